This is an optimization exercise on Yosys and OpenROAD, whose aim is small area, not a production implementation.
At most, simulation tests tie the RTL to the original design; equivalence was not proved.
Order is by start time. A run may have started before the one above it ended, and the first run may already hold edits.
Not every run is shown, and edits may drop behaviour that the tests do not exercise.
Function not checked in run 5: the RTL went through the layout flow alone.
Power figures rest on the tool's default switching activity, not on a simulated workload.

===== config.mk =====
export PLATFORM = sky130hd
export DESIGN_NAME = mc6809i
export DESIGN_NICKNAME = mc6809i
export VERILOG_FILES = /design/flow/design.v
export SDC_FILE = /design/flow/constraint.sdc
export NUM_CORES = 4
export LEC_CHECK = 0
export CAP_MARGIN = 20
export CORE_MARGIN = 2
export CORE_UTILIZATION = 30
export PLACE_DENSITY = 0.45
export SLEW_MARGIN = 20

===== constraint.sdc =====
create_clock -name core_clock -period 24.0 [get_ports {clk}]
set_input_delay 4.8000 -clock core_clock [delete_from_list [all_inputs] [get_ports {clk}]]
set_output_delay 4.8000 -clock core_clock [all_outputs]
set_load 0.01 [all_outputs]

===== design.v =====
`timescale 1ns / 1ns
module mc6809i
#(
    parameter ILLEGAL_INSTRUCTIONS="GHOST"
)
(
    input   [7:0]  D,
    output  [7:0]  DOut,
    output  [15:0] ADDR,
    output  RnW,
    input   clk,
    output  BS,
    output  BA,
    input   nIRQ,
    input   nFIRQ,
    input   nNMI,
    output  AVMA,
    output  BUSY,
    output  LIC,
    input   nHALT,
    input   nRESET,
    input   nDMABREQ
);
reg     [7:0]   a;
reg     [7:0]   b;
reg     [15:0]  x;
reg     [15:0]  y;
reg     [15:0]  u;
reg     [15:0]  s;
reg     [15:0]  pc;
reg     [7:0]   dp;
reg     [7:0]   cc;
reg     [15:0]  ea;
reg     [7:0]   Inst1;
reg     [7:0]   Inst2;       
reg             InstPage2;
reg             InstPage3;
reg     [5:0]   st;          
reg     [1:0]   ns;          
reg     [2:0]   ity;         
reg             fhi;         
reg             fu;          
reg             flic;        
reg             frti;        
reg     rnRESET;
reg     NMILatched;
reg     NMISample2;
reg     NMIMask;
reg     IRQSample2;
reg     IRQLatched;
reg     FIRQSample2;
reg     FIRQLatched;
reg     HALTSample2;
reg     HALTLatched;
reg     DMABREQSample2;
reg     DMABREQLatched;
localparam CC_E=  8'H80;
localparam CC_F=  8'H40;
localparam CC_H=  8'H20;
localparam CC_I=  8'H10;
localparam CC_N=  8'H08;
localparam CC_Z=  8'H04;
localparam CC_V=  8'H02;
localparam CC_C=  8'H01;
localparam CC_E_BIT=  3'd7;
localparam CC_F_BIT=  3'd6;
localparam CC_H_BIT=  3'd5;
localparam CC_I_BIT=  3'd4;
localparam CC_N_BIT=  3'd3;
localparam CC_Z_BIT=  3'd2;
localparam CC_V_BIT=  3'd1;
localparam CC_C_BIT=  3'd0;
localparam INTTYPE_NMI      = 3'H0 ;
localparam INTTYPE_IRQ      = 3'H1 ;
localparam INTTYPE_FIRQ     = 3'H2 ;
localparam INTTYPE_SWI      = 3'H3 ;
localparam INTTYPE_SWI2     = 3'H4 ;
localparam INTTYPE_SWI3     = 3'H5 ;
localparam IDX_REG_X   =  3'd0;
localparam IDX_REG_Y   =  3'd1;
localparam IDX_REG_U   =  3'd2;
localparam IDX_REG_S   =  3'd3;
localparam IDX_REG_PC  =  3'd4;
localparam IDX_MODE_POSTINC1   =  4'd0;
localparam IDX_MODE_POSTINC2   =  4'd1;
localparam IDX_MODE_PREDEC1    =  4'd2;
localparam IDX_MODE_PREDEC2    =  4'd3;
localparam IDX_MODE_NOOFFSET   =  4'd4;
localparam IDX_MODE_B_OFFSET   =  4'd5;
localparam IDX_MODE_A_OFFSET   =  4'd6;
localparam IDX_MODE_5BIT_OFFSET=  4'd7;     
localparam IDX_MODE_8BIT_OFFSET=  4'd8;
localparam IDX_MODE_16BIT_OFFSET   =  4'd9;
localparam IDX_MODE_D_OFFSET       =  4'd11;
localparam IDX_MODE_8BIT_OFFSET_PC =  4'd12;
localparam IDX_MODE_16BIT_OFFSET_PC=  4'd13;
localparam IDX_MODE_EXTENDED_INDIRECT  =  4'd15;
localparam ST8_REG_A   =  1'b0;
localparam ST8_REG_B   =  1'b1;
localparam ST16_REG_X  =  3'd0;
localparam ST16_REG_Y  =  3'd1;
localparam ST16_REG_U  =  3'd2;
localparam ST16_REG_S  =  3'd3;
localparam ST16_REG_D  =  3'd4;
localparam ALU16_REG_X =  3'd0;
localparam ALU16_REG_Y =  3'd1;
localparam ALU16_REG_U =  3'd2;
localparam ALU16_REG_S =  3'd3;
localparam ALU16_REG_D =  3'd4;
localparam  ALUOP16_SUB        =  3'H0;
localparam  ALUOP16_ADD        =  3'H1;
localparam  ALUOP16_LD         =  3'H2;
localparam  ALUOP16_CMP        =  3'H3;
localparam  ALUOP16_LEA        =  3'H4;
localparam  ALUOP16_INVALID    =  3'H7;
localparam        ALUOP_NEG  =  5'd0;
localparam        ALUOP_COM  =  5'd3;
localparam        ALUOP_LSR  =  5'd4;
localparam        ALUOP_ROR  =  5'd6;
localparam        ALUOP_ASR  =  5'd7;
localparam        ALUOP_ASL  =  5'd8;
localparam        ALUOP_LSL  =  5'd8;
localparam        ALUOP_ROL  =  5'd9;
localparam        ALUOP_DEC  =  5'd10;
localparam        ALUOP_INC  =  5'd12;
localparam        ALUOP_TST  =  5'd13;
localparam        ALUOP_CLR  =  5'd15;
localparam        ALUOP_SUB  =  5'd16;
localparam        ALUOP_CMP  =  5'd17;
localparam        ALUOP_SBC  =  5'd18;
localparam        ALUOP_AND  =  5'd20;
localparam        ALUOP_BIT  =  5'd21;
localparam        ALUOP_LD   =  5'd22;
localparam        ALUOP_EOR  =  5'd24;
localparam        ALUOP_ADC  =  5'd25;
localparam        ALUOP_OR   =  5'd26;
localparam        ALUOP_ADD  =  5'd27;
localparam TYPE_INHERENT   =  3'd0;
localparam TYPE_IMMEDIATE  =  3'd1;
localparam TYPE_DIRECT     =  3'd2;
localparam TYPE_RELATIVE   =  3'd3;
localparam TYPE_INDEXED    =  3'd4;
localparam TYPE_EXTENDED   =  3'd5;
localparam TYPE_INVALID    =  3'd7;
localparam OPCODE_INH_ABX           =  8'H3A;
localparam OPCODE_INH_RTS           =  8'H39;
localparam OPCODE_INH_RTI           =  8'H3B;
localparam OPCODE_INH_CWAI          =  8'H3C;
localparam OPCODE_INH_MUL           =  8'H3D;
localparam OPCODE_INH_SWI           =  8'H3F;
localparam OPCODE_INH_SEX           =  8'H1D;
localparam OPCODE_INH_NOP           =  8'H12;
localparam OPCODE_INH_SYNC          =  8'H13;
localparam OPCODE_INH_DAA           =  8'H19;
localparam OPCODE_IMM_ORCC          =  8'H1A;
localparam OPCODE_IMM_ANDCC         =  8'H1C;
localparam OPCODE_IMM_EXG           =  8'H1E;
localparam OPCODE_IMM_TFR           =  8'H1F;
localparam OPCODE_IMM_PSHS          =  8'H34;
localparam OPCODE_IMM_PULS          =  8'H35;
localparam OPCODE_IMM_PSHU          =  8'H36;
localparam OPCODE_IMM_PULU          =  8'H37;
localparam OPCODE_IMM_SUBD          =  8'H83;
localparam OPCODE_IMM_CMPX          =  8'H8C;
localparam OPCODE_IMM_LDX           =  8'H8E;
localparam OPCODE_IMM_ADDD          =  8'HC3;
localparam OPCODE_IMM_LDD           =  8'HCC;
localparam OPCODE_IMM_LDU           =  8'HCE;
localparam OPCODE_IMM_CMPD          =  8'H83;     
localparam OPCODE_IMM_CMPY          =  8'H8C;     
localparam OPCODE_IMM_LDY           =  8'H8E;     
localparam OPCODE_IMM_LDS           =  8'HCE;     
localparam OPCODE_IMM_CMPU          =  8'H83;     
localparam OPCODE_IMM_CMPS          =  8'H8C;     
localparam EXGTFR_REG_D             =  4'H0;
localparam EXGTFR_REG_X             =  4'H1;
localparam EXGTFR_REG_Y             =  4'H2;
localparam EXGTFR_REG_U             =  4'H3;
localparam EXGTFR_REG_S             =  4'H4;
localparam EXGTFR_REG_PC            =  4'H5;
localparam EXGTFR_REG_A             =  4'H8;
localparam EXGTFR_REG_B             =  4'H9;
localparam EXGTFR_REG_CC            =  4'HA;
localparam EXGTFR_REG_DP            =  4'HB;
localparam INST_LBRA   =  8'H16;                 
localparam INST_LBSR   =  8'H17;                
localparam INST_BRA    =  8'H20;            
localparam INST_BRN    =  8'H21;            
localparam INST_BHI    =  8'H22;            
localparam INST_BLS    =  8'H23;            
localparam INST_BCC    =  8'H24;            
localparam INST_BHS    =  8'H24;            
localparam INST_BCS    =  8'H25;            
localparam INST_BLO    =  8'H25;            
localparam INST_BNE    =  8'H26;            
localparam INST_BEQ    =  8'H27;            
localparam INST_BVC    =  8'H28;            
localparam INST_BVS    =  8'H29;            
localparam INST_BPL    =  8'H2A;            
localparam INST_BMI    =  8'H2B;            
localparam INST_BGE    =  8'H2C;            
localparam INST_BLT    =  8'H2D;            
localparam INST_BGT    =  8'H2E;            
localparam INST_BLE    =  8'H2F;            
localparam INST_BSR    =  8'H8D;            
localparam NYB_BRA     =  4'H0;             
localparam NYB_BRN     =  4'H1;             
localparam NYB_BHI     =  4'H2;             
localparam NYB_BLS     =  4'H3;             
localparam NYB_BCC     =  4'H4;             
localparam NYB_BHS     =  4'H4;             
localparam NYB_BCS     =  4'H5;             
localparam NYB_BLO     =  4'H5;             
localparam NYB_BNE     =  4'H6;             
localparam NYB_BEQ     =  4'H7;             
localparam NYB_BVC     =  4'H8;             
localparam NYB_BVS     =  4'H9;             
localparam NYB_BPL     =  4'HA;             
localparam NYB_BMI     =  4'HB;             
localparam NYB_BGE     =  4'HC;             
localparam NYB_BLT     =  4'HD;             
localparam NYB_BGT     =  4'HE;             
localparam NYB_BLE     =  4'HF;             
function [7:0] MapInstruction(input [7:0] i);
reg [3:0] topnyb;
reg [3:0] btmnyb;
reg [7:0] newinst;
begin
    newinst = i;
    topnyb = i[7:4];
    btmnyb = i[3:0];
    if ( (topnyb == 4'H0) || 
         (topnyb == 4'H4) || 
         (topnyb == 4'H5) || 
         (topnyb == 4'H6) ||
         (topnyb == 4'H7) 
        )
    begin
        if (btmnyb == 4'H1)
            newinst = {topnyb, 4'H0};
        if (btmnyb == 4'H2)
            newinst = {topnyb, 4'H3};
        if (btmnyb == 4'H5)
            newinst = {topnyb, 4'H4};
        if (btmnyb == 4'HB)
            newinst = {topnyb, 4'HA};
    end
    MapInstruction = newinst;
end
endfunction
function [7:0] IndexDecode(input   [7:0] postbyte);
reg     [2:0]  regnum;
reg     indirect;
reg     [3:0]  mode;
begin
    indirect   =  0;
    mode       =  0;
    if (postbyte[7] == 0)            
    begin
        mode   =  IDX_MODE_5BIT_OFFSET;
    end
    else
    begin
        mode   =  postbyte[3:0];
        indirect   =  postbyte[4];
    end            
    if ((mode != IDX_MODE_8BIT_OFFSET_PC) && (mode != IDX_MODE_16BIT_OFFSET_PC))
        regnum[2:0]    =  postbyte[6:5];
    else
        regnum[2:0]    =  IDX_REG_PC;
    IndexDecode    =  {indirect, mode, regnum};
end
endfunction
function IsJMP(input   [7:0] inst);
reg     [3:0] hi;
reg     [3:0] lo;
begin
    hi =  inst[7:4];
    lo =  inst[3:0];
    IsJMP  =  0;
    if ((hi == 4'H0) || (hi == 4'H6) || (hi == 4'H7))
        if (lo == 4'HE)
            IsJMP  =  1;
end
endfunction
function [1:0] IsST8(input   [7:0] inst);
reg     regnum;
reg     IsStore;
begin
    IsStore        =  1'b0;
    regnum =  1'b1;
    if ( (Inst1 == 8'H97) || (Inst1 == 8'HA7) || (Inst1 == 8'HB7) )
    begin
        IsStore    =  1'b1;
        regnum     =  1'b0;
    end
    else if ( (Inst1 == 8'HD7) || (Inst1 == 8'HE7) || (Inst1 == 8'HF7) )
    begin
        IsStore    =  1'b1;
        regnum     =  1'b1;
    end
    IsST8  =  {IsStore, regnum};
end
endfunction
function [3:0] IsST16(input   [7:0] inst);
reg     [3:0] hi;
reg     [3:0] lo;
reg     [2:0] regnum;
reg     IsStore;
begin
    hi =  inst[7:4];
    lo =  inst[3:0];
    IsStore    =  1'b0;
    regnum     =  3'b111;
    if ((inst == 8'H9F) || (inst == 8'HAF) || (inst == 8'HBF))
    begin
        IsStore    =  1;
        if (~InstPage2)
            regnum =  ST16_REG_X;
        else
            regnum =  ST16_REG_Y;
    end
    else if ((inst == 8'HDF) || (inst == 8'HEF) || (inst == 8'HFF))
    begin
        IsStore        =  1;
        if (~InstPage2)
            regnum =  ST16_REG_U;
        else
            regnum =  ST16_REG_S;
    end
    else if ((inst == 8'HDD) || (inst == 8'HED) || (inst == 8'HFD))
    begin
        IsStore        =  1;
        regnum =  ST16_REG_D;
    end
    IsST16 =  {IsStore, regnum};
end
endfunction
function IsSpecialImm(input   [7:0] inst);
reg     is;
reg     [3:0] hi;
reg     [3:0] lo;
begin
    hi =  inst[7:4];
    lo =  inst[3:0];
    is =  0;
    if (hi == 4'H1)
    begin
        if ( (lo == 4'HA) || (lo == 4'HC) || (lo == 4'HE) || (lo == 4'HF) )      
            is =  1;
    end
    else if (hi == 4'H3)
    begin
        if ( (lo >= 4'H3) && (lo <= 4'H7) )      
            is =  1;
    end
    else
        is =  0;
    IsSpecialImm   =  is;
end
endfunction
function IsOneByteInstruction(input   [7:0] inst);
reg     is;
reg     [3:0] hi;
reg     [3:0] lo;
begin
    hi =  inst[7:4];
    lo =  inst[3:0];
    is = 1'b0;
    if ( (hi == 4'H4) || (hi == 4'H5) )
        is =  1'b1;
    else if ( hi == 4'H1)
    begin
        if ( (lo == 4'H2) || (lo == 4'H3) || (lo == 4'H9) || (lo == 4'HD) )
            is =  1'b1;
    end
    else if (hi == 4'H3)
    begin
        if ( (lo >= 4'H9) && (lo != 4'HC) )
            is =  1'b1;
    end
    else
        is =  1'b0;
    IsOneByteInstruction   =  is;           
end
endfunction 
function [2:0] ALU16RegFromInst(input   Page2, input   Page3, input   [7:0] inst);
reg     [2:0] srcreg;
begin
    srcreg =  3'b111;        
    casex ({Page2, Page3, inst})  
        10'b1010xx0011:          
            srcreg =  ALU16_REG_D;
        10'b1010xx1100:          
            srcreg =  ALU16_REG_Y;
        10'b0110xx0011:          
            srcreg =  ALU16_REG_U;
        10'b0110xx1100:          
            srcreg =  ALU16_REG_S;
        10'b0010xx1100:          
            srcreg =  ALU16_REG_X;
        10'b0011xx0011:          
            srcreg =  ALU16_REG_D;
        10'b0011xx1100:          
            srcreg =  ALU16_REG_D;            
        10'b0010xx1110:          
            srcreg =  ALU16_REG_X;
        10'b0011xx1110:          
            srcreg =  ALU16_REG_U;        
        10'b1010xx1110:          
            srcreg =  ALU16_REG_Y;
        10'b1011xx1110:          
            srcreg =  ALU16_REG_S;               
        10'b0010xx0011:          
            srcreg =  ALU16_REG_D;
        10'H03A:                 
            srcreg =  ALU16_REG_X;
        10'H030:                 
            srcreg =  ALU16_REG_X;
        10'H031:                 
            srcreg =  ALU16_REG_Y;
        10'H032:                 
            srcreg =  ALU16_REG_S;
        10'H033:                 
            srcreg =  ALU16_REG_U;
        default:
            srcreg =  3'b111;
    endcase
    ALU16RegFromInst   =  srcreg;
end
endfunction
function [3:0] ALU16OpFromInst(input   Page2, input   Page3, input   [7:0] inst);
reg     [2:0] aluop;
reg     writeback;
begin
    aluop  =  3'b111;
    writeback  =  1'b1;
    casex ({Page2, Page3, inst})
        10'b1010xx0011:          
        begin 
            aluop  =  ALUOP16_CMP;
            writeback  =  1'b0;
        end                
        10'b1010xx1100:          
        begin 
            aluop      =  ALUOP16_CMP;
            writeback  =  1'b0;
        end                
        10'b0110xx0011:          
        begin 
            aluop      =  ALUOP16_CMP;
            writeback  =  1'b0;
        end                
        10'b0110xx1100:          
        begin 
            aluop      =  ALUOP16_CMP;
            writeback  =  1'b0;
        end                
        10'b0010xx1100:          
        begin 
            aluop      =  ALUOP16_CMP;
            writeback  =  1'b0;
        end                
        10'b0011xx0011:          
            aluop  =  ALUOP16_ADD;
        10'b0011xx1100:          
            aluop  =  ALUOP16_LD;                
        10'b001xxx1110:          
            aluop  =  ALUOP16_LD;
        10'b101xxx1110:          
            aluop  =  ALUOP16_LD;
        10'b0010xx0011:          
            aluop  =  ALUOP16_SUB;
        10'H03A:                 
            aluop  =  ALUOP16_ADD;
        10'b00001100xx:          
            aluop  =  ALUOP16_LEA;
        default:
            aluop  =  ALUOP16_INVALID;
    endcase
    ALU16OpFromInst    =  {writeback, aluop};
end
endfunction
function [2:0] addressing_mode_type(input   [7:0] inst);
begin
    casex (inst)
    8'b0000???? :                 addressing_mode_type   =  TYPE_DIRECT;
    8'b0001???? :
    begin
        casex (inst[3:0])
        4'b0010:
            addressing_mode_type   =  TYPE_INHERENT;
        4'b0011:
            addressing_mode_type   =  TYPE_INHERENT;
        4'b1001:
            addressing_mode_type   =  TYPE_INHERENT;
        4'b1101:
            addressing_mode_type   =  TYPE_INHERENT;
        4'b0110:
            addressing_mode_type   =  TYPE_RELATIVE;
        4'b0111:
            addressing_mode_type   =  TYPE_RELATIVE;
        4'b1010:
            addressing_mode_type   =  TYPE_IMMEDIATE;
        4'b1100:
            addressing_mode_type   =  TYPE_IMMEDIATE;
        4'b1110:
            addressing_mode_type   =  TYPE_IMMEDIATE;
        4'b1111:
            addressing_mode_type   =  TYPE_IMMEDIATE;
        default:
            addressing_mode_type   =  TYPE_INVALID;
        endcase
    end
    8'b0010????:                     addressing_mode_type   =  TYPE_RELATIVE;
    8'b0011????:
    begin
        casex(inst[3:0])
        4'b00??:
            addressing_mode_type   =  TYPE_INDEXED;
        4'b01??:
            addressing_mode_type   =  TYPE_IMMEDIATE;
        4'b1001:
            addressing_mode_type   =  TYPE_INHERENT;
        4'b101?:
            addressing_mode_type   =  TYPE_INHERENT;
        4'b1100:
            addressing_mode_type   =  TYPE_INHERENT;
        4'b1101:
            addressing_mode_type   =  TYPE_INHERENT;
        4'b1111:
            addressing_mode_type   =  TYPE_INHERENT;
        default:
            addressing_mode_type   =  TYPE_INVALID;
        endcase
    end
    8'b010?????:                addressing_mode_type   =  TYPE_INHERENT;
    8'b0110????:                addressing_mode_type   =  TYPE_INDEXED;
    8'b0111????:                addressing_mode_type   =  TYPE_EXTENDED;
    8'b1000????:
    begin
        casex (inst[3:0])
        4'b0111:                addressing_mode_type   =  TYPE_INVALID;
        4'b1111:                addressing_mode_type   =  TYPE_INVALID;
        4'b1101:                addressing_mode_type   =  TYPE_RELATIVE;
        default:                addressing_mode_type   =  TYPE_IMMEDIATE;
        endcase
    end
    8'b1001????:                addressing_mode_type   =  TYPE_DIRECT;
    8'b1010????:                addressing_mode_type   =  TYPE_INDEXED;
    8'b1011????:                addressing_mode_type   =  TYPE_EXTENDED;
    8'b1100????:                addressing_mode_type   =  TYPE_IMMEDIATE;
    8'b1101????:                addressing_mode_type   =  TYPE_DIRECT;
    8'b1110????:                addressing_mode_type   =  TYPE_INDEXED;
    8'b1111????:                addressing_mode_type   =  TYPE_EXTENDED;
    endcase
end
endfunction
function IsALU8Set0(input   [7:0] instr);
reg     result;
reg     [3:0] hi;
reg     [3:0] lo;
begin
    hi =  instr[7:4];
    lo =  instr[3:0];
    if ( (hi == 4'H0) || (hi == 4'H4) || (hi == 4'H5) || (hi == 4'H6) || (hi == 4'H7) )
    begin
        if ( (lo != 4'H1) && (lo != 4'H2) && (lo != 4'H5) && (lo != 4'HB) && (lo != 4'HE) )      
            result =  1;
        else
            result =  0;
    end
    else
        result =  0;
    IsALU8Set0     =  result;            
end
endfunction    
function IsALU8Set1(input   [7:0] instr);
reg     result;
reg     [3:0] hi;
reg     [3:0] lo;
begin
    hi =  instr[7:4];
    lo =  instr[3:0];
    if ( (hi >= 4'H8) )
    begin
        if ( (lo <= 4'HB) && (lo != 4'H3) && (lo != 4'H7) )      
            result =  1;
        else
            result =  0;
    end
    else
        result =  0;
    IsALU8Set1     =  result;                
end
endfunction
function IsRegA(input   [7:0] instr);
reg     result;
reg     [3:0]    hi;
begin
    hi =  instr[7:4];
    if ((hi == 4'H4) || (hi == 4'H8) || (hi == 4'H9) || (hi == 4'HA) || (hi == 4'HB) )
        result =  1;
    else
        result =  0;
    IsRegA =  result;
end
endfunction
function take_branch(input   [7:0] Inst1, input   [7:0] cc);
begin
    take_branch    =  0;     
    if ( (Inst1 == INST_BSR) || (Inst1 == INST_LBSR) || (Inst1 == INST_LBRA) )
        take_branch    =  1;
    else
        case (Inst1[3:0])
            NYB_BRA:
                take_branch    =  1;
            NYB_BRN:
                take_branch    =  0;
            NYB_BHI:
                if ( ( cc[CC_Z_BIT] | cc[CC_C_BIT] ) == 0)
                    take_branch    =  1;
            NYB_BLS:
                if ( cc[CC_Z_BIT] | cc[CC_C_BIT] )
                    take_branch    =  1;
            NYB_BCC:
                if ( cc[CC_C_BIT] == 0 )
                    take_branch    =  1;
            NYB_BCS:
                if ( cc[CC_C_BIT] == 1 )
                    take_branch    =  1;
            NYB_BNE:
                if ( cc[CC_Z_BIT] == 0 )
                    take_branch    =  1;
            NYB_BEQ:
                if ( cc[CC_Z_BIT] == 1 )
                    take_branch    =  1;
            NYB_BVC:
                if ( cc[CC_V_BIT] == 0)
                    take_branch    =  1;
            NYB_BVS:
                if ( cc[CC_V_BIT] == 1)
                    take_branch    =  1;
            NYB_BPL:
                if ( cc[CC_N_BIT] == 0 )
                    take_branch    =  1;
            NYB_BMI:
                if (cc[CC_N_BIT] == 1)
                    take_branch    =  1;
            NYB_BGE:
                if ((cc[CC_N_BIT] ^ cc[CC_V_BIT]) == 0)
                    take_branch    =  1;
            NYB_BLT:
                if ((cc[CC_N_BIT] ^ cc[CC_V_BIT]) == 1)
                    take_branch    =  1;
            NYB_BGT:
                if ( ((cc[CC_N_BIT] ^ cc[CC_V_BIT]) == 0) & (cc[CC_Z_BIT] == 0) )
                    take_branch    =  1;
            NYB_BLE:
                if ( ((cc[CC_N_BIT] ^ cc[CC_V_BIT]) == 1) | (cc[CC_Z_BIT] == 1) )
                    take_branch    =  1;
    endcase
end
endfunction
localparam RC_D   = 4'h0;
localparam RC_X   = 4'h1;
localparam RC_Y   = 4'h2;
localparam RC_U   = 4'h3;
localparam RC_S   = 4'h4;
localparam RC_PC  = 4'h5;
localparam RC_NO  = 4'h7;
localparam RC_A   = 4'h8;
localparam RC_B   = 4'h9;
localparam RC_CC  = 4'hA;
localparam RC_DP  = 4'hB;
localparam RB_EA   = 5'h10;
localparam RB_DPH  = 5'h11;
localparam RB_I2   = 5'h12;
localparam RB_ZERO = 5'h13;
localparam Y_ZERO = 4'd0;
localparam Y_ONE  = 4'd1;
localparam Y_SD   = 4'd2;
localparam Y_ID   = 4'd3;
localparam Y_ED   = 4'd4;
localparam Y_SA   = 4'd5;
localparam Y_SB   = 4'd6;
localparam Y_AB   = 4'd7;
localparam Y_ZB   = 4'd8;
localparam Y_S5   = 4'd9;
localparam Y_SI   = 4'd10;
localparam Y_EA   = 4'd11;
localparam Y_CORR = 4'd12;
localparam Y_MUL  = 4'd13;
localparam RS_ADD = 2'd0;
localparam RS_L   = 2'd1;
localparam RS_DD  = 2'd2;
localparam RS_MUL = 2'd3;
localparam AO_XI    = 2'd0;
localparam AO_XO    = 2'd1;
localparam AO_CONST = 2'd2;
localparam AO_PC    = 2'd3;
localparam XI_PC = 2'd0;
localparam XI_S  = 2'd1;
localparam XI_U  = 2'd2;
localparam XI_EA = 2'd3;
localparam XD_P1 = 2'd0;
localparam XD_P2 = 2'd1;
localparam XD_M1 = 2'd2;
localparam XD_0  = 2'd3;
localparam ES_R   = 2'd0;
localparam ES_XO  = 2'd1;
localparam ES_X16 = 2'd2;
localparam F_NONE = 3'd0;
localparam F_ALU8 = 3'd1;
localparam F_A16  = 3'd2;
localparam F_LD16 = 3'd3;
localparam F_LEAZ = 3'd4;
localparam F_DAA  = 3'd5;
localparam F_MUL  = 3'd6;
localparam I2_HOLD = 3'd0;
localparam I2_D    = 3'd1;
localparam I2_R    = 3'd2;
localparam I2_FF   = 3'd3;
localparam I2_81   = 3'd4;
localparam I2_01   = 3'd5;
localparam I2_0F   = 3'd6;
localparam I2_DEC  = 3'd7;
localparam IV_NMI  = 3'b110;
localparam IV_SWI  = 3'b101;
localparam IV_IRQ  = 3'b100;
localparam IV_FIRQ = 3'b011;
localparam IV_SWI2 = 3'b010;
localparam NS_FETCH = 2'd0;
localparam NS_IRQ   = 2'd1;
localparam NS_CWAI  = 2'd2;
localparam S_RESET        = 6'd0;
localparam S_RESET0       = 6'd1;
localparam S_RESET2       = 6'd2;
localparam S_FETCH_I1     = 6'd3;
localparam S_FETCH_I1V2   = 6'd4;
localparam S_FETCH_I2     = 6'd5;
localparam S_LBRA_OFFLO   = 6'd6;
localparam S_LBRA_DC      = 6'd7;
localparam S_LBRA_DC2     = 6'd8;
localparam S_BRA_DC       = 6'd9;
localparam S_BSR_DC1      = 6'd10;
localparam S_JSR_DC       = 6'd11;
localparam S_RET_LO       = 6'd12;
localparam S_RET_HI       = 6'd13;
localparam S_EXG1         = 6'd14;
localparam S_EXG2         = 6'd15;
localparam S_TFR1         = 6'd16;
localparam S_TFR2         = 6'd17;
localparam S_TFR3         = 6'd18;
localparam S_DONE         = 6'd19;
localparam S_RTS_HI       = 6'd20;
localparam S_RTS_LO       = 6'd21;
localparam S_IMM16_LO     = 6'd22;
localparam S_JMPCHK       = 6'd23;
localparam S_ALU_EA       = 6'd24;
localparam S_ALU_DC       = 6'd25;
localparam S_ALU_WB       = 6'd26;
localparam S_LD16_LO      = 6'd27;
localparam S_ST16_LO      = 6'd28;
localparam S_ALU16_LO     = 6'd29;
localparam S_EXT_ADDRLO   = 6'd30;
localparam S_INDEXED_BASE = 6'd31;
localparam S_IDXCHK       = 6'd32;
localparam S_IDX16_LO     = 6'd33;
localparam S_OFF16_DC1    = 6'd34;
localparam S_OFF16_DC0    = 6'd35;
localparam S_OFF16_DC2    = 6'd36;
localparam S_PC16OFF_DC   = 6'd37;
localparam S_DOFF_DC1     = 6'd38;
localparam S_DOFF_DC2     = 6'd39;
localparam S_EXTIND_LO    = 6'd40;
localparam S_EXTIND_DC    = 6'd41;
localparam S_INDIRECT_HI  = 6'd42;
localparam S_INDIRECT_LO  = 6'd43;
localparam S_MUL          = 6'd44;
localparam S_PP_DC1       = 6'd45;
localparam S_PP_DC2       = 6'd46;
localparam S_PSH_DC3      = 6'd47;
localparam S_PSH          = 6'd48;
localparam S_PUL          = 6'd49;
localparam S_INT_START    = 6'd50;
localparam S_IRQ_DC       = 6'd51;
localparam S_IRQ_DC2      = 6'd52;
localparam S_VEC_HI       = 6'd53;
localparam S_VEC_LO       = 6'd54;
localparam S_CC_DC        = 6'd55;
localparam S_CWAI         = 6'd56;
localparam S_CWAI_POST    = 6'd57;
localparam S_SYNC         = 6'd58;
localparam S_SYNC_EXIT    = 6'd59;
localparam S_DMABREQ      = 6'd60;
localparam S_BUSEXIT      = 6'd61;
localparam S_HALTED       = 6'd62;
wire [7:0] MappedInstruction = MapInstruction(D);
wire    [3:0]  IndexedMode;
wire    IndexedIndirect;
wire    [2:0]  IndexedRegister;
assign  {IndexedIndirect, IndexedMode, IndexedRegister}    =  IndexDecode(Inst2);
wire    IsStore8;
wire    Store8RegisterNum;
assign  {IsStore8, Store8RegisterNum}  =  IsST8(Inst1);
wire    IsStore16;
wire    [2:0] StoreRegisterNum;
assign  {IsStore16, StoreRegisterNum}  =  IsST16(Inst1);
wire    IsSpecialImmediate =  IsSpecialImm(Inst1);
wire    [2:0] ALU16Reg     =  ALU16RegFromInst(InstPage2, InstPage3, Inst1);
wire    ALU16OpWriteback;
wire    [2:0]  ALU16Opcode;
assign  {ALU16OpWriteback, ALU16Opcode}    =  ALU16OpFromInst(InstPage2, InstPage3, Inst1);
wire    IsALU16Opcode  =  (ALU16Opcode != 3'b111);
wire    [4:0] ALU8Op = {Inst1[7], Inst1[3:0]};
wire    ALU8Writeback = (ALU8Op != ALUOP_CMP) && (ALU8Op != ALUOP_TST) && (ALU8Op != ALUOP_BIT);
wire    [2:0] AddrModeType = addressing_mode_type(Inst1);
wire    Is8BitInst     =  IsALU8Set0(Inst1) | IsALU8Set1(Inst1);
wire    IsTargetRegA   =  IsRegA(Inst1);
wire    TakeBranch     =  take_branch(Inst1, cc);
wire    InstIsJMP      =  IsJMP(Inst1);
function [3:0] code16(input [2:0] r);    
begin
    case (r)
        3'd0: code16 = RC_X;
        3'd1: code16 = RC_Y;
        3'd2: code16 = RC_U;
        3'd3: code16 = RC_S;
        3'd4: code16 = RC_D;
        default: code16 = RC_NO;
    endcase
end
endfunction
wire [3:0] a16code = code16(ALU16Reg);
wire [3:0] st16code = code16(StoreRegisterNum);
wire [3:0] idxcode  = (IndexedRegister == IDX_REG_PC) ? RC_PC : code16(IndexedRegister);
wire       idxpc    = (IndexedRegister == IDX_REG_PC);
wire [3:0] acode    = IsTargetRegA ? RC_A : RC_B;
reg  [1:0]  ao;
reg  [2:0]  vidx;
reg         vlo;
reg  [1:0]  xisel;
reg  [1:0]  xd;
reg         rnw;
reg         dhi;
reg         bs, ba, avma, busy, lic;
reg  [4:0]  rb;
reg         xdsel;
reg         ix, iy, cin;
reg  [3:0]  ysel;
reg  [1:0]  rsel;
reg  [4:0]  aop;         
reg         alu8;        
reg  [3:0]  wp;          
reg         whi, wlo;
reg         pc_inc, s_xo, u_xo;
reg         ea_hi_we, ea_lo_we;
reg  [1:0]  ea_src;
reg  [2:0]  fop;
reg         f_sub;
reg         set_e, clr_e, set_f, set_i;
reg         rst_regs, a_clr;
reg  [2:0]  i2op;
reg         i2mask;
reg  [7:0]  i2mask_v;
reg         i1_we;
reg         fl_we;
reg  [3:0]  fl_v;
reg         fhi_tog;
reg  [5:0]  st_n;
reg  [1:0]  ns_n;
reg  [2:0]  ity_n;
reg  [2:0]  pshbit;
reg  [2:0]  pulbit;
always @(*)
begin
    casez (Inst2)
        8'b1???????: pshbit = 3'd7;
        8'b01??????: pshbit = 3'd6;
        8'b001?????: pshbit = 3'd5;
        8'b0001????: pshbit = 3'd4;
        8'b00001???: pshbit = 3'd3;
        8'b000001??: pshbit = 3'd2;
        8'b0000001?: pshbit = 3'd1;
        default:     pshbit = 3'd0;
    endcase
    casez (Inst2)
        8'b???????1: pulbit = 3'd0;
        8'b??????10: pulbit = 3'd1;
        8'b?????100: pulbit = 3'd2;
        8'b????1000: pulbit = 3'd3;
        8'b???10000: pulbit = 3'd4;
        8'b??100000: pulbit = 3'd5;
        8'b?1000000: pulbit = 3'd6;
        default:     pulbit = 3'd7;
    endcase
end
function [3:0] stkcode(input [2:0] bitn, input onu);
begin
    case (bitn)
        3'd7: stkcode = RC_PC;
        3'd6: stkcode = onu ? RC_S : RC_U;
        3'd5: stkcode = RC_Y;
        3'd4: stkcode = RC_X;
        3'd3: stkcode = RC_DP;
        3'd2: stkcode = RC_B;
        3'd1: stkcode = RC_A;
        default: stkcode = RC_CC;
    endcase
end
endfunction
wire [7:0] pshclr = Inst2 & ~(8'd1 << pshbit);
wire [7:0] pulclr = Inst2 & ~(8'd1 << pulbit);
wire       psh16  = pshbit[2];
wire       pul16  = pulbit[2];
wire [7:0] psh_next = (psh16 & ~fhi) ? Inst2 : pshclr;
wire [3:0] exD1 = D[7:4];
wire [3:0] exD2 = D[3:0];
wire       exDs = (exD1 == RC_S) ^ (exD2 == RC_S);
wire [3:0] exDq = (exD1 == RC_S) ? exD2 : exD1;
wire [3:0] exI1 = Inst2[7:4];
wire [3:0] exI2 = Inst2[3:0];
wire       exIs = (exI1 == RC_S) ^ (exI2 == RC_S);
wire [3:0] exIq = (exI1 == RC_S) ? exI2 : exI1;
wire ity_hw   = (ity == IV_NMI) | (ity == IV_IRQ) | (ity == IV_FIRQ);
always @(*)
begin
    ao = AO_CONST; vidx = 3'b111; vlo = 1'b1;
    xisel = XI_PC; xd = XD_P1;
    rnw = 1'b1; dhi = 1'b0;
    bs = 1'b0; ba = 1'b0; avma = 1'b1; busy = 1'b0; lic = 1'b0;
    rb = RB_ZERO; xdsel = 1'b0; ix = 1'b0; iy = 1'b0; cin = 1'b0;
    ysel = Y_ZERO; rsel = RS_ADD;
    aop = ALU8Op; alu8 = 1'b0;
    wp = RC_NO; whi = 1'b1; wlo = 1'b1;
    pc_inc = 1'b0; s_xo = 1'b0; u_xo = 1'b0;
    ea_hi_we = 1'b0; ea_lo_we = 1'b0; ea_src = ES_R;
    fop = F_NONE; f_sub = 1'b0;
    set_e = 1'b0; clr_e = 1'b0; set_f = 1'b0; set_i = 1'b0;
    rst_regs = 1'b0; a_clr = 1'b0;
    i2op = I2_HOLD; i2mask = 1'b0; i2mask_v = Inst2;
    i1_we = 1'b0;
    fl_we = 1'b0; fl_v = 4'b0000; fhi_tog = 1'b0;
    st_n = st; ns_n = ns; ity_n = ity;
    case (st)
    S_RESET:
    begin
        rst_regs = 1'b1;
        st_n = S_RESET0;
    end
    S_RESET0:
    begin
        vlo = 1'b0;              
        busy = 1'b1;
        bs = 1'b1;
        lic = 1'b1;
        rsel = RS_DD; ysel = Y_SD; wp = RC_PC; wlo = 1'b0;
        st_n = S_RESET2;
    end
    S_RESET2:
    begin
        bs = 1'b1;
        lic = 1'b1;
        rsel = RS_DD; ysel = Y_SD; wp = RC_PC; whi = 1'b0;
        st_n = S_FETCH_I1;
    end
    S_FETCH_I1:
    begin
        ao = AO_XI;
        i1_we = 1'b1;
        if (~DMABREQLatched)
        begin
            avma = 1'b0;
            i2op = I2_0F;
            bs = 1'b1; ba = 1'b1; lic = 1'b1;
            st_n = S_DMABREQ;
        end
        else if (~HALTLatched)
        begin
            avma = 1'b0;
            bs = 1'b1; ba = 1'b1; lic = 1'b1;
            st_n = S_HALTED;
        end
        else if (~NMILatched)
        begin
            ity_n = IV_NMI;
            st_n = S_INT_START;
        end
        else if (~FIRQLatched & ~cc[CC_F_BIT])
        begin
            ity_n = IV_FIRQ;
            st_n = S_INT_START;
        end
        else if (~IRQLatched & ~cc[CC_I_BIT])
        begin
            ity_n = IV_IRQ;
            st_n = S_INT_START;
        end
        else
        begin
            pc_inc = 1'b1;
            if ((MappedInstruction == 8'h10) | (MappedInstruction == 8'h11))
                st_n = S_FETCH_I1V2;
            else
                st_n = S_FETCH_I2;
        end
    end
    S_FETCH_I1V2:
    begin
        ao = AO_XI;
        pc_inc = 1'b1;
        i1_we = 1'b1;
        if ((MappedInstruction == 8'h10) | (MappedInstruction == 8'h11))
            st_n = S_FETCH_I1V2;
        else
            st_n = S_FETCH_I2;
    end
    S_FETCH_I2:
    begin
        ao = AO_XI;
        pc_inc = 1'b1;
        i2op = I2_D;
        st_n = S_FETCH_I1;
        case (AddrModeType)
        TYPE_INDEXED:
            st_n = S_INDEXED_BASE;
        TYPE_EXTENDED:
        begin
            rsel = RS_DD; ea_hi_we = 1'b1;
            st_n = S_EXT_ADDRLO;
        end
        TYPE_DIRECT:
        begin
            rb = RB_DPH; xdsel = 1'b1;           
            ea_hi_we = 1'b1; ea_lo_we = 1'b1;
            avma = 1'b0;
            st_n = S_JMPCHK;
        end
        TYPE_INHERENT:
        begin
            if (IsOneByteInstruction(Inst1))
                pc_inc = 1'b0;
            if (Inst1 == OPCODE_INH_NOP)
                lic = 1'b1;
            else if (Inst1 == OPCODE_INH_DAA)
            begin
                rb = {1'b0, RC_A}; ysel = Y_CORR;
                wp = RC_A; fop = F_DAA;
                lic = 1'b1;
            end
            else if (Inst1 == OPCODE_INH_SYNC)
            begin
                lic = 1'b1; avma = 1'b0;
                st_n = S_SYNC;
            end
            else if (Inst1 == OPCODE_INH_MUL)
            begin
                rb = {1'b0, RC_D};                   
                ea_hi_we = 1'b1; ea_lo_we = 1'b1;
                a_clr = 1'b1;
                i2op = I2_0F;
                avma = 1'b0;
                st_n = S_MUL;
            end
            else if (Inst1 == OPCODE_INH_RTS)
                st_n = S_RTS_HI;
            else if (Inst1 == OPCODE_INH_RTI)
            begin
                i2op = I2_01;
                fl_we = 1'b1; fl_v = 4'b0001;
                ns_n = NS_FETCH;
                st_n = S_PUL;
            end
            else if (Inst1 == OPCODE_INH_SWI)
            begin
                ity_n = InstPage2 ? IV_SWI2 : IV_SWI;
                st_n = S_INT_START;
            end
            else if (Inst1 == OPCODE_INH_CWAI)
            begin
                rb = {1'b0, RC_CC}; aop = ALUOP_AND; rsel = RS_L;
                wp = RC_CC; set_e = 1'b1;
                st_n = S_CWAI;
            end
            else if (Inst1 == OPCODE_INH_SEX)
            begin
                ysel = Y_SB; wp = RC_D; fop = F_LD16;
                lic = 1'b1;
            end
            else if (Inst1 == OPCODE_INH_ABX)
            begin
                rb = {1'b0, RC_X}; ysel = Y_ZB; wp = RC_X;
                avma = 1'b0;
                st_n = S_DONE;
            end
            else
            begin
                rb = {1'b0, acode}; alu8 = 1'b1; fop = F_ALU8;
                if (ALU8Writeback)
                    wp = acode;
                lic = 1'b1;
            end
        end
        TYPE_IMMEDIATE:
        begin
            if (IsSpecialImmediate)
            begin
                if ((Inst1 == OPCODE_IMM_ANDCC) | (Inst1 == OPCODE_IMM_ORCC))
                begin
                    rb = {1'b0, RC_CC}; rsel = RS_L;
                    aop = Inst1[1] ? ALUOP_OR : ALUOP_AND;
                    wp = RC_CC;
                    st_n = S_CC_DC;
                end
                else if (Inst1 == OPCODE_IMM_TFR)
                begin
                    rb = {1'b0, exD1}; cin = (exD1 == RC_PC);
                    wp = exD2;
                    avma = 1'b0;
                    st_n = S_TFR1;
                end
                else if (Inst1 == OPCODE_IMM_EXG)
                begin
                    if (exDs)
                    begin
                        rb = {1'b0, exDq}; cin = (exDq == RC_PC);
                        wp = RC_S;
                        ao = AO_PC;
                        xisel = XI_S; xd = XD_0;
                        ea_src = ES_XO; ea_hi_we = 1'b1; ea_lo_we = 1'b1;
                        pc_inc = 1'b0;
                    end
                    else
                    begin
                        rb = {1'b0, exD1}; cin = (exD1 == RC_PC);
                        ea_hi_we = 1'b1; ea_lo_we = 1'b1;
                    end
                    avma = 1'b0;
                    st_n = S_EXG1;
                end
                else     
                begin
                    fl_we = 1'b1; fl_v = {1'b0, Inst1[1], 2'b00};
                    ns_n = NS_FETCH;
                    avma = 1'b0;
                    st_n = S_PP_DC1;
                end
            end
            else if (Is8BitInst)
            begin
                rb = {1'b0, acode}; alu8 = 1'b1; fop = F_ALU8;
                if (ALU8Writeback)
                    wp = acode;
                lic = 1'b1;
            end
            else if (IsALU16Opcode)
                st_n = S_IMM16_LO;
        end
        TYPE_RELATIVE:
        begin
            rsel = RS_DD; ea_hi_we = 1'b1;
            if (InstPage2 | (Inst1 == INST_LBRA) | (Inst1 == INST_LBSR))
                st_n = S_LBRA_OFFLO;
            else
            begin
                avma = 1'b0;
                st_n = S_BRA_DC;
            end
        end
        default:
        begin
        end
        endcase
    end
    S_LBRA_OFFLO:
    begin
        ao = AO_XI;
        pc_inc = 1'b1;
        ysel = Y_SD; ea_lo_we = 1'b1;
        avma = 1'b0;
        st_n = S_LBRA_DC;
    end
    S_LBRA_DC:
    begin
        if (TakeBranch)
        begin
            avma = 1'b0;
            st_n = S_LBRA_DC2;
        end
        else
        begin
            lic = 1'b1;
            st_n = S_FETCH_I1;
        end
    end
    S_LBRA_DC2:
    begin
        rb = {1'b0, RC_PC}; ysel = Y_EA;
        if (Inst1 == INST_LBSR)
        begin
            ea_hi_we = 1'b1; ea_lo_we = 1'b1;
            st_n = S_BSR_DC1;
        end
        else
        begin
            wp = RC_PC;
            lic = 1'b1;
            st_n = S_FETCH_I1;
        end
    end
    S_BRA_DC:
    begin
        rb = {1'b0, RC_PC}; ysel = Y_SI;
        if (TakeBranch & (Inst1 == INST_BSR))
        begin
            ea_hi_we = 1'b1; ea_lo_we = 1'b1;
            st_n = S_BSR_DC1;
        end
        else
        begin
            if (TakeBranch)
                wp = RC_PC;
            lic = 1'b1;
            st_n = S_FETCH_I1;
        end
    end
    S_BSR_DC1:
    begin
        ao = AO_XI; xisel = XI_EA;
        avma = 1'b0;
        st_n = S_JSR_DC;
    end
    S_JSR_DC:
    begin
        ysel = Y_EA; wp = RC_PC;
        xisel = XI_PC; xd = XD_0;
        ea_src = ES_XO; ea_hi_we = 1'b1; ea_lo_we = 1'b1;
        st_n = S_RET_LO;
    end
    S_RET_LO:
    begin
        ao = AO_XO; xisel = XI_S; xd = XD_M1; s_xo = 1'b1;
        rnw = 1'b0; rb = RB_EA;
        st_n = S_RET_HI;
    end
    S_RET_HI:
    begin
        ao = AO_XO; xisel = XI_S; xd = XD_M1; s_xo = 1'b1;
        rnw = 1'b0; rb = RB_EA; dhi = 1'b1;
        lic = 1'b1;
        st_n = S_FETCH_I1;
    end
    S_EXG1:
    begin
        avma = 1'b0;
        if (exIs)
        begin
            ysel = Y_EA; wp = exIq;      
            pc_inc = 1'b1;
        end
        else
        begin
            rb = {1'b0, exI2}; wp = exI1;
        end
        st_n = S_EXG2;
    end
    S_EXG2:
    begin
        avma = 1'b0;
        if (~exIs)
        begin
            ysel = Y_EA; wp = exI2;
        end
        st_n = S_TFR1;
    end
    S_TFR1:
    begin
        avma = 1'b0;
        st_n = S_TFR2;
    end
    S_TFR2:
    begin
        avma = 1'b0;
        st_n = S_TFR3;
    end
    S_TFR3:
    begin
        avma = 1'b0;
        st_n = S_DONE;
    end
    S_DONE:
    begin
        lic = 1'b1;
        st_n = S_FETCH_I1;
    end
    S_RTS_HI:
    begin
        ao = AO_XI; xisel = XI_S; xd = XD_P1; s_xo = 1'b1;
        rsel = RS_DD; ysel = Y_SD; wp = RC_PC; wlo = 1'b0;
        st_n = S_RTS_LO;
    end
    S_RTS_LO:
    begin
        ao = AO_XI; xisel = XI_S; xd = XD_P1; s_xo = 1'b1;
        rsel = RS_DD; ysel = Y_SD; wp = RC_PC; whi = 1'b0;
        avma = 1'b0;
        st_n = S_DONE;
    end
    S_IMM16_LO:
    begin
        ao = AO_XI;
        pc_inc = 1'b1;
        ysel = Y_ID;
        if (ALU16Opcode == ALUOP16_LD)
        begin
            fop = F_LD16;
            lic = 1'b1;
            st_n = S_FETCH_I1;
        end
        else
        begin
            rb = {1'b0, a16code};
            fop = F_A16;
            if (ALU16Opcode != ALUOP16_ADD)
            begin
                iy = 1'b1; cin = 1'b1; f_sub = 1'b1;
            end
            avma = 1'b0;
            st_n = S_DONE;
        end
        if (ALU16OpWriteback)
            wp = a16code;
    end
    S_JMPCHK:
    begin
        if (InstIsJMP)
        begin
            ysel = Y_EA; wp = RC_PC;
            lic = 1'b1;
            st_n = S_FETCH_I1;
        end
        else
            st_n = S_ALU_EA;
    end
    S_ALU_EA:
    begin
        if (IsALU8Set1(Inst1))
        begin
            ao = AO_XI; xisel = XI_EA;
            rb = {1'b0, acode}; alu8 = 1'b1; fop = F_ALU8;
            if (ALU8Writeback)
                wp = acode;
            lic = 1'b1;
            st_n = S_FETCH_I1;
        end
        else if (IsStore8)
        begin
            ao = AO_XI; xisel = XI_EA;
            rnw = 1'b0;
            rb = {1'b0, acode}; aop = ALUOP_TST; alu8 = 1'b1; fop = F_ALU8;
            lic = 1'b1;
            st_n = S_FETCH_I1;
        end
        else if (IsALU16Opcode & (ALU16Opcode == ALUOP16_LD))
        begin
            ao = AO_XI; xisel = XI_EA;
            ea_src = ES_XO; ea_hi_we = 1'b1; ea_lo_we = 1'b1;
            rsel = RS_DD; wp = a16code; wlo = 1'b0;
            busy = 1'b1;
            st_n = S_LD16_LO;
        end
        else if (IsStore16)
        begin
            ao = AO_XI; xisel = XI_EA;
            ea_src = ES_XO; ea_hi_we = 1'b1; ea_lo_we = 1'b1;
            rb = {1'b0, st16code}; dhi = 1'b1;
            fop = F_LD16;
            rnw = 1'b0;
            busy = 1'b1;
            st_n = S_ST16_LO;
        end
        else if (IsALU8Set0(Inst1))
        begin
            ao = AO_XI; xisel = XI_EA;
            xdsel = 1'b1; alu8 = 1'b1; fop = F_ALU8;
            i2op = I2_R;
            avma = 1'b0;
            if (ALU8Op == ALUOP_TST)
                st_n = S_TFR3;
            else
            begin
                busy = 1'b1;
                st_n = S_ALU_DC;
            end
        end
        else if (IsALU16Opcode && (ALU16Opcode != ALUOP16_LD) && ((Inst1 < 8'H30) || (Inst1 > 8'H33)))
        begin
            ao = AO_XI; xisel = XI_EA;
            ea_src = ES_XO; ea_hi_we = 1'b1; ea_lo_we = 1'b1;
            i2op = I2_D;
            busy = 1'b1;
            st_n = S_ALU16_LO;
        end
        else if ((Inst1 == 8'H9D) || (Inst1 == 8'HAD) || (Inst1 == 8'HBD))
        begin
            ao = AO_XI; xisel = XI_EA;
            avma = 1'b0;
            st_n = S_JSR_DC;
        end
        else if ((Inst1 >= 8'H30) && (Inst1 <= 8'H33))
        begin
            if (ALU16Opcode == ALUOP16_LEA)
            begin
                ysel = Y_EA; wp = a16code;
                if ((ALU16Reg == ALU16_REG_X) | (ALU16Reg == ALU16_REG_Y))
                    fop = F_LEAZ;
            end
            lic = 1'b1;
            st_n = S_FETCH_I1;
        end
    end
    S_ALU_DC:
    begin
        busy = 1'b1;
        st_n = S_ALU_WB;
    end
    S_ALU_WB:
    begin
        ao = AO_XI; xisel = XI_EA;
        rnw = 1'b0; rb = RB_I2;
        lic = 1'b1;
        st_n = S_FETCH_I1;
    end
    S_LD16_LO:
    begin
        ao = AO_XI; xisel = XI_EA;
        rb = {1'b0, a16code}; xdsel = 1'b1;      
        wp = a16code; whi = 1'b0;
        fop = F_LD16;
        lic = 1'b1;
        st_n = S_FETCH_I1;
    end
    S_ST16_LO:
    begin
        ao = AO_XI; xisel = XI_EA;
        rb = {1'b0, st16code};
        rnw = 1'b0;
        lic = 1'b1;
        st_n = S_FETCH_I1;
    end
    S_ALU16_LO:
    begin
        ao = AO_XI; xisel = XI_EA;
        rb = {1'b0, a16code}; ysel = Y_ID;
        fop = F_A16;
        if (ALU16Opcode != ALUOP16_ADD)
        begin
            iy = 1'b1; cin = 1'b1; f_sub = 1'b1;
        end
        if (ALU16OpWriteback)
            wp = a16code;
        avma = 1'b0;
        st_n = S_DONE;
    end
    S_EXT_ADDRLO:
    begin
        ao = AO_XI;
        pc_inc = 1'b1;
        ysel = Y_SD; ea_lo_we = 1'b1;
        avma = 1'b0;
        st_n = S_JMPCHK;
    end
    S_INDEXED_BASE:
    begin
        ao = AO_XI;
        rb = {1'b0, idxcode};
        case (IndexedMode)
            IDX_MODE_NOOFFSET:
            begin
                ea_hi_we = 1'b1; ea_lo_we = 1'b1;
                if (IndexedIndirect)
                    st_n = S_INDIRECT_HI;
                else if (InstIsJMP)
                begin
                    wp = RC_PC;
                    lic = 1'b1;
                    st_n = S_FETCH_I1;
                end
                else
                    st_n = S_ALU_EA;
            end
            IDX_MODE_5BIT_OFFSET:
            begin
                ysel = Y_S5;
                ea_hi_we = 1'b1; ea_lo_we = 1'b1;
                avma = 1'b0;
                st_n = S_IDXCHK;
            end
            IDX_MODE_8BIT_OFFSET_PC,
            IDX_MODE_8BIT_OFFSET:
            begin
                ysel = Y_SD; cin = idxpc;
                pc_inc = 1'b1;
                ea_hi_we = 1'b1; ea_lo_we = 1'b1;
                avma = 1'b0;
                st_n = S_IDXCHK;
            end
            IDX_MODE_A_OFFSET:
            begin
                ysel = Y_SA;
                ea_hi_we = 1'b1; ea_lo_we = 1'b1;
                avma = 1'b0;
                st_n = S_IDXCHK;
            end
            IDX_MODE_B_OFFSET:
            begin
                ysel = Y_SB;
                ea_hi_we = 1'b1; ea_lo_we = 1'b1;
                avma = 1'b0;
                st_n = S_IDXCHK;
            end
            IDX_MODE_D_OFFSET:
            begin
                ysel = Y_AB;
                ea_hi_we = 1'b1; ea_lo_we = 1'b1;
                st_n = S_DOFF_DC1;
            end
            IDX_MODE_POSTINC1:
            begin
                cin = 1'b1; wp = idxcode;
                ea_src = ES_X16; ea_hi_we = 1'b1; ea_lo_we = 1'b1;
                avma = 1'b0;
                st_n = S_OFF16_DC2;
            end
            IDX_MODE_POSTINC2:
            begin
                ysel = Y_ONE; cin = 1'b1; wp = idxcode;
                ea_src = ES_X16; ea_hi_we = 1'b1; ea_lo_we = 1'b1;
                avma = 1'b0;
                st_n = S_OFF16_DC0;
            end
            IDX_MODE_PREDEC1:
            begin
                iy = 1'b1; wp = idxcode;
                ea_hi_we = 1'b1; ea_lo_we = 1'b1;
                avma = 1'b0;
                st_n = S_OFF16_DC2;
            end
            IDX_MODE_PREDEC2:
            begin
                ysel = Y_ONE; iy = 1'b1; wp = idxcode;
                ea_hi_we = 1'b1; ea_lo_we = 1'b1;
                st_n = S_OFF16_DC0;
            end
            IDX_MODE_16BIT_OFFSET_PC,
            IDX_MODE_16BIT_OFFSET:
            begin
                rsel = RS_DD; ea_hi_we = 1'b1;
                pc_inc = 1'b1;
                st_n = S_IDX16_LO;
            end
            IDX_MODE_EXTENDED_INDIRECT:
            begin
                rsel = RS_DD; ea_hi_we = 1'b1;
                pc_inc = 1'b1;
                st_n = S_EXTIND_LO;
            end
            default:
            begin
                lic = 1'b1;
                st_n = S_FETCH_I1;
            end
        endcase
    end
    S_IDXCHK:
    begin
        if (IndexedIndirect)
            st_n = S_INDIRECT_HI;
        else if (InstIsJMP)
        begin
            ysel = Y_EA; wp = RC_PC;
            lic = 1'b1;
            st_n = S_FETCH_I1;
        end
        else
            st_n = S_ALU_EA;
    end
    S_IDX16_LO:
    begin
        ao = AO_XI;
        pc_inc = 1'b1;
        rb = {1'b0, idxcode}; cin = idxpc; ysel = Y_ED;
        ea_hi_we = 1'b1; ea_lo_we = 1'b1;
        st_n = S_OFF16_DC1;
    end
    S_OFF16_DC1:
    begin
        ao = AO_XI;
        avma = 1'b0;
        st_n = S_OFF16_DC2;
    end
    S_OFF16_DC0:
    begin
        avma = 1'b0;
        st_n = S_OFF16_DC2;
    end
    S_OFF16_DC2:
    begin
        avma = 1'b0;
        st_n = idxpc ? S_PC16OFF_DC : S_IDXCHK;
    end
    S_PC16OFF_DC:
    begin
        avma = 1'b0;
        st_n = S_IDXCHK;
    end
    S_DOFF_DC1:
    begin
        ao = AO_XO; xd = XD_P1;
        st_n = S_DOFF_DC2;
    end
    S_DOFF_DC2:
    begin
        ao = AO_XO; xd = XD_P2;
        avma = 1'b0;
        st_n = S_OFF16_DC2;
    end
    S_EXTIND_LO:
    begin
        ao = AO_XI;
        pc_inc = 1'b1;
        ysel = Y_SD; ea_lo_we = 1'b1;
        st_n = S_EXTIND_DC;
    end
    S_EXTIND_DC:
    begin
        ao = AO_XI;
        if (IndexedIndirect)
            st_n = S_INDIRECT_HI;
        else if (InstIsJMP)
        begin
            ysel = Y_EA; wp = RC_PC;
            lic = 1'b1;
            st_n = S_FETCH_I1;
        end
        else
            st_n = S_ALU_EA;
    end
    S_INDIRECT_HI:
    begin
        ao = AO_XI; xisel = XI_EA;
        i2op = I2_D;
        busy = 1'b1;
        st_n = S_INDIRECT_LO;
    end
    S_INDIRECT_LO:
    begin
        ao = AO_XO; xisel = XI_EA; xd = XD_P1;
        ysel = Y_ID; ea_hi_we = 1'b1; ea_lo_we = 1'b1;
        avma = 1'b0;
        st_n = S_JMPCHK;
    end
    S_MUL:
    begin
        avma = 1'b0;
        rb = {1'b0, RC_D};
        if (Inst2[3])
        begin
            ysel = Y_MUL; rsel = RS_MUL; wp = RC_D;
            i2op = I2_DEC;
        end
        else
        begin
            fop = F_MUL;
            lic = 1'b1; avma = 1'b1;
            st_n = S_FETCH_I1;
        end
    end
    S_PP_DC1:
    begin
        avma = 1'b0;
        st_n = S_PP_DC2;
    end
    S_PP_DC2:
    begin
        st_n = Inst1[0] ? S_PUL : S_PSH_DC3;
    end
    S_PSH_DC3:
    begin
        ao = AO_XI; xisel = Inst1[1] ? XI_U : XI_S;
        st_n = S_PSH;
    end
    S_PSH:
    begin
        lic = flic;
        xisel = fu ? XI_U : XI_S; xd = XD_M1;
        i2mask = 1'b1; i2mask_v = psh_next;
        if (Inst2 != 8'h00)
        begin
            ao = AO_XO;
            s_xo = ~fu; u_xo = fu;
            rnw = 1'b0;
            rb = {1'b0, stkcode(pshbit, fu)};
            dhi = psh16 & fhi;
            fhi_tog = psh16;
        end
        if (psh_next == 8'h00)
        begin
            if (ns == NS_FETCH)
            begin
                lic = 1'b1;
                st_n = S_FETCH_I1;
            end
            else
            begin
                avma = 1'b0;
                st_n = (ns == NS_IRQ) ? S_IRQ_DC2 : S_CWAI_POST;
            end
        end
    end
    S_PUL:
    begin
        ao = AO_XI; xisel = fu ? XI_U : XI_S; xd = XD_P1;
        if (Inst2 != 8'h00)
        begin
            s_xo = ~fu; u_xo = fu;
            rsel = RS_DD; ysel = Y_SD;
            wp = stkcode(pulbit, fu);
            i2mask = 1'b1;
            if (pul16)
            begin
                whi = ~fhi; wlo = fhi;
                fhi_tog = 1'b1;
                i2mask_v = fhi ? pulclr : Inst2;
            end
            else if ((pulbit == 3'd0) & frti)
                i2mask_v = D[CC_E_BIT] ? 8'hFE : 8'h80;
            else
                i2mask_v = pulclr;
        end
        else
        begin
            lic = 1'b1;
            st_n = S_FETCH_I1;
        end
    end
    S_INT_START:
    begin
        ao = AO_XI;
        avma = (ity != IV_NMI);
        i2op = (ity == IV_FIRQ) ? I2_81 : I2_FF;
        fl_we = 1'b1; fl_v = {2'b00, ity_hw, 1'b0};
        ns_n = NS_IRQ;
        if (ity == IV_FIRQ)
            clr_e = 1'b1;
        else
            set_e = 1'b1;
        st_n = S_IRQ_DC;
    end
    S_IRQ_DC:
    begin
        st_n = S_PSH;
    end
    S_IRQ_DC2:
    begin
        lic = 1'b1;
        st_n = S_VEC_HI;
    end
    S_VEC_HI:
    begin
        vidx = ity; vlo = 1'b0;
        bs = ity_hw;
        rsel = RS_DD; ysel = Y_SD; wp = RC_PC; wlo = 1'b0;
        busy = 1'b1;
        lic = 1'b1;
        st_n = S_VEC_LO;
    end
    S_VEC_LO:
    begin
        vidx = ity;
        bs = ity_hw;
        rsel = RS_DD; ysel = Y_SD; wp = RC_PC; whi = 1'b0;
        set_i = (ity != IV_SWI2);
        set_f = (ity == IV_NMI) | (ity == IV_SWI) | (ity == IV_FIRQ);
        lic = 1'b1;
        st_n = S_DONE;
    end
    S_CC_DC:
    begin
        ao = AO_XI;
        lic = 1'b1;
        st_n = S_FETCH_I1;
    end
    S_CWAI:
    begin
        ao = AO_XI;
        i2op = I2_FF;
        fl_we = 1'b1; fl_v = 4'b0000;
        ns_n = NS_CWAI;
        avma = 1'b0;
        st_n = S_IRQ_DC;
    end
    S_CWAI_POST:
    begin
        avma = 1'b0;
        if (~NMILatched)
        begin
            avma = 1'b1;
            ity_n = IV_NMI;
            set_f = 1'b1; set_i = 1'b1;
            st_n = S_VEC_HI;
        end
        else if (~FIRQLatched & ~cc[CC_F_BIT])
        begin
            avma = 1'b1;
            ity_n = IV_FIRQ;
            set_f = 1'b1; set_i = 1'b1;
            st_n = S_VEC_HI;
        end
        else if (~IRQLatched & ~cc[CC_I_BIT])
        begin
            avma = 1'b1;
            ity_n = IV_IRQ;
            set_i = 1'b1;
            st_n = S_VEC_HI;
        end
    end
    S_SYNC:
    begin
        ba = 1'b1; lic = 1'b1; avma = 1'b0;
        if (~(NMILatched & FIRQLatched & IRQLatched))
            st_n = S_SYNC_EXIT;
    end
    S_SYNC_EXIT:
    begin
        ba = 1'b1; lic = 1'b1;
        st_n = S_FETCH_I1;
    end
    S_DMABREQ:
    begin
        avma = 1'b0;
        bs = 1'b1; ba = 1'b1; lic = 1'b1;
        i2op = I2_DEC;
        if ((Inst2[3:0] == 4'h0) | DMABREQSample2)
            st_n = S_BUSEXIT;
    end
    S_BUSEXIT:
    begin
        st_n = S_FETCH_I1;
    end
    S_HALTED:
    begin
        avma = 1'b0;
        bs = 1'b1; ba = 1'b1; lic = 1'b1;
        if (HALTSample2)
            st_n = S_BUSEXIT;
    end
    default:
    begin
        st_n = S_FETCH_I1;
    end
    endcase
    if (alu8)
    begin
        if (aop[4])
            ysel = Y_SD;
        case (aop)
            ALUOP_NEG: begin ix = 1'b1; cin = 1'b1; end
            ALUOP_DEC: begin iy = 1'b1; end
            ALUOP_INC: begin cin = 1'b1; end
            ALUOP_SUB, ALUOP_CMP: begin iy = 1'b1; cin = 1'b1; end
            ALUOP_SBC: begin iy = 1'b1; cin = ~cc[CC_C_BIT]; end
            ALUOP_ADC: begin cin = cc[CC_C_BIT]; end
            default: begin end
        endcase
        case (aop)
            ALUOP_NEG, ALUOP_DEC, ALUOP_INC, ALUOP_SUB, ALUOP_CMP, ALUOP_SBC, ALUOP_ADC, ALUOP_ADD:
                rsel = RS_ADD;
            default:
                rsel = RS_L;
        endcase
    end
end
reg [15:0] RB;
always @(*)
begin
    case (rb)
        {1'b0, RC_D}:  RB = {a, b};
        {1'b0, RC_X}:  RB = x;
        {1'b0, RC_Y}:  RB = y;
        {1'b0, RC_U}:  RB = u;
        {1'b0, RC_S}:  RB = s;
        {1'b0, RC_PC}: RB = pc;
        {1'b0, RC_A}:  RB = {8'hFF, a};
        {1'b0, RC_B}:  RB = {8'hFF, b};
        {1'b0, RC_CC}: RB = {8'hFF, cc};
        {1'b0, RC_DP}: RB = {8'hFF, dp};
        RB_EA:         RB = ea;
        RB_DPH:        RB = {dp, 8'h00};
        RB_I2:         RB = {8'h00, Inst2};
        default:       RB = 16'h0000;
    endcase
end
wire [7:0]  P   = xdsel ? D : RB[7:0];
wire [15:0] X16 = {RB[15:8], P};
wire daa_hi = cc[CC_C_BIT] | (a[7:4] > 4'H9) | ((a[7:4] > 4'H8) & (a[3:0] > 4'H9));
wire daa_lo = cc[CC_H_BIT] | (a[3:0] > 4'H9);
wire [7:0] corr = {1'b0, daa_hi, daa_hi, 1'b0, 1'b0, daa_lo, daa_lo, 1'b0};
reg [15:0] Y16;
always @(*)
begin
    case (ysel)
        Y_ONE:  Y16 = 16'h0001;
        Y_SD:   Y16 = {{8{D[7]}}, D};
        Y_ID:   Y16 = {Inst2, D};
        Y_ED:   Y16 = {ea[15:8], D};
        Y_SA:   Y16 = {{8{a[7]}}, a};
        Y_SB:   Y16 = {{8{b[7]}}, b};
        Y_AB:   Y16 = {a, b};
        Y_ZB:   Y16 = {8'h00, b};
        Y_S5:   Y16 = {{11{Inst2[4]}}, Inst2[4:0]};
        Y_SI:   Y16 = {{8{Inst2[7]}}, Inst2};
        Y_EA:   Y16 = ea;
        Y_CORR: Y16 = {8'h00, corr};
        Y_MUL:  Y16 = {ea[15:8] & {8{b[0]}}, 8'h00};
        default: Y16 = 16'h0000;
    endcase
end
wire [15:0] ax = X16 ^ {16{ix}};
wire [15:0] ay = Y16 ^ {16{iy}};
wire [16:0] ac;
wire [15:0] Radd;
assign ac[0] = cin;
genvar gi;
generate
    for (gi = 0; gi < 16; gi = gi + 1)
    begin : addbit
        wire p = ax[gi] ^ ay[gi];
        assign Radd[gi] = p ^ ac[gi];
        assign ac[gi+1] = (ax[gi] & ay[gi]) | (p & ac[gi]);
    end
endgenerate
reg [7:0] L8;
always @(*)
begin
    case (aop)
        ALUOP_COM: L8 = ~P;
        ALUOP_LSR: L8 = {1'b0, P[7:1]};
        ALUOP_ROR: L8 = {cc[CC_C_BIT], P[7:1]};
        ALUOP_ASR: L8 = {P[7], P[7:1]};
        ALUOP_ASL: L8 = {P[6:0], 1'b0};
        ALUOP_ROL: L8 = {P[6:0], cc[CC_C_BIT]};
        ALUOP_TST: L8 = P;
        ALUOP_AND, ALUOP_BIT: L8 = P & D;
        ALUOP_LD:  L8 = D;
        ALUOP_EOR: L8 = P ^ D;
        ALUOP_OR:  L8 = P | D;
        default:   L8 = 8'h00;
    endcase
end
reg [15:0] R;
always @(*)
begin
    case (rsel)
        RS_L:    R = {Radd[15:8], L8};
        RS_DD:   R = {D, Radd[7:0]};
        RS_MUL:  R = {ac[16], Radd[15:1]};
        default: R = Radd;
    endcase
end
reg [15:0] XI;
always @(*)
begin
    case (xisel)
        XI_S:    XI = s;
        XI_U:    XI = u;
        XI_EA:   XI = ea;
        default: XI = pc;
    endcase
end
wire        xdn = (xd == XD_M1);
wire [16:0] xc;
wire [15:0] XO;
assign xc[0] = (xd == XD_P1) | (xd == XD_M1);
assign XO[0] = XI[0] ^ xc[0];
assign xc[1] = (xd == XD_P2) | (xc[0] & (XI[0] ^ xdn));
generate
    for (gi = 1; gi < 16; gi = gi + 1)
    begin : incbit
        assign XO[gi] = XI[gi] ^ xc[gi];
        assign xc[gi+1] = xc[gi] & (XI[gi] ^ xdn);
    end
endgenerate
reg [15:0] addr_o;
always @(*)
begin
    case (ao)
        AO_XI:   addr_o = XI;
        AO_XO:   addr_o = XO;
        AO_PC:   addr_o = pc;
        default: addr_o = {12'hFFF, vidx, vlo};
    endcase
end
assign ADDR = addr_o;
assign RnW  = rnw;
assign DOut = dhi ? RB[15:8] : RB[7:0];
assign BS   = bs;
assign BA   = ba;
assign AVMA = avma;
assign BUSY = busy;
assign LIC  = lic;
wire z8  = (R[7:0] == 8'h00);
wire z16 = (Radd == 16'h0000);
wire ov8 = ac[7] ^ ac[8];
wire ov16 = ac[15] ^ ac[16];
reg [7:0] cc_f;
always @(*)
begin
    cc_f = cc;
    if (wp == RC_CC)
        cc_f = R[7:0];
    case (fop)
        F_ALU8:
        begin
            cc_f[CC_N_BIT] = R[7];
            cc_f[CC_Z_BIT] = z8;
            case (aop)
                ALUOP_NEG, ALUOP_SUB, ALUOP_CMP, ALUOP_SBC:
                begin
                    cc_f[CC_V_BIT] = ov8;
                    cc_f[CC_C_BIT] = ~ac[8];
                end
                ALUOP_ADD, ALUOP_ADC:
                begin
                    cc_f[CC_V_BIT] = ov8;
                    cc_f[CC_C_BIT] = ac[8];
                    cc_f[CC_H_BIT] = ac[4];
                end
                ALUOP_INC, ALUOP_DEC:
                    cc_f[CC_V_BIT] = ov8;
                ALUOP_COM:
                begin
                    cc_f[CC_V_BIT] = 1'b0;
                    cc_f[CC_C_BIT] = 1'b1;
                end
                ALUOP_CLR:
                begin
                    cc_f[CC_V_BIT] = 1'b0;
                    cc_f[CC_C_BIT] = 1'b0;
                end
                ALUOP_LSR, ALUOP_ROR, ALUOP_ASR:
                    cc_f[CC_C_BIT] = P[0];
                ALUOP_ASL, ALUOP_ROL:
                begin
                    cc_f[CC_V_BIT] = P[7] ^ P[6];
                    cc_f[CC_C_BIT] = P[7];
                end
                ALUOP_TST, ALUOP_AND, ALUOP_BIT, ALUOP_LD, ALUOP_EOR, ALUOP_OR:
                    cc_f[CC_V_BIT] = 1'b0;
                default:
                begin
                end
            endcase
        end
        F_A16:
        begin
            cc_f[CC_N_BIT] = Radd[15];
            cc_f[CC_Z_BIT] = z16;
            cc_f[CC_V_BIT] = ov16;
            cc_f[CC_C_BIT] = ac[16] ^ f_sub;
        end
        F_LD16:
        begin
            cc_f[CC_N_BIT] = Radd[15];
            cc_f[CC_Z_BIT] = z16;
            cc_f[CC_V_BIT] = 1'b0;
        end
        F_LEAZ:
            cc_f[CC_Z_BIT] = z16;
        F_DAA:
        begin
            cc_f[CC_N_BIT] = R[7];
            cc_f[CC_Z_BIT] = z8;
            cc_f[CC_C_BIT] = cc[CC_C_BIT] | ac[8];
        end
        F_MUL:
        begin
            cc_f[CC_Z_BIT] = z16;
            cc_f[CC_C_BIT] = Radd[7];
        end
        default:
        begin
        end
    endcase
    if (set_e) cc_f[CC_E_BIT] = 1'b1;
    if (clr_e) cc_f[CC_E_BIT] = 1'b0;
    if (set_f) cc_f[CC_F_BIT] = 1'b1;
    if (set_i) cc_f[CC_I_BIT] = 1'b1;
    if (rst_regs) cc_f = CC_F | CC_I;
end
wire wp_d  = (wp == RC_D);
wire wp_x  = (wp == RC_X);
wire wp_y  = (wp == RC_Y);
wire wp_u  = (wp == RC_U);
wire wp_s  = (wp == RC_S);
wire wp_pc = (wp == RC_PC);
wire wp_a  = (wp == RC_A);
wire wp_b  = (wp == RC_B);
wire wp_dp = (wp == RC_DP);
reg [15:0] s_d;
always @(*)
begin
    s_d = s;
    if (rst_regs)
        s_d = 16'hFFFD;
    else if (wp_s)
    begin
        if (whi) s_d[15:8] = R[15:8];
        if (wlo) s_d[7:0]  = R[7:0];
    end
    else if (s_xo)
        s_d = XO;
end
wire s_change = (s_d != s);
wire NMIClear_new = (st == S_INT_START) & (ity == IV_NMI);
wire NMIMask_new  = s_change ? 1'b0 : NMIMask;
always @(posedge clk)
begin
    if (rnRESET == 0)
        NMILatched <= 1;
    else if (NMIClear_new == 1)
        NMILatched <= 1;
    else if ((NMISample2 == 1) && (nNMI == 0))
        NMILatched <= NMIMask_new;
end
always @(posedge clk)
begin
    rnRESET <= nRESET;
    NMISample2 <= nNMI;
    IRQSample2 <= nIRQ;
    IRQLatched <= IRQSample2;
    FIRQSample2 <= nFIRQ;
    FIRQLatched <= FIRQSample2;
    HALTSample2 <= nHALT;
    HALTLatched <= HALTSample2;
    DMABREQSample2 <= nDMABREQ;
    DMABREQLatched <= DMABREQSample2;
    if (rnRESET == 1)
    begin
        st <= st_n;
        ns <= ns_n;
        ity <= ity_n;
        if (s_change)
            NMIMask <= 1'b0;
        s <= s_d;
        cc <= cc_f;
        if (rst_regs | a_clr)
            a <= 8'h00;
        else if (wp_d & whi)
            a <= R[15:8];
        else if (wp_a & wlo)
            a <= R[7:0];
        if (rst_regs)
            b <= 8'h00;
        else if ((wp_d | wp_b) & wlo)
            b <= R[7:0];
        if (rst_regs)
            dp <= 8'h00;
        else if (wp_dp & wlo)
            dp <= R[7:0];
        if (rst_regs)
            x <= 16'h0000;
        else if (wp_x)
        begin
            if (whi) x[15:8] <= R[15:8];
            if (wlo) x[7:0]  <= R[7:0];
        end
        if (rst_regs)
            y <= 16'h0000;
        else if (wp_y)
        begin
            if (whi) y[15:8] <= R[15:8];
            if (wlo) y[7:0]  <= R[7:0];
        end
        if (rst_regs)
            u <= 16'h0000;
        else if (wp_u)
        begin
            if (whi) u[15:8] <= R[15:8];
            if (wlo) u[7:0]  <= R[7:0];
        end
        else if (u_xo)
            u <= XO;
        if (wp_pc)
        begin
            if (whi) pc[15:8] <= R[15:8];
            if (wlo) pc[7:0]  <= R[7:0];
        end
        else if (pc_inc)
            pc <= XO;
        if (ea_hi_we)
            ea[15:8] <= (ea_src == ES_XO) ? XO[15:8] : (ea_src == ES_X16) ? X16[15:8] : R[15:8];
        if (ea_lo_we)
            ea[7:0]  <= (ea_src == ES_XO) ? XO[7:0]  : (ea_src == ES_X16) ? X16[7:0]  : R[7:0];
        if (i1_we)
        begin
            Inst1 <= MappedInstruction;
            if (st == S_FETCH_I1)
            begin
                InstPage2 <= (MappedInstruction == 8'h10);
                InstPage3 <= (MappedInstruction == 8'h11);
            end
            else
            begin
                if ((MappedInstruction == 8'h10) & ~InstPage3)
                    InstPage2 <= 1'b1;
                if ((MappedInstruction == 8'h11) & ~InstPage2)
                    InstPage3 <= 1'b1;
            end
        end
        if (i2mask)
            Inst2 <= i2mask_v;
        else
            case (i2op)
                I2_D:   Inst2 <= D;
                I2_R:   Inst2 <= R[7:0];
                I2_FF:  Inst2 <= 8'hFF;
                I2_81:  Inst2 <= 8'h81;
                I2_01:  Inst2 <= 8'h01;
                I2_0F:  Inst2 <= 8'h0F;
                I2_DEC: Inst2[3:0] <= Inst2[3:0] - 4'h1;
                default: begin end
            endcase
        if (fl_we)
            {fhi, fu, flic, frti} <= fl_v;
        else if (fhi_tog)
            fhi <= ~fhi;
    end
    else
    begin
        st <= S_RESET;
        NMIMask <= 1'b1;
    end
end
endmodule

===== run.sh =====
#!/bin/bash
# synth_recipe.tcl (not shown) runs the flow's synth.tcl, then flattens the netlist and writes it again
# the make line also repeats each setting of config.mk as NAME=value (left out here)
make -C /OpenROAD-flow-scripts/flow DESIGN_CONFIG=/design/flow/config.mk WORK_HOME=/design/flow/orfs CLKGATE_MAP_FILE= SYNTH_SCRIPT=/design/flow/synth_recipe.tcl finish

==> key figures, run 1 <==
Synth
  • Most common library cells after synthesis: 332 x nor2_1, 298 x nand2_1, 221 x a21oi_1
  • Dominant cells by area after synthesis: edfxtp_1 22%, nor2_1 5.9%, nand2_1 5.3%, a21oi_1 5.3%, o21ai_0 4.0%
  • Fraction of registers with async set/reset: 0%
  • Mapped Area: 0.0210 sq mm
  • Synthesized net count: 2850
  • Post-synthesis register bit count: 176
  • Yosys cell types: 125
  • Top-count cell post-synth: nor2_1
  • Synthesized instance count: 2795
  • Seq/Total Area, Yosys: 24.2%
  • Synth top area share: 22.2%
  • Main synth FF type: edfxtp_1
  • Post-synth EDFFs: 155
  • Yosys top cell by area: edfxtp_1
  • Avg Cell Area, Syn: 7.50 sq um
  • Warnings from Yosys: 1

Timing
  • Endpoints failing hold: 0
  • Final worst path period need: 17.15 ns
  • Slew @ Worst Pin: 1.24 ns
  • FMAX: 58.3 MHz
  • RSZ-0062 raised after global routing: false
  • Final period util: 71.5%
  • # setup viols final: 0
  • Skew final: 0.0247 ns
  • Slew margin rel.: 15.0%
  • Setup_tns: 0 ns
  • Final Max Tran Viols: 0
  • Hold Slack: 0.333 ns

Power and ir drop
  • Clock power share: 9.5%
  • Lkg Pwr: 7.82 nW
  • Flop pwr share: 23.2%
  • Peak VDD IR: 72.2 uV
  • Switching share of total power: 59.1%
  • P_sw: 1.89 mW
  • Cell Int Power: 1.31 mW
  • Pwr Total: 3.19 mW
  • Logic pwr share: 67.3%
  • P per Cell Area: 138 mW/mm^2

GRT
  • Number of global-route vias before repair: 23.9k
  • GR Util All Layers: 38.5%
  • Number of antenna violations at the first check in global routing: 3
  • GR Util met1: 48.4%
  • First-pass GRT wire length: 194000 um
  • Met3 layer usage reported by global route: 8.17%
  • GR Layer Usage met2: 58.7%
  • Busiest grt layer: met2
  • Grt total ovfl: 0
  • Largest net degree at the start of global routing: 59

Clocking
  • Post-CTS setup buffer count: 0
  • Num CTS Buffers: 17
  • Clock transition at path regs: 0.09 ns
  • CTS tree: yes
  • H-Tree Depth: 4
  • CTS resizes: 0
  • Hold buffer count at CTS: 0
  • Root Driver: clkbuf_16
  • TritonCTS sink count: 176
  • Maximum buffer depth of the clock tree: 2
  • Clock Latency Late Sink: 0.51 ns

Critical path
  • Most used cell, CP: fa_1
  • CP startpoint kind: input pin
  • R2R cell count: 37
  • Worst R2R Setup Slack: 9.74 ns
  • CP max FO: 19
  • Critical R2R Capture: NMILatched
  • Reg2reg start: Inst1[6]
  • Setup crit end kind: flip-flop
  • WS Path Type: input pin to flip-flop
  • Data required, critical path: 24.42 ns
  • CP max stage delay: 0.88 ns
  • Worst path arrival time: 17.57 ns
  • Slowest CP cell: clkdlybuf4s50_1

Die
  • Initial Util: 30.4%
  • Chip width: 268 um
  • # IOs: 45
  • Die Y-Extent: 268 um
  • CORE AREA: 0.0688 sq mm
  • Die area: 0.0720 sq mm
  • # rows: 96

Min path
  • Worst hold stages: 0
  • Worst hold-check path type: flip-flop to flip-flop
  • Worst hold start: FIRQSample2
  • Hold Crit Endpoint: FIRQLatched

Route
  • DR vias/cell: 6.98
  • Initial DRT Pass Iterations: 10
  • Routed Antenna Nets: 0
  • # DRC: 0
  • Wire per inst: 38.1 um
  • DRT Wirelength: 141000 um
  • DRT iter0 DRCs: 4470
  • Vias: 25.9k

Run
  • Max-cap violations: 0

Placement
  • I/O Buffers: 44
  • Final RePlAce weighted congestion: 1.05
  • HPWL after DPL: 109000 um

Finish
  • Core Util, Final: 33.6%
  • # nets final: 2810
  • Area delta synth->final: 10.3%
  • Share of cells above drive strength 1: 9.61%
  • Layout filler cell count: 7449

Run status
  • Status: no timing/DRC/antenna violations
worst max-delay path, delay by kind of cell:
kind            cells  cell delay (ns)
buf+inv             4             1.19
compound gates      9             1.97
simple gates        8             3.07
xor+xnor            1             0.15
fa+ha+maj          16             6.35
power groups by stage:
stage | logic [mW] | registers [mW] | clock network [mW]
2_1_floorplan | 1.24 | 0.597 | 0
3_3_place_gp | 2.07 | 0.738 | 0
3_5_place_dp | 2.06 | 0.735 | 0
4_1_cts | 2.07 | 0.728 | 0.307
5_1_grt | 2.22 | 0.733 | 0.315
6_report | 2.15 | 0.740 | 0.303
kinds of logic after synthesis:
| logic type | synth area share, % |
|---|---|
| buffers and inverters | 6.03 |
| AND/OR/NAND/NOR | 28.1 |
| XOR/XNOR | 3.17 |
| AO/OA/AOI/OAI | 32.5 |
| flip-flops | 24.2 |
| multiplexers | 2.91 |
| adder cells (fa/ha/maj) | 3.01 |
routing by layer:
| layer | part of all wire (%) | up-vias |
|---|---|---|
| li1 | - | 10700 |
| met1 | 38 | 12700 |
| met2 | 43 | 1978 |
| met3 | 10 | 481 |
| met4 | 8.4 | 2 |
| met5 | 0.0092 | - |
layout make-up:
cell class / instances / area (sq um) / area share (%)
clock inverter: 15 / 166 / 0.720
tap: 931 / 1160 / 5.04
timing repair buffer: 159 / 1300 / 5.64
multi-input combinational: 2332 / 14700 / 63.6
inverter: 69 / 259 / 1.12
sequential: 176 / 5080 / 22.0
antenna: 4 / 10.0 / 0.0433
clock buffer: 17 / 425 / 1.84
metrics by stage:
step	setup slack, ns	instances	cell area [sq um]
2_1_floorplan	9.11	2795	21000
6_report	6.85	3703	23100
3_5_place_dp	6.72	3667	22500
3_3_place_gp	6.81	3667	22500
4_1_cts	7.21	3699	23100
5_1_grt	6.40	3699	23100
flip-flops by register name, indices dropped and copies added (netlist names), 2 cells and up, named ones only:
name	flops
cc	8
ns	2
st	6
a	8
ity	3
ea	16
pc	16
Inst2	8
Inst1	8
y	16
s	16
b	8
u	16
x	16
dp	8
cell usage in the layout (no fill, tap or decap), types with 25 or more instances in the layout:
master,count
a221o_1,29
a221oi_1,30
nor3_1,90
a21oi_1,221
clkdlybuf4s50_1,44
xnor2_1,38
a22oi_1,50
o22ai_1,54
mux2i_1,38
a211oi_1,44
o211ai_1,25
o31ai_1,28
nor2_1,332
nand4_1,38
nand2_1,298
xor2_1,36
inv_1,67
nand2b_1,35
nor2b_1,42
o21ai_0,167
a31oi_1,52
and3_1,39
nand3_1,113
buf_4,115
edfxtp_1,155
worst max-delay path by stage:
stage,from,to
final,D[6],NMILatched
after detailed placement,D[6],NMILatched
after global placement,D[6],NMILatched
after global routing,D[6],NMILatched
after floorplan,D[5],NMILatched
after CTS,D[6],NMILatched
==> run 2: changes to the inputs <==
--- a/design.v
+++ b/design.v
@@ -41,5 +41,2 @@
 reg             fhi;         
-reg             fu;          
-reg             flic;        
-reg             frti;        
 reg     rnRESET;
@@ -697,10 +694,9 @@
 localparam RS_MUL = 2'd3;
-localparam AO_XI    = 2'd0;
-localparam AO_XO    = 2'd1;
-localparam AO_CONST = 2'd2;
-localparam AO_PC    = 2'd3;
-localparam XI_PC = 2'd0;
-localparam XI_S  = 2'd1;
-localparam XI_U  = 2'd2;
-localparam XI_EA = 2'd3;
+localparam AO_XI    = 1'b0;
+localparam AO_XO    = 1'b1;
+localparam XI_PC = 3'd0;
+localparam XI_S  = 3'd1;
+localparam XI_U  = 3'd2;
+localparam XI_EA = 3'd3;
+localparam XI_K  = 3'd4;
 localparam XD_P1 = 2'd0;
@@ -839,6 +835,6 @@
 wire [3:0] acode    = IsTargetRegA ? RC_A : RC_B;
-reg  [1:0]  ao;
+reg         ao;
 reg  [2:0]  vidx;
 reg         vlo;
-reg  [1:0]  xisel;
+reg  [2:0]  xisel;
 reg  [1:0]  xd;
@@ -849,3 +845,3 @@
 reg         xdsel;
-reg         ix, iy, cin;
+reg         iy, cin;
 reg  [3:0]  ysel;
@@ -926,9 +922,12 @@
 wire ity_hw   = (ity == IV_NMI) | (ity == IV_IRQ) | (ity == IV_FIRQ);
+wire fu   = (ns == NS_FETCH) & Inst1[1] & ~Inst1[3];      
+wire flic = (ns == NS_IRQ) & ity_hw;                      
+wire frti = Inst1[3];                                     
 always @(*)
 begin
-    ao = AO_CONST; vidx = 3'b111; vlo = 1'b1;
-    xisel = XI_PC; xd = XD_P1;
+    ao = AO_XI; vidx = 3'b111; vlo = 1'b1;
+    xisel = XI_K; xd = XD_P1;
     rnw = 1'b1; dhi = 1'b0;
     bs = 1'b0; ba = 1'b0; avma = 1'b1; busy = 1'b0; lic = 1'b0;
-    rb = RB_ZERO; xdsel = 1'b0; ix = 1'b0; iy = 1'b0; cin = 1'b0;
+    rb = RB_ZERO; xdsel = 1'b0; iy = 1'b0; cin = 1'b0;
     ysel = Y_ZERO; rsel = RS_ADD;
@@ -969,4 +968,6 @@
     begin
-        ao = AO_XI;
+        ao = AO_XI; xisel = XI_PC;
         i1_we = 1'b1;
+        rb = {1'b0, RC_S};                   
+        ea_hi_we = 1'b1; ea_lo_we = 1'b1;
         if (~DMABREQLatched)
@@ -1010,3 +1011,3 @@
     begin
-        ao = AO_XI;
+        ao = AO_XI; xisel = XI_PC;
         pc_inc = 1'b1;
@@ -1020,3 +1021,3 @@
     begin
-        ao = AO_XI;
+        ao = AO_XI; xisel = XI_PC;
         pc_inc = 1'b1;
@@ -1041,58 +1042,3 @@
         begin
-            if (IsOneByteInstruction(Inst1))
-                pc_inc = 1'b0;
-            if (Inst1 == OPCODE_INH_NOP)
-                lic = 1'b1;
-            else if (Inst1 == OPCODE_INH_DAA)
-            begin
-                rb = {1'b0, RC_A}; ysel = Y_CORR;
-                wp = RC_A; fop = F_DAA;
-                lic = 1'b1;
-            end
-            else if (Inst1 == OPCODE_INH_SYNC)
-            begin
-                lic = 1'b1; avma = 1'b0;
-                st_n = S_SYNC;
-            end
-            else if (Inst1 == OPCODE_INH_MUL)
-            begin
-                rb = {1'b0, RC_D};                   
-                ea_hi_we = 1'b1; ea_lo_we = 1'b1;
-                a_clr = 1'b1;
-                i2op = I2_0F;
-                avma = 1'b0;
-                st_n = S_MUL;
-            end
-            else if (Inst1 == OPCODE_INH_RTS)
-                st_n = S_RTS_HI;
-            else if (Inst1 == OPCODE_INH_RTI)
-            begin
-                i2op = I2_01;
-                fl_we = 1'b1; fl_v = 4'b0001;
-                ns_n = NS_FETCH;
-                st_n = S_PUL;
-            end
-            else if (Inst1 == OPCODE_INH_SWI)
-            begin
-                ity_n = InstPage2 ? IV_SWI2 : IV_SWI;
-                st_n = S_INT_START;
-            end
-            else if (Inst1 == OPCODE_INH_CWAI)
-            begin
-                rb = {1'b0, RC_CC}; aop = ALUOP_AND; rsel = RS_L;
-                wp = RC_CC; set_e = 1'b1;
-                st_n = S_CWAI;
-            end
-            else if (Inst1 == OPCODE_INH_SEX)
-            begin
-                ysel = Y_SB; wp = RC_D; fop = F_LD16;
-                lic = 1'b1;
-            end
-            else if (Inst1 == OPCODE_INH_ABX)
-            begin
-                rb = {1'b0, RC_X}; ysel = Y_ZB; wp = RC_X;
-                avma = 1'b0;
-                st_n = S_DONE;
-            end
-            else
+            if (Inst1[6])
             begin
@@ -1102,2 +1048,63 @@
                 lic = 1'b1;
+                pc_inc = 1'b0;
+            end
+            else
+            begin
+                pc_inc = 1'b0;
+                casez ({Inst1[5], Inst1[3:0]})
+                5'b0_0010:                           
+                    lic = 1'b1;
+                5'b0_1001:                           
+                begin
+                    rb = {1'b0, RC_A}; ysel = Y_CORR;
+                    wp = RC_A; fop = F_DAA;
+                    lic = 1'b1;
+                end
+                5'b0_0011:                           
+                begin
+                    lic = 1'b1; avma = 1'b0;
+                    st_n = S_SYNC;
+                end
+                5'b0_1101:                           
+                begin
+                    ysel = Y_SB; wp = RC_D; fop = F_LD16;
+                    lic = 1'b1;
+                end
+                5'b1_1101:                           
+                begin
+                    rb = {1'b0, RC_D};               
+                    ea_hi_we = 1'b1; ea_lo_we = 1'b1;
+                    a_clr = 1'b1;
+                    i2op = I2_0F;
+                    avma = 1'b0;
+                    st_n = S_MUL;
+                end
+                5'b1_1001:                           
+                    st_n = S_RTS_HI;
+                5'b1_1011:                           
+                begin
+                    i2op = I2_01;
+                    fl_we = 1'b1;
+                    ns_n = NS_FETCH;
+                    st_n = S_PUL;
+                end
+                5'b1_1111:                           
+                begin
+                    ity_n = InstPage2 ? IV_SWI2 : IV_SWI;
+                    st_n = S_INT_START;
+                end
+                5'b1_1100:                           
+                begin
+                    pc_inc = 1'b1;
+                    rb = {1'b0, RC_CC}; aop = ALUOP_AND; rsel = RS_L;
+                    wp = RC_CC; set_e = 1'b1;
+                    st_n = S_CWAI;
+                end
+                default:                             
+                begin
+                    rb = {1'b0, RC_X}; ysel = Y_ZB; wp = RC_X;
+                    avma = 1'b0;
+                    st_n = S_DONE;
+                end
+                endcase
             end
@@ -1106,5 +1113,12 @@
         begin
-            if (IsSpecialImmediate)
+            if (~Inst1[7])               
             begin
-                if ((Inst1 == OPCODE_IMM_ANDCC) | (Inst1 == OPCODE_IMM_ORCC))
+                if (Inst1[5])            
+                begin
+                    fl_we = 1'b1;
+                    ns_n = NS_FETCH;
+                    avma = 1'b0;
+                    st_n = S_PP_DC1;
+                end
+                else if (~Inst1[2] | ~Inst1[1])      
                 begin
@@ -1115,3 +1129,3 @@
                 end
-                else if (Inst1 == OPCODE_IMM_TFR)
+                else if (Inst1[0])       
                 begin
@@ -1122,3 +1136,3 @@
                 end
-                else if (Inst1 == OPCODE_IMM_EXG)
+                else                     
                 begin
@@ -1128,6 +1142,2 @@
                         wp = RC_S;
-                        ao = AO_PC;
-                        xisel = XI_S; xd = XD_0;
-                        ea_src = ES_XO; ea_hi_we = 1'b1; ea_lo_we = 1'b1;
-                        pc_inc = 1'b0;
                     end
@@ -1141,11 +1151,4 @@
                 end
-                else     
-                begin
-                    fl_we = 1'b1; fl_v = {1'b0, Inst1[1], 2'b00};
-                    ns_n = NS_FETCH;
-                    avma = 1'b0;
-                    st_n = S_PP_DC1;
-                end
             end
-            else if (Is8BitInst)
+            else if ((Inst1[3:0] != 4'h3) & (Inst1[3:0] != 4'h7) & ~(Inst1[3] & Inst1[2]))   
             begin
@@ -1162,3 +1165,3 @@
             rsel = RS_DD; ea_hi_we = 1'b1;
-            if (InstPage2 | (Inst1 == INST_LBRA) | (Inst1 == INST_LBSR))
+            if (InstPage2 | (Inst1[7:1] == 7'b0001011))      
                 st_n = S_LBRA_OFFLO;
@@ -1177,3 +1180,3 @@
     begin
-        ao = AO_XI;
+        ao = AO_XI; xisel = XI_PC;
         pc_inc = 1'b1;
@@ -1229,3 +1232,4 @@
     begin
-        ao = AO_XI; xisel = XI_EA;
+        ao = AO_XI; xisel = XI_EA; xd = XD_0; pc_inc = 1'b1;
+        rb = {1'b0, RC_PC}; ea_hi_we = 1'b1; ea_lo_we = 1'b1;
         avma = 1'b0;
@@ -1235,5 +1239,2 @@
     begin
-        ysel = Y_EA; wp = RC_PC;
-        xisel = XI_PC; xd = XD_0;
-        ea_src = ES_XO; ea_hi_we = 1'b1; ea_lo_we = 1'b1;
         st_n = S_RET_LO;
@@ -1259,3 +1260,2 @@
             ysel = Y_EA; wp = exIq;      
-            pc_inc = 1'b1;
         end
@@ -1311,3 +1311,3 @@
     begin
-        ao = AO_XI;
+        ao = AO_XI; xisel = XI_PC;
         pc_inc = 1'b1;
@@ -1347,75 +1347,90 @@
     begin
-        if (IsALU8Set1(Inst1))
-        begin
-            ao = AO_XI; xisel = XI_EA;
-            rb = {1'b0, acode}; alu8 = 1'b1; fop = F_ALU8;
-            if (ALU8Writeback)
-                wp = acode;
-            lic = 1'b1;
-            st_n = S_FETCH_I1;
-        end
-        else if (IsStore8)
-        begin
-            ao = AO_XI; xisel = XI_EA;
-            rnw = 1'b0;
-            rb = {1'b0, acode}; aop = ALUOP_TST; alu8 = 1'b1; fop = F_ALU8;
-            lic = 1'b1;
-            st_n = S_FETCH_I1;
-        end
-        else if (IsALU16Opcode & (ALU16Opcode == ALUOP16_LD))
-        begin
-            ao = AO_XI; xisel = XI_EA;
-            ea_src = ES_XO; ea_hi_we = 1'b1; ea_lo_we = 1'b1;
-            rsel = RS_DD; wp = a16code; wlo = 1'b0;
-            busy = 1'b1;
-            st_n = S_LD16_LO;
-        end
-        else if (IsStore16)
-        begin
-            ao = AO_XI; xisel = XI_EA;
-            ea_src = ES_XO; ea_hi_we = 1'b1; ea_lo_we = 1'b1;
-            rb = {1'b0, st16code}; dhi = 1'b1;
-            fop = F_LD16;
-            rnw = 1'b0;
-            busy = 1'b1;
-            st_n = S_ST16_LO;
-        end
-        else if (IsALU8Set0(Inst1))
+        ao = AO_XI; xisel = XI_EA;
+        if (~Inst1[7])
         begin
-            ao = AO_XI; xisel = XI_EA;
-            xdsel = 1'b1; alu8 = 1'b1; fop = F_ALU8;
-            i2op = I2_R;
-            avma = 1'b0;
-            if (ALU8Op == ALUOP_TST)
-                st_n = S_TFR3;
-            else
+            if (Inst1[4] & ~Inst1[6])            
             begin
-                busy = 1'b1;
-                st_n = S_ALU_DC;
+                ao = AO_XI; xisel = XI_K;
+                if (ALU16Opcode == ALUOP16_LEA)
+                begin
+                    ysel = Y_EA; wp = a16code;
+                    if (~Inst1[1])               
+                        fop = F_LEAZ;
+                end
+                lic = 1'b1;
+                st_n = S_FETCH_I1;
+            end
+            else                                 
+            begin
+                xdsel = 1'b1; alu8 = 1'b1; fop = F_ALU8;
+                i2op = I2_R;
+                avma = 1'b0;
+                if (ALU8Op == ALUOP_TST)
+                    st_n = S_TFR3;
+                else
+                begin
+                    busy = 1'b1;
+                    st_n = S_ALU_DC;
+                end
             end
         end
-        else if (IsALU16Opcode && (ALU16Opcode != ALUOP16_LD) && ((Inst1 < 8'H30) || (Inst1 > 8'H33)))
-        begin
-            ao = AO_XI; xisel = XI_EA;
-            ea_src = ES_XO; ea_hi_we = 1'b1; ea_lo_we = 1'b1;
-            i2op = I2_D;
-            busy = 1'b1;
-            st_n = S_ALU16_LO;
-        end
-        else if ((Inst1 == 8'H9D) || (Inst1 == 8'HAD) || (Inst1 == 8'HBD))
-        begin
-            ao = AO_XI; xisel = XI_EA;
-            avma = 1'b0;
-            st_n = S_JSR_DC;
-        end
-        else if ((Inst1 >= 8'H30) && (Inst1 <= 8'H33))
+        else
         begin
-            if (ALU16Opcode == ALUOP16_LEA)
+            case (Inst1[3:0])
+            4'h7:                                
             begin
-                ysel = Y_EA; wp = a16code;
-                if ((ALU16Reg == ALU16_REG_X) | (ALU16Reg == ALU16_REG_Y))
-                    fop = F_LEAZ;
+                rnw = 1'b0;
+                rb = {1'b0, acode}; aop = ALUOP_TST; alu8 = 1'b1; fop = F_ALU8;
+                lic = 1'b1;
+                st_n = S_FETCH_I1;
             end
-            lic = 1'b1;
-            st_n = S_FETCH_I1;
+            4'hD, 4'hF:
+            begin
+                if (~Inst1[6] & ~Inst1[1])       
+                begin
+                    xd = XD_0; pc_inc = 1'b1;
+                    rb = {1'b0, RC_PC}; ea_hi_we = 1'b1; ea_lo_we = 1'b1;
+                    avma = 1'b0;
+                    st_n = S_JSR_DC;
+                end
+                else                             
+                begin
+                    ea_src = ES_XO; ea_hi_we = 1'b1; ea_lo_we = 1'b1;
+                    rb = {1'b0, st16code}; dhi = 1'b1;
+                    fop = F_LD16;
+                    rnw = 1'b0;
+                    busy = 1'b1;
+                    st_n = S_ST16_LO;
+                end
+            end
+            4'h3, 4'hC, 4'hE:
+            begin
+                if (IsALU16Opcode)
+                begin
+                    ea_src = ES_XO; ea_hi_we = 1'b1; ea_lo_we = 1'b1;
+                    busy = 1'b1;
+                    if (ALU16Opcode == ALUOP16_LD)   
+                    begin
+                        rsel = RS_DD; wp = a16code; wlo = 1'b0;
+                        i2op = I2_D;
+                        st_n = S_LD16_LO;
+                    end
+                    else
+                    begin
+                        i2op = I2_D;
+                        st_n = S_ALU16_LO;
+                    end
+                end
+                else
+                    xisel = XI_K;                        
+            end
+            default:                             
+            begin
+                rb = {1'b0, acode}; alu8 = 1'b1; fop = F_ALU8;
+                if (ALU8Writeback)
+                    wp = acode;
+                lic = 1'b1;
+                st_n = S_FETCH_I1;
+            end
+            endcase
         end
@@ -1437,3 +1452,3 @@
         ao = AO_XI; xisel = XI_EA;
-        rb = {1'b0, a16code}; xdsel = 1'b1;      
+        ysel = Y_ID;                             
         wp = a16code; whi = 1'b0;
@@ -1467,3 +1482,3 @@
     begin
-        ao = AO_XI;
+        ao = AO_XI; xisel = XI_PC;
         pc_inc = 1'b1;
@@ -1475,3 +1490,3 @@
     begin
-        ao = AO_XI;
+        ao = AO_XI; xisel = XI_PC;
         rb = {1'b0, idxcode};
@@ -1590,3 +1605,3 @@
     begin
-        ao = AO_XI;
+        ao = AO_XI; xisel = XI_PC;
         pc_inc = 1'b1;
@@ -1598,3 +1613,3 @@
     begin
-        ao = AO_XI;
+        ao = AO_XI; xisel = XI_PC;
         avma = 1'b0;
@@ -1619,3 +1634,3 @@
     begin
-        ao = AO_XO; xd = XD_P1;
+        ao = AO_XO; xisel = XI_PC; xd = XD_P1;
         st_n = S_DOFF_DC2;
@@ -1624,3 +1639,3 @@
     begin
-        ao = AO_XO; xd = XD_P2;
+        ao = AO_XO; xisel = XI_PC; xd = XD_P2;
         avma = 1'b0;
@@ -1630,3 +1645,3 @@
     begin
-        ao = AO_XI;
+        ao = AO_XI; xisel = XI_PC;
         pc_inc = 1'b1;
@@ -1637,3 +1652,3 @@
     begin
-        ao = AO_XI;
+        ao = AO_XI; xisel = XI_PC;
         if (IndexedIndirect)
@@ -1696,3 +1711,2 @@
         lic = flic;
-        xisel = fu ? XI_U : XI_S; xd = XD_M1;
         i2mask = 1'b1; i2mask_v = psh_next;
@@ -1700,3 +1714,3 @@
         begin
-            ao = AO_XO;
+            ao = AO_XO; xisel = fu ? XI_U : XI_S; xd = XD_M1;
             s_xo = ~fu; u_xo = fu;
@@ -1749,3 +1763,3 @@
     begin
-        ao = AO_XI;
+        ao = AO_XI; xisel = XI_PC;
         avma = (ity != IV_NMI);
@@ -1790,3 +1804,3 @@
     begin
-        ao = AO_XI;
+        ao = AO_XI; xisel = XI_PC;
         lic = 1'b1;
@@ -1796,3 +1810,3 @@
     begin
-        ao = AO_XI;
+        ao = AO_XI; xisel = XI_PC;
         i2op = I2_FF;
@@ -1868,3 +1882,3 @@
         case (aop)
-            ALUOP_NEG: begin ix = 1'b1; cin = 1'b1; end
+            ALUOP_NEG: begin rb = RB_ZERO; ysel = xdsel ? Y_SD : (acode == RC_A) ? Y_SA : Y_SB; xdsel = 1'b0; iy = 1'b1; cin = 1'b1; end
             ALUOP_DEC: begin iy = 1'b1; end
@@ -1904,3 +1918,3 @@
 end
-wire [7:0]  P   = xdsel ? D : RB[7:0];
+wire [7:0]  P   = RB[7:0] | ({8{xdsel}} & D);      
 wire [15:0] X16 = {RB[15:8], P};
@@ -1929,3 +1943,3 @@
 end
-wire [15:0] ax = X16 ^ {16{ix}};
+wire [15:0] ax = X16;
 wire [15:0] ay = Y16 ^ {16{iy}};
@@ -1975,2 +1989,3 @@
     case (xisel)
+        XI_PC:   XI = pc;
         XI_S:    XI = s;
@@ -1978,3 +1993,3 @@
         XI_EA:   XI = ea;
-        default: XI = pc;
+        default: XI = {12'hFFF, vidx, vlo};
     endcase
@@ -1994,13 +2009,3 @@
 endgenerate
-reg [15:0] addr_o;
-always @(*)
-begin
-    case (ao)
-        AO_XI:   addr_o = XI;
-        AO_XO:   addr_o = XO;
-        AO_PC:   addr_o = pc;
-        default: addr_o = {12'hFFF, vidx, vlo};
-    endcase
-end
-assign ADDR = addr_o;
+assign ADDR = ao ? XO : XI;
 assign RnW  = rnw;
@@ -2163,33 +2168,18 @@
             a <= R[7:0];
-        if (rst_regs)
-            b <= 8'h00;
-        else if ((wp_d | wp_b) & wlo)
+        if (rst_regs | ((wp_d | wp_b) & wlo))
             b <= R[7:0];
-        if (rst_regs)
-            dp <= 8'h00;
-        else if (wp_dp & wlo)
+        if (rst_regs | (wp_dp & wlo))
             dp <= R[7:0];
-        if (rst_regs)
-            x <= 16'h0000;
-        else if (wp_x)
-        begin
-            if (whi) x[15:8] <= R[15:8];
-            if (wlo) x[7:0]  <= R[7:0];
-        end
-        if (rst_regs)
-            y <= 16'h0000;
-        else if (wp_y)
-        begin
-            if (whi) y[15:8] <= R[15:8];
-            if (wlo) y[7:0]  <= R[7:0];
-        end
-        if (rst_regs)
-            u <= 16'h0000;
-        else if (wp_u)
-        begin
-            if (whi) u[15:8] <= R[15:8];
-            if (wlo) u[7:0]  <= R[7:0];
-        end
-        else if (u_xo)
-            u <= XO;
+        if (rst_regs | (wp_x & whi))
+            x[15:8] <= R[15:8];
+        if (rst_regs | (wp_x & wlo))
+            x[7:0]  <= R[7:0];
+        if (rst_regs | (wp_y & whi))
+            y[15:8] <= R[15:8];
+        if (rst_regs | (wp_y & wlo))
+            y[7:0]  <= R[7:0];
+        if (rst_regs | (wp_u & whi) | u_xo)
+            u[15:8] <= (rst_regs | wp_u) ? R[15:8] : XO[15:8];
+        if (rst_regs | (wp_u & wlo) | u_xo)
+            u[7:0]  <= (rst_regs | wp_u) ? R[7:0] : XO[7:0];
         if (wp_pc)
@@ -2235,3 +2225,3 @@
         if (fl_we)
-            {fhi, fu, flic, frti} <= fl_v;
+            fhi <= 1'b0;
         else if (fhi_tog)
--- a/config.mk
+++ b/config.mk
@@ -7,2 +7,3 @@
 export LEC_CHECK = 0
+export ABC_AREA = 1
 export CAP_MARGIN = 20
==> key figures, run 2 <==
Run status
  • Status: no timing/DRC/antenna violations

Critical path
  • Critical Path Sink: NMILatched
  • Setup crit end kind: flip-flop
  • WS Path Type: input pin to flip-flop
  • Most used cell, CP: fa_1
  • CP max stage delay: 0.79 ns (-0.09 ns)
  • Slowest CP cell: clkdlybuf4s50_1
  • Worst R2R Setup Slack: 10.99 ns (+1.25 ns)
  • CP startpoint kind: input pin
  • Critical R2R Capture: NMILatched
  • Reg2reg start: Inst1[1]
  • CP max FO: 16 (-3)
  • Data required, critical path: 24.45 ns (+0.03 ns)
  • R2R cell count: 53 (+43%)
  • Worst path arrival time: 16.33 ns (-1.24 ns)
  • CP Launch Point: D[7]

Route
  • Initial DRT Pass Iterations: 6 (-4)
  • DRT iter0 DRCs: 2995 (-33%)
  • # DRC: 0 (unchanged)
  • DRT Wirelength: 130000 um (-7.9%)
  • DR vias/cell: 6.05 (-13%)
  • Vias: 23.9k (-7.6%)
  • Routed Antenna Nets: 0 (unchanged)
  • Wire per inst: 32.9 um (-14%)

Synth
  • Post-synthesis register bit count: 173 (-1.7%)
  • Most common library cells after synthesis: 789 x nand2_1, 399 x inv_1, 378 x nor2_1
  • Mapped Area: 0.0192 sq mm (-8.1%)
  • Dominant cells by area after synthesis: edfxtp_1 24%, nand2_1 15%, inv_1 7.8%, nor2_1 7.4%, o21ai_0 5.8%
  • Yosys top cell by area: edfxtp_1
  • Synthesized net count: 3118 (+9.4%)
  • Post-synth EDFFs: 152 (-1.9%)
  • Fraction of registers with async set/reset: 0% (unchanged)
  • Yosys cell types: 79 (-37%)
  • Avg Cell Area, Syn: 6.28 sq um (-16%)
  • Top-count cell post-synth: nand2_1
  • Warnings from Yosys: 1 (unchanged)
  • Seq/Total Area, Yosys: 25.9% (+1.7 points)
  • Main synth FF type: edfxtp_1
  • Synthesized instance count: 3064 (+9.6%)
  • Synth top area share: 23.7% (+1.5 points)

Timing
  • Setup_tns: 0 ns (unchanged)
  • RSZ-0062 raised after global routing: false
  • Final Max Tran Viols: 0 (unchanged)
  • # setup viols final: 0 (unchanged)
  • Hold Slack: 0.330 ns (-0.00272 ns)
  • Final worst path period need: 15.88 ns (-1.27 ns)
  • Final period util: 66.2% (-5.3 points)
  • FMAX: 63.0 MHz (+8.0%)
  • Slew margin rel.: 11.8% (-3.2 points)
  • Endpoints failing hold: 0 (unchanged)
  • Skew final: 0.0252 ns (+0.000486 ns)
  • Min setup slack post-route: 8.12 ns (+1.27 ns)
  • Slew @ Worst Pin: 1.32 ns (+0.0724 ns)

Placement
  • HPWL after DPL: 107000 um (-2.0%)
  • Final RePlAce weighted congestion: 1.02 (-2.1%)
  • Pre-CTS setup slack: 7.73 ns (+1.01 ns)
  • I/O Buffers: 44 (unchanged)

Finish
  • # nets final: 3145 (+12%)
  • Most common cell after layout, fill and taps aside: nand2_1
  • Core Util, Final: 33.8% (+0.19 points)
  • Most frequent cells in the layout: 789 x nand2_1, 398 x inv_1, 376 x nor2_1
  • Share of cells above drive strength 1: 7.77% (-1.8 points)
  • Ant. Diodes: 0 (-4)
  • Area delta synth->final: 10.9%

Die
  • Die area: 0.0662 sq mm (-8.0%)
  • Chip width: 257 um (-4.1%)
  • CORE AREA: 0.0632 sq mm (-8.2%)
  • Initial Util: 30.5% (about the same)
  • # IOs: 45 (unchanged)
  • # rows: 92 (-4.2%)
  • Die Y-Extent: 257 um (-4.1%)

GRT
  • Number of global-route vias before repair: 22.6k (-5.5%)
  • Number of antenna violations at the first check in global routing: 2 (-1)
  • GR Util All Layers: 38.4% (-0.057 points)
  • First-pass GRT wire length: 179000 um (-7.9%)
  • Grt total ovfl: 0 (unchanged)
  • Largest net degree at the start of global routing: 31 (-47%)

Run
  • Max-cap violations: 0 (unchanged)

Clocking
  • Root Driver: clkbuf_16
  • Maximum buffer depth of the clock tree: 2 (unchanged)
  • Hold buffer count at CTS: 0 (unchanged)
  • Post-CTS setup buffer count: 0 (unchanged)
  • H-Tree Depth: 4 (unchanged)
  • Num CTS Buffers: 17 (unchanged)
  • Clock transition at path regs: 0.08 ns (about the same)
  • Clock Latency Late Sink: 0.51 ns (about the same)
  • TritonCTS sink count: 173 (-1.7%)
  • CTS resizes: 0 (unchanged)
  • CTS tree: yes

Min path
  • Worst hold-check path type: flip-flop to flip-flop
==> run 2: cell count changes after synthesis, sizes merged, moves of 69 or more <==
cell    before  now
a21oi      224  155
clkbuf     147   55
inv         68  441
nand2      299  815
nand3      114  225
nor2       337  410
o21ai      176  246
==> run 2: area by class of cell <==
| class | count | area [sq um] |
|---|---|---|
| clock buffers | 17 | 425 |
| clock inverters | 14 | 175 |
| fillers | 7119 | 41900 |
| inverters | 447 | 1680 |
| multi-input cells | 2358 | 12200 |
| flip-flops and latches | 173 | 4990 |
| well taps | 846 | 1060 |
| repair buffers | 94 | 816 |
==> run 2: critical path, delay by kind of cell <==
kind            cells  cell delay (ns)
compound gates      5             0.69
simple gates       19             2.14
buf+inv            12             2.45
fa+ha+maj          16             6.19
==> run 2: metal layers <==
metal | global-route usage [%] | routed length, um
met5 | 0 | 0
met2 | 60.7 | 58200
met1 | 48.2 | 51400
met3 | 6.39 | 10300
met4 | 25.6 | 10100
==> run 2: per-stage QoR <==
step           cells  cell area [sq um]
5_1_grt         3949              21300
2_1_floorplan   3064              19200
3_3_place_gp    3918              20700
3_5_place_dp    3918              20700
4_1_cts         3949              21300
6_report        3949              21300
==> run 2: cell families (layout without fill, tap and decap cells) <==
kind of cell,Yosys count,after routing,share of synthesized area (%)
adders and majority gates,39,39,3.16
muxes,2,2,0.117
DFF,173,173,25.9
and+or+nand+nor,1654,1654,38.2
buffers and inverters,533,572,11.0
xor gates and xnor gates,29,29,1.32
AOI/OAI and AO/OA,634,634,20.4
==> run 2: worst min-delay path by stage <==
stage | start | end | cells past startpoint
2_1_floorplan | FIRQSample2 | FIRQLatched | 0
3_3_place_gp | FIRQSample2 | FIRQLatched | 0
3_5_place_dp | FIRQSample2 | FIRQLatched | 0
4_1_cts | FIRQSample2 | FIRQLatched | 0
5_1_grt | FIRQSample2 | FIRQLatched | 0
6_report | FIRQSample2 | FIRQLatched | 0
Power of run 2 is not shown: the default activity estimate is doubtful for this run.
==> run 3: changes to the inputs <==
--- a/config.mk
+++ b/config.mk
@@ -10,4 +10,5 @@
 export CORE_MARGIN = 2
-export CORE_UTILIZATION = 30
-export PLACE_DENSITY = 0.45
+export CORE_UTILIZATION = 55
+export CTS_BUF_LIST = sky130_fd_sc_hd__clkbuf_4 sky130_fd_sc_hd__clkbuf_8
+export PLACE_DENSITY = 0.65
 export SLEW_MARGIN = 20
==> key figures, run 3 <==
Run status
  • Status: no timing/DRC/antenna violations

Die
  • Die Y-Extent: 191 um (-26%)
  • CORE AREA: 0.0345 sq mm (-45%)
  • # rows: 68 (-26%)
  • # IOs: 45 (unchanged)
  • Die area: 0.0365 sq mm (-45%)
  • Chip width: 191 um (-26%)
  • Initial Util: 55.7% (+25 points)

GRT
  • GR Layer Usage met2: 80.9% (+20 points)
  • GR Util All Layers: 58.8% (+20 points)
  • Grt total ovfl: 0 (unchanged)
  • First-pass GRT wire length: 155000 um (-14%)
  • Number of global-route vias before repair: 23.6k (+4.4%)
  • Number of antenna violations at the first check in global routing: 7 (+5)
  • GR Util met1: 65.8% (+18 points)
  • Met3 layer usage reported by global route: 30.8% (+24 points)
  • Busiest grt layer: met2
  • Largest net degree at the start of global routing: 32 (+3.2%)

Timing
  • Setup_tns: 0 ns (unchanged)
  • Skew final: 0.0268 ns (+0.00162 ns)
  • Final Max Tran Viols: 0 (unchanged)
  • Slew margin rel.: 14.0% (+2.2 points)
  • Endpoints failing hold: 0 (unchanged)
  • FMAX: 64.4 MHz (+2.3%)
  • Slew @ Worst Pin: 1.29 ns (-0.0255 ns)
  • Final worst path period need: 15.53 ns (-0.353 ns)
  • RSZ-0062 raised after global routing: false
  • # setup viols final: 0 (unchanged)
  • Final period util: 64.7% (-1.5 points)

Critical path
  • CP max stage delay: 0.93 ns (+0.14 ns)
  • CP startpoint kind: input pin
  • Worst path arrival time: 16.03 ns (-0.30 ns)
  • Slowest CP cell: clkdlybuf4s50_1
  • R2R cell count: 54 (+1.9%)
  • Data required, critical path: 24.50 ns (+0.05 ns)
  • Worst R2R Setup Slack: 10.61 ns (-0.38 ns)
  • CP max FO: 16 (unchanged)
  • Most used cell, CP: fa_1
  • Setup crit end kind: flip-flop
  • WS Path Type: input pin to flip-flop
  • Reg2reg start: Inst1[0]
  • Critical R2R Capture: NMILatched

Run
  • Max-cap violations: 0 (unchanged)

Finish
  • Multi-input gate area: 0.0122 sq mm (-0.19%)
  • Share of cells above drive strength 1: 7.16% (-0.61 points)
  • Area delta synth->final: 6.75%
  • Register area: 0.00499 sq mm (unchanged)
  • Most common cell after layout, fill and taps aside: nand2_1
  • Core Util, Final: 59.5% (+26 points)
  • Layout filler cell count: 3427 (-52%)
  • Most frequent cells in the layout: 789 x nand2_1, 399 x inv_1, 378 x nor2_1
  • # nets final: 3128 (-0.54%)

Synth
  • Most common library cells after synthesis: 789 x nand2_1, 399 x inv_1, 378 x nor2_1
  • Top-count cell post-synth: nand2_1
  • Synthesized instance count: 3064 (unchanged)
  • Warnings from Yosys: 1 (unchanged)
  • Seq/Total Area, Yosys: 25.9% (unchanged)
  • Yosys cell types: 79 (unchanged)
  • Mapped Area: 0.0192 sq mm (unchanged)
  • Main synth FF type: edfxtp_1
  • Synthesized net count: 3118 (unchanged)
  • Dominant cells by area after synthesis: edfxtp_1 24%, nand2_1 15%, inv_1 7.8%, nor2_1 7.4%, o21ai_0 5.8%
  • Post-synth EDFFs: 152 (unchanged)
  • Avg Cell Area, Syn: 6.28 sq um (unchanged)
  • Fraction of registers with async set/reset: 0% (unchanged)
  • Synth top area share: 23.7% (unchanged)
  • Post-synthesis register bit count: 173 (unchanged)
  • Yosys top cell by area: edfxtp_1

Placement
  • HPWL after DPL: 81100 um (-24%)
  • Final RePlAce weighted congestion: 1.31 (+28%)
  • I/O Buffers: 44 (unchanged)

Clocking
  • H-Tree Depth: 4 (unchanged)
  • TritonCTS sink count: 173 (unchanged)
  • CTS tree: yes
  • Maximum buffer depth of the clock tree: 2 (unchanged)
  • Clock Latency Late Sink: 0.56 ns (+0.05 ns)
  • Root Driver: clkbuf_8
  • Num CTS Buffers: 17 (unchanged)
  • Post-CTS setup buffer count: 0 (unchanged)
  • Hold buffer count at CTS: 0 (unchanged)
  • CTS resizes: 0 (unchanged)
  • Clock transition at path regs: 0.10 ns (+0.02 ns)

Route
  • DR vias/cell: 7.23 (+19%)
  • Routed Antenna Nets: 0 (unchanged)
  • Initial DRT Pass Iterations: 12 (+6)
  • Wire per inst: 30.3 um (-8.0%)
  • DRT iter0 DRCs: 5572 (+86%)
  • Vias: 25.7k (+7.3%)
  • DRT Wirelength: 108000 um (-17%)
  • # DRC: 0 (unchanged)

Min path
  • Worst hold start: IRQSample2
  • Worst hold-check path type: flip-flop to flip-flop
  • Worst hold stages: 0 (unchanged)
  • Hold Crit Endpoint: IRQLatched
[run 3: cell counts after synthesis]
Identical to the previous run, type by type.
[run 3: critical path: cells and delay by family]
family                     cells  cell delay [ns]
AOI/OAI and AO/OA              5             0.88
adders and majority gates     16             6.09
and+or+nand+nor               19             2.08
buffers and inverters         11             2.18
[run 3: logic make-up (layout without fill, tap and decap cells)]
family                     after synthesis  in the layout  share of synthesized area [%]
and+or+nand+nor                       1654           1654                           38.2
AOI/OAI and AO/OA                      634            634                           20.4
buffers and inverters                  533            556                           11.0
DFF                                    173            173                           25.9
adders and majority gates               39             39                           3.16
xor gates and xnor gates                29             29                           1.32
muxes                                    2              2                          0.117
other                                    0              8                              0
[run 3: layer usage]
metal  wire length, um  vias to the layer above
li1                  -                    10400
met1             34000                    11500
met2             41300                     2799
met3             19500                      920
met4             12600                        2
met5                12                        -
[run 3: worst max path at each step]
stage / startpoint / to / slack [ns] / depth (start not counted)
2_1_floorplan: D[7] / NMILatched / 9.94 / 49
3_3_place_gp: D[7] / NMILatched / 8.61 / 50
3_5_place_dp: D[7] / NMILatched / 8.36 / 50
4_1_cts: D[7] / NMILatched / 8.89 / 51
5_1_grt: D[7] / NMILatched / 8.02 / 51
6_report: D[4] / NMILatched / 8.47 / 51
[run 3: cell type report]
cell class                      instances  area share, %
Multi-Input combinational cell       2358           59.3
Sequential cell                       173           24.3
Inverter                              447           8.19
Timing Repair Buffer                   77           3.35
Tap cell                              455           2.77
Clock buffer                           20           1.28
Clock inverter                         12          0.786
Antenna cell                            8         0.0974
[run 3: per-stage QoR]
step / instances / hold WS (ns) / worst slack, ns / instance area, sq um
after floorplan: 3064 / 0.310 / 9.94 / 19200
after global placement: 3506 / 0.314 / 8.61 / 20100
final: 3550 / 0.357 / 8.47 / 20500
after CTS: 3538 / 0.359 / 8.89 / 20500
after detailed placement: 3506 / 0.326 / 8.36 / 20100
after global routing: 3543 / 0.361 / 8.02 / 20500
Power of run 3 is not shown: the default activity estimate is doubtful for this run.
==> run 4: changes to the inputs <==
==> flow/run.sh (new file) <==
#!/bin/bash
set -euo pipefail
W=$(pwd)
cat > "$W/my_synth.tcl" <<EOT
proc abc {args} {
  set i [lsearch \$args -script]
  if {\$i >= 0} { lset args [expr {\$i+1}] $W/flow/abc_area2.script }
  yosys abc {*}\$args
}
source $W/synth_recipe.tcl
EOT
sed "s|SYNTH_SCRIPT=[^ ]*|SYNTH_SCRIPT=$W/my_synth.tcl|" standard.sh > my_standard.sh
grep -q "SYNTH_SCRIPT=$W/my_synth.tcl" my_standard.sh
bash my_standard.sh > flow_make.log 2>&1
==> flow/abc_area2.script (new file) <==
strash
ifraig
scorr
dc2
strash
dch -f
amap
topo
==> standard.sh (new file) <==
#!/bin/bash
# synth_recipe.tcl (not shown) runs the flow's synth.tcl, then flattens the netlist and writes it again
# the make line also repeats each setting of config.mk as NAME=value (left out here)
make -C /OpenROAD-flow-scripts/flow DESIGN_CONFIG=/design/flow/config.mk WORK_HOME=/design/flow/orfs CLKGATE_MAP_FILE= SYNTH_SCRIPT=/design/flow/synth_recipe.tcl "${@:-finish}"
--- a/config.mk
+++ b/config.mk
@@ -10,5 +10,4 @@
 export CORE_MARGIN = 2
-export CORE_UTILIZATION = 55
-export CTS_BUF_LIST = sky130_fd_sc_hd__clkbuf_4 sky130_fd_sc_hd__clkbuf_8
-export PLACE_DENSITY = 0.65
+export CORE_UTILIZATION = 30
+export PLACE_DENSITY = 0.45
 export SLEW_MARGIN = 20
removed: run.sh
==> key figures, run 4 <==
Route
  • Routed Antenna Nets: 0 (unchanged)
  • DR vias/cell: 7.01 (-3.1%)
  • DRT Wirelength: 119000 um (+10%)
  • Vias: 21.8k (-15%)
  • Wire per inst: 38.1 um (+26%)
  • DRT iter0 DRCs: 4198 (-25%)
  • # DRC: 0 (unchanged)
  • Initial DRT Pass Iterations: 9 (-3)

Critical path
  • Most used cell, CP: fa_1
  • WS Path Type: input pin to flip-flop
  • CP max stage delay: 0.79 ns (-0.14 ns)
  • Setup crit end kind: flip-flop
  • Data required, critical path: 24.42 ns (-0.08 ns)
  • CP max FO: 12 (-4)
  • Worst path bufs/invs: 8 (-3)
  • Delay-heaviest family, CP: adder cells
  • Slowest CP cell: a221oi_1
  • CP startpoint kind: input pin
  • Worst path arrival time: 19.24 ns (+3.21 ns)

Finish
  • Share of cells above drive strength 1: 6.37% (-0.79 points)
  • Most common cell after layout, fill and taps aside: nor2_1
  • # nets final: 2460 (-21%)
  • Layout filler cell count: 5796 (+69%)
  • Area delta synth->final: 17.4%
  • Most frequent cells in the layout: 453 x nor2_1, 341 x clkinv_1, 155 x o21ai_0

GRT
  • Grt total ovfl: 0 (unchanged)
  • Largest net degree at the start of global routing: 34 (+6.3%)
  • First-pass GRT wire length: 163000 um (+5.2%)
  • Number of global-route vias before repair: 19.6k (-17%)
  • Number of antenna violations at the first check in global routing: 10 (+3)
  • GR Util All Layers: 41.6% (-17 points)

Timing
  • RSZ-0062 raised after global routing: false
  • Endpoints failing hold: 0 (unchanged)
  • Slew @ Worst Pin: 1.32 ns (+0.0293 ns)
  • FMAX: 53.1 MHz (-17%)
  • # setup viols final: 0 (unchanged)
  • Slew margin rel.: 11.2% (-2.8 points)
  • Final worst path period need: 18.82 ns (+3.29 ns)
  • Final period util: 78.4% (+14 points)
  • Skew final: 0.0192 ns (-0.00759 ns)
  • Final Max Tran Viols: 0 (unchanged)
  • Setup_tns: 0 ns (unchanged)

Synth
  • Dominant cells by area after synthesis: edfxtp_1 28%, nor2_1 11%, clkinv_1 7.8%, o21ai_0 4.9%, o22ai_1 4.6%
  • Synth top area share: 28.1% (+4.4 points)
  • Seq/Total Area, Yosys: 30.7% (+4.8 points)
  • Avg Cell Area, Syn: 7.27 sq um (+16%)
  • Top-count cell post-synth: nor2_1
  • Post-synthesis register bit count: 173 (unchanged)
  • Most common library cells after synthesis: 456 x nor2_1, 340 x clkinv_1, 159 x o21ai_0
  • Fraction of registers with async set/reset: 0% (unchanged)
  • Warnings from Yosys: 1 (unchanged)
  • Post-synth EDFFs: 152 (unchanged)
  • Yosys top cell by area: edfxtp_1
  • Synthesized net count: 2291 (-27%)
  • Mapped Area: 0.0163 sq mm (-16%)
  • Main synth FF type: edfxtp_1
  • Yosys cell types: 55 (-30%)
  • Synthesized instance count: 2237 (-27%)

Die
  • CORE AREA: 0.0537 sq mm (+55%)
  • Chip width: 237 um (+24%)
  • # IOs: 45 (unchanged)
  • Die Y-Extent: 237 um (+24%)
  • Initial Util: 30.3% (-25 points)
  • # rows: 85 (+25%)
  • Die area: 0.0561 sq mm (+54%)

Clocking
  • Root Driver: clkbuf_16
  • TritonCTS sink count: 173 (unchanged)
  • CTS resizes: 0 (unchanged)
  • Maximum buffer depth of the clock tree: 2 (unchanged)
  • Num CTS Buffers: 17 (unchanged)
  • Post-CTS setup buffer count: 0 (unchanged)
  • Hold buffer count at CTS: 0 (unchanged)
  • Clock transition at path regs: 0.08 ns (-0.02 ns)
  • Clock Latency Late Sink: 0.51 ns (-0.05 ns)
  • H-Tree Depth: 4 (unchanged)
  • CTS tree: yes

Placement
  • HPWL after DPL: 96600 um (+19%)
  • Final RePlAce weighted congestion: 1.09 (-16%)
  • I/O Buffers: 44 (unchanged)

Run
  • Max-cap violations: 0 (unchanged)

Min path
  • Worst hold-check path type: flip-flop to flip-flop

Run status
  • Status: no timing/DRC/antenna violations
==> run 4: cell type report <==
class                           count  area, sq um  share of cell area [%]
Clock inverter                     15          198                    1.04
Clock buffer                       17          425                    2.23
Sequential cell                   173         4980                    26.1
Antenna cell                        1         2.50                  0.0131
Inverter                          340         1280                    6.69
Tap cell                          696          871                    4.56
Timing Repair Buffer              153         1260                    6.60
Multi-Input combinational cell   1721        10100                    52.8
==> run 4: worst paths after layout <==
kind              cells past startpoint    endpoint  slack [ns]        from
hold reg to reg                       0  IRQLatched        0.33  IRQSample2
hold / removal                        0  IRQLatched        0.33  IRQSample2
setup / recovery                     42  NMILatched        5.18        D[7]
setup reg to reg                     52  NMILatched        5.82    Inst1[4]
==> run 4: cells by family (layout without fill, tap and decap cells) <==
family | after synthesis | after routing | share of synthesized area (%)
compound gates | 774 | 774 | 32.7
other cells | 0 | 1 | 0
fa+ha+maj | 39 | 39 | 3.74
flops | 173 | 173 | 30.7
simple gates | 908 | 908 | 25.0
buf+inv | 343 | 525 | 7.92
==> run 4: worst register-to-register path, delay by kind of cell, from the launching register on <==
| kind | cells | cell delay [ns] |
|---|---|---|
| AO/OA/AOI/OAI | 13 | 4.85 |
| buffers and inverters | 13 | 2.70 |
| AND/OR/NAND/NOR | 12 | 4.53 |
| adder cells (fa/ha/maj) | 14 | 5.53 |
| flip-flops | 1 | 0.51 |
==> run 4: metrics by stage <==
| stage | hold WS (ns) | util, % | instances | area [sq um] | worst slack (ns) |
|---|---|---|---|---|---|
| floorplan | 0.310 | - | 2237 | 16300 | 8.44 |
| global placement | 0.312 | 34.3 | 3081 | 18400 | 5.40 |
| detailed placement | 0.317 | 34.3 | 3082 | 18400 | 5.03 |
| CTS | 0.336 | 35.5 | 3114 | 19100 | 5.56 |
| global route | 0.338 | 35.5 | 3115 | 19100 | 4.65 |
| finish | 0.333 | 35.5 | 3116 | 19100 | 5.18 |
==> run 4: layer usage <==
metal	track usage, %	share of wire [%]	routed length, um	vias to the layer above
met4	22.0	6.4	7650	14
li1	-	-	-	8948
met2	60.0	41	48600	1813
met1	56.3	40	47900	10700
met3	11.4	12	14400	384
met5	0	0.083	98	-
Power of run 4 is not shown: the default activity estimate is doubtful for this run.
==> run 5: changes to the inputs <==
--- a/design.v
+++ b/design.v
@@ -38,3 +38,2 @@
 reg     [5:0]   st;          
-reg     [1:0]   ns;          
 reg     [2:0]   ity;         
@@ -734,62 +733,62 @@
 localparam S_RESET2       = 6'd2;
-localparam S_FETCH_I1     = 6'd3;
-localparam S_FETCH_I1V2   = 6'd4;
-localparam S_FETCH_I2     = 6'd5;
-localparam S_LBRA_OFFLO   = 6'd6;
-localparam S_LBRA_DC      = 6'd7;
-localparam S_LBRA_DC2     = 6'd8;
-localparam S_BRA_DC       = 6'd9;
-localparam S_BSR_DC1      = 6'd10;
-localparam S_JSR_DC       = 6'd11;
-localparam S_RET_LO       = 6'd12;
-localparam S_RET_HI       = 6'd13;
-localparam S_EXG1         = 6'd14;
-localparam S_EXG2         = 6'd15;
-localparam S_TFR1         = 6'd16;
-localparam S_TFR2         = 6'd17;
-localparam S_TFR3         = 6'd18;
-localparam S_DONE         = 6'd19;
-localparam S_RTS_HI       = 6'd20;
-localparam S_RTS_LO       = 6'd21;
-localparam S_IMM16_LO     = 6'd22;
-localparam S_JMPCHK       = 6'd23;
-localparam S_ALU_EA       = 6'd24;
-localparam S_ALU_DC       = 6'd25;
-localparam S_ALU_WB       = 6'd26;
-localparam S_LD16_LO      = 6'd27;
-localparam S_ST16_LO      = 6'd28;
-localparam S_ALU16_LO     = 6'd29;
-localparam S_EXT_ADDRLO   = 6'd30;
-localparam S_INDEXED_BASE = 6'd31;
-localparam S_IDXCHK       = 6'd32;
-localparam S_IDX16_LO     = 6'd33;
-localparam S_OFF16_DC1    = 6'd34;
-localparam S_OFF16_DC0    = 6'd35;
-localparam S_OFF16_DC2    = 6'd36;
-localparam S_PC16OFF_DC   = 6'd37;
-localparam S_DOFF_DC1     = 6'd38;
-localparam S_DOFF_DC2     = 6'd39;
-localparam S_EXTIND_LO    = 6'd40;
-localparam S_EXTIND_DC    = 6'd41;
-localparam S_INDIRECT_HI  = 6'd42;
-localparam S_INDIRECT_LO  = 6'd43;
-localparam S_MUL          = 6'd44;
-localparam S_PP_DC1       = 6'd45;
-localparam S_PP_DC2       = 6'd46;
-localparam S_PSH_DC3      = 6'd47;
-localparam S_PSH          = 6'd48;
-localparam S_PUL          = 6'd49;
-localparam S_INT_START    = 6'd50;
-localparam S_IRQ_DC       = 6'd51;
-localparam S_IRQ_DC2      = 6'd52;
-localparam S_VEC_HI       = 6'd53;
-localparam S_VEC_LO       = 6'd54;
-localparam S_CC_DC        = 6'd55;
-localparam S_CWAI         = 6'd56;
-localparam S_CWAI_POST    = 6'd57;
-localparam S_SYNC         = 6'd58;
-localparam S_SYNC_EXIT    = 6'd59;
-localparam S_DMABREQ      = 6'd60;
-localparam S_BUSEXIT      = 6'd61;
-localparam S_HALTED       = 6'd62;
+localparam S_FETCH_I1     = 6'd32;
+localparam S_FETCH_I1V2   = 6'd33;
+localparam S_FETCH_I2     = 6'd34;
+localparam S_LBRA_OFFLO   = 6'd35;
+localparam S_LBRA_DC      = 6'd3;
+localparam S_LBRA_DC2     = 6'd4;
+localparam S_BRA_DC       = 6'd5;
+localparam S_BSR_DC1      = 6'd55;
+localparam S_JSR_DC       = 6'd6;
+localparam S_RET_LO       = 6'd56;
+localparam S_RET_HI       = 6'd57;
+localparam S_EXG1         = 6'd7;
+localparam S_EXG2         = 6'd8;
+localparam S_TFR1         = 6'd9;
+localparam S_TFR2         = 6'd10;
+localparam S_TFR3         = 6'd11;
+localparam S_DONE         = 6'd12;
+localparam S_RTS_HI       = 6'd58;
+localparam S_RTS_LO       = 6'd59;
+localparam S_IMM16_LO     = 6'd36;
+localparam S_JMPCHK       = 6'd13;
+localparam S_ALU_EA       = 6'd48;
+localparam S_ALU_DC       = 6'd14;
+localparam S_ALU_WB       = 6'd49;
+localparam S_LD16_LO      = 6'd50;
+localparam S_ST16_LO      = 6'd51;
+localparam S_ALU16_LO     = 6'd52;
+localparam S_EXT_ADDRLO   = 6'd37;
+localparam S_INDEXED_BASE = 6'd38;
+localparam S_IDXCHK       = 6'd15;
+localparam S_IDX16_LO     = 6'd39;
+localparam S_OFF16_DC1    = 6'd40;
+localparam S_OFF16_DC0    = 6'd16;
+localparam S_OFF16_DC2    = 6'd17;
+localparam S_PC16OFF_DC   = 6'd18;
+localparam S_DOFF_DC1     = 6'd46;
+localparam S_DOFF_DC2     = 6'd47;
+localparam S_EXTIND_LO    = 6'd41;
+localparam S_EXTIND_DC    = 6'd42;
+localparam S_INDIRECT_HI  = 6'd53;
+localparam S_INDIRECT_LO  = 6'd54;
+localparam S_MUL          = 6'd19;
+localparam S_PP_DC1       = 6'd20;
+localparam S_PP_DC2       = 6'd21;
+localparam S_PSH_DC3      = 6'd60;
+localparam S_PSH          = 6'd61;
+localparam S_PUL          = 6'd62;
+localparam S_INT_START    = 6'd43;
+localparam S_IRQ_DC       = 6'd22;
+localparam S_IRQ_DC2      = 6'd23;
+localparam S_VEC_HI       = 6'd24;
+localparam S_VEC_LO       = 6'd25;
+localparam S_CC_DC        = 6'd44;
+localparam S_CWAI         = 6'd45;
+localparam S_CWAI_POST    = 6'd26;
+localparam S_SYNC         = 6'd27;
+localparam S_SYNC_EXIT    = 6'd28;
+localparam S_DMABREQ      = 6'd29;
+localparam S_BUSEXIT      = 6'd30;
+localparam S_HALTED       = 6'd31;
 wire [7:0] MappedInstruction = MapInstruction(D);
@@ -867,3 +866,3 @@
 reg  [5:0]  st_n;
-reg  [1:0]  ns_n;
+reg         i1_int;
 reg  [2:0]  ity_n;
@@ -922,4 +921,4 @@
 wire ity_hw   = (ity == IV_NMI) | (ity == IV_IRQ) | (ity == IV_FIRQ);
-wire fu   = (ns == NS_FETCH) & Inst1[1] & ~Inst1[3];      
-wire flic = (ns == NS_IRQ) & ity_hw;                      
+wire fu   = Inst1[1] & ~Inst1[3];                         
+wire flic = Inst1[3] & Inst1[0] & ity_hw;                 
 wire frti = Inst1[3];                                     
@@ -943,3 +942,3 @@
     fl_we = 1'b0; fl_v = 4'b0000; fhi_tog = 1'b0;
-    st_n = st; ns_n = ns; ity_n = ity;
+    st_n = st; ity_n = ity; i1_int = 1'b0;
     case (st)
@@ -975,3 +974,3 @@
             avma = 1'b0;
-            i2op = I2_0F;
+            i2op = I2_FF;
             bs = 1'b1; ba = 1'b1; lic = 1'b1;
@@ -987,3 +986,3 @@
         begin
-            ity_n = IV_NMI;
+            ity_n = IV_NMI; i1_int = 1'b1;
             st_n = S_INT_START;
@@ -992,3 +991,3 @@
         begin
-            ity_n = IV_FIRQ;
+            ity_n = IV_FIRQ; i1_int = 1'b1;
             st_n = S_INT_START;
@@ -997,3 +996,3 @@
         begin
-            ity_n = IV_IRQ;
+            ity_n = IV_IRQ; i1_int = 1'b1;
             st_n = S_INT_START;
@@ -1077,3 +1076,3 @@
                     a_clr = 1'b1;
-                    i2op = I2_0F;
+                    i2op = I2_FF;
                     avma = 1'b0;
@@ -1085,5 +1084,4 @@
                 begin
-                    i2op = I2_01;
+                    i2op = I2_FF;              
                     fl_we = 1'b1;
-                    ns_n = NS_FETCH;
                     st_n = S_PUL;
@@ -1118,3 +1116,2 @@
                     fl_we = 1'b1;
-                    ns_n = NS_FETCH;
                     avma = 1'b0;
@@ -1723,3 +1720,3 @@
         begin
-            if (ns == NS_FETCH)
+            if (~Inst1[3])
             begin
@@ -1731,3 +1728,3 @@
                 avma = 1'b0;
-                st_n = (ns == NS_IRQ) ? S_IRQ_DC2 : S_CWAI_POST;
+                st_n = Inst1[0] ? S_IRQ_DC2 : S_CWAI_POST;
             end
@@ -1767,3 +1764,2 @@
         fl_we = 1'b1; fl_v = {2'b00, ity_hw, 1'b0};
-        ns_n = NS_IRQ;
         if (ity == IV_FIRQ)
@@ -1813,3 +1809,2 @@
         fl_we = 1'b1; fl_v = 4'b0000;
-        ns_n = NS_CWAI;
         avma = 1'b0;
@@ -2156,3 +2151,2 @@
         st <= st_n;
-        ns <= ns_n;
         ity <= ity_n;
@@ -2197,3 +2191,3 @@
         begin
-            Inst1 <= MappedInstruction;
+            Inst1 <= i1_int ? 8'h3F : MappedInstruction;      
             if (st == S_FETCH_I1)
@@ -2219,4 +2213,2 @@
                 I2_81:  Inst2 <= 8'h81;
-                I2_01:  Inst2 <= 8'h01;
-                I2_0F:  Inst2 <= 8'h0F;
                 I2_DEC: Inst2[3:0] <= Inst2[3:0] - 4'h1;
==> flow/abc_area2.script (replaced) <==
strash
ifraig
dc2
drw
drf
dc2
dch -f
amap
strash
dc2
drw
dch -f
amap
strash
dc2
dch -f
amap
topo
--- a/config.mk
+++ b/config.mk
@@ -10,4 +10,6 @@
 export CORE_MARGIN = 2
-export CORE_UTILIZATION = 30
-export PLACE_DENSITY = 0.45
+export CORE_UTILIZATION = 40
+export CTS_BUF_LIST = sky130_fd_sc_hd__clkbuf_8
+export GPL_TIMING_DRIVEN = 0
+export PLACE_DENSITY = 0.55
 export SLEW_MARGIN = 20
==> key figures, run 5 <==
GRT
  • Number of antenna violations at the first check in global routing: 1 (-9)
  • GR Util met1: 61.3% (+5.0 points)
  • Busiest grt layer: met1
  • GR Layer Usage met2: 61.2% (+1.1 points)
  • Met3 layer usage reported by global route: 16.1% (+4.7 points)
  • First-pass GRT wire length: 132000 um (-19%)
  • GR Util All Layers: 44.5% (+3.0 points)
  • Largest net degree at the start of global routing: 26 (-24%)
  • Number of global-route vias before repair: 18.5k (-5.5%)
  • Grt total ovfl: 0 (unchanged)

Finish
  • Core Util, Final: 45.7% (+10 points)
  • # nets final: 2326 (-5.4%)
  • Area delta synth->final: 12.1%
  • Most common cell after layout, fill and taps aside: nor2_1
  • Share of cells above drive strength 1: 4.29% (-2.1 points)
  • Most frequent cells in the layout: 456 x nor2_1, 324 x clkinv_1, 150 x edfxtp_1

Clocking
  • H-Tree Depth: 4 (unchanged)
  • Post-CTS setup buffer count: 0 (unchanged)
  • Maximum buffer depth of the clock tree: 2 (unchanged)
  • Num CTS Buffers: 17 (unchanged)
  • Clock transition at path regs: 0.12 ns (+0.04 ns)
  • Hold buffer count at CTS: 0 (unchanged)
  • Root Driver: clkbuf_8
  • CTS resizes: 0 (unchanged)
  • Clock Latency Late Sink: 0.59 ns (+0.08 ns)
  • TritonCTS sink count: 171 (-1.2%)
  • CTS tree: yes

Critical path
  • CP max stage delay: 0.83 ns (+0.04 ns)
  • Worst path arrival time: 21.04 ns (+1.80 ns)
  • Setup crit end kind: flip-flop
  • Slowest CP cell: a31oi_1
  • Most used cell, CP: fa_1
  • CP max FO: 15 (+3)
  • WS Path Type: flip-flop to flip-flop
  • Data required, critical path: 24.51 ns (+0.09 ns)
  • CP startpoint kind: flip-flop

Timing
  • Setup_tns: 0 ns (unchanged)
  • Slew @ Worst Pin: 1.36 ns (+0.0368 ns)
  • Final period util: 85.6% (+7.1 points)
  • FMAX: 48.7 MHz (-8.4%)
  • Endpoints failing hold: 0 (unchanged)
  • # setup viols final: 0 (unchanged)
  • Slew margin rel.: 8.62% (-2.6 points)
  • Min setup slack post-route: 3.47 ns (-1.71 ns)
  • RSZ-0062 raised after global routing: false
  • Skew final: 0.0244 ns (+0.00519 ns)
  • Final Max Tran Viols: 0 (unchanged)
  • Final worst path period need: 20.53 ns (+1.71 ns)

Synth
  • Synthesized net count: 2231 (-2.6%)
  • Top-count cell post-synth: nor2_1
  • Mapped Area: 0.0158 sq mm (-2.6%)
  • Yosys top cell by area: edfxtp_1
  • Post-synth EDFFs: 150 (-1.3%)
  • Dominant cells by area after synthesis: edfxtp_1 28%, nor2_1 11%, clkinv_1 7.7%, o21ai_0 4.7%, o22ai_1 4.7%
  • Synthesized instance count: 2177 (-2.7%)
  • Avg Cell Area, Syn: 7.27 sq um (about the same)
  • Fraction of registers with async set/reset: 0% (unchanged)
  • Post-synthesis register bit count: 171 (-1.2%)
  • Seq/Total Area, Yosys: 31.1% (+0.45 points)
  • Main synth FF type: edfxtp_1
  • Yosys cell types: 54 (-1.8%)
  • Most common library cells after synthesis: 468 x nor2_1, 325 x clkinv_1, 150 x edfxtp_1
  • Synth top area share: 28.5% (+0.38 points)
  • Warnings from Yosys: 1 (unchanged)

Route
  • Wire per inst: 33.4 um (-12%)
  • DRT iter0 DRCs: 3960 (-5.7%)
  • Vias: 20.5k (-5.9%)
  • DR vias/cell: 7.32 (+4.5%)
  • Initial DRT Pass Iterations: 9 (unchanged)
  • # DRC: 0 (unchanged)
  • Routed Antenna Nets: 0 (unchanged)
  • DRT Wirelength: 93600 um (-21%)

Die
  • Die Y-Extent: 203 um (-14%)
  • # rows: 72 (-15%)
  • Die area: 0.0412 sq mm (-27%)
  • Initial Util: 40.8% (+11 points)
  • Chip width: 203 um (-14%)
  • CORE AREA: 0.0388 sq mm (-28%)
  • # IOs: 45 (unchanged)

Placement
  • HPWL after DPL: 74500 um (-23%)
  • Final RePlAce weighted congestion: 1.06 (-3.1%)
  • I/O Buffers: 44 (unchanged)
  • Pre-CTS setup slack: 3.18 ns (-1.85 ns)

Run status
  • Status: no timing/DRC/antenna violations

Run
  • Max-cap violations: 0 (unchanged)

Min path
  • Worst hold-check path type: flip-flop to flip-flop
-- run 5: cell types whose count changed after synthesis, sizes merged, moves of 9 or more --
cell / before / now
a211oi: 12 / 25
nor3: 110 / 96
o211ai: 24 / 12
o22a: 0 / 10
nor2: 456 / 468
nor2b: 8 / 17
clkinv: 340 / 325
o221ai: 56 / 36
nor4: 53 / 41
o21ai: 159 / 148
a222oi: 25 / 36
-- run 5: kinds of logic after synthesis --
kind of cell,after synthesis,share of synthesized area [%]
buffers and inverters,325,7.71
AO/OA/AOI/OAI,761,32.9
AND/OR/NAND/NOR,881,24.5
adder cells (fa/ha/maj),39,3.84
flip-flops,171,31.1
-- run 5: cell type report --
type	instances	area, sq um
fillers	4064	21100
multi-input cells	1681	9850
flip-flops and latches	171	4930
inverters	325	1220
repair buffers	76	682
well taps	518	648
clock buffers	17	234
clock inverters	15	175
diodes	2	5.00
-- run 5: per-layer routing --
layer / wire length, um / vias up
met3: 14800 / 349
met1: 36700 / 9785
met5: 19 / -
met4: 5190 / 2
li1: - / 8535
met2: 36900 / 1869
-- run 5: path summary, 6_finish.rpt --
kind                            cells after the start  slack, ns       start         end
worst min register to register                      0       0.35  IRQSample2  IRQLatched
worst min-delay path                                0       0.35  IRQSample2  IRQLatched
worst max-delay path                               57       3.47    Inst1[0]  NMILatched
worst max register to register                     57       3.47    Inst1[0]  NMILatched
-- run 5: metrics by stage --
step                instance area, sq um  hold slack, ns  instances
finish                             17700           0.350       2805
global route                       17700           0.356       2803
CTS                                17700           0.352       2799
detailed placement                 17300           0.320       2767
global placement                   16900           0.317       2739
floorplan                          15800           0.310       2177
-- run 5: worst max-delay path, delay by kind of cell, from the launching register on --
kind	cells	cell delay, ns
flops	1	0.75
simple gates	13	4.45
buf+inv	12	3.24
compound gates	16	5.65
fa+ha+maj	16	6.30
Power of run 5 is not shown: the default activity estimate is doubtful for this run.
==> run 6: changes to the inputs <==
--- a/design.v
+++ b/design.v
@@ -812,3 +812,17 @@
 wire    ALU8Writeback = (ALU8Op != ALUOP_CMP) && (ALU8Op != ALUOP_TST) && (ALU8Op != ALUOP_BIT);
-wire    [2:0] AddrModeType = addressing_mode_type(Inst1);
+wire    [3:0] ih = Inst1[7:4];
+wire    [3:0] il = Inst1[3:0];
+wire    [2:0] AddrModeType =
+    (ih == 4'h0 || ih == 4'h9 || ih == 4'hD) ? TYPE_DIRECT :
+    (ih == 4'h6 || ih == 4'hA || ih == 4'hE) ? TYPE_INDEXED :
+    (ih == 4'h7 || ih == 4'hB || ih == 4'hF) ? TYPE_EXTENDED :
+    (ih == 4'h4 || ih == 4'h5) ? TYPE_INHERENT :
+    (ih == 4'h2) ? TYPE_RELATIVE :
+    (ih == 4'hC) ? TYPE_IMMEDIATE :
+    (ih == 4'h8) ? ((il == 4'h7 || il == 4'hF) ? TYPE_INVALID : (il == 4'hD) ? TYPE_RELATIVE : TYPE_IMMEDIATE) :
+    (ih == 4'h1) ? ((il == 4'h2 || il == 4'h3 || il == 4'h9 || il == 4'hD) ? TYPE_INHERENT :
+                    (il == 4'h6 || il == 4'h7) ? TYPE_RELATIVE :
+                    (il == 4'hA || il == 4'hC || il == 4'hE || il == 4'hF) ? TYPE_IMMEDIATE : TYPE_INVALID) :
+            ((il[3:2] == 2'b00) ? TYPE_INDEXED : (il[3:2] == 2'b01) ? TYPE_IMMEDIATE :
+                    (il == 4'h8 || il == 4'hE) ? TYPE_INVALID : TYPE_INHERENT);
 wire    Is8BitInst     =  IsALU8Set0(Inst1) | IsALU8Set1(Inst1);
@@ -1885,8 +1899,7 @@
         endcase
-        case (aop)
-            ALUOP_NEG, ALUOP_DEC, ALUOP_INC, ALUOP_SUB, ALUOP_CMP, ALUOP_SBC, ALUOP_ADC, ALUOP_ADD:
-                rsel = RS_ADD;
-            default:
-                rsel = RS_L;
-        endcase
+        if ((aop == ALUOP_NEG) | (aop == ALUOP_DEC) | (aop == ALUOP_INC) | (aop == ALUOP_SUB) |
+            (aop == ALUOP_CMP) | (aop == ALUOP_SBC) | (aop == ALUOP_ADC) | (aop == ALUOP_ADD))
+            rsel = RS_ADD;
+        else
+            rsel = RS_L;
     end
--- a/flow/run.sh
+++ b/flow/run.sh
@@ -1,2 +1,7 @@
 #!/bin/bash
+# The standard layout (standard.sh), with two changes:
+#  - synthesis maps the logic with a stronger area-oriented ABC script
+#    (flow/abc_area2.script); everything else in synthesis (yosys synth with
+#    -nofsm -noshare, flattening, renaming, registers) is the standard flow's own script;
+#  - clock tree synthesis uses clkbuf_8 and no dummy loads.
 set -euo pipefail
@@ -13,2 +18,3 @@
 grep -q "SYNTH_SCRIPT=$W/my_synth.tcl" my_standard.sh
+export CTS_ARGS="-sink_clustering_enable -repair_clock_nets -buf_list sky130_fd_sc_hd__clkbuf_8 -dont_use_dummy_load"
 bash my_standard.sh > flow_make.log 2>&1
==> key figures, run 6 <==
GRT
  • Grt total ovfl: 0 (unchanged)
  • GR Util All Layers: 47.0% (+2.5 points)
  • First-pass GRT wire length: 136000 um (+2.6%)
  • Number of antenna violations at the first check in global routing: 4 (+3)
  • Number of global-route vias before repair: 18.5k (-0.28%)
  • Largest net degree at the start of global routing: 29 (+12%)

Critical path
  • Worst path arrival time: 22.18 ns (+1.14 ns)
  • Setup crit end kind: flip-flop
  • Worst path bufs/invs: 10 (-2)
  • CP startpoint kind: flip-flop
  • CP Launch Point: st[5]
  • Most used cell, CP: fa_1
  • CP max stage delay: 1.14 ns (+0.31 ns)
  • Data required, critical path: 24.48 ns (-0.03 ns)
  • Stages on the worst setup path: 50 (-12%)
  • R2R cell count: 50 (-12%)
  • Reg2reg start: st[5]
  • WS Path Type: flip-flop to flip-flop
  • Delay-heaviest family, CP: adder cells
  • CP max FO: 22 (+7)
  • Slowest CP cell: nor2_1
  • Worst R2R Setup Slack: 2.30 ns (-1.16 ns)

Die
  • Chip width: 202 um (-0.66%)
  • Initial Util: 40.5% (-0.27 points)
  • Die area: 0.0406 sq mm (-1.3%)
  • Die Y-Extent: 202 um (-0.66%)
  • # IOs: 45 (unchanged)
  • # rows: 72 (unchanged)
  • CORE AREA: 0.0386 sq mm (-0.70%)

Clocking
  • Clock Latency Late Sink: 0.59 ns (about the same)
  • Hold buffer count at CTS: 0 (unchanged)
  • Root Driver: clkbuf_8
  • CTS tree: yes
  • Clock transition at path regs: 0.11 ns (about the same)
  • Maximum buffer depth of the clock tree: 2 (unchanged)
  • H-Tree Depth: 4 (unchanged)
  • CTS resizes: 0 (unchanged)
  • Num CTS Buffers: 17 (unchanged)
  • Post-CTS setup buffer count: 0 (unchanged)
  • TritonCTS sink count: 168 (-1.8%)

Route
  • DRT iter0 DRCs: 4405 (+11%)
  • Initial DRT Pass Iterations: 10 (+1)
  • DR vias/cell: 7.44 (+1.7%)
  • DRT Wirelength: 97100 um (+3.7%)
  • Wire per inst: 35.1 um (+5.3%)
  • # DRC: 0 (unchanged)
  • Routed Antenna Nets: 0 (unchanged)
  • Vias: 20.6k (+0.14%)

Synth
  • Yosys cell types: 53 (-1.9%)
  • Warnings from Yosys: 1 (unchanged)
  • Main synth FF type: edfxtp_1
  • Yosys top cell by area: edfxtp_1
  • Area share of fa/ha/maj cells after synthesis: 3.81% (-0.028 points)
  • Synthesized instance count: 2155 (-1.0%)
  • Most common library cells after synthesis: 462 x nor2_1, 311 x clkinv_1, 153 x o21ai_0
  • Top-count cell post-synth: nor2_1
  • Synth Area in XOR/XNOR: 0% (unchanged)
  • Compound-Gate Fraction of Synth Area: 31.8% (-1.1 points)
  • Post-synth EDFFs: 150 (unchanged)
  • Avg Cell Area, Syn: 7.25 sq um (-0.34%)
  • Multiplexer share of the synthesized area: 0% (unchanged)
  • Post-synthesis register bit count: 168 (-1.8%)
  • Dominant cells by area after synthesis: edfxtp_1 29%, nor2_1 11%, clkinv_1 7.5%, o22ai_1 5.0%, o21ai_0 4.9%
  • Mapped Area: 0.0156 sq mm (-1.3%)
  • Synth top area share: 28.8% (+0.39 points)
  • Synthesized net count: 2208 (-1.0%)
  • Largest family of logic cells by synthesized area: compound AO/OA/AOI/OAI gates
  • Post-synthesis simple-gate area fraction: 25.7% (+1.3 points)
  • Fraction of registers with async set/reset: 0% (unchanged)
  • Seq/Total Area, Yosys: 31.1% (+0.039 points)

Finish
  • Most common cell after layout, fill and taps aside: nor2_1
  • Most frequent cells in the layout: 450 x nor2_1, 310 x clkinv_1, 151 x nand2_1
  • Layout filler cell count: 4090 (+0.64%)
  • Share of cells above drive strength 1: 3.57% (-0.72 points)
  • Register area: 0.00487 sq mm (-1.2%)
  • # nets final: 2299 (-1.2%)
  • Multi-input gate area: 0.00976 sq mm (-0.93%)
  • Area delta synth->final: 11.1%

Timing
  • Skew final: 0.0495 ns (+0.0251 ns)
  • Slew margin rel.: 9.37% (+0.75 points)
  • Final Max Tran Viols: 0 (unchanged)
  • FMAX: 46.1 MHz (-5.4%)
  • # setup viols final: 0 (unchanged)
  • Slew @ Worst Pin: 1.36 ns (+0.00314 ns)
  • Endpoints failing hold: 0 (unchanged)
  • Final period util: 90.4% (+4.8 points)
  • Final worst path period need: 21.70 ns (+1.16 ns)
  • Setup_tns: 0 ns (unchanged)
  • RSZ-0062 raised after global routing: false

Placement
  • HPWL after DPL: 77200 um (+3.7%)
  • I/O Buffers: 44 (unchanged)
  • Final RePlAce weighted congestion: 1.12 (+5.3%)

Run status
  • Status: no timing/DRC/antenna violations

Min path
  • Worst hold stages: 0 (unchanged)
  • Worst hold-check path type: flip-flop to flip-flop
  • Worst hold start: FIRQSample2

Run
  • Max-cap violations: 0 (unchanged)
-- run 6: cell count changes in the layout (fill, tap and decap cells not counted), moves of 8 or more --
cell / before / now
or2_0: 14 / 26
nand2_1: 130 / 151
o221ai_1: 36 / 55
a222oi_1: 36 / 23
o2111ai_1: 14 / 22
clkinv_1: 324 / 310
a21oi_1: 114 / 98
o31ai_1: 11 / 1
a22oi_1: 31 / 23
a31oi_1: 40 / 28
-- run 6: logic make-up (layout without fill, tap and decap cells) --
group,count (synthesis),after routing
simple gates,913,913
compound gates,725,725
buf+inv,311,400
flops,168,168
fa+ha+maj,38,38
other cells,0,1
-- run 6: worst paths after layout --
| check | end |
|---|---|
| worst min-delay path | FIRQLatched |
| worst min register to register | FIRQLatched |
| worst max register to register | NMILatched |
| worst max-delay path | NMILatched |
-- run 6: worst register-to-register path, delay by kind of cell (launching register included) --
family	cells	cell delay, ns
fa+ha+maj	16	7.22
simple gates	10	4.86
buf+inv	10	4.46
flops	1	0.41
compound gates	14	4.66
-- run 6: metrics by stage --
step	std cells	util [%]	cell area (sq um)	hold slack, ns	worst slack [ns]
finish	2763	45.0	17400	0.339	2.30
global route	2763	45.0	17400	0.340	2.02
CTS	2760	44.9	17300	0.339	3.37
detailed placement	2743	44.3	17100	0.319	2.77
global placement	2717	43.3	16700	0.310	2.26
floorplan	2155	-	15600	0.310	7.92
-- run 6: routing by layer --
layer,GRT usage [%],wire (um),up-vias
li1,-,-,8415
met1,63.8,36900,9724
met2,63.2,37200,2059
met3,20.9,17300,366
met4,21.8,5630,4
met5,0,24,-
-- run 6: area by class of cell --
type	count	area share, %
Multi-Input combinational cell	1676	56.2
Sequential cell	168	28.0
Inverter	311	6.73
Timing Repair Buffer	72	3.88
Tap cell	518	3.74
Clock buffer	17	1.35
Antenna cell	1	0.0144
Power of run 6 is not shown: the default activity estimate is doubtful for this run.
==> run 7: changes to the inputs <==
--- a/flow/run.sh
+++ b/flow/run.sh
@@ -5,3 +5,4 @@
 #    -nofsm -noshare, flattening, renaming, registers) is the standard flow's own script;
-#  - clock tree synthesis uses clkbuf_8 and no dummy loads.
+#  - clock tree synthesis uses clkbuf_8 and no dummy loads;
+#  - the port buffers are buf_1 cells.
 set -euo pipefail
@@ -19,2 +20,3 @@
 export CTS_ARGS="-sink_clustering_enable -repair_clock_nets -buf_list sky130_fd_sc_hd__clkbuf_8 -dont_use_dummy_load"
+export BUFFER_PORTS_ARGS="-buffer_cell sky130_fd_sc_hd__buf_1"
 bash my_standard.sh > flow_make.log 2>&1
==> key figures, run 7 <==
Synth
  • Synth top area share: 28.8% (unchanged)
  • Top-count cell post-synth: nor2_1
  • Post-synthesis simple-gate area fraction: 25.7% (unchanged)
  • Warnings from Yosys: 1 (unchanged)
  • Dominant cells by area after synthesis: edfxtp_1 29%, nor2_1 11%, clkinv_1 7.5%, o22ai_1 5.0%, o21ai_0 4.9%
  • Post-synthesis register bit count: 168 (unchanged)
  • Most common library cells after synthesis: 462 x nor2_1, 311 x clkinv_1, 153 x o21ai_0
  • Main synth FF type: edfxtp_1
  • Yosys cell types: 53 (unchanged)
  • Fraction of registers with async set/reset: 0% (unchanged)
  • Compound-Gate Fraction of Synth Area: 31.8% (unchanged)
  • Synth Area in XOR/XNOR: 0% (unchanged)
  • Mapped Area: 0.0156 sq mm (unchanged)
  • Post-synth EDFFs: 150 (unchanged)
  • Avg Cell Area, Syn: 7.25 sq um (unchanged)
  • Area share of fa/ha/maj cells after synthesis: 3.81% (unchanged)
  • Yosys top cell by area: edfxtp_1
  • Largest family of logic cells by synthesized area: compound AO/OA/AOI/OAI gates
  • Synthesized net count: 2208 (unchanged)
  • Synthesized instance count: 2155 (unchanged)
  • Multiplexer share of the synthesized area: 0% (unchanged)
  • Seq/Total Area, Yosys: 31.1% (unchanged)

GRT
  • Number of antenna violations at the first check in global routing: 2 (-2)
  • Number of global-route vias before repair: 18.3k (-0.77%)
  • Largest net degree at the start of global routing: 29 (unchanged)
  • Grt total ovfl: 0 (unchanged)
  • GR Util All Layers: 46.4% (-0.59 points)
  • First-pass GRT wire length: 134000 um (-0.80%)

Route
  • Top sig layer: met4
  • Vias: 20.5k (-0.34%)
  • # DRC: 0 (unchanged)
  • Wire per inst: 35.0 um (-0.34%)
  • DR vias/cell: 7.42 (-0.34%)
  • Routed Antenna Nets: 0 (unchanged)
  • Metal2 WL: 37600 um (+0.91%)
  • Met3 wire length: 16400 um (-5.2%)
  • Initial DRT Pass Iterations: 9 (-1)
  • Post-Route M1 WL: 37700 um (+2.2%)
  • DRT iter0 DRCs: 4170 (-5.3%)
  • DRT Wirelength: 96800 um (-0.34%)

Min path
  • Worst hold stages: 0 (unchanged)
  • Worst hold-check path type: flip-flop to flip-flop

Critical path
  • Most used cell, CP: fa_1
  • Slowest CP cell: nor3_1
  • Data required, critical path: 24.49 ns (about the same)
  • CP max stage delay: 0.88 ns (-0.26 ns)
  • Setup crit end kind: flip-flop
  • R2R cell count: 54 (+8.0%)
  • CP startpoint kind: flip-flop
  • Worst path arrival time: 22.33 ns (+0.15 ns)
  • CP max FO: 15 (-32%)
  • WS Path Type: flip-flop to flip-flop

Finish
  • Area delta synth->final: 9.54%
  • Most frequent cells in the layout: 450 x nor2_1, 311 x clkinv_1, 151 x nand2_1
  • Most common cell after layout, fill and taps aside: nor2_1
  • # nets final: 2300 (+0.043%)
  • Ant. Diodes: 0 (-1)
  • Share of cells above drive strength 1: 3.65% (+0.087 points)

Die
  • # IOs: 45 (unchanged)
  • Chip width: 202 um (unchanged)
  • CORE AREA: 0.0386 sq mm (unchanged)
  • Die area: 0.0406 sq mm (unchanged)
  • Die Y-Extent: 202 um (unchanged)
  • Initial Util: 40.5% (unchanged)
  • # rows: 72 (unchanged)

Run status
  • Status: no timing/DRC/antenna violations

Clocking
  • Num CTS Buffers: 17 (unchanged)
  • Post-CTS setup buffer count: 0 (unchanged)
  • Root Driver: clkbuf_8
  • Clock transition at path regs: 0.09 ns (-0.02 ns)
  • Clock Latency Late Sink: 0.58 ns (about the same)
  • CTS tree: yes
  • Maximum buffer depth of the clock tree: 2 (unchanged)
  • H-Tree Depth: 4 (unchanged)
  • Hold buffer count at CTS: 0 (unchanged)
  • TritonCTS sink count: 168 (unchanged)
  • CTS resizes: 0 (unchanged)

Timing
  • Slew @ Worst Pin: 1.29 ns (-0.0699 ns)
  • Final period util: 91.0% (+0.58 points)
  • Endpoints failing hold: 0 (unchanged)
  • RSZ-0062 raised after global routing: false
  • Slew margin rel.: 13.2% (+3.9 points)
  • Skew final: 0.0359 ns (-0.0136 ns)
  • FMAX: 45.8 MHz (-0.64%)
  • # setup viols final: 0 (unchanged)
  • Final Max Tran Viols: 0 (unchanged)
  • Final worst path period need: 21.84 ns (+0.139 ns)
  • Setup_tns: 0 ns (unchanged)

Placement
  • I/O Buffers: 44 (unchanged)
  • HPWL after DPL: 77100 um (-0.17%)
  • Final RePlAce weighted congestion: 1.13 (+1.6%)

Run
  • Max-cap violations: 0 (unchanged)
[run 7: changes by cell type in the layout (fill, tap and decap cells not counted), moves of 2 or more]
cell	delta
buf_2	-2
buf_1	+44
o21ai_0	-3
nor2_2	+2
a2111oi_0	-2
buf_4	+2
nor2_4	-2
o21ai_1	+3
clkdlybuf4s50_1	-44
[run 7: logic make-up after synthesis]
kind of cell	Yosys count
flip-flops	168
buffers and inverters	311
AND/OR/NAND/NOR	913
AO/OA/AOI/OAI	725
adder cells (fa/ha/maj)	38
[run 7: worst paths after layout]
check	from	to	slack, ns
max	Inst1[1]	NMILatched	2.16
min	FIRQSample2	FIRQLatched	0.33
max reg2reg	Inst1[1]	NMILatched	2.16
min reg2reg	FIRQSample2	FIRQLatched	0.33
[run 7: layout make-up]
cell class	count	area, sq um
Clock buffer	17	234
Fill cell	4120	21400
Inverter	311	1170
Multi-Input combinational cell	1676	9770
Sequential cell	168	4870
Tap cell	518	648
Timing Repair Buffer	73	428
[run 7: worst max-delay path: cells and delay by family, from the launching register on]
| kind | cells | cell delay (ns) |
|---|---|---|
| adders and majority gates | 16 | 7.22 |
| buffers and inverters | 10 | 3.42 |
| AOI/OAI and AO/OA | 15 | 4.72 |
| and+or+nand+nor | 13 | 5.58 |
| DFF | 1 | 0.75 |
[run 7: layer usage]
layer  global-route usage [%]  up-vias
li1                         -     8413
met1                     63.4     9824
met2                     63.3     1922
met3                     19.5      340
met4                     20.4        0
met5                        0        -
[run 7: metrics by stage]
stage | hold WS, ns | area, sq um | worst slack (ns) | utilization [%] | std cells
after floorplan | 0.310 | 15600 | 7.92 | - | 2155
after global placement | 0.310 | 16400 | 2.28 | 42.6 | 2717
after detailed placement | 0.317 | 16800 | 2.99 | 43.7 | 2745
after CTS | 0.333 | 17100 | 3.50 | 44.3 | 2762
after global routing | 0.340 | 17100 | 1.97 | 44.4 | 2763
final | 0.334 | 17100 | 2.16 | 44.4 | 2763
Power of run 7 is not shown: the default activity estimate is doubtful for this run.
==> run 8: changes to the inputs <==
--- a/flow/run.sh
+++ b/flow/run.sh
@@ -5,4 +5,3 @@
 #    -nofsm -noshare, flattening, renaming, registers) is the standard flow's own script;
-#  - clock tree synthesis uses clkbuf_8 and no dummy loads;
-#  - the port buffers are buf_1 cells.
+#  - clock tree synthesis uses clkbuf_16 and no dummy loads.
 set -euo pipefail
@@ -19,4 +18,3 @@
 grep -q "SYNTH_SCRIPT=$W/my_synth.tcl" my_standard.sh
-export CTS_ARGS="-sink_clustering_enable -repair_clock_nets -buf_list sky130_fd_sc_hd__clkbuf_8 -dont_use_dummy_load"
-export BUFFER_PORTS_ARGS="-buffer_cell sky130_fd_sc_hd__buf_1"
+export CTS_ARGS="-sink_clustering_enable -repair_clock_nets -buf_list sky130_fd_sc_hd__clkbuf_16 -dont_use_dummy_load"
 bash my_standard.sh > flow_make.log 2>&1
--- a/flow/abc_area2.script
+++ b/flow/abc_area2.script
@@ -6,2 +6,10 @@
 dc2
+&get -n
+&deepsyn -T 60
+&put
+dc2
+drw
+&get -n
+&deepsyn -T 60
+&put
 dch -f
--- a/config.mk
+++ b/config.mk
@@ -11,3 +11,2 @@
 export CORE_UTILIZATION = 40
-export CTS_BUF_LIST = sky130_fd_sc_hd__clkbuf_8
 export GPL_TIMING_DRIVEN = 0
==> key figures, run 8 <==
Critical path
  • Setup crit end kind: flip-flop
  • CP startpoint kind: flip-flop
  • Slowest CP cell: nor4_1
  • Reg2reg start: Inst1[3]
  • Worst path bufs/invs: 10 (unchanged)
  • Delay-heaviest family, CP: adder cells
  • WS Path Type: flip-flop to flip-flop
  • Worst R2R Setup Slack: 2.04 ns (-0.12 ns)
  • R2R cell count: 60 (+11%)
  • Most used cell, CP: fa_1
  • Stages on the worst setup path: 60 (+11%)
  • Critical Path Sink: NMILatched
  • Data required, critical path: 24.40 ns (-0.09 ns)
  • CP max stage delay: 1.00 ns (+0.12 ns)
  • CP Launch Point: Inst1[3]
  • Worst path arrival time: 22.36 ns (+0.03 ns)
  • Critical R2R Capture: NMILatched
  • CP max FO: 14 (-1)

Power and ir drop
  • Cell Int Power: 1.00 mW
  • P_sw: 1.18 mW
  • Pwr Total: 2.18 mW
  • Lkg Pwr: 5.33 nW
  • Clock power share: 11.4%
  • P per Cell Area: 132 mW/mm^2
  • Flop pwr share: 29.1%
  • Logic pwr share: 59.6%
  • Switching share of total power: 54.0%
  • Peak VDD IR: 74.4 uV

Finish
  • Layout filler cell count: 3667 (-11%)
  • Multi-input gate area: 0.00883 sq mm (-9.5%)
  • Most frequent cells in the layout: 431 x nor2_1, 283 x clkinv_1, 150 x edfxtp_1
  • # nets final: 2128 (-7.5%)
  • Share of cells above drive strength 1: 3.86% (+0.21 points)
  • Register area: 0.00487 sq mm (unchanged)
  • Area delta synth->final: 12.7%
  • Most common cell after layout, fill and taps aside: nor2_1

GRT
  • Number of global-route vias before repair: 17.3k (-5.8%)
  • Number of antenna violations at the first check in global routing: 6 (+4)
  • Largest net degree at the start of global routing: 25 (-14%)
  • GR Util All Layers: 46.8% (+0.39 points)
  • First-pass GRT wire length: 127000 um (-5.9%)
  • Grt total ovfl: 0 (unchanged)

Clocking
  • CTS tree: yes
  • Clock transition at path regs: 0.09 ns (about the same)
  • TritonCTS sink count: 168 (unchanged)
  • Maximum buffer depth of the clock tree: 2 (unchanged)
  • Hold buffer count at CTS: 0 (unchanged)
  • Clock Latency Late Sink: 0.49 ns (-0.09 ns)
  • Post-CTS setup buffer count: 0 (unchanged)
  • Num CTS Buffers: 17 (unchanged)
  • CTS resizes: 0 (unchanged)
  • H-Tree Depth: 4 (unchanged)
  • Root Driver: clkbuf_16

Die
  • # rows: 69 (-4.2%)
  • Chip width: 195 um (-3.2%)
  • Die Y-Extent: 195 um (-3.2%)
  • # IOs: 45 (unchanged)
  • Die area: 0.0381 sq mm (-6.3%)
  • Initial Util: 40.9% (+0.36 points)
  • CORE AREA: 0.0357 sq mm (-7.3%)

Timing
  • Final period util: 91.5% (+0.51 points)
  • FMAX: 45.5 MHz (-0.56%)
  • Endpoints failing hold: 0 (unchanged)
  • Setup_tns: 0 ns (unchanged)
  • Final Max Tran Viols: 0 (unchanged)
  • Slew @ Worst Pin: 1.27 ns (-0.0213 ns)
  • Slew margin rel.: 14.4% (+1.1 points)
  • Final worst path period need: 21.96 ns (+0.123 ns)
  • Hold Slack: 0.313 ns (-0.0210 ns)
  • # setup viols final: 0 (unchanged)
  • Skew final: 0.0553 ns (+0.0194 ns)
  • RSZ-0062 raised after global routing: false

Placement
  • Final RePlAce weighted congestion: 1.06 (-6.4%)
  • I/O Buffers: 44 (unchanged)
  • HPWL after DPL: 70900 um (-8.0%)

Route
  • # DRC: 0 (unchanged)
  • Routed Antenna Nets: 0 (unchanged)
  • Wire per inst: 36.1 um (+3.0%)
  • DR vias/cell: 7.58 (+2.1%)
  • Initial DRT Pass Iterations: 19 (+10)
  • Vias: 19.2k (-6.2%)
  • DRT Wirelength: 91500 um (-5.4%)
  • DRT iter0 DRCs: 3984 (-4.5%)

Synth
  • Post-synth EDFFs: 150 (unchanged)
  • Post-synthesis register bit count: 168 (unchanged)
  • Fraction of registers with async set/reset: 0% (unchanged)
  • Most common library cells after synthesis: 440 x nor2_1, 283 x clkinv_1, 150 x edfxtp_1
  • Warnings from Yosys: 1 (unchanged)
  • Mapped Area: 0.0146 sq mm (-6.5%)
  • Dominant cells by area after synthesis: edfxtp_1 31%, nor2_1 11%, clkinv_1 7.3%, o22ai_1 5.4%, a21oi_1 4.1%
  • Synthesized instance count: 1981 (-8.1%)
  • Top-count cell post-synth: nor2_1
  • Yosys cell types: 57 (+7.5%)
  • Main synth FF type: edfxtp_1
  • Seq/Total Area, Yosys: 33.3% (+2.2 points)
  • Synthesized net count: 2034 (-7.9%)
  • Synth top area share: 30.8% (+2.0 points)
  • Avg Cell Area, Syn: 7.37 sq um (+1.7%)
  • Yosys top cell by area: edfxtp_1

Min path
  • Worst hold-check path type: flip-flop to flip-flop
  • Worst hold stages: 0 (unchanged)

Run status
  • Status: no timing/DRC/antenna violations

Run
  • Max-cap violations: 0 (unchanged)
## run 8: changes by cell type in the layout (fill, tap and decap cells not counted), moves of 19 or more
cell | previous run | this run
o21ai_0 | 146 | 111
clkdlybuf4s50_1 | 0 | 44
buf_1 | 44 | 0
o221ai_1 | 55 | 33
a21oi_1 | 98 | 119
clkinv_1 | 311 | 283
nor2_1 | 450 | 431
## run 8: final cells by class
| cell class | count | share of cell area [%] |
|---|---|---|
| Multi-Input combinational cell | 1530 | 53.7 |
| Sequential cell | 168 | 29.6 |
| Inverter | 283 | 6.45 |
| Timing Repair Buffer | 75 | 4.20 |
| Tap cell | 461 | 3.50 |
| Clock buffer | 17 | 2.58 |
| Antenna cell | 3 | 0.0456 |
## run 8: worst min path at each step
stage,to,startpoint,slack (ns)
after floorplan,FIRQLatched,FIRQSample2,0.31
after global placement,IRQLatched,IRQSample2,0.31
after detailed placement,IRQLatched,IRQSample2,0.31
after CTS,FIRQLatched,FIRQSample2,0.31
after global routing,FIRQLatched,FIRQSample2,0.32
final,FIRQLatched,FIRQSample2,0.31
## run 8: stage by stage
step                worst slack, ns  cell area, sq um  cells  util, %
finish                         2.04             16500   2537     46.1
global route                   2.09             16500   2535     46.0
CTS                            3.03             16400   2530     45.9
detailed placement             2.54             16000   2513     44.7
floorplan                      7.42             14600   1981        -
global placement              0.691             15600   2486     43.7
## run 8: cells by family after synthesis
kind of cell / after synthesis / synth area share (%)
fa+ha+maj: 38 / 4.08
buf+inv: 283 / 7.27
compound gates: 674 / 31.3
flops: 168 / 33.3
simple gates: 818 / 24.0
## run 8: metal layers
layer	vias up	part of all wire (%)	wire length, um	GRT usage [%]
met5	-	0.35	324	4.21
met3	488	18	16000	21.2
met1	9026	37	33900	61.2
met2	1994	39	35400	65.2
li1	7702	-	-	-
met4	14	6.4	5860	21.5
## run 8: power by group through the flow
stage          Combinational [mW]  Clock [mW]  Sequential [mW]
5_1_grt                      1.32       0.251            0.635
6_report                     1.30       0.248            0.634
2_1_floorplan               0.684           0            0.571
4_1_cts                      1.19       0.243            0.620
3_5_place_dp                 1.18           0            0.625
3_3_place_gp                 1.14           0            0.624
==> run 9: changes to the inputs <==
--- a/flow/run.sh
+++ b/flow/run.sh
@@ -5,3 +5,4 @@
 #    -nofsm -noshare, flattening, renaming, registers) is the standard flow's own script;
-#  - clock tree synthesis uses clkbuf_16 and no dummy loads.
+#  - clock tree synthesis uses clkbuf_16 and no dummy loads;
+#  - the port buffers are buf_1 cells.
 set -euo pipefail
@@ -19,2 +20,3 @@
 export CTS_ARGS="-sink_clustering_enable -repair_clock_nets -buf_list sky130_fd_sc_hd__clkbuf_16 -dont_use_dummy_load"
+export BUFFER_PORTS_ARGS="-buffer_cell sky130_fd_sc_hd__buf_1"
 bash my_standard.sh > flow_make.log 2>&1
==> key figures, run 9 <==
Critical path
  • Data required, critical path: 24.37 ns (-0.03 ns)
  • Slowest CP cell: a2111oi_1
  • CP max FO: 16 (+2)
  • Most used cell, CP: fa_1
  • Worst path arrival time: 22.48 ns (+0.12 ns)
  • CP max stage delay: 1.04 ns (+0.04 ns)
  • WS Path Type: flip-flop to flip-flop
  • Setup crit end kind: flip-flop
  • Delay-heaviest family, CP: adder cells
  • Worst path bufs/invs: 8 (-2)
  • CP startpoint kind: flip-flop

GRT
  • GR Util met1: 62.4% (+1.2 points)
  • Largest net degree at the start of global routing: 25 (unchanged)
  • Met3 layer usage reported by global route: 18.0% (-3.2 points)
  • GR Layer Usage met2: 63.2% (-1.9 points)
  • Number of antenna violations at the first check in global routing: 3 (-3)
  • GR Util All Layers: 45.7% (-1.1 points)
  • Grt total ovfl: 0 (unchanged)
  • Number of global-route vias before repair: 16.9k (-1.9%)
  • Busiest grt layer: met2
  • First-pass GRT wire length: 124000 um (-2.1%)

Timing
  • Final worst path period need: 22.11 ns (+0.149 ns)
  • Final period util: 92.1% (+0.62 points)
  • FMAX: 45.2 MHz (-0.67%)
  • RSZ-0062 raised after global routing: false
  • Slew @ Worst Pin: 1.31 ns (+0.0412 ns)
  • Endpoints failing hold: 0 (unchanged)
  • Skew final: 0.0353 ns (-0.0199 ns)
  • # setup viols final: 0 (unchanged)
  • Slew margin rel.: 11.9% (-2.5 points)
  • Final Max Tran Viols: 0 (unchanged)
  • Setup_tns: 0 ns (unchanged)

Finish
  • Share of cells above drive strength 1: 3.81% (-0.045 points)
  • # nets final: 2126 (-0.094%)
  • Area delta synth->final: 10.6%
  • Core Util, Final: 45.2% (-0.84 points)
  • Most common cell after layout, fill and taps aside: nor2_1
  • Fin cells: 2538 (+0.039%)
  • Most frequent cells in the layout: 432 x nor2_1, 283 x clkinv_1, 150 x edfxtp_1

Route
  • Wire per inst: 35.1 um (-2.7%)
  • DRT iter0 DRCs: 3906 (-2.0%)
  • Routed Antenna Nets: 0 (unchanged)
  • Vias: 18.9k (-1.6%)
  • DRT Wirelength: 89100 um (-2.7%)
  • Initial DRT Pass Iterations: 10 (-9)
  • DR vias/cell: 7.45 (-1.6%)
  • # DRC: 0 (unchanged)

Clocking
  • CTS tree: yes
  • CTS resizes: 0 (unchanged)
  • Clock Latency Late Sink: 0.48 ns (about the same)
  • Hold buffer count at CTS: 0 (unchanged)
  • Clock transition at path regs: 0.06 ns (-0.03 ns)
  • Maximum buffer depth of the clock tree: 2 (unchanged)
  • H-Tree Depth: 4 (unchanged)
  • TritonCTS sink count: 168 (unchanged)
  • Num CTS Buffers: 17 (unchanged)
  • Root Driver: clkbuf_16
  • Post-CTS setup buffer count: 0 (unchanged)

Power and ir drop
  • Peak VDD IR: 90.3 uV (+21%)
  • Flop pwr share: 29.4% (+0.3 points)
  • Lkg Pwr: 5.19 nW (-2.6%)
  • Cell Int Power: 977 uW (-2.5%)
  • Pwr Total: 2.14 mW (-1.8%)
  • P per Cell Area: 132 mW/mm^2 (about the same)
  • P_sw: 1.16 mW (-1.1%)
  • Switching share of total power: 54.4% (+0.35 points)
  • Logic pwr share: 59.3% (-0.3 points)
  • Clock power share: 11.3% (about the same)

Synth
  • Post-synthesis register bit count: 168 (unchanged)
  • Synth top area share: 30.8% (unchanged)
  • Warnings from Yosys: 1 (unchanged)
  • Yosys cell types: 57 (unchanged)
  • Yosys top cell by area: edfxtp_1
  • Synthesized instance count: 1981 (unchanged)
  • Mapped Area: 0.0146 sq mm (unchanged)
  • Synthesized net count: 2034 (unchanged)
  • Seq/Total Area, Yosys: 33.3% (unchanged)
  • Most common library cells after synthesis: 440 x nor2_1, 283 x clkinv_1, 150 x edfxtp_1
  • Dominant cells by area after synthesis: edfxtp_1 31%, nor2_1 11%, clkinv_1 7.3%, o22ai_1 5.4%, a21oi_1 4.1%
  • Top-count cell post-synth: nor2_1
  • Post-synth EDFFs: 150 (unchanged)
  • Fraction of registers with async set/reset: 0% (unchanged)
  • Main synth FF type: edfxtp_1
  • Avg Cell Area, Syn: 7.37 sq um (unchanged)

Run
  • Max-cap violations: 0 (unchanged)

Placement
  • Placed Instances: 2514 (+0.040%)
  • HPWL after DPL: 69700 um (-1.7%)
  • Final RePlAce weighted congestion: 1.10 (+3.7%)
  • I/O Buffers: 44 (unchanged)

Die
  • # rows: 69 (unchanged)
  • Die area: 0.0381 sq mm (unchanged)
  • # IOs: 45 (unchanged)
  • Initial Util: 40.9% (unchanged)
  • CORE AREA: 0.0357 sq mm (unchanged)
  • Chip width: 195 um (unchanged)
  • Die Y-Extent: 195 um (unchanged)

Min path
  • Worst hold-check path type: flip-flop to flip-flop

Run status
  • Status: no timing/DRC/antenna violations
[run 9: cell families after synthesis]
| kind of cell | after synthesis | synth area share, % |
|---|---|---|
| compound gates | 674 | 31.3 |
| fa+ha+maj | 38 | 4.08 |
| buf+inv | 283 | 7.27 |
| flops | 168 | 33.3 |
| simple gates | 818 | 24.0 |
[run 9: area by class of cell]
type / instances / area [sq um]
Antenna cell: 6 / 15.0
Multi-Input combinational cell: 1530 / 8840
Inverter: 283 / 1060
Timing Repair Buffer: 73 / 374
Tap cell: 461 / 577
Sequential cell: 168 / 4870
Fill cell: 3736 / 19600
Clock buffer: 17 / 425
[run 9: through the flow]
| step | hold slack (ns) | cell area [sq um] | worst slack, ns |
|---|---|---|---|
| 2_1_floorplan | 0.310 | 14600 | 7.42 |
| 3_3_place_gp | 0.310 | 15300 | 1.44 |
| 3_5_place_dp | 0.318 | 15700 | 3.20 |
| 4_1_cts | 0.333 | 16100 | 3.15 |
| 5_1_grt | 0.340 | 16100 | 1.71 |
| 6_report | 0.330 | 16200 | 1.89 |
[run 9: final timing paths]
kind / start / to / slack [ns] / cells after the start
worst max-delay path: Inst1[3] / NMILatched / 1.89 / 59
worst max register to register: Inst1[3] / NMILatched / 1.89 / 59
worst min-delay path: IRQSample2 / IRQLatched / 0.33 / 0
worst min register to register: IRQSample2 / IRQLatched / 0.33 / 0
[run 9: power by group through the flow]
stage	sequential [mW]	clock, mW	combinational, mW
global placement	0.625	0	1.12
finish	0.630	0.242	1.27
detailed placement	0.625	0	1.17
global route	0.632	0.250	1.31
CTS	0.619	0.240	1.18
floorplan	0.571	0	0.684
[run 9: worst register-to-register path, delay by kind of cell (launching register included)]
| kind | cells | cell delay, ns |
|---|---|---|
| DFF | 1 | 0.78 |
| adders and majority gates | 15 | 6.79 |
| and+or+nand+nor | 21 | 5.54 |
| AOI/OAI and AO/OA | 15 | 6.30 |
| buffers and inverters | 8 | 2.62 |
[run 9: per-layer routing]
metal | wire length [um] | vias up
li1 | - | 7711
met1 | 34200 | 8975
met2 | 34700 | 1857
met3 | 15100 | 374
met4 | 5050 | 0
met5 | 0 | -
==> run 10: changes to the inputs <==
--- a/design.v
+++ b/design.v
@@ -38,3 +38,2 @@
 reg     [5:0]   st;          
-reg     [2:0]   ity;         
 reg             fhi;         
@@ -881,3 +880,3 @@
 reg         i1_int;
-reg  [2:0]  ity_n;
+reg  [1:0]  i1_code;
 reg  [2:0]  pshbit;
@@ -934,3 +933,5 @@
 wire [3:0] exIq = (exI1 == RC_S) ? exI2 : exI1;
-wire ity_hw   = (ity == IV_NMI) | (ity == IV_IRQ) | (ity == IV_FIRQ);
+wire [2:0] ity = (Inst1[2:1] == 2'b00) ? IV_NMI : (Inst1[2:1] == 2'b01) ? IV_IRQ :
+                 (Inst1[2:1] == 2'b10) ? IV_FIRQ : (InstPage2 ? IV_SWI2 : IV_SWI);
+wire ity_hw   = (Inst1[2:1] != 2'b11);
 wire fu   = Inst1[1] & ~Inst1[3];                         
@@ -956,3 +957,3 @@
     fl_we = 1'b0; fl_v = 4'b0000; fhi_tog = 1'b0;
-    st_n = st; ity_n = ity; i1_int = 1'b0;
+    st_n = st; i1_code = 2'b11; i1_int = 1'b0;
     case (st)
@@ -1000,3 +1001,3 @@
         begin
-            ity_n = IV_NMI; i1_int = 1'b1;
+            i1_code = 2'b00; i1_int = 1'b1;
             st_n = S_INT_START;
@@ -1005,3 +1006,3 @@
         begin
-            ity_n = IV_FIRQ; i1_int = 1'b1;
+            i1_code = 2'b10; i1_int = 1'b1;
             st_n = S_INT_START;
@@ -1010,3 +1011,3 @@
         begin
-            ity_n = IV_IRQ; i1_int = 1'b1;
+            i1_code = 2'b01; i1_int = 1'b1;
             st_n = S_INT_START;
@@ -1104,3 +1105,2 @@
                 begin
-                    ity_n = InstPage2 ? IV_SWI2 : IV_SWI;
                     st_n = S_INT_START;
@@ -1832,3 +1832,3 @@
             avma = 1'b1;
-            ity_n = IV_NMI;
+            i1_we = 1'b1; i1_int = 1'b1; i1_code = 2'b00;
             set_f = 1'b1; set_i = 1'b1;
@@ -1839,3 +1839,3 @@
             avma = 1'b1;
-            ity_n = IV_FIRQ;
+            i1_we = 1'b1; i1_int = 1'b1; i1_code = 2'b10;
             set_f = 1'b1; set_i = 1'b1;
@@ -1846,3 +1846,3 @@
             avma = 1'b1;
-            ity_n = IV_IRQ;
+            i1_we = 1'b1; i1_int = 1'b1; i1_code = 2'b01;
             set_i = 1'b1;
@@ -2164,3 +2164,2 @@
         st <= st_n;
-        ity <= ity_n;
         if (s_change)
@@ -2204,4 +2203,7 @@
         begin
-            Inst1 <= i1_int ? 8'h3F : MappedInstruction;      
-            if (st == S_FETCH_I1)
+            Inst1 <= i1_int ? {5'b00111, i1_code, 1'b1} : MappedInstruction;      
+            if (st == S_CWAI_POST)
+            begin
+            end
+            else if (st == S_FETCH_I1)
             begin
==> flow/abc_area2.script (replaced) <==
strash
ifraig
dc2
drw
drf
dc2
&get -n
&deepsyn -T 80
&put
dc2
drw
&get -n
&deepsyn -T 80
&put
dc2
drf
&get -n
&deepsyn -T 80
&put
dch -f
amap
strash
dc2
drw
dch -f
amap
strash
dc2
dch -f
amap
topo
==> key figures, run 10 <==
Run status
  • Status: no timing/DRC/antenna violations

Clocking
  • Num CTS Buffers: 17 (unchanged)
  • CTS tree: yes
  • Hold buffer count at CTS: 0 (unchanged)
  • Maximum buffer depth of the clock tree: 2 (unchanged)
  • CTS resizes: 0 (unchanged)
  • Post-CTS setup buffer count: 0 (unchanged)
  • Clock transition at path regs: 0.06 ns (about the same)
  • Clock Latency Late Sink: 0.47 ns (about the same)
  • TritonCTS sink count: 165 (-1.8%)
  • Root Driver: clkbuf_16
  • H-Tree Depth: 4 (unchanged)

Synth
  • Post-synth EDFFs: 147 (-2.0%)
  • Seq/Total Area, Yosys: 33.0% (-0.29 points)
  • Warnings from Yosys: 1 (unchanged)
  • Avg Cell Area, Syn: 7.41 sq um (+0.48%)
  • Most common library cells after synthesis: 421 x nor2_1, 271 x clkinv_1, 149 x nand2_1
  • Mapped Area: 0.0145 sq mm (-0.99%)
  • Synth top area share: 30.5% (-0.31 points)
  • Synthesized net count: 2005 (-1.4%)
  • Fraction of registers with async set/reset: 0% (unchanged)
  • Main synth FF type: edfxtp_1
  • Dominant cells by area after synthesis: edfxtp_1 31%, nor2_1 11%, clkinv_1 7.0%, o22ai_1 4.7%, a21oi_1 4.4%
  • Post-synthesis register bit count: 165 (-1.8%)
  • Synthesized instance count: 1952 (-1.5%)
  • Yosys top cell by area: edfxtp_1
  • Yosys cell types: 56 (-1.8%)
  • Top-count cell post-synth: nor2_1

Placement
  • I/O Buffers: 44 (unchanged)
  • HPWL after DPL: 70600 um (+1.4%)
  • Final RePlAce weighted congestion: 1.12 (+2.0%)
  • Dpl cell area: 0.0157 sq mm (-0.30%)

Power and ir drop
  • Pwr Total: 2.71 mW (+27%)
  • P per Cell Area: 168 mW/mm^2 (+27%)
  • Peak VDD IR: 84.5 uV (-6.4%)
  • Lkg Pwr: 5.09 nW (-1.8%)

Critical path
  • Data required, critical path: 24.37 ns (about the same)
  • CP Launch Point: Inst1[3]
  • Worst path arrival time: 22.50 ns (+0.02 ns)
  • WS Path Type: flip-flop to flip-flop
  • CP max FO: 16 (unchanged)
  • CP startpoint kind: flip-flop
  • Reg2reg start: Inst1[3]
  • Worst R2R Setup Slack: 1.87 ns (-0.03 ns)
  • Most used cell, CP: fa_1
  • CP max stage delay: 1.03 ns (about the same)
  • Delay-heaviest family, CP: adder cells
  • Critical R2R Capture: NMILatched
  • Worst path bufs/invs: 11 (+3)
  • Setup crit end kind: flip-flop
  • Critical Path Sink: NMILatched
  • R2R cell count: 58 (-1.7%)
  • Stages on the worst setup path: 58 (-1.7%)
  • Slowest CP cell: a221oi_1

Timing
  • RSZ-0062 raised after global routing: false
  • Endpoints failing hold: 0 (unchanged)
  • Final Max Tran Viols: 0 (unchanged)
  • Final worst path period need: 22.13 ns (+0.0282 ns)
  • FMAX: 45.2 MHz (-0.13%)
  • Hold Slack: 0.316 ns (-0.0133 ns)
  • # setup viols final: 0 (unchanged)
  • Slew @ Worst Pin: 1.25 ns (-0.0595 ns)
  • Skew final: 0.0322 ns (-0.00312 ns)
  • Setup_tns: 0 ns (unchanged)
  • Slew margin rel.: 16.5% (+4.6 points)
  • Final period util: 92.2% (+0.12 points)

Finish
  • Core Util, Final: 45.3% (+0.089 points)
  • Most frequent cells in the layout: 408 x nor2_1, 271 x clkinv_1, 149 x nand2_1
  • Most common cell after layout, fill and taps aside: nor2_1
  • Fin area: 0.0161 sq mm (-0.29%)
  • Layout filler cell count: 3743 (+0.19%)
  • Area delta synth->final: 11.4%
  • Share of cells above drive strength 1: 4.59% (+0.77 points)
  • # nets final: 2105 (-0.99%)

Die
  • # IOs: 45 (unchanged)
  • Die Y-Extent: 194 um (-0.49%)
  • CORE AREA: 0.0356 sq mm (-0.48%)
  • Initial Util: 40.7% (-0.21 points)
  • Die area: 0.0377 sq mm (-0.97%)
  • # rows: 69 (unchanged)
  • Chip width: 194 um (-0.49%)

GRT
  • Number of antenna violations at the first check in global routing: 2 (-1)
  • First-pass GRT wire length: 126000 um (+1.7%)
  • Number of global-route vias before repair: 17.3k (+2.1%)
  • Largest net degree at the start of global routing: 24 (-4.0%)
  • GR Util All Layers: 46.5% (+0.84 points)
  • Grt total ovfl: 0 (unchanged)

Route
  • Routed Antenna Nets: 0 (unchanged)
  • Vias: 18.9k (+0.16%)
  • DRT Wirelength: 90400 um (+1.5%)
  • # DRC: 0 (unchanged)
  • DRT iter0 DRCs: 3929 (+0.59%)
  • Initial DRT Pass Iterations: 10 (unchanged)
  • Wire per inst: 36.0 um (+2.5%)
  • DR vias/cell: 7.54 (+1.2%)

Run
  • Max-cap violations: 0 (unchanged)

Min path
  • Worst hold-check path type: flip-flop to flip-flop
-- run 10: cell count changes after synthesis, sizes merged, moves of 10 or more --
cell	before	now
o2111ai	27	17
o22ai	126	109
a221oi	53	40
a22oi	11	21
clkinv	283	271
nor2	440	421
-- run 10: worst min-delay path by stage --
stage          depth (start not counted)  slack, ns          end        start
2_1_floorplan                          0       0.31  FIRQLatched  FIRQSample2
3_3_place_gp                           0       0.31   IRQLatched   IRQSample2
3_5_place_dp                           0       0.31   IRQLatched   IRQSample2
4_1_cts                                0       0.32   IRQLatched   IRQSample2
5_1_grt                                0       0.32   IRQLatched   IRQSample2
6_report                               0       0.32   IRQLatched   IRQSample2
-- run 10: cells by family (layout without fill, tap and decap cells) --
| group | after synthesis | in the layout | synth area share, % |
|---|---|---|---|
| other | 0 | 1 | 0 |
| AND/OR/NAND/NOR | 809 | 809 | 24.2 |
| AO/OA/AOI/OAI | 669 | 669 | 31.6 |
| flip-flops | 165 | 165 | 33.0 |
| buffers and inverters | 271 | 369 | 7.03 |
| adder cells (fa/ha/maj) | 38 | 38 | 4.12 |
-- run 10: report_power, final --
group          leakage (nW)  switching, mW  total (mW)  internal (mW)
Combinational          3.38           1.33        1.81          0.475
Sequential             1.51          0.108       0.667          0.560
Clock                 0.209          0.114       0.237          0.123
-- run 10: cell type report --
| cell class | instances | area, sq um | area share, % |
|---|---|---|---|
| Antenna cell | 1 | 2.50 | 0.0155 |
| Clock buffer | 17 | 425 | 2.64 |
| Inverter | 271 | 1020 | 6.31 |
| Multi-Input combinational cell | 1516 | 8860 | 55.0 |
| Sequential cell | 165 | 4780 | 29.6 |
| Tap cell | 461 | 577 | 3.58 |
| Timing Repair Buffer | 81 | 457 | 2.83 |
-- run 10: layer usage --
| metal | up-vias | GRT usage (%) | wire length (um) |
|---|---|---|---|
| met3 | 448 | 21.1 | 15900 |
| met4 | 0 | 24.5 | 6160 |
| met1 | 8914 | 61.7 | 33900 |
| li1 | 7644 | - | - |
| met5 | - | 0 | 0 |
| met2 | 1942 | 62.6 | 34500 |
-- run 10: through the flow --
| stage | instances | setup WS, ns |
|---|---|---|
| floorplan | 1952 | 8.08 |
| global route | 2511 | 2.05 |
| CTS | 2509 | 3.17 |
| finish | 2512 | 1.87 |
| global placement | 2457 | 2.67 |
| detailed placement | 2492 | 2.76 |
==> run 11: changes to the inputs <==
--- a/flow/run.sh
+++ b/flow/run.sh
@@ -5,4 +5,3 @@
 #    -nofsm -noshare, flattening, renaming, registers) is the standard flow's own script;
-#  - clock tree synthesis uses clkbuf_16 and no dummy loads;
-#  - the port buffers are buf_1 cells.
+#  - clock tree synthesis uses clkbuf_16 and no dummy loads.
 set -euo pipefail
@@ -20,3 +19,2 @@
 export CTS_ARGS="-sink_clustering_enable -repair_clock_nets -buf_list sky130_fd_sc_hd__clkbuf_16 -dont_use_dummy_load"
-export BUFFER_PORTS_ARGS="-buffer_cell sky130_fd_sc_hd__buf_1"
 bash my_standard.sh > flow_make.log 2>&1
==> key figures, run 11 <==
Run status
  • Status: no timing/DRC/antenna violations

Synth
  • Dominant cells by area after synthesis: edfxtp_1 31%, nor2_1 11%, clkinv_1 7.0%, o22ai_1 4.7%, a21oi_1 4.4%
  • Top-count cell post-synth: nor2_1
  • Avg Cell Area, Syn: 7.41 sq um (unchanged)
  • Synthesized instance count: 1952 (unchanged)
  • Synth top area share: 30.5% (unchanged)
  • Yosys top cell by area: edfxtp_1
  • Main synth FF type: edfxtp_1
  • Fraction of registers with async set/reset: 0% (unchanged)
  • Post-synth EDFFs: 147 (unchanged)
  • Warnings from Yosys: 1 (unchanged)
  • Mapped Area: 0.0145 sq mm (unchanged)
  • Synthesized net count: 2005 (unchanged)
  • Yosys cell types: 56 (unchanged)
  • Most common library cells after synthesis: 421 x nor2_1, 271 x clkinv_1, 149 x nand2_1
  • Seq/Total Area, Yosys: 33.0% (unchanged)
  • Post-synthesis register bit count: 165 (unchanged)

Timing
  • Endpoints failing hold: 0 (unchanged)
  • Setup_tns: 0 ns (unchanged)
  • Slew @ Worst Pin: 1.20 ns (-0.0523 ns)
  • Final Max Tran Viols: 0 (unchanged)
  • Slew margin rel.: 19.9% (+3.4 points)
  • # setup viols final: 0 (unchanged)
  • FMAX: 45.9 MHz (+1.6%)
  • RSZ-0062 raised after global routing: false
  • Final period util: 90.8% (-1.5 points)
  • Skew final: 0.0260 ns (-0.00619 ns)
  • Final worst path period need: 21.79 ns (-0.350 ns)
  • Min setup slack post-route: 2.21 ns (+0.350 ns)

Run
  • Max-cap violations: 0 (unchanged)

Critical path
  • Data required, critical path: 24.37 ns (about the same)
  • Worst R2R Setup Slack: 2.59 ns (+0.72 ns)
  • R2R cell count: 61 (+5.2%)
  • Reg2reg start: Inst1[3]
  • Most used cell, CP: fa_1
  • WS Path Type: input pin to flip-flop
  • Worst path arrival time: 22.16 ns (-0.34 ns)
  • CP startpoint kind: input pin
  • CP max FO: 16 (unchanged)
  • Slowest CP cell: a2111oi_1
  • Setup crit end kind: flip-flop
  • Critical R2R Capture: NMILatched
  • CP max stage delay: 0.99 ns (-0.04 ns)

Placement
  • Pre-CTS setup slack: 2.56 ns (-0.202 ns)
  • HPWL after DPL: 71000 um (+0.45%)
  • Final RePlAce weighted congestion: 1.13 (+0.39%)
  • I/O Buffers: 44 (unchanged)
  • Dpl cell area: 0.0160 sq mm (+1.9%)

GRT
  • Busiest grt layer: met2
  • Met3 layer usage reported by global route: 20.4% (-0.70 points)
  • GR Util All Layers: 46.7% (+0.18 points)
  • Number of global-route vias before repair: 17.7k (+2.1%)
  • First-pass GRT wire length: 127000 um (+0.94%)
  • Number of antenna violations at the first check in global routing: 4 (+2)
  • Largest net degree at the start of global routing: 24 (unchanged)
  • GR Util met1: 62.1% (+0.43 points)
  • Grt total ovfl: 0 (unchanged)
  • GR Layer Usage met2: 63.2% (+0.58 points)

Route
  • Initial DRT Pass Iterations: 10 (unchanged)
  • DRT Wirelength: 91200 um (+0.85%)
  • Routed Antenna Nets: 0 (unchanged)
  • Wire per inst: 36.2 um (+0.61%)
  • DR vias/cell: 7.68 (+1.9%)
  • Vias: 19.3k (+2.1%)
  • # DRC: 0 (unchanged)
  • DRT iter0 DRCs: 4199 (+6.9%)

Clocking
  • Maximum buffer depth of the clock tree: 2 (unchanged)
  • Clock Latency Late Sink: 0.47 ns (about the same)
  • Root Driver: clkbuf_16
  • Hold buffer count at CTS: 0 (unchanged)
  • Clock transition at path regs: 0.06 ns (about the same)
  • H-Tree Depth: 4 (unchanged)
  • Post-CTS setup buffer count: 0 (unchanged)
  • Num CTS Buffers: 17 (unchanged)
  • CTS tree: yes
  • TritonCTS sink count: 165 (unchanged)
  • CTS resizes: 0 (unchanged)

Finish
  • Most frequent cells in the layout: 411 x nor2_1, 271 x clkinv_1, 149 x nand2_1
  • Fin area: 0.0164 sq mm (+2.0%)
  • Share of cells above drive strength 1: 4.72% (+0.14 points)
  • # nets final: 2108 (+0.14%)
  • Most common cell after layout, fill and taps aside: nor2_1
  • Area delta synth->final: 13.6%
  • Core Util, Final: 46.2% (+0.89 points)

Die
  • Initial Util: 40.7% (unchanged)
  • # IOs: 45 (unchanged)
  • CORE AREA: 0.0356 sq mm (unchanged)
  • # rows: 69 (unchanged)
  • Chip width: 194 um (unchanged)
  • Die area: 0.0377 sq mm (unchanged)
  • Die Y-Extent: 194 um (unchanged)

Min path
  • Worst hold-check path type: flip-flop to flip-flop
  • Worst hold start: IRQSample2
  • Worst hold stages: 0 (unchanged)
  • Hold Crit Endpoint: IRQLatched

Power and ir drop
  • Logic pwr share: 67.3% (+0.6 points)
  • P_sw: 1.58 mW (+1.3%)
  • Switching share of total power: 56.7% (-0.66 points)
  • Cell Int Power: 1.20 mW (+4.0%)
  • Clock power share: 8.6% (about the same)
  • Flop pwr share: 24.1% (-0.5 points)
  • P per Cell Area: 169 mW/mm^2 (+0.48%)
  • Lkg Pwr: 5.23 nW (+2.7%)
  • Peak VDD IR: 110 uV (+30%)
run 11: cell families after synthesis:
logic type / Yosys count / share of synthesized area, %
buf+inv: 271 / 7.03
simple gates: 809 / 24.2
fa+ha+maj: 38 / 4.12
flops: 165 / 33.0
compound gates: 669 / 31.6
run 11: area by class of cell:
class | count | area [sq um]
sequential | 165 | 4780
clock buffer | 17 | 425
antenna | 4 | 10.0
tap | 461 | 577
fill | 3631 | 19100
inverter | 271 | 1020
timing repair buffer | 84 | 754
multi-input combinational | 1516 | 8870
run 11: how the worst max path moves through the flow:
stage	slack [ns]	cells past startpoint	to	start
2_1_floorplan	8.08	44	NMILatched	D[7]
3_3_place_gp	2.23	45	NMILatched	D[7]
3_5_place_dp	2.56	45	NMILatched	D[7]
4_1_cts	2.82	45	NMILatched	D[7]
5_1_grt	2.11	48	NMILatched	D[7]
6_report	2.21	47	NMILatched	D[6]
run 11: power groups by stage:
stage / logic, mW / registers (mW) / clock network [mW]
6_report: 1.87 / 0.670 / 0.240
5_1_grt: 1.89 / 0.672 / 0.244
4_1_cts: 1.71 / 0.658 / 0.234
3_5_place_dp: 1.71 / 0.663 / 0
3_3_place_gp: 1.60 / 0.662 / 0
2_1_floorplan: 0.950 / 0.608 / 0
run 11: per-stage QoR:
| step | std cells | power (mW) | hold WS (ns) |
|---|---|---|---|
| 2_1_floorplan | 1952 | 1.56 | 0.310 |
| 3_3_place_gp | 2457 | 2.27 | 0.310 |
| 3_5_place_dp | 2495 | 2.37 | 0.314 |
| 4_1_cts | 2512 | 2.60 | 0.328 |
| 5_1_grt | 2514 | 2.81 | 0.335 |
| 6_report | 2518 | 2.78 | 0.326 |
run 11: worst max-delay path: cells and delay by family:
family	cells	cell delay [ns]
compound gates	13	4.60
fa+ha+maj	16	6.85
buf+inv	5	1.80
simple gates	13	4.04
run 11: layer usage:
metal  up-vias  share of wire (%)
met4         4                6.8
met5         -              0.047
met1      9138                 37
met2      2080                 38
met3       478                 18
li1       7645                  -
==> run 12: changes to the inputs <==
--- a/flow/run.sh
+++ b/flow/run.sh
@@ -5,3 +5,4 @@
 #    -nofsm -noshare, flattening, renaming, registers) is the standard flow's own script;
-#  - clock tree synthesis uses clkbuf_16 and no dummy loads.
+#  - clock tree synthesis uses clkbuf_16 and no dummy loads;
+#  - the port buffers are buf_1 cells.
 set -euo pipefail
@@ -19,2 +20,3 @@
 export CTS_ARGS="-sink_clustering_enable -repair_clock_nets -buf_list sky130_fd_sc_hd__clkbuf_16 -dont_use_dummy_load"
+export BUFFER_PORTS_ARGS="-buffer_cell sky130_fd_sc_hd__buf_1"
 bash my_standard.sh > flow_make.log 2>&1
==> flow/abc_area2.script (replaced) <==
strash
ifraig
dc2
drw
drf
dc2
&get -n
&deepsyn -T 150
&put
dc2
drw
&get -n
&deepsyn -T 150
&put
dc2
drf
&get -n
&deepsyn -T 150
&put
dch -f
amap
strash
dc2
drw
dch -f
amap
strash
dc2
dch -f
amap
topo
==> key figures, run 12 <==
Timing
  • RSZ-0062 raised after global routing: false
  • Setup_tns: 0 ns (unchanged)
  • Slew @ Worst Pin: 1.35 ns (+0.157 ns)
  • # setup viols final: 0 (unchanged)
  • Final worst path period need: 20.47 ns (-1.31 ns)
  • Skew final: 0.0185 ns (-0.00748 ns)
  • Endpoints failing hold: 0 (unchanged)
  • FMAX: 48.8 MHz (+6.4%)
  • Final Max Tran Viols: 0 (unchanged)
  • Final period util: 85.3% (-5.5 points)
  • Slew margin rel.: 7.37% (-12 points)

GRT
  • Number of antenna violations at the first check in global routing: 2 (-2)
  • GR Util All Layers: 46.7% (about the same)
  • First-pass GRT wire length: 126000 um (-0.81%)
  • Grt total ovfl: 0 (unchanged)
  • Largest net degree at the start of global routing: 22 (-8.3%)
  • Number of global-route vias before repair: 17.1k (-3.0%)

Clocking
  • Num CTS Buffers: 17 (unchanged)
  • CTS tree: yes
  • Post-CTS setup buffer count: 0 (unchanged)
  • CTS resizes: 0 (unchanged)
  • TritonCTS sink count: 165 (unchanged)
  • Clock transition at path regs: 0.06 ns (about the same)
  • Maximum buffer depth of the clock tree: 2 (unchanged)
  • Hold buffer count at CTS: 0 (unchanged)
  • H-Tree Depth: 4 (unchanged)
  • Root Driver: clkbuf_16
  • Clock Latency Late Sink: 0.46 ns (about the same)

Synth
  • Warnings from Yosys: 1 (unchanged)
  • Synthesized instance count: 1972 (+1.0%)
  • Mapped Area: 0.0144 sq mm (-0.34%)
  • Yosys top cell by area: edfxtp_1
  • Dominant cells by area after synthesis: edfxtp_1 31%, nor2_1 12%, clkinv_1 7.1%, o22ai_1 5.4%, o21ai_0 5.1%
  • Post-synthesis register bit count: 165 (unchanged)
  • Seq/Total Area, Yosys: 33.1% (+0.11 points)
  • Avg Cell Area, Syn: 7.31 sq um (-1.3%)
  • Synthesized net count: 2025 (+1.0%)
  • Main synth FF type: edfxtp_1
  • Top-count cell post-synth: nor2_1
  • Yosys cell types: 53 (-5.4%)
  • Synth top area share: 30.6% (+0.10 points)
  • Fraction of registers with async set/reset: 0% (unchanged)
  • Most common library cells after synthesis: 447 x nor2_1, 273 x clkinv_1, 155 x nand2_1
  • Post-synth EDFFs: 147 (unchanged)

Power and ir drop
  • Clock power share: 9.2% (+0.6 points)
  • P per Cell Area: 161 mW/mm^2 (-4.6%)
  • P_sw: 1.48 mW (-6.2%)
  • Switching share of total power: 57.0% (+0.29 points)
  • Flop pwr share: 24.9% (+0.8 points)
  • Logic pwr share: 65.9% (-1.4 points)
  • Peak VDD IR: 96.3 uV (-13%)
  • Cell Int Power: 1.12 mW (-7.3%)
  • Lkg Pwr: 5.13 nW (-2.0%)

Critical path
  • CP startpoint kind: input pin
  • Slowest CP cell: a2111oi_0
  • Reg2reg start: Inst1[3]
  • Worst path arrival time: 20.84 ns (-1.32 ns)
  • Data required, critical path: 24.37 ns (about the same)
  • Most used cell, CP: fa_1
  • CP max stage delay: 1.13 ns (+0.14 ns)
  • CP max FO: 11 (-5)
  • WS Path Type: input pin to flip-flop
  • CP Launch Point: D[7]
  • Setup crit end kind: flip-flop

Route
  • DRT Wirelength: 89900 um (-1.3%)
  • Routed Antenna Nets: 0 (unchanged)
  • Initial DRT Pass Iterations: 10 (unchanged)
  • DRT iter0 DRCs: 3802 (-9.5%)
  • Vias: 18.8k (-2.9%)
  • # DRC: 0 (unchanged)
  • DR vias/cell: 7.42 (-3.5%)
  • Wire per inst: 35.5 um (-1.9%)

Finish
  • Layout filler cell count: 3719 (+2.4%)
  • Fin cells: 2532 (+0.56%)
  • Area delta synth->final: 11.6%
  • # nets final: 2123 (+0.71%)
  • Most frequent cells in the layout: 442 x nor2_1, 273 x clkinv_1, 155 x nand2_1
  • Most common cell after layout, fill and taps aside: nor2_1
  • Share of cells above drive strength 1: 4.11% (-0.61 points)

Run status
  • Status: no timing/DRC/antenna violations

Die
  • CORE AREA: 0.0356 sq mm (unchanged)
  • Die area: 0.0376 sq mm (-0.33%)
  • # rows: 69 (unchanged)
  • # IOs: 45 (unchanged)
  • Initial Util: 40.5% (-0.14 points)
  • Die Y-Extent: 194 um (-0.17%)
  • Chip width: 194 um (-0.17%)

Min path
  • Worst hold start: IRQSample2
  • Worst hold-check path type: flip-flop to flip-flop

Run
  • Max-cap violations: 0 (unchanged)

Placement
  • I/O Buffers: 44 (unchanged)
  • Placed Instances: 2510 (+0.60%)
  • Final RePlAce weighted congestion: 1.09 (-3.5%)
  • HPWL after DPL: 71100 um (+0.13%)
run 12: changes by cell type after synthesis, moves of 6 or more:
cell,before,now
nand2_1,149,155
a211oi_1,15,25
nor2_1,421,447
o211ai_1,16,10
or3_1,18,12
a31oi_1,27,39
a21oi_1,127,105
o22ai_1,109,124
a2111oi_0,33,22
o21ai_0,118,146
a222oi_1,19,12
run 12: power by group through the flow:
stage	registers, mW	clock network (mW)	logic [mW]
global placement	0.643	0	1.48
floorplan	0.597	0	0.891
detailed placement	0.642	0	1.57
finish	0.646	0.238	1.71
CTS	0.637	0.234	1.58
global route	0.651	0.245	1.75
run 12: final timing paths:
kind                 to  slack [ns]  cells past startpoint
max          NMILatched        3.53                     38
min          IRQLatched        0.33                      0
max reg2reg  NMILatched        3.56                     53
min reg2reg  IRQLatched        0.33                      0
run 12: layout make-up:
| type | instances | area (sq um) | share of cell area [%] |
|---|---|---|---|
| antenna | 3 | 7.51 | 0.0467 |
| clock buffer | 17 | 425 | 2.65 |
| multi-input combinational | 1534 | 8800 | 54.7 |
| timing repair buffer | 79 | 475 | 2.96 |
| inverter | 273 | 1020 | 6.37 |
| sequential | 165 | 4780 | 29.7 |
| tap | 461 | 577 | 3.59 |
run 12: per-layer routing:
metal	wire (um)	track usage, %	up-vias	part of all wire [%]
met5	0	0.383	-	0
met4	5850	23.5	0	6.5
met3	15600	19.4	390	17
met2	34200	62.4	1920	38
met1	34300	64.1	8833	38
li1	-	-	7632	-
run 12: critical path, delay by kind of cell:
family	cells	cell delay [ns]
AO/OA/AOI/OAI	9	5.06
buffers and inverters	6	2.33
AND/OR/NAND/NOR	7	1.92
adder cells (fa/ha/maj)	16	6.68
run 12: through the flow:
stage	power [mW]	hold WS, ns	area, sq um	worst slack [ns]	utilization [%]
after global routing	2.64	0.332	16100	3.41	45.2
after CTS	2.45	0.327	16000	4.46	45.1
after detailed placement	2.21	0.312	15600	4.02	43.9
after floorplan	1.49	0.310	14400	8.24	-
after global placement	2.12	0.312	15200	2.88	42.6
final	2.59	0.326	16100	3.53	45.2
run 12: kinds of logic after synthesis:
group,Yosys count,synth area share (%)
and+or+nand+nor,822,24.4
AOI/OAI and AO/OA,674,31.3
buffers and inverters,273,7.11
adders and majority gates,38,4.13
DFF,165,33.1

==> port drivers added, routing unchanged <==
The flow's constraints put no driver on any port. The routed layouts listed below were extracted and timed again, unchanged, in two steps. Step 1, drivers: a clkbuf_16 drives clk and a buf_2 each remaining input, both assumed. Step 2 times the ports against the registers' clock, not the clock port: input delays grow and output delays shrink by t, the midpoint of the rising clock arrivals with the driver on. Three values: ideal ports, drivers, drivers and shift; two values: the first two.
run	t, ns	setup WS [ns]	hold slack, ns	worst setup path at the end
run 1	0.567	6.851 / 6.896 / 6.329	0.333 / 0.333 / 0.333	input to register
run 2	0.569	8.121 / 8.169 / 7.601	0.330 / 0.330 / 0.330	input to register
run 3	0.608	8.474 / 8.510 / 7.902	0.357 / 0.357 / 0.357	input to register
run 4	0.568	5.181 / 5.223 / 4.655	0.333 / 0.333 / 0.333	input to register
run 5	0.634	3.466 / 3.466 / 3.372	0.350 / 0.350 / 0.350	input to register
run 6	0.621	2.304 / 2.304 / 1.885	0.339 / 0.339 / 0.339	input to register
run 7	0.623	2.164 / 2.164 / 2.077	0.334 / 0.334 / 0.334	input to register
run 8	0.523	2.042 / 2.042 / 1.834	0.313 / 0.313 / 0.313	input to register
run 9	0.524	1.893 / 1.893 / 1.893	0.330 / 0.330 / 0.330	register to register
run 10	0.509	1.865 / 1.865 / 1.672	0.316 / 0.316 / 0.316	input to register
run 11	0.513	2.215 / 2.250 / 1.737	0.326 / 0.326 / 0.326	input to register
run 12	0.500	3.528 / 3.551 / 3.051	0.326 / 0.326 / 0.326	input to register
After both steps every run listed still meets setup and hold. The setup slack of run 3, which loses most, moves by +0.036 ns with the drivers and by -0.572 ns with both steps.
